What follows belongs to an exercise in optimizing a design on an open flow for small area; a production flow would make more cautious choices. In this exercise RTL edits were held to simulation tests only and were not proved equivalent to the original. Runs are listed by start time; runs that overlapped did not see each other's results, and the first one shown may already differ from the original design. The series may have gaps, and a smaller design here may also do less where the tests do not look. The clock port is modelled as an ideal driver; clocking choices that lean on that would not hold on a real chip. Power and IR drop assume default switching activity.

**design/flow/config.mk**
```make
export PLATFORM = sky130hd
export DESIGN_NAME = LandauController
export DESIGN_NICKNAME = LandauController
export VERILOG_FILES = /design/flow/design.v
export SDC_FILE = /design/flow/constraint.sdc
export NUM_CORES = 4
export LEC_CHECK = 0
export CAP_MARGIN = 20
export CORE_MARGIN = 2
export CORE_UTILIZATION = 40
export SLEW_MARGIN = 20
```
**design/flow/constraint.sdc**
```tcl
create_clock -name core_clock -period 20.0 [get_ports {clk}]
set_input_delay 4.0000 -clock core_clock [delete_from_list [all_inputs] [get_ports {clk}]]
set_output_delay 4.0000 -clock core_clock [all_outputs]
set_load 0.01 [all_outputs]
```
**design/flow/design.v**
```verilog
module UartRx#(
    parameter CLK_FREQ = 50_000_000,
    parameter BAUD_RATE = 9600,
    parameter FRAME_BITS = 8
)(
    input wire clk,
    input wire rst,
    input wire rx,
    output reg [FRAME_BITS-1:0] rx_data,
    output reg rx_done,
    output reg rx_busy
);
localparam CLKS_PER_BIT = CLK_FREQ / BAUD_RATE;
localparam MID_BIT = CLKS_PER_BIT / 2;
localparam BIT_INDEX_WIDTH = 4;
reg [15:0] clk_count;
reg [BIT_INDEX_WIDTH-1:0] bit_index;
reg [FRAME_BITS-1:0] shift_reg;
reg [1:0] state;
localparam IDLE  = 2'd0,
           START = 2'd1,
           READ  = 2'd2,
           DONE  = 2'd3;
always @(posedge clk or posedge rst) begin
    if (rst) begin
        rx_data <= 0;
        rx_done <= 0;
        rx_busy <= 0;
        clk_count <= 0;
        bit_index <= 0;
        shift_reg <= 0;
        state <= IDLE;
    end else begin
        case (state)
            IDLE: begin
                rx_done <= 0;
                rx_busy <= 0;
                clk_count <= 0;
                bit_index <= 0;
                if (rx == 0) begin
                    state <= START;
                    rx_busy <= 1;
                end
            end
            START: begin
                if (clk_count == MID_BIT) begin
                    if (rx == 0) begin
                        clk_count <= 0;
                        bit_index <= 0;
                        state <= READ;
                    end else begin
                        state <= IDLE;
                    end
                end else begin
                    clk_count <= clk_count + 1;
                end
            end
            READ: begin
                if (clk_count < CLKS_PER_BIT - 1) begin
                    clk_count <= clk_count + 1;
                end else begin
                    clk_count <= 0;
                    if (bit_index == FRAME_BITS) begin
                        state <= DONE;
                    end else begin
                        shift_reg[bit_index] <= rx;
                        bit_index <= bit_index + 1;
                    end
                end
            end
            DONE: begin
                rx_data <= shift_reg;
                rx_done <= 1;
                rx_busy <= 0;
                state <= IDLE;
            end
        endcase
    end
end
endmodule
module UartRxPidBuffer(
    input  wire        clk,
    input  wire        rst,
    input  wire        rx_done,
    input  wire [7:0]  rx_byte,
    output reg  [31:0] a1,
    output reg  [31:0] a2,
    output reg         ready,
    output reg         test
);
    localparam TEST_PID    = 8'h69;
    localparam START_FRAME = 8'hAA;
    localparam END_FRAME   = 8'h55;
    localparam IDLE      = 2'd0;
    localparam GOT_START = 2'd1;    
    localparam GOT_PID   = 2'd2;    
    localparam GOT_VAL   = 2'd3;    
    reg [1:0] state;
    reg [7:0] pid_byte;
    reg [7:0] value_byte;
    reg [7:0] a1_bytes [3:0];
    reg [7:0] a2_bytes [3:0];
    reg [3:0] a1_written;
    reg [3:0] a2_written;
    reg set_ready;
    reg set_ready_ff;
    always @(posedge clk or posedge rst) begin
        if (rst) begin
            state        <= IDLE;
            pid_byte     <= 8'h00;
            value_byte   <= 8'h00;
            a1_bytes[0]  <= 8'h00; a1_bytes[1] <= 8'h00;
            a1_bytes[2]  <= 8'h00; a1_bytes[3] <= 8'h00;
            a2_bytes[0]  <= 8'h00; a2_bytes[1] <= 8'h00;
            a2_bytes[2]  <= 8'h00; a2_bytes[3] <= 8'h00;
            a1_written   <= 4'b0;
            a2_written   <= 4'b0;
            set_ready    <= 1'b0;
        end else begin
            set_ready <= 1'b0;                       
            if (rx_done) begin
                case (state)
                    IDLE:       if (rx_byte == START_FRAME)
                                     state <= GOT_START;
                    GOT_START:  begin
                                    pid_byte <= rx_byte;  
                                    state    <= GOT_PID;
                                 end
                    GOT_PID:    begin
                                    value_byte <= rx_byte;  
                                    state      <= GOT_VAL;
                                 end
                    GOT_VAL:    begin
                                    if (rx_byte == END_FRAME) begin
                                        reg [3:0] a1_written_n;
                                        reg [3:0] a2_written_n;
                                        a1_written_n = a1_written;
                                        a2_written_n = a2_written;
                                        case (pid_byte)
                                            8'h10: begin a1_bytes[3] <= value_byte; a1_written_n[3] = 1'b1; end
                                            8'h11: begin a1_bytes[2] <= value_byte; a1_written_n[2] = 1'b1; end
                                            8'h12: begin a1_bytes[1] <= value_byte; a1_written_n[1] = 1'b1; end
                                            8'h13: begin a1_bytes[0] <= value_byte; a1_written_n[0] = 1'b1; end
                                            8'h20: begin a2_bytes[3] <= value_byte; a2_written_n[3] = 1'b1; end
                                            8'h21: begin a2_bytes[2] <= value_byte; a2_written_n[2] = 1'b1; end
                                            8'h22: begin a2_bytes[1] <= value_byte; a2_written_n[1] = 1'b1; end
                                            8'h23: begin a2_bytes[0] <= value_byte; a2_written_n[0] = 1'b1; end
                                            TEST_PID: begin
                                                a1_bytes[0] <= value_byte;
                                                a2_bytes[0] <= value_byte;
                                                set_ready   <= 1'b1;
                                                a1_written_n = 4'b0;
                                                a2_written_n = 4'b0;
                                            end
                                            default: ;  
                                        endcase
                                        a1_written <= a1_written_n;
                                        a2_written <= a2_written_n;
                                        if (pid_byte != TEST_PID &&
                                            &a1_written_n && &a2_written_n) begin
                                            set_ready  <= 1'b1;
                                            a1_written <= 4'b0;
                                            a2_written <= 4'b0;
                                        end
                                    end
                                    state <= IDLE;
                                 end
                    default:     state <= IDLE;
                endcase
            end
        end
    end
    always @(posedge clk or posedge rst) begin
        if (rst) begin
            a1 <= 32'h0;  a2 <= 32'h0;
            ready <= 1'b0; test <= 1'b0;
            set_ready_ff <= 1'b0;
        end else begin
            set_ready_ff <= set_ready;               
            if (set_ready_ff) begin
                a1    <= {a1_bytes[3], a1_bytes[2], a1_bytes[1], a1_bytes[0]};
                a2    <= {a2_bytes[3], a2_bytes[2], a2_bytes[1], a2_bytes[0]};
                ready <= 1'b1;
            end else begin
                ready <= 1'b0;
            end
            test <= (pid_byte == TEST_PID);
        end
    end
endmodule
module LandauControlLaw#(
    parameter signed [31:0] K1 = -32'sd13107,  
    parameter signed [31:0] K2 = -32'sd26214   
)(
    input wire signed [31:0] a1,
    input wire signed [31:0] a2,
    input wire test,
    output reg signed [31:0] b
);
    wire signed [63:0] mult1_wide = a1 * K1;
    wire signed [63:0] mult2_wide = a2 * K2;
    wire signed [63:0] sum_wide   = mult1_wide + mult2_wide;
    wire signed [31:0] sum_result = sum_wide[47:16];
    always @(*) begin
        if (test) begin
            b = a1 + 32'sh00010000;  
        end else begin
            b = sum_result;
        end
    end
endmodule
module UartTxPidBuffer( 
    input  wire        clk,
    input  wire        rst,
    input  wire [31:0] tx_float,      
    input  wire        tx_valid,      
    input  wire        tx_busy,       
    input  wire        test,          
    output reg  [7:0]  tx_data,       
    output reg         tx_start       
);
    localparam START_DEL   = 8'hAA;
    localparam END_DEL     = 8'h55;
    localparam TEST_PID    = 8'h42;
    localparam DATA_PID    = 8'h69;
    localparam [1:0]
        S_IDLE     = 2'd0,
        S_LOAD     = 2'd1,
        S_WAITBUSY = 2'd2,
        S_WAITFREE = 2'd3;
    reg [1:0]  state;
    reg [2:0]  byte_index;
    reg [31:0] buffer;
    reg        pending_valid;
    reg        test_latched;
    always @(posedge clk or posedge rst) begin
        if (rst) begin
            state         <= S_IDLE;
            tx_data       <= 8'h00;
            tx_start      <= 1'b0;
            byte_index    <= 3'd0;
            buffer        <= 32'h0;
            pending_valid <= 1'b0;
            test_latched  <= 1'b0;
        end else begin
            tx_start <= 1'b0;
            if (tx_valid && state == S_IDLE && tx_busy)
                pending_valid <= 1'b1;
            case (state)
                S_IDLE: begin
                    if ((tx_valid && !tx_busy) || (pending_valid && !tx_busy)) begin
                        buffer        <= tx_float;
                        test_latched  <= test;
                        byte_index    <= 3'd0;
                        state         <= S_LOAD;
                        pending_valid <= 1'b0;  
                    end
                end
                S_LOAD: begin
                    case (byte_index)
                        3'd0: tx_data <= START_DEL;
                        3'd1: tx_data <= test_latched ? TEST_PID : DATA_PID;
                        3'd2: tx_data <= buffer[7:0];
                        3'd3: tx_data <= buffer[15:8];
                        3'd4: tx_data <= buffer[23:16];
                        3'd5: tx_data <= buffer[31:24];
                        3'd6: tx_data <= END_DEL;
                        default: tx_data <= 8'h00;
                    endcase
                    tx_start <= 1'b1;
                    state    <= S_WAITBUSY;
                end
                S_WAITBUSY: begin
                    if (tx_busy) begin
                        tx_start <= 1'b0;  
                        state    <= S_WAITFREE;
                    end
                end
                S_WAITFREE: begin
                    if (!tx_busy) begin
                        if (byte_index == 3'd6)
                            state <= S_IDLE;
                        else begin
                            byte_index <= byte_index + 1;
                            state      <= S_LOAD;
                        end
                    end
                end
                default: state <= S_IDLE;
            endcase
        end
    end
endmodule
module UartTx#(
    parameter CLK_FREQ = 50_000_000,         
    parameter BAUD_RATE = 9600,              
    parameter FRAME_BITS = 8 
)(
    input wire clk,                          
    input wire rst,                          
    input wire [FRAME_BITS-1:0] frame_data,  
    input wire tx_start,                     
    output reg tx,                           
    output reg tx_busy,                      
    output reg tx_done                       
);
    localparam CLKS_PER_BIT = CLK_FREQ / BAUD_RATE;
    localparam BIT_INDEX_WIDTH = 4;
    reg [15:0] clk_count;   
    reg [BIT_INDEX_WIDTH-1:0] bit_index;   
    reg [FRAME_BITS+1:0] tx_shift_reg;         
    reg [1:0] state;
    localparam IDLE  = 2'd0,
               TRANS = 2'd1,
               DONE  = 2'd2;
    always @(posedge clk or posedge rst) begin
        if (rst) begin
            tx <= 1'b1;           
            tx_busy <= 0;
            tx_done <= 0;
            clk_count <= 0;
            bit_index <= 0;
            tx_shift_reg <= 0;
            state <= IDLE;
        end else begin
            case (state)
                IDLE: begin
                    tx <= 1'b1;
                    tx_done <= 0;
                    if (tx_start) begin  
                        tx_shift_reg <= {1'b1, frame_data, 1'b0};   
                        tx_busy <= 1;
                        clk_count <= 0;
                        bit_index <= 0;
                        state <= TRANS;
                    end
                end
                TRANS: begin
                    tx <= tx_shift_reg[bit_index];   
                    if (clk_count < CLKS_PER_BIT - 1) begin
                        clk_count <= clk_count + 1;
                    end else begin
                        clk_count <= 0;
                        bit_index <= bit_index + 1;
                        if (bit_index == FRAME_BITS + 1) begin
                            state <= DONE;
                        end
                    end
                end
                DONE: begin
                    tx <= 1'b1;        
                    tx_busy <= 0;
                    tx_done <= 1;      
                    state <= IDLE;
                end
            endcase
        end
    end
endmodule
module LandauController (
    input  wire clk,
    input  wire rst,
    input  wire rx,
    output wire tx
);
    wire [7:0]  rx_data;
    wire        rx_done;
    wire        rx_busy;
    wire [31:0] a1;
    wire [31:0] a2;
    wire        ready;
    wire        test;
    wire [31:0] b;
    wire [7:0]  tx_data;
    wire        tx_start;
    wire        tx_busy;
    wire        tx_done;
    UartRx #(
        .CLK_FREQ(50_000_000),
        .BAUD_RATE(9600),
        .FRAME_BITS(8)
    ) uart_rx_inst (
        .clk(clk),
        .rst(rst),
        .rx(rx),
        .rx_data(rx_data),
        .rx_done(rx_done),
        .rx_busy(rx_busy)
    );
    UartRxPidBuffer rx_pid_buffer (
        .clk(clk),
        .rst(rst),
        .rx_done(rx_done),
        .rx_byte(rx_data),
        .a1(a1),
        .a2(a2),
        .ready(ready),
        .test(test)
    );
    LandauControlLaw control_law (
        .a1(a1),
        .a2(a2),
        .test(test),
        .b(b)
    );
    UartTxPidBuffer tx_pid_buffer (
        .clk(clk),
        .rst(rst),
        .tx_float(b),
        .tx_valid(ready),
        .tx_busy(tx_busy),
        .test(test),
        .tx_data(tx_data),
        .tx_start(tx_start)
    );
    UartTx #(
        .CLK_FREQ(50_000_000),
        .BAUD_RATE(9600),
        .FRAME_BITS(8)
    ) uart_tx_inst (
        .clk(clk),
        .rst(rst),
        .frame_data(tx_data),
        .tx_start(tx_start),
        .tx(tx),
        .tx_busy(tx_busy),
        .tx_done(tx_done)
    );
endmodule
```
**design/flow/run.sh**
```bash
#!/bin/bash
# synth_recipe.tcl (not shown) runs the flow's synth.tcl, then flattens the netlist and writes it again
# the make line also repeats each setting of config.mk as NAME=value (left out here)
make -C /OpenROAD-flow-scripts/flow DESIGN_CONFIG=/design/flow/config.mk WORK_HOME=/design/flow/orfs CLKGATE_MAP_FILE= SYNTH_SCRIPT=/design/flow/synth_recipe.tcl finish
```
==> reports/summary.json, run 1 <==
{
  "grt_antenna_before_repair": {"value": 4},
  "insertedDiodeCount": {"value": 0},
  "area.growth.synth_to_final": {"value": 7.36, "unit": "%"},
  "min-delay-path-class": {"value": "reg2reg"},
  "routedWlPerCell": {"value": 18.4, "unit": "um"},
  "ctsHoldBuffers": {"value": 0},
  "worst_setup_path_end_kind": {"value": "flip-flop"},
  "cts_post_setup_buffers_inserted": {"value": 0},
  "critPathKind": {"value": "reg2reg"},
  "drt_pass1_iterations": {"value": 5},
  "synth_enable_flop_cells": {"value": 0},
  "max_root_sink_buffers": {"value": 3},
  "cp.required": {"value": 20410, "unit": "ps"},
  "grt_pass1_vias": {"value": 24902},
  "drt-total-wl": {"value": 82.5, "unit": "mm"},
  "cts_tree": {"value": "yes"},
  "mapped_avg_cell_area": {"value": 9.82, "unit": "sq um"},
  "power.share.sequential": {"value": 0.440},
  "cts_inserted_buffers": {"value": 36},
  "chipHeight": {"value": 292, "unit": "um"},
  "hpwlAfterDp": {"value": 66.6, "unit": "mm"},
  "post-route-min-period": {"value": 8510, "unit": "ps"},
  "power.net_switching": {"value": 391, "unit": "uW"},
  "ioPinCount": {"value": 4},
  "global_route.overflow_total": {"value": 0},
  "finalSetupTns": {"value": 0, "unit": "ps"},
  "core": {"value": 0.0822, "unit": "sq mm"},
  "synth-warning-count": {"value": 7},
  "post_cts.resized_instances": {"value": 0},
  "setup_violations": {"value": 0},
  "run_status": {"value": "timing/DRC/antenna clean"},
  "post-synth-top-area-fraction": {"value": 0.217},
  "vias_per_cell": {"value": 5.26},
  "power.switching_fraction": {"value": 0.279},
  "nets": {"value": 4318},
  "max_fclk": {"value": 0.118, "unit": "GHz"},
  "synth_async_sr_flop_share": {"value": 1.00},
  "num_clock_sinks": {"value": 278},
  "clk_pin_slew_worst_paths": {"value": 60, "unit": "ps"},
  "port_buffers": {"value": 3},
  "global_route.usage.total": {"value": 0.201},
  "finalCritPeriodShare": {"value": 0.425},
  "max_cap_violations": {"value": 0},
  "detailedRoute.firstIterationViolations": {"value": 1359},
  "totalPowerFinal": {"value": 1.40, "unit": "mW"},
  "powerDensity": {"value": 39.3, "unit": "mW/mm^2"},
  "synth.area.top_cells": {"value": "fa_1, ha_1, dfrtp_1"},
  "synth_cells": {"value": 3386},
  "cts-htree-levels": {"value": 2},
  "postSynthRegisterBits": {"value": 278},
  "largest_net_degree_at_the_start_of_global_routing": {"value": 158},
  "floorplan.rows": {"value": 105},
  "synth_commonest_cells": {"value": "inv_1, ha_1, fa_1, dfrtp_1, nand2_1"},
  "crit_start_category": {"value": "flip-flop"},
  "ant_nets": {"value": 0},
  "synth_most_common_cell": {"value": "inv_1"},
  "start_util": {"value": 0.405},
  "cell_internal_power": {"value": 1.01, "unit": "mW"},
  "largest_vdd_supply_drop": {"value": 0.0838, "unit": "mV"},
  "cellLeakagePower": {"value": 19.3, "unit": "nW"},
  "timing.critical_path.max_delay_family": {"value": "adder cells"},
  "finalHoldViolations": {"value": 0},
  "slowest_delay": {"value": 740, "unit": "ps"},
  "grt_pass1_wl": {"value": 135, "unit": "mm"},
  "pwr-share-clk": {"value": 0.471},
  "die-area": {"value": 0.0855, "unit": "sq mm"},
  "slew_viol_final": {"value": 0},
  "mappedNetlistArea": {"value": 0.0333, "unit": "sq mm"},
  "post-route-drc-count": {"value": 0},
  "netlist-cell-type-count": {"value": 92},
  "netlist.top_cell.by_area": {"value": "fa_1"},
  "synth.net_count": {"value": 4322},
  "cts.root.buffer_cell": {"value": "clkbuf_16"},
  "cp.arrival": {"value": 8920, "unit": "ps"},
  "synth_ff_type": {"value": "dfrtp_1"},
  "power_frac_comb": {"value": 0.089},
  "rsz0062_at_grt": {"value": "false"},
  "slew-limit-headroom": {"value": 0.304},
  "detailroute.via_count": {"value": 23542},
  "clk_latency": {"value": 560, "unit": "ps"},
  "worstPathMaxFanout": {"value": 9},
  "cp_slowest_cell": {"value": "a211oi_1"},
  "fin_worst_skew": {"value": 17.0, "unit": "ps"},
  "cp.buffers_inverters": {"value": 2},
  "gp_congestion": {"value": 0.924},
  "tightest_slew": {"value": 1040, "unit": "ps"},
  "die_width": {"value": 292, "unit": "um"},
  "post_route_cells_drive_above_1_share": {"value": 0.0602},
  "seq_total_area_yosys": {"value": 0.209}
}
worst paths after layout:
path                                              start  depth (start not counted)                    endpoint  slack (ps)
worst min register to register  rx_pid_buffer.set_ready                          0  rx_pid_buffer.set_ready_ff         350
min in group asynchronous                           rst                          2   uart_rx_inst.clk_count[3]        4000
worst max register to register     rx_pid_buffer.a1[16]                         30    tx_pid_buffer.buffer[27]       11490
worst max-delay path               rx_pid_buffer.a1[16]                         30    tx_pid_buffer.buffer[27]       11490
max in group asynchronous                           rst                          3         rx_pid_buffer.a2[2]       14500
worst min-delay path            rx_pid_buffer.set_ready                          0  rx_pid_buffer.set_ready_ff         350
power groups by stage:
stage | Sequential [mW] | Combinational, mW | Clock (mW)
global route | 0.622 | 0.145 | 0.699
finish | 0.618 | 0.125 | 0.662
global placement | 0.629 | 0.124 | 0
detailed placement | 0.629 | 0.126 | 0
CTS | 0.619 | 0.127 | 0.679
floorplan | 0.606 | 0.103 | 0
per-stage QoR:
stage | std cells | instance area [sq um] | hold WS, ps | worst slack (ps) | utilization
after floorplan | 3386 | 33300 | 331 | 8340 | -
after global placement | 4414 | 34500 | 335 | 11660 | 0.420
after detailed placement | 4414 | 34500 | 336 | 11640 | 0.420
after CTS | 4476 | 35700 | 352 | 11600 | 0.434
after global routing | 4476 | 35700 | 357 | 10970 | 0.434
final | 4476 | 35700 | 350 | 11490 | 0.434
layout by cell type, fill, tap and decap left out, types with 53 or more instances in the layout:
master,Yosys,final
a21o_1,71,71
a21oi_1,147,147
dfrtp_1,277,276
fa_1,360,360
ha_1,573,573
inv_1,624,623
mux2_2,97,97
nand2_1,234,234
nand3_1,53,53
nor2_1,111,111
o21ai_0,228,228
xnor2_1,86,86
xor2_1,59,59
cells by family (layout without fill, tap and decap cells):
logic type      after synthesis  in the layout  synth area share
fa+ha+maj                   933            933             0.432
buf+inv                     682            702            0.0770
compound gates              640            640             0.120
simple gates                597            597            0.0855
flops                       278            278             0.209
xor+xnor                    146            146            0.0389
mux                         110            110            0.0371
metal layers:
layer | GRT usage | part of all wire | vias to the layer above
met1 | 0.272 | 0.46 | 11667
li1 | - | - | 11309
met5 | 0 | 0.00027 | -
met3 | 0.0255 | 0.043 | 122
met4 | 0.0537 | 0.028 | 2
met2 | 0.339 | 0.47 | 442
layout make-up:
cell class,instances,area [sq um]
clock buffers,42,963
clock inverters,20,208
inverters,625,2350
repair buffers,15,133
multi-input cells,2426,23800
fillers,7902,46500
flip-flops and latches,278,6960
well taps,1070,1340
==> run 2: changes to the inputs <==
==> design/flow/design.v (replaced) <==
module LandauController (
    input  wire clk,
    input  wire rst,
    input  wire rx,
    output wire tx
);
    reg  [10:0] presc;
    wire        tick = presc[10] & presc[9] & presc[7] & presc[6] & presc[2] & presc[1] & presc[0];
    wire [2:0]  ph   = presc[2:0];
    wire        win  = (presc[10:3] == 8'd0);
    always @(posedge clk or posedge rst)
        if (rst) presc <= 11'd0;
        else     presc <= tick ? 11'd0 : presc + 11'd1;
    reg [3:0] rxbit;
    reg [1:0] rxsub;
    wire rx_idle = (rxbit == 4'd9);
    wire rsamp   = tick & (rxsub == 2'd1) & ~rx_idle;    
    wire rdata   = rsamp & ~rxbit[3];                    
    wire rend    = rsamp & (rxbit == 4'd8);              
    always @(posedge clk or posedge rst)
        if (rst)
            rxbit <= 4'd9;
        else if (rx_idle) begin
            if (!rx) rxbit <= 4'd15;
        end else if (tick) begin
            if (rend)               rxbit <= 4'd9;
            else if (rxsub == 2'd2) rxbit <= rxbit + 4'd1;
        end
    always @(posedge clk)
        if (rx_idle)
            rxsub <= 2'd0;
        else if (tick)
            rxsub <= (rxsub == 2'd2) ? 2'd0 : rxsub + 2'd1;
    localparam P_AA = 2'd0, P_PID = 2'd1, P_VAL = 2'd2, P_END = 2'd3;
    reg [1:0] ps;
    reg       mt;                   
    reg       p0, p1;               
    reg       f1, f2, f69;          
    reg [7:0] marks;
    reg       pv;                   
    reg [2:0] pl;                   
    reg       rtest;                
    wire [2:0] k = rxbit[2:0];
    reg  pat1, pat2, pat69;
    always @(*) begin
        case (k)
            3'd4:    pat1 = 1'b1;
            default: pat1 = 1'b0;
        endcase
        case (k)
            3'd5:    pat2 = 1'b1;
            default: pat2 = 1'b0;
        endcase
        case (k)
            3'd0, 3'd3, 3'd5, 3'd6: pat69 = 1'b1;
            default:                pat69 = 1'b0;
        endcase
    end
    wire        is69   = f69 & p0 & ~p1;
    wire        islane = f1 | f2;
    wire [2:0]  lane   = {f2, ~p1, ~p0};
    wire [7:0]  mnew   = marks | ({7'd0, islane} << lane);
    wire        fend   = rend & (ps == P_END) & mt;            
    wire        go     = fend & (is69 | (islane & (&mnew)));   
    reg  [2:0] txbyte;    
    reg  [3:0] txbit;     
    reg  [1:0] txsub;
    wire       hold = txbyte[2] & ~(txbyte[1] & txbyte[0] & txbit[3]);
    wire       endw = win & (ph == 3'd7);
    always @(posedge clk or posedge rst)
        if (rst) begin
            ps    <= P_AA;
            marks <= 8'd0;
            pv    <= 1'b0;
        end else begin
            if (rend) begin
                case (ps)
                    P_AA:    if (mt) ps <= P_PID;
                    P_PID:   ps <= P_VAL;
                    P_VAL:   ps <= P_END;
                    default: ps <= P_AA;
                endcase
            end
            if (fend & (islane | is69)) begin
                pv    <= 1'b1;
                marks <= go ? 8'd0 : mnew;
            end else if (pv & ~hold & endw)
                pv <= 1'b0;
        end
    always @(posedge clk) begin
        if (rx_idle)
            mt <= 1'b1;
        else if (rdata)
            mt <= mt & (rx == (k[0] ^ (ps == P_END)));
        if (rdata & (ps == P_PID)) begin
            if (k == 3'd0) begin
                p0 <= rx; f1 <= 1'b1; f2 <= 1'b1; f69 <= rx;
            end else if (k == 3'd1) begin
                p1 <= rx; f69 <= f69 & ~rx;
            end else begin
                f1  <= f1  & (rx == pat1);
                f2  <= f2  & (rx == pat2);
                f69 <= f69 & (rx == pat69);
            end
        end
        if (fend) pl <= lane;
        if (go)   rtest <= is69;
    end
    reg clr;    
    always @(posedge clk or posedge rst)
        if (rst)       clr <= 1'b1;
        else if (endw) clr <= 1'b0;
    reg [7:0] vl;                         
    wire vwr = (ps == P_VAL) & ~rxbit[3] & (rxsub == 2'd2) & win & (ph == k) & ~rx_idle;
    always @(posedge clk)
        vl <= {vwr ? rx : vl[0], vl[7:1]};
    wire wtest = is69 & (ps == P_AA);
    reg [7:0] ln [0:7];                   
    wire cw = pv & ~hold;
    genvar g;
    generate
        for (g = 0; g < 8; g = g + 1) begin : lanes
            wire we = cw & (wtest ? (g[1:0] == 2'd0) : (pl == g[2:0]));
            always @(posedge clk)
                ln[g] <= {clr ? 1'b0 : (we ? vl[0] : ln[g][0]), ln[g][7:1]};
        end
    endgenerate
    reg txr;
    reg qd1, qd2;                      
    assign tx = txr;
    wire [2:0] d = txbit[2:0];         
    reg  nbit;
    always @(*) begin
        case (txbyte)
            3'd2:    nbit = d[0];                                   
            3'd3:    nbit = rtest ? (d == 3'd1 || d == 3'd6)        
                                  : (d == 3'd0 || d == 3'd3 || d == 3'd5 || d == 3'd6);  
            3'd0:    nbit = ~d[0];                                  
            default: nbit = qd1;                                    
        endcase
    end
    always @(posedge clk or posedge rst)
        if (rst) begin
            txbyte <= 3'd1; txr <= 1'b1;
        end else if (tick) begin
            if (txbyte == 3'd1) begin
                if (go) begin
                    txbyte <= 3'd2; txr <= 1'b0;
                end
            end else if (txsub == 2'd2) begin
                if (txbit == 4'd9) begin
                    txbyte <= txbyte + 3'd1;
                    txr    <= (txbyte == 3'd0);
                end else
                    txr    <= (txbit == 4'd8) ? 1'b1 : nbit;
            end
        end
    always @(posedge clk)
        if (tick) begin
            if (txbyte == 3'd1) begin
                txbit <= 4'd0; txsub <= 2'd0;
            end else if (txsub == 2'd2) begin
                txsub <= 2'd0;
                txbit <= (txbit == 4'd9) ? 4'd0 : txbit + 4'd1;
            end else
                txsub <= txsub + 2'd1;
        end
    wire pass1 = ~txbyte[2] & txbyte[1];       
    wire pass2 = txbyte[2];                    
    wire step  = (pass1 | pass2) & ~txbit[3] & (txsub == 2'd1) & win & (ph == d);
    wire [4:0] i  = {txbyte[2] & txbyte[1], txbyte[0], d};
    wire [4:0] j  = i - 5'd1;
    wire i0   = (i == 5'd0);
    wire i16  = (i == 5'd16);
    wire ge17 = i[4] & (i[3:0] != 4'd0);
    wire m_lo1 = i[3] ? ln[1][0] : ln[0][0];
    wire m_hi1 = i[3] ? ln[3][0] : ln[2][0];
    wire m_lo2 = j[3] ? ln[5][7] : ln[4][7];
    wire m_hi2 = j[3] ? ln[7][7] : ln[6][7];
    reg cA, cB, sg1, sg2;
    reg [2:0] acc;
    wire x1  = i[4] ? m_hi1 : m_lo1;                          
    wire x2  = rtest ? i16 : (~i0 & (j[4] ? m_hi2 : m_lo2));  
    wire ca  = ~i0 & cA;
    wire s   = x1 ^ x2 ^ ca;
    wire coA = (x1 & x2) | (x1 & ca) | (x2 & ca);
    wire y1  = i[4] ? sg1 : m_hi1;                            
    wire y2  = ge17 ? sg2 : (j[4] ? m_lo2 : m_hi2);           
    wire h   = y1 ^ y2 ^ cB;
    wire coB = (y1 & y2) | (y1 & cB) | (y2 & cB);
    wire [2:0] u  = acc + {2'd0, qd2} + {2'd0, s};
    wire       q  = h ^ u[0];
    wire [2:0] vn = {1'b0, u[2:1]} + {2'd0, u[0] & ~h};
    wire [2:0] an = i0 ? 3'd0 : acc;
    reg  [2:0] acc_n;
    always @(*) begin
        case ({s, an})
            4'b0_000: acc_n = 3'd0;
            4'b0_001: acc_n = 3'd3;
            4'b0_010: acc_n = 3'd1;
            4'b0_011: acc_n = 3'd4;
            4'b0_100: acc_n = 3'd2;
            4'b1_000: acc_n = 3'd2;
            4'b1_001: acc_n = 3'd0;
            4'b1_010: acc_n = 3'd3;
            4'b1_011: acc_n = 3'd1;
            4'b1_100: acc_n = 3'd4;
            default:  acc_n = 3'd0;
        endcase
    end
    always @(posedge clk)
        if (step) begin
            cA  <= coA;
            sg1 <= i[4] ? sg1 : m_hi1;
            sg2 <= ge17 ? sg2 : y2;
            if (pass1) begin
                acc <= acc_n;
                qd1 <= 1'b0;
                qd2 <= 1'b0;
                if (i[3:0] == 4'd15) cB <= coA;
            end else begin
                acc <= vn;
                cB  <= coB;
                qd2 <= qd1;
                qd1 <= rtest ? s : q;
            end
        end
endmodule
==> reports/summary.json, run 2 <==
{
  "cts-htree-levels": {"value": 4, "change": "was 2"},
  "fin_worst_skew": {"value": 8.39, "unit": "ps", "change": "was 17.0 ps"},
  "path_cells": {"value": "clkdlybuf4s50_1"},
  "max_cap_violations": {"value": 0, "change": "unchanged"},
  "largest_register_ffs": {"value": 64},
  "vias_per_cell": {"value": 5.05, "change": "was 5.26"},
  "global_route.usage.total": {"value": 0.150, "change": "was 0.201"},
  "cp.depth": {"value": 1, "change": "was 30"},
  "synth_enable_flop_cells": {"value": 24, "change": "was 0"},
  "cts_post_setup_buffers_inserted": {"value": 0, "change": "unchanged"},
  "cts.root.buffer_cell": {"value": "clkbuf_16", "change": "unchanged"},
  "slew_viol_final": {"value": 0, "change": "unchanged"},
  "grt_antenna_before_repair": {"value": 0, "change": "was 4"},
  "area.growth.synth_to_final": {"value": 14.1, "unit": "%", "change": "was 7.36%"},
  "cts_tree": {"value": "yes", "change": "unchanged"},
  "global_route.overflow_total": {"value": 0, "change": "unchanged"},
  "gp_congestion": {"value": 0.828, "change": "was 0.924"},
  "core": {"value": 0.0133, "unit": "sq mm", "change": "was 0.0822 sq mm"},
  "ctsHoldBuffers": {"value": 0, "change": "unchanged"},
  "post-route-min-period": {"value": 5480, "unit": "ps", "change": "was 8510 ps"},
  "min-delay-path-class": {"value": "reg2reg", "change": "unchanged"},
  "hold_path_startpoint": {"value": "ln[0][5]", "change": "was rx_pid_buffer.set_ready"},
  "synthAdderAreaFrac": {"value": 0.0821, "change": "was 0.432"},
  "drt-total-wl": {"value": 10.0, "unit": "mm", "change": "was 82.5 mm"},
  "crit-reg2reg-launch": {"value": "txbit[0]", "change": "was rx_pid_buffer.a1[16]"},
  "crit_start_category": {"value": "flip-flop", "change": "unchanged"},
  "setup_violations": {"value": 0, "change": "unchanged"},
  "nFillCells": {"value": 1221, "change": "was 7,902"},
  "worstPathMaxFanout": {"value": 3, "change": "was 9"},
  "mappedNetlistArea": {"value": 0.00546, "unit": "sq mm", "change": "was 0.0333 sq mm"},
  "synth_cells": {"value": 499, "change": "was 3,386"},
  "nets": {"value": 543, "change": "was 4,318"},
  "clk_latency": {"value": 410, "unit": "ps", "change": "was 560 ps"},
  "synth_xor_area_frac": {"value": 0.0321, "change": "was 0.0389"},
  "detailedRoute.firstIterationViolations": {"value": 261, "change": "was 1,359"},
  "max_root_sink_buffers": {"value": 2, "change": "was 3"},
  "detailroute.via_count": {"value": 3507, "change": "was 23,542"},
  "chipHeight": {"value": 121, "unit": "um", "change": "was 292 um"},
  "clk_pin_slew_worst_paths": {"value": 60, "unit": "ps", "change": "about the same"},
  "synth_ff_type": {"value": "dfxtp_1", "change": "was dfrtp_1"},
  "multiInputGateArea": {"value": 0.00223, "unit": "sq mm", "change": "was 0.0238 sq mm"},
  "start_util": {"value": 0.411, "change": "was 0.405"},
  "worst_setup_path_end_kind": {"value": "output pin", "change": "was flip-flop"},
  "layout_commonest_cell": {"value": "dfxtp_1", "change": "was inv_1"},
  "routedWlPerCell": {"value": 14.5, "unit": "um", "change": "was 18.4 um"},
  "synth_most_common_cell": {"value": "dfxtp_1", "change": "was inv_1"},
  "drt_pass1_iterations": {"value": 4, "change": "was 5"},
  "slowest_delay": {"value": 540, "unit": "ps", "change": "was 740 ps"},
  "cp.required": {"value": 16000, "unit": "ps", "change": "was 20,410 ps"},
  "finalCritPeriodShare": {"value": 0.274, "change": "was 0.425"},
  "timing.critical_path.max_delay_family": {"value": "flip-flops", "change": "was adder cells"},
  "run_status": {"value": "timing/DRC/antenna clean", "change": "unchanged"},
  "cp.arrival": {"value": 1480, "unit": "ps", "change": "was 8920 ps"},
  "ant_nets": {"value": 0, "change": "unchanged"},
  "reg_top3": {"value": "ln x64, presc x11"},
  "synth-simple-area-share": {"value": 0.161, "change": "was 0.0855"},
  "port_buffers": {"value": 3, "change": "unchanged"},
  "seq_total_area_yosys": {"value": 0.550, "change": "was 0.209"},
  "grt_pass1_vias": {"value": 3551, "change": "was 24,902"},
  "ioPinCount": {"value": 4, "change": "unchanged"},
  "cp_slowest_cell": {"value": "dfstp_2", "change": "was a211oi_1"},
  "complex_gate_fraction_of_the_synthesized_area": {"value": 0.0986, "change": "was 0.120"},
  "netlist-cell-type-count": {"value": 69, "change": "was 92"},
  "postSynthRegisterBits": {"value": 130, "change": "was 278"},
  "register_area": {"value": 0.00300, "unit": "sq mm", "change": "was 0.00696 sq mm"},
  "largest_register": {"value": "ln"},
  "mapped_avg_cell_area": {"value": 10.9, "unit": "sq um", "change": "was 9.82 sq um"},
  "synth.net_count": {"value": 536, "change": "was 4,322"},
  "yosys-mux-area-fraction": {"value": 0.0358, "change": "was 0.0371"},
  "r2r_cells": {"value": 14, "change": "was 30"},
  "min_delay_path_depth": {"value": 0, "change": "unchanged"},
  "finalSetupTns": {"value": 0, "unit": "ps", "change": "unchanged"},
  "cts_inserted_buffers": {"value": 17, "change": "was 36"},
  "post_cts.resized_instances": {"value": 0, "change": "unchanged"},
  "max_fclk": {"value": 0.183, "unit": "GHz", "change": "was 0.118 GHz"},
  "post-synth-top-area-fraction": {"value": 0.275, "change": "was 0.217"},
  "synth.area.top_cells": {"value": "dfxtp_1, edfxtp_1, dfrtp_1", "change": "was fa_1, ha_1, dfrtp_1"},
  "cp-startpoint": {"value": "txr", "change": "was rx_pid_buffer.a1[16]"},
  "finalHoldViolations": {"value": 0, "change": "unchanged"},
  "synth_async_sr_flop_share": {"value": 0.238, "change": "was 1.00"},
  "post_route_cells_drive_above_1_share": {"value": 0.106, "change": "was 0.0602"},
  "synth-warning-count": {"value": 2, "change": "was 7"},
  "floorplan.rows": {"value": 42, "change": "was 105"},
  "die_width": {"value": 121, "unit": "um", "change": "was 292 um"},
  "final_cell_mix": {"value": "dfxtp_1, nor2_1, inv_1", "change": "was inv_1, ha_1, fa_1"},
  "cp.buffers_inverters": {"value": 1, "change": "was 2"},
  "netlist.top_cell.by_area": {"value": "dfxtp_1", "change": "was fa_1"},
  "grt_pass1_wl": {"value": 17.1, "unit": "mm", "change": "was 135 mm"},
  "rsz0062_at_grt": {"value": "false", "change": "unchanged"},
  "synth_top_family_by_area": {"value": "simple AND/OR/NAND/NOR gates", "change": "was adder cells"},
  "hpwlAfterDp": {"value": 6.89, "unit": "mm", "change": "was 66.6 mm"},
  "largest_net_degree_at_the_start_of_global_routing": {"value": 32, "change": "was 158"},
  "post-route-drc-count": {"value": 0, "change": "unchanged"},
  "slew-limit-headroom": {"value": 0.591, "change": "was 0.304"},
  "insertedDiodeCount": {"value": 0, "change": "unchanged"},
  "synth_commonest_cells": {"value": "dfxtp_1, nor2_1, inv_1, ha_1, nand2_1", "change": "was inv_1, ha_1, fa_1, dfrtp_1, nand2_1"},
  "num_clock_sinks": {"value": 130, "change": "was 278"},
  "tightest_slew": {"value": 612, "unit": "ps", "change": "was 1040 ps"},
  "die-area": {"value": 0.0146, "unit": "sq mm", "change": "was 0.0855 sq mm"},
  "critPathKind": {"value": "reg2out", "change": "was reg2reg"}
}
## run 2: cell families after synthesis
| family | Yosys count |
|---|---|
| AND/OR/NAND/NOR | 163 |
| multiplexers | 18 |
| AO/OA/AOI/OAI | 78 |
| flip-flops | 130 |
| buffers and inverters | 56 |
| XOR/XNOR | 20 |
| adder cells (fa/ha/maj) | 34 |
## run 2: path summary, 6_finish.rpt
path                       endpoint  slack, ps
min reg2reg                ln[0][4]        320
max in group asynchronous       clr      15680
min in group asynchronous  rxbit[2]       3970
min                        ln[0][4]        320
max                              tx      14520
max reg2reg                  acc[1]      15720
## run 2: routing by layer
| layer | wire length (um) | share of wire | up-vias | GRT usage |
|---|---|---|---|---|
| met1 | 4820 | 0.48 | 1707 | 0.193 |
| met3 | 274 | 0.027 | 7 | 0.0396 |
| met5 | 0 | 0 | - | 0 |
| met2 | 4840 | 0.48 | 36 | 0.244 |
| li1 | - | - | 1757 | - |
| met4 | 108 | 0.011 | 0 | 0.0509 |
## run 2: layout make-up
cell class | count | area share
Sequential cell | 130 | 0.482
Multi-Input combinational cell | 313 | 0.359
Clock buffer | 17 | 0.0683
Tap cell | 176 | 0.0353
Clock inverter | 15 | 0.0253
Inverter | 40 | 0.0241
Timing Repair Buffer | 4 | 0.00603
## run 2: per-stage QoR
step	util	cell area, sq um	setup WS (ps)	hold WS (ps)	cells
global placement	0.425	5650	14390	310	663
detailed placement	0.425	5650	14340	312	663
global route	0.469	6230	14480	334	695
finish	0.469	6230	14520	322	695
floorplan	-	5460	14930	310	499
CTS	0.469	6230	14490	323	695
Power of run 2 is not shown: the default activity estimate is doubtful for this run.
==> run 3: changes to the inputs <==
==> design/flow/flow/run.sh (new file) <==
#!/bin/bash
# Standard layout, but clock tree synthesis without dummy loads.
set -euo pipefail
export CTS_ARGS="-sink_clustering_enable -repair_clock_nets -dont_use_dummy_load -buf_list sky130_fd_sc_hd__clkbuf_8"
bash standard.sh finish > standard.log 2>&1
==> design/flow/standard.sh (new file) <==
#!/bin/bash
# synth_recipe.tcl (not shown) runs the flow's synth.tcl, then flattens the netlist and writes it again
# the make line also repeats each setting of config.mk as NAME=value (left out here)
make -C /OpenROAD-flow-scripts/flow DESIGN_CONFIG=/design/flow/config.mk WORK_HOME=/design/flow/orfs CLKGATE_MAP_FILE= SYNTH_SCRIPT=/design/flow/synth_recipe.tcl "${@:-finish}"
removed: design/flow/run.sh
==> reports/summary.json, run 3 <==
{
  "finalSetupTns": {"value": 0, "unit": "ps", "change": "unchanged"},
  "cp_slowest_cell": {"value": "dfstp_2", "change": "unchanged"},
  "run_status": {"value": "timing/DRC/antenna clean", "change": "unchanged"},
  "die-area": {"value": 0.0146, "unit": "sq mm", "change": "unchanged"},
  "slowest_delay": {"value": 540, "unit": "ps", "change": "about the same"},
  "post_route_cells_drive_above_1_share": {"value": 0.0794, "change": "was 0.106"},
  "slew-limit-headroom": {"value": 0.570, "change": "was 0.591"},
  "placed_area": {"value": 0.00565, "unit": "sq mm", "change": "unchanged"},
  "grt_antenna_before_repair": {"value": 0, "change": "unchanged"},
  "clk_latency": {"value": 430, "unit": "ps", "change": "was 410 ps"},
  "ctsHoldBuffers": {"value": 0, "change": "unchanged"},
  "max_cap_violations": {"value": 0, "change": "unchanged"},
  "final_area": {"value": 0.00588, "unit": "sq mm", "change": "was 0.00623 sq mm"},
  "synth_cells": {"value": 499, "change": "unchanged"},
  "post-synth-top-area-fraction": {"value": 0.275, "change": "unchanged"},
  "cp.required": {"value": 16000, "unit": "ps", "change": "about the same"},
  "reg_top3": {"value": "ln x64, presc x11", "change": "unchanged"},
  "rsz0062_at_grt": {"value": "false", "change": "unchanged"},
  "mapped_avg_cell_area": {"value": 10.9, "unit": "sq um", "change": "unchanged"},
  "slew_viol_final": {"value": 0, "change": "unchanged"},
  "netlist.top_cell.by_area": {"value": "dfxtp_1", "change": "unchanged"},
  "global_route.usage.total": {"value": 0.148, "change": "was 0.150"},
  "cts_inserted_buffers": {"value": 17, "change": "unchanged"},
  "synth.net_count": {"value": 536, "change": "unchanged"},
  "gp_congestion": {"value": 0.828, "change": "unchanged"},
  "hpwlAfterDp": {"value": 6.89, "unit": "mm", "change": "unchanged"},
  "drt-total-wl": {"value": 9.71, "unit": "mm", "change": "was 10.0 mm"},
  "min_delay_path_depth": {"value": 0, "change": "unchanged"},
  "timing.critical_path.max_delay_family": {"value": "flip-flops", "change": "unchanged"},
  "path_cells": {"value": "clkdlybuf4s50_1", "change": "unchanged"},
  "seq_total_area_yosys": {"value": 0.550, "change": "unchanged"},
  "grt_pass1_wl": {"value": 16.8, "unit": "mm", "change": "was 17.1 mm"},
  "global_route.overflow_total": {"value": 0, "change": "unchanged"},
  "tightest_slew": {"value": 644, "unit": "ps", "change": "was 612 ps"},
  "detailroute.via_count": {"value": 3470, "change": "was 3,507"},
  "post_cts.resized_instances": {"value": 0, "change": "unchanged"},
  "cp.buffers_inverters": {"value": 1, "change": "unchanged"},
  "cts_tree": {"value": "yes", "change": "unchanged"},
  "synth_async_sr_flop_share": {"value": 0.238, "change": "unchanged"},
  "chipHeight": {"value": 121, "unit": "um", "change": "unchanged"},
  "r2r_cells": {"value": 14, "change": "unchanged"},
  "final_cell_mix": {"value": "dfxtp_1, nor2_1, inv_1", "change": "unchanged"},
  "synth_most_common_cell": {"value": "dfxtp_1", "change": "unchanged"},
  "drt_pass1_iterations": {"value": 4, "change": "unchanged"},
  "detailedRoute.firstIterationViolations": {"value": 224, "change": "was 261"},
  "port_buffers": {"value": 3, "change": "unchanged"},
  "netlist-cell-type-count": {"value": 69, "change": "unchanged"},
  "insertedDiodeCount": {"value": 0, "change": "unchanged"},
  "nFillCells": {"value": 1259, "change": "was 1,221"},
  "routedWlPerCell": {"value": 14.3, "unit": "um", "change": "was 14.5 um"},
  "post-route-min-period": {"value": 5490, "unit": "ps", "change": "was 5480 ps"},
  "critPathKind": {"value": "reg2out", "change": "unchanged"},
  "start_util": {"value": 0.411, "change": "unchanged"},
  "synth_commonest_cells": {"value": "dfxtp_1, nor2_1, inv_1, ha_1, nand2_1", "change": "unchanged"},
  "floorplan.rows": {"value": 42, "change": "unchanged"},
  "nets": {"value": 543, "change": "unchanged"},
  "mappedNetlistArea": {"value": 0.00546, "unit": "sq mm", "change": "unchanged"},
  "synth_enable_flop_cells": {"value": 24, "change": "unchanged"},
  "worst_setup_path_end_kind": {"value": "output pin", "change": "unchanged"},
  "finalHoldViolations": {"value": 0, "change": "unchanged"},
  "core": {"value": 0.0133, "unit": "sq mm", "change": "unchanged"},
  "cp.arrival": {"value": 1490, "unit": "ps", "change": "was 1480 ps"},
  "cp.depth": {"value": 1, "change": "unchanged"},
  "clk_pin_slew_worst_paths": {"value": 90, "unit": "ps", "change": "was 60 ps"},
  "ioPinCount": {"value": 4, "change": "unchanged"},
  "synth.area.top_cells": {"value": "dfxtp_1, edfxtp_1, dfrtp_1", "change": "unchanged"},
  "area.growth.synth_to_final": {"value": 7.72, "unit": "%", "change": "was 14.1%"},
  "fin_worst_skew": {"value": 34.2, "unit": "ps", "change": "was 8.39 ps"},
  "post-route-drc-count": {"value": 0, "change": "unchanged"},
  "num_clock_sinks": {"value": 130, "change": "unchanged"},
  "ant_nets": {"value": 0, "change": "unchanged"},
  "largest_register_ffs": {"value": 64, "change": "unchanged"},
  "max_fclk": {"value": 0.182, "unit": "GHz", "change": "was 0.183 GHz"},
  "min-delay-path-class": {"value": "reg2reg", "change": "unchanged"},
  "finalCritPeriodShare": {"value": 0.274, "change": "about the same"},
  "largest_register": {"value": "ln", "change": "unchanged"},
  "grt_pass1_vias": {"value": 3499, "change": "was 3,551"},
  "worstPathMaxFanout": {"value": 3, "change": "unchanged"},
  "crit_start_category": {"value": "flip-flop", "change": "unchanged"},
  "die_width": {"value": 121, "unit": "um", "change": "unchanged"},
  "max_root_sink_buffers": {"value": 2, "change": "unchanged"},
  "cts-htree-levels": {"value": 4, "change": "unchanged"},
  "postSynthRegisterBits": {"value": 130, "change": "unchanged"},
  "synth_ff_type": {"value": "dfxtp_1", "change": "unchanged"},
  "layout_commonest_cell": {"value": "dfxtp_1", "change": "unchanged"},
  "vias_per_cell": {"value": 5.10, "change": "was 5.05"},
  "cts_post_setup_buffers_inserted": {"value": 0, "change": "unchanged"},
  "synth-warning-count": {"value": 2, "change": "unchanged"},
  "setup_violations": {"value": 0, "change": "unchanged"},
  "largest_net_degree_at_the_start_of_global_routing": {"value": 32, "change": "unchanged"},
  "cts.root.buffer_cell": {"value": "clkbuf_8", "change": "was clkbuf_16"}
}
## run 3: final timing paths
kind / slack [ps] / endpoint / startpoint
setup / recovery: 14510 / tx / txr
hold / removal: 300 / ln[7][3] / ln[7][4]
setup reg to reg: 15680 / acc[1] / txbit[0]
hold reg to reg: 300 / ln[7][3] / ln[7][4]
max in group asynchronous: 15680 / rxbit[3] / rst
min in group asynchronous: 3970 / txbyte[2] / rst
## run 3: cells by family (layout without fill, tap and decap cells)
kind of cell    Yosys count  in the layout  share of synthesized area
simple gates            163            163                      0.161
xor+xnor                 20             20                     0.0321
mux                      18             18                     0.0358
buf+inv                  56             61                     0.0403
fa+ha+maj                34             34                     0.0821
flops                   130            130                      0.550
compound gates           78             78                     0.0986
## run 3: worst register-to-register path: stages, from the launching register on
cell      delay, ps
edfxtp_1        540
inv_1           180
ha_1            220
nor3b_1         560
nand2_1         220
and2_1          220
fa_1            660
inv_1           110
fa_1            490
inv_1            40
ha_1            200
ha_1            210
ha_1            270
nand2_1          60
o21ai_1          60
## run 3: cell type report
| cell class | count | area, sq um | share of cell area |
|---|---|---|---|
| flip-flops and latches | 130 | 3000 | 0.511 |
| repair buffers | 4 | 37.5 | 0.00638 |
| clock buffers | 17 | 234 | 0.0398 |
| well taps | 176 | 220 | 0.0374 |
| multi-input cells | 313 | 2230 | 0.380 |
| inverters | 40 | 150 | 0.0255 |
## run 3: through the flow
step / hold WS, ps / instances / setup WS, ps / utilization
final: 305 / 680 / 14510 / 0.442
after global routing: 321 / 680 / 14470 / 0.442
after CTS: 303 / 680 / 14480 / 0.442
after detailed placement: 312 / 663 / 14340 / 0.425
after global placement: 310 / 663 / 14390 / 0.425
after floorplan: 310 / 499 / 14930 / -
## run 3: routing by layer
layer / vias up / part of all wire / wire (um) / global-route usage
li1: 1740 / - / - / -
met1: 1693 / 0.50 / 4810 / 0.191
met2: 33 / 0.48 / 4610 / 0.238
met3: 4 / 0.023 / 220 / 0.0382
met4: 0 / 0.0069 / 67 / 0.0567
met5: - / 0 / 0 / 0
Power of run 3 is not shown: the default activity estimate is doubtful for this run.
==> run 4: changes to the inputs <==
==> design/flow/run.sh (new file) <==
#!/bin/bash
# synth_recipe.tcl (not shown) runs the flow's synth.tcl, then flattens the netlist and writes it again
# the make line also repeats each setting of config.mk as NAME=value (left out here)
make -C /OpenROAD-flow-scripts/flow DESIGN_CONFIG=/design/flow/config.mk WORK_HOME=/design/flow/orfs CLKGATE_MAP_FILE= SYNTH_SCRIPT=/design/flow/synth_recipe.tcl finish
--- a/design/flow/config.mk
+++ b/design/flow/config.mk
@@ -8,4 +8,5 @@
 export CAP_MARGIN = 20
 export CORE_MARGIN = 2
 export CORE_UTILIZATION = 40
+export CTS_BUF_LIST = sky130_fd_sc_hd__clkbuf_8
 export SLEW_MARGIN = 20
removed: design/flow/flow/run.sh
removed: design/flow/standard.sh
==> reports/summary.json, run 4 <==
{
  "path_cells": {"value": "clkdlybuf4s50_1", "change": "unchanged"},
  "cp.buffers_inverters": {"value": 1, "change": "unchanged"},
  "crit_start_category": {"value": "flip-flop", "change": "unchanged"},
  "synth_most_common_cell": {"value": "dfxtp_1", "change": "unchanged"},
  "core": {"value": 0.0133, "unit": "sq mm", "change": "unchanged"},
  "nets": {"value": 543, "change": "unchanged"},
  "layout_commonest_cell": {"value": "dfxtp_1", "change": "unchanged"},
  "rsz0062_at_grt": {"value": "false", "change": "unchanged"},
  "synth_enable_flop_cells": {"value": 24, "change": "unchanged"},
  "cp.arrival": {"value": 1520, "unit": "ps", "change": "was 1490 ps"},
  "cts_tree": {"value": "yes", "change": "unchanged"},
  "synth_commonest_cells": {"value": "dfxtp_1, nor2_1, inv_1, ha_1, nand2_1", "change": "unchanged"},
  "cts-htree-levels": {"value": 4, "change": "unchanged"},
  "num_clock_sinks": {"value": 130, "change": "unchanged"},
  "routedWlPerCell": {"value": 14.2, "unit": "um", "change": "was 14.3 um"},
  "clk_latency": {"value": 440, "unit": "ps", "change": "was 430 ps"},
  "gp_congestion": {"value": 0.828, "change": "unchanged"},
  "port_buffers": {"value": 3, "change": "unchanged"},
  "vias_per_cell": {"value": 5.07, "change": "was 5.10"},
  "min-delay-path-class": {"value": "reg2reg", "change": "unchanged"},
  "netlist.top_cell.by_area": {"value": "dfxtp_1", "change": "unchanged"},
  "critPathKind": {"value": "reg2out", "change": "unchanged"},
  "insertedDiodeCount": {"value": 0, "change": "unchanged"},
  "grt_antenna_before_repair": {"value": 0, "change": "unchanged"},
  "synth.area.top_cells": {"value": "dfxtp_1, edfxtp_1, dfrtp_1", "change": "unchanged"},
  "grt_pass1_wl": {"value": 17.0, "unit": "mm", "change": "was 16.8 mm"},
  "post_route_cells_drive_above_1_share": {"value": 0.106, "change": "was 0.0794"},
  "fin_worst_skew": {"value": 14.7, "unit": "ps", "change": "was 34.2 ps"},
  "synth.net_count": {"value": 536, "change": "unchanged"},
  "ant_nets": {"value": 0, "change": "unchanged"},
  "global_route.overflow_total": {"value": 0, "change": "unchanged"},
  "max_fclk": {"value": 0.181, "unit": "GHz", "change": "was 0.182 GHz"},
  "slowest_delay": {"value": 550, "unit": "ps", "change": "was 540 ps"},
  "cp.required": {"value": 16000, "unit": "ps", "change": "about the same"},
  "tightest_slew": {"value": 609, "unit": "ps", "change": "was 644 ps"},
  "max_root_sink_buffers": {"value": 2, "change": "unchanged"},
  "detailroute.via_count": {"value": 3522, "change": "was 3,470"},
  "ioPinCount": {"value": 4, "change": "unchanged"},
  "area.growth.synth_to_final": {"value": 10.6, "unit": "%", "change": "was 7.72%"},
  "seq_total_area_yosys": {"value": 0.550, "change": "unchanged"},
  "post_cts.resized_instances": {"value": 0, "change": "unchanged"},
  "worstPathMaxFanout": {"value": 3, "change": "unchanged"},
  "mappedNetlistArea": {"value": 0.00546, "unit": "sq mm", "change": "unchanged"},
  "post-synth-top-area-fraction": {"value": 0.275, "change": "unchanged"},
  "postSynthRegisterBits": {"value": 130, "change": "unchanged"},
  "drt_pass1_iterations": {"value": 4, "change": "unchanged"},
  "synth_cells": {"value": 499, "change": "unchanged"},
  "final_cell_mix": {"value": "dfxtp_1, nor2_1, inv_1", "change": "unchanged"},
  "grt_pass1_vias": {"value": 3524, "change": "was 3,499"},
  "largest_net_degree_at_the_start_of_global_routing": {"value": 32, "change": "unchanged"},
  "post-route-drc-count": {"value": 0, "change": "unchanged"},
  "clk_pin_slew_worst_paths": {"value": 90, "unit": "ps", "change": "about the same"},
  "netlist-cell-type-count": {"value": 69, "change": "unchanged"},
  "floorplan.rows": {"value": 42, "change": "unchanged"},
  "largest_register": {"value": "ln", "change": "unchanged"},
  "finalCritPeriodShare": {"value": 0.276, "change": "was 0.274"},
  "cp_slowest_cell": {"value": "dfstp_2", "change": "unchanged"},
  "slew-limit-headroom": {"value": 0.593, "change": "was 0.570"},
  "die-area": {"value": 0.0146, "unit": "sq mm", "change": "unchanged"},
  "post-route-min-period": {"value": 5520, "unit": "ps", "change": "was 5490 ps"},
  "slew_viol_final": {"value": 0, "change": "unchanged"},
  "max_cap_violations": {"value": 0, "change": "unchanged"},
  "worst_setup_path_end_kind": {"value": "output pin", "change": "unchanged"},
  "ctsHoldBuffers": {"value": 0, "change": "unchanged"},
  "die_width": {"value": 121, "unit": "um", "change": "unchanged"},
  "synth_ff_type": {"value": "dfxtp_1", "change": "unchanged"},
  "setup_violations": {"value": 0, "change": "unchanged"},
  "cts_inserted_buffers": {"value": 17, "change": "unchanged"},
  "largest_register_ffs": {"value": 64, "change": "unchanged"},
  "synth-warning-count": {"value": 2, "change": "unchanged"},
  "detailedRoute.firstIterationViolations": {"value": 250, "change": "was 224"},
  "start_util": {"value": 0.411, "change": "unchanged"},
  "drt-total-wl": {"value": 9.87, "unit": "mm", "change": "was 9.71 mm"},
  "hpwlAfterDp": {"value": 6.89, "unit": "mm", "change": "unchanged"},
  "synth_async_sr_flop_share": {"value": 0.238, "change": "unchanged"},
  "cts_post_setup_buffers_inserted": {"value": 0, "change": "unchanged"},
  "run_status": {"value": "timing/DRC/antenna clean", "change": "unchanged"},
  "finalHoldViolations": {"value": 0, "change": "unchanged"},
  "reg_top3": {"value": "ln x64, presc x11", "change": "unchanged"},
  "chipHeight": {"value": 121, "unit": "um", "change": "unchanged"},
  "timing.critical_path.max_delay_family": {"value": "flip-flops", "change": "unchanged"},
  "mapped_avg_cell_area": {"value": 10.9, "unit": "sq um", "change": "unchanged"},
  "global_route.usage.total": {"value": 0.149, "change": "was 0.148"},
  "finalSetupTns": {"value": 0, "unit": "ps", "change": "unchanged"},
  "cts.root.buffer_cell": {"value": "clkbuf_8", "change": "unchanged"}
}
-- run 4: cell types whose count changed in the layout (fill, tap and decap cells not counted), sizes merged --
| cell | before | now |
|---|---|---|
| inv | 40 | 50 |
| clkinv | 0 | 2 |
| clkinvlp | 0 | 3 |
-- run 4: cell type report --
type                            instances  area (sq um)
Clock buffer                           17           234
Clock inverter                         15           158
Fill cell                            1251          7260
Inverter                               40           150
Multi-Input combinational cell        313          2230
Sequential cell                       130          3000
Tap cell                              176           220
Timing Repair Buffer                    4          37.5
-- run 4: routing by layer --
layer | share of wire | vias to the layer above | GRT usage
li1 | - | 1757 | -
met1 | 0.48 | 1709 | 0.192
met2 | 0.47 | 43 | 0.240
met3 | 0.028 | 13 | 0.0425
met4 | 0.014 | 0 | 0.0531
met5 | 0 | - | 0
-- run 4: path summary, 6_finish.rpt --
check | startpoint | slack [ps] | to | cells past startpoint
worst max-delay path | txr | 14480 | tx | 1
worst min-delay path | ln[0][5] | 320 | ln[0][4] | 0
worst max register to register | txbit[0] | 15730 | acc[1] | 14
worst min register to register | ln[0][5] | 320 | ln[0][4] | 0
max in group asynchronous | rst | 15720 | rxbit[3] | 3
min in group asynchronous | rst | 3940 | presc[7] | 3
-- run 4: cells by family (layout without fill, tap and decap cells) --
group,Yosys count,after routing,share of synthesized area
AO/OA/AOI/OAI,78,78,0.0986
XOR/XNOR,20,20,0.0321
adder cells (fa/ha/maj),34,34,0.0821
buffers and inverters,56,76,0.0403
flip-flops,130,130,0.550
multiplexers,18,18,0.0358
AND/OR/NAND/NOR,163,163,0.161
-- run 4: through the flow --
stage | hold slack, ps | utilization | cell area [sq um] | std cells | worst slack, ps
after detailed placement | 312 | 0.425 | 5650 | 663 | 14340
after global routing | 337 | 0.454 | 6040 | 695 | 14440
after floorplan | 310 | - | 5460 | 499 | 14930
final | 325 | 0.454 | 6040 | 695 | 14480
after CTS | 325 | 0.454 | 6040 | 695 | 14450
after global placement | 310 | 0.425 | 5650 | 663 | 14390
Power of run 4 is not shown: the default activity estimate is doubtful for this run.
==> run 5: changes to the inputs <==
--- a/design/flow/design.v
+++ b/design/flow/design.v
@@ -36,7 +36,6 @@
     reg       mt;                   
     reg       p0, p1;               
     reg       f1, f2, f69;          
-    reg [7:0] marks;
     reg       pv;                   
     reg [2:0] pl;                   
     reg       rtest;                
@@ -59,9 +58,12 @@
     wire        is69   = f69 & p0 & ~p1;
     wire        islane = f1 | f2;
     wire [2:0]  lane   = {f2, ~p1, ~p0};
-    wire [7:0]  mnew   = marks | ({7'd0, islane} << lane);
+    reg  [7:0]  mk;
+    reg         scan;
+    wire        mbit   = mk[0] | (ph == lane);
+    wire        others = (ph == 3'd0 ? 1'b1 : scan) & mbit;
     wire        fend   = rend & (ps == P_END) & mt;            
-    wire        go     = fend & (is69 | (islane & (&mnew)));   
+    wire        go     = fend & (is69 | (islane & others));    
     reg  [2:0] txbyte;    
     reg  [3:0] txbit;     
     reg  [1:0] txsub;
@@ -70,7 +72,6 @@
     always @(posedge clk or posedge rst)
         if (rst) begin
             ps    <= P_AA;
-            marks <= 8'd0;
             pv    <= 1'b0;
         end else begin
             if (rend) begin
@@ -81,10 +82,9 @@
                     default: ps <= P_AA;
                 endcase
             end
-            if (fend & (islane | is69)) begin
+            if (fend & (islane | is69))
                 pv    <= 1'b1;
-                marks <= go ? 8'd0 : mnew;
-            end else if (pv & ~hold & endw)
+            else if (pv & ~hold & endw)
                 pv <= 1'b0;
         end
     always @(posedge clk) begin
@@ -115,8 +115,12 @@
     always @(posedge clk)
         vl <= {vwr ? rx : vl[0], vl[7:1]};
     wire wtest = is69 & (ps == P_AA);
+    wire cw    = pv & ~hold;
+    always @(posedge clk) begin
+        scan <= others;
+        mk   <= {~clr & (txbyte != 3'd2) & (mk[0] | (cw & (ph == pl))), mk[7:1]};
+    end
     reg [7:0] ln [0:7];                   
-    wire cw = pv & ~hold;
     genvar g;
     generate
         for (g = 0; g < 8; g = g + 1) begin : lanes
==> design/flow/flow/run.sh (new file) <==
#!/bin/bash
set -euo pipefail
export CTS_ARGS="-sink_clustering_enable -repair_clock_nets -dont_use_dummy_load -buf_list sky130_fd_sc_hd__clkbuf_8"
bash standard.sh cts > standard_cts.log 2>&1
R=orfs/results/$FLOW_PLATFORM/LandauController/base
openroad -no_init -exit flow/shrink_clk.tcl > shrink_clk.log 2>&1
bash standard.sh finish > standard.log 2>&1
==> design/flow/flow/shrink_clk.tcl (new file) <==
# Shrink clock buffers after CTS, checking clock-pin slew with placement parasitics.
set plat $::env(FLOW_PLATFORM)
set res orfs/results/$plat/LandauController/base
read_liberty $::env(FLOW_HOME)/platforms/$plat/lib/sky130_fd_sc_hd__tt_025C_1v80.lib
read_db $res/4_cts.odb
read_sdc $res/4_cts.sdc
source $::env(FLOW_HOME)/platforms/$plat/setRC.tcl
set limit 0.105
set sizes {sky130_fd_sc_hd__clkbuf_2 sky130_fd_sc_hd__clkbuf_4 sky130_fd_sc_hd__clkbuf_8}
proc max_slew {} {
  estimate_parasitics -placement
  set mx 0
  foreach p [get_pins -hierarchical */CLK] {
    set s [get_property $p slew_max]
    if {$s > $mx} { set mx $s }
  }
  return $mx
}
puts "before: max clock pin slew [max_slew]"
foreach inst [get_cells clkbuf_*] {
  set name [get_full_name $inst]
  set orig [get_full_name [get_lib_cells -of_objects $inst]]
  set orig [lindex [split $orig /] end]
  foreach sz $sizes {
    if {$sz == $orig} { break }
    replace_cell $name $sz
    set s [max_slew]
    if {$s <= $limit} {
      puts "$name: $orig -> $sz (max slew $s)"
      break
    }
    replace_cell $name $orig
  }
}
puts "after: max clock pin slew [max_slew]"
write_db $res/4_cts.odb
==> design/flow/standard.sh (new file) <==
#!/bin/bash
# synth_recipe.tcl (not shown) runs the flow's synth.tcl, then flattens the netlist and writes it again
# the make line also repeats each setting of config.mk as NAME=value (left out here)
make -C /OpenROAD-flow-scripts/flow DESIGN_CONFIG=/design/flow/config.mk WORK_HOME=/design/flow/orfs CLKGATE_MAP_FILE= SYNTH_SCRIPT=/design/flow/synth_recipe.tcl "${@:-finish}"
--- a/design/flow/config.mk
+++ b/design/flow/config.mk
@@ -8,5 +8,4 @@
 export CAP_MARGIN = 20
 export CORE_MARGIN = 2
 export CORE_UTILIZATION = 40
-export CTS_BUF_LIST = sky130_fd_sc_hd__clkbuf_8
 export SLEW_MARGIN = 20
removed: design/flow/run.sh
==> reports/summary.json, run 5 <==
{
  "run_status": {"value": "timing/DRC/antenna clean", "change": "unchanged"},
  "r2r_cells": {"value": 15, "change": "was 14"},
  "mapped_avg_cell_area": {"value": 11.2, "unit": "sq um", "change": "was 10.9 sq um"},
  "post_cts.resized_instances": {"value": 0, "change": "unchanged"},
  "reg_top3": {"value": "ln x64, presc x11", "change": "unchanged"},
  "gp_congestion": {"value": 0.794, "change": "was 0.828"},
  "synth_commonest_cells": {"value": "dfxtp_1, nor2_1, inv_1, ha_1, nand2_1", "change": "unchanged"},
  "num_clock_sinks": {"value": 131, "change": "was 130"},
  "grt_pass1_wl": {"value": 15.4, "unit": "mm", "change": "was 17.0 mm"},
  "grt_antenna_before_repair": {"value": 0, "change": "unchanged"},
  "synth_ff_type": {"value": "dfxtp_1", "change": "unchanged"},
  "clk_latency": {"value": 660, "unit": "ps", "change": "was 440 ps"},
  "worstPathMaxFanout": {"value": 3, "change": "unchanged"},
  "largest_register": {"value": "ln", "change": "unchanged"},
  "detailroute.via_count": {"value": 3186, "change": "was 3,522"},
  "vias_per_cell": {"value": 4.95, "change": "was 5.07"},
  "max_cap_violations": {"value": 0, "change": "unchanged"},
  "slowest_delay": {"value": 540, "unit": "ps", "change": "was 550 ps"},
  "nFillCells": {"value": 1239, "change": "was 1,251"},
  "netlist.top_cell.by_area": {"value": "dfxtp_1", "change": "unchanged"},
  "slew_viol_final": {"value": 0, "change": "unchanged"},
  "start_util": {"value": 0.413, "change": "was 0.411"},
  "post-route-drc-count": {"value": 0, "change": "unchanged"},
  "ctsHoldBuffers": {"value": 0, "change": "unchanged"},
  "max_root_sink_buffers": {"value": 2, "change": "unchanged"},
  "die_width": {"value": 118, "unit": "um", "change": "was 121 um"},
  "hold_path_startpoint": {"value": "ln[7][5]", "change": "was ln[0][5]"},
  "path_cells": {"value": "clkdlybuf4s50_1", "change": "unchanged"},
  "finalCritPeriodShare": {"value": 0.285, "change": "was 0.276"},
  "layout_commonest_cell": {"value": "dfxtp_1", "change": "unchanged"},
  "netlist-cell-type-count": {"value": 63, "change": "was 69"},
  "area.growth.synth_to_final": {"value": 6.03, "unit": "%", "change": "was 10.6%"},
  "synth_cells": {"value": 466, "change": "was 499"},
  "slew-limit-headroom": {"value": 0.402, "change": "was 0.593"},
  "routedWlPerCell": {"value": 14.2, "unit": "um", "change": "about the same"},
  "synth_enable_flop_cells": {"value": 24, "change": "unchanged"},
  "synth_async_sr_flop_share": {"value": 0.176, "change": "was 0.238"},
  "cts_tree": {"value": "yes", "change": "unchanged"},
  "floorplan.rows": {"value": 41, "change": "was 42"},
  "crit_start_category": {"value": "flip-flop", "change": "unchanged"},
  "fin_worst_skew": {"value": 51.8, "unit": "ps", "change": "was 14.7 ps"},
  "rsz0062_at_grt": {"value": "false", "change": "unchanged"},
  "grt_pass1_vias": {"value": 3161, "change": "was 3,524"},
  "worst_path_setup_slack_after_routing": {"value": 14290, "unit": "ps", "change": "was 14,480 ps"},
  "chipHeight": {"value": 118, "unit": "um", "change": "was 121 um"},
  "post-synth-top-area-fraction": {"value": 0.322, "change": "was 0.275"},
  "cp_slowest_cell": {"value": "dfstp_2", "change": "unchanged"},
  "post-route-min-period": {"value": 5710, "unit": "ps", "change": "was 5520 ps"},
  "ioPinCount": {"value": 4, "change": "unchanged"},
  "min-delay-path-class": {"value": "reg2reg", "change": "unchanged"},
  "tightest_slew": {"value": 896, "unit": "ps", "change": "was 609 ps"},
  "cts-htree-levels": {"value": 4, "change": "unchanged"},
  "global_route.usage.total": {"value": 0.141, "change": "was 0.149"},
  "postLayoutCoreUtil": {"value": 0.437, "change": "was 0.454"},
  "clk_pin_slew_worst_paths": {"value": 90, "unit": "ps", "change": "about the same"},
  "critPathKind": {"value": "reg2out", "change": "unchanged"},
  "seq_total_area_yosys": {"value": 0.571, "change": "was 0.550"},
  "synth.net_count": {"value": 503, "change": "was 536"},
  "worst_setup_path_end_kind": {"value": "output pin", "change": "unchanged"},
  "post_route_cells_drive_above_1_share": {"value": 0.0722, "change": "was 0.106"},
  "mappedNetlistArea": {"value": 0.00523, "unit": "sq mm", "change": "was 0.00546 sq mm"},
  "detailedRoute.firstIterationViolations": {"value": 137, "change": "was 250"},
  "drt_pass1_iterations": {"value": 4, "change": "unchanged"},
  "finalSetupTns": {"value": 0, "unit": "ps", "change": "unchanged"},
  "timing.critical_path.max_delay_family": {"value": "flip-flops", "change": "unchanged"},
  "hpwlAfterDp": {"value": 6.42, "unit": "mm", "change": "was 6.89 mm"},
  "synth.area.top_cells": {"value": "dfxtp_1, edfxtp_1, dfrtp_1", "change": "unchanged"},
  "nets": {"value": 510, "change": "was 543"},
  "max_fclk": {"value": 0.175, "unit": "GHz", "change": "was 0.181 GHz"},
  "ant_nets": {"value": 0, "change": "unchanged"},
  "setup_violations": {"value": 0, "change": "unchanged"},
  "cp.arrival": {"value": 1710, "unit": "ps", "change": "was 1520 ps"},
  "die-area": {"value": 0.0140, "unit": "sq mm", "change": "was 0.0146 sq mm"},
  "core": {"value": 0.0127, "unit": "sq mm", "change": "was 0.0133 sq mm"},
  "cp.required": {"value": 16000, "unit": "ps", "change": "about the same"},
  "postSynthRegisterBits": {"value": 131, "change": "was 130"},
  "drt-total-wl": {"value": 9.14, "unit": "mm", "change": "was 9.87 mm"},
  "final_cell_mix": {"value": "dfxtp_1, nor2_1, inv_1", "change": "unchanged"},
  "finalHoldViolations": {"value": 0, "change": "unchanged"},
  "crit-reg2reg-launch": {"value": "txbit[0]", "change": "unchanged"},
  "port_buffers": {"value": 3, "change": "unchanged"},
  "global_route.overflow_total": {"value": 0, "change": "unchanged"},
  "cp.buffers_inverters": {"value": 1, "change": "unchanged"},
  "synth_most_common_cell": {"value": "dfxtp_1", "change": "unchanged"},
  "cts.root.buffer_cell": {"value": "clkbuf_8", "change": "unchanged"},
  "holdPathEnd": {"value": "ln[7][4]", "change": "was ln[0][4]"},
  "min_delay_path_depth": {"value": 0, "change": "unchanged"},
  "cts_inserted_buffers": {"value": 17, "change": "unchanged"},
  "insertedDiodeCount": {"value": 0, "change": "unchanged"},
  "largest_net_degree_at_the_start_of_global_routing": {"value": 24, "change": "was 32"},
  "dp_worst_setup_slack": {"value": 14510, "unit": "ps", "change": "was 14,340 ps"},
  "finalHoldWorstSlack": {"value": 308, "unit": "ps", "change": "was 325 ps"},
  "reg2reg_slack": {"value": 15850, "unit": "ps", "change": "was 15,730 ps"},
  "cts_post_setup_buffers_inserted": {"value": 0, "change": "unchanged"},
  "largest_register_ffs": {"value": 64, "change": "unchanged"},
  "synth-warning-count": {"value": 2, "change": "unchanged"},
  "crit-reg2reg-capture": {"value": "acc[1]", "change": "unchanged"}
}
==> run 5: cell count changes after synthesis, sizes merged, moves of 3 or more <==
| cell | previous run | this run |
|---|---|---|
| dfxtp | 75 | 84 |
| dfrtp | 26 | 18 |
| nor2 | 49 | 41 |
| nand3 | 13 | 8 |
| o21a | 5 | 0 |
| xnor2 | 11 | 16 |
| a31oi | 9 | 5 |
| nand2 | 31 | 27 |
| mux2 | 2 | 5 |
| o211ai | 5 | 2 |
==> run 5: worst max path at each step <==
stage / to / from / depth (start not counted) / slack, ps
floorplan: rxbit[1] / rx / 3 / 15300
global placement: rxbit[1] / rx / 4 / 14550
detailed placement: rxbit[1] / rx / 4 / 14510
CTS: tx / txr / 1 / 14480
global route: tx / txr / 1 / 14200
finish: tx / txr / 1 / 14290
==> run 5: kinds of logic (layout without fill, tap and decap cells) <==
kind of cell / count (synthesis) / after routing / share of synthesized area
flip-flops: 131 / 131 / 0.571
AO/OA/AOI/OAI: 62 / 62 / 0.0771
multiplexers: 20 / 20 / 0.0419
adder cells (fa/ha/maj): 34 / 34 / 0.0857
AND/OR/NAND/NOR: 140 / 140 / 0.141
buffers and inverters: 55 / 60 / 0.0431
XOR/XNOR: 24 / 24 / 0.0402
==> run 5: layout make-up <==
class | instances | area (sq um) | area share
clock buffers | 17 | 145 | 0.0262
well taps | 172 | 215 | 0.0388
flip-flops and latches | 131 | 2980 | 0.538
repair buffers | 3 | 30.0 | 0.00542
inverters | 40 | 150 | 0.0271
multi-input cells | 280 | 2020 | 0.364
==> run 5: per-layer routing <==
layer | global-route usage | routed length, um
met1 | 0.179 | 4470
met2 | 0.222 | 4290
met3 | 0.0434 | 252
met4 | 0.0587 | 129
met5 | 0 | 0
==> run 5: metrics by stage <==
step | area [sq um] | instances
2_1_floorplan | 5230 | 466
3_3_place_gp | 5400 | 626
3_5_place_dp | 5400 | 626
4_1_cts | 5630 | 643
5_1_grt | 5540 | 643
6_report | 5540 | 643
==> run 5: worst register-to-register path, cell delays in order (launching register included) <==
cell and delay [ps]:
edfxtp_1 580, inv_1 160, ha_1 220, and3_1 190
xnor2_1 270, mux2i_1 140, o211a_1 240, fa_1 670
inv_1 120, fa_1 500, inv_1 40, ha_1 190
ha_1 190, ha_1 260, nand2_1 50, o21ai_0 80
Power of run 5 is not shown: the default activity estimate is doubtful for this run.
==> run 6: changes to the inputs <==
--- a/design/flow/design.v
+++ b/design/flow/design.v
@@ -8,6 +8,12 @@
     wire        tick = presc[10] & presc[9] & presc[7] & presc[6] & presc[2] & presc[1] & presc[0];
     wire [2:0]  ph   = presc[2:0];
     wire        win  = (presc[10:3] == 8'd0);
+    wire        w64  = (presc[10:6] == 5'd0);      
+    wire        e64  = w64 & (presc[5:0] == 6'd63);
+    reg  [2:0]  phh;
+    always @(posedge clk)
+        if (ph == 3'd7) phh <= phh + 3'd1;
+    wire [5:0]  ph64 = {phh, ph};
     always @(posedge clk or posedge rst)
         if (rst) presc <= 11'd0;
         else     presc <= tick ? 11'd0 : presc + 11'd1;
@@ -35,29 +41,27 @@
     reg [1:0] ps;
     reg       mt;                   
     reg       p0, p1;               
-    reg       f1, f2, f69;          
+    reg [1:0] cs;                   
     reg       pv;                   
     reg [2:0] pl;                   
     reg       rtest;                
     wire [2:0] k = rxbit[2:0];
-    reg  pat1, pat2, pat69;
+    reg [1:0] cs_n;
     always @(*) begin
+        cs_n = cs;
         case (k)
-            3'd4:    pat1 = 1'b1;
-            default: pat1 = 1'b0;
+            3'd2: if (rx) cs_n = 2'd0;
+            3'd3: if (rx) cs_n = (cs == 2'd1) ? 2'd3 : 2'd0;
+            3'd4: if (cs == 2'd1) cs_n = rx ? 2'd1 : 2'd2;
+                  else if (rx) cs_n = 2'd0;
+            3'd5: if (rx == (cs == 2'd1)) cs_n = 2'd0;
+            3'd6: if (rx != (cs == 2'd3)) cs_n = 2'd0;
+            default: if (rx) cs_n = 2'd0;
         endcase
-        case (k)
-            3'd5:    pat2 = 1'b1;
-            default: pat2 = 1'b0;
-        endcase
-        case (k)
-            3'd0, 3'd3, 3'd5, 3'd6: pat69 = 1'b1;
-            default:                pat69 = 1'b0;
-        endcase
-    end
-    wire        is69   = f69 & p0 & ~p1;
-    wire        islane = f1 | f2;
-    wire [2:0]  lane   = {f2, ~p1, ~p0};
+    end
+    wire        is69   = (cs == 2'd3) & p0 & ~p1;
+    wire        islane = cs[0] ^ cs[1];
+    wire [2:0]  lane   = {cs[1], ~p1, ~p0};
     reg  [7:0]  mk;
     reg         scan;
     wire        mbit   = mk[0] | (ph == lane);
@@ -84,7 +88,7 @@
             end
             if (fend & (islane | is69))
                 pv    <= 1'b1;
-            else if (pv & ~hold & endw)
+            else if (pv & ~hold & e64)
                 pv <= 1'b0;
         end
     always @(posedge clk) begin
@@ -94,14 +98,11 @@
             mt <= mt & (rx == (k[0] ^ (ps == P_END)));
         if (rdata & (ps == P_PID)) begin
             if (k == 3'd0) begin
-                p0 <= rx; f1 <= 1'b1; f2 <= 1'b1; f69 <= rx;
-            end else if (k == 3'd1) begin
-                p1 <= rx; f69 <= f69 & ~rx;
-            end else begin
-                f1  <= f1  & (rx == pat1);
-                f2  <= f2  & (rx == pat2);
-                f69 <= f69 & (rx == pat69);
-            end
+                p0 <= rx; cs <= 2'd1;
+            end else if (k == 3'd1)
+                p1 <= rx;
+            else
+                cs <= cs_n;
         end
         if (fend) pl <= lane;
         if (go)   rtest <= is69;
@@ -109,7 +110,7 @@
     reg clr;    
     always @(posedge clk or posedge rst)
         if (rst)       clr <= 1'b1;
-        else if (endw) clr <= 1'b0;
+        else if (e64)  clr <= 1'b0;
     reg [7:0] vl;                         
     wire vwr = (ps == P_VAL) & ~rxbit[3] & (rxsub == 2'd2) & win & (ph == k) & ~rx_idle;
     always @(posedge clk)
@@ -120,15 +121,10 @@
         scan <= others;
         mk   <= {~clr & (txbyte != 3'd2) & (mk[0] | (cw & (ph == pl))), mk[7:1]};
     end
-    reg [7:0] ln [0:7];                   
-    genvar g;
-    generate
-        for (g = 0; g < 8; g = g + 1) begin : lanes
-            wire we = cw & (wtest ? (g[1:0] == 2'd0) : (pl == g[2:0]));
-            always @(posedge clk)
-                ln[g] <= {clr ? 1'b0 : (we ? vl[0] : ln[g][0]), ln[g][7:1]};
-        end
-    endgenerate
+    reg [63:0] al;
+    wire we = cw & (wtest ? (phh[1:0] == 2'd0) : (phh == pl));
+    always @(posedge clk)
+        al <= {clr ? 1'b0 : (we ? vl[0] : al[0]), al[63:1]};
     reg txr;
     reg qd1, qd2;                      
     assign tx = txr;
@@ -171,25 +167,20 @@
         end
     wire pass1 = ~txbyte[2] & txbyte[1];       
     wire pass2 = txbyte[2];                    
-    wire step  = (pass1 | pass2) & ~txbit[3] & (txsub == 2'd1) & win & (ph == d);
+    wire step  = (pass1 | pass2) & ~txbit[3] & (txsub == 2'd1) & w64 & (ph64 == {1'b0, i});
     wire [4:0] i  = {txbyte[2] & txbyte[1], txbyte[0], d};
-    wire [4:0] j  = i - 5'd1;
     wire i0   = (i == 5'd0);
     wire i16  = (i == 5'd16);
     wire ge17 = i[4] & (i[3:0] != 4'd0);
-    wire m_lo1 = i[3] ? ln[1][0] : ln[0][0];
-    wire m_hi1 = i[3] ? ln[3][0] : ln[2][0];
-    wire m_lo2 = j[3] ? ln[5][7] : ln[4][7];
-    wire m_hi2 = j[3] ? ln[7][7] : ln[6][7];
     reg cA, cB, sg1, sg2;
     reg [2:0] acc;
-    wire x1  = i[4] ? m_hi1 : m_lo1;                          
-    wire x2  = rtest ? i16 : (~i0 & (j[4] ? m_hi2 : m_lo2));  
+    wire x1  = al[0];                                         
+    wire x2  = rtest ? i16 : (~i0 & al[31]);                  
     wire ca  = ~i0 & cA;
     wire s   = x1 ^ x2 ^ ca;
     wire coA = (x1 & x2) | (x1 & ca) | (x2 & ca);
-    wire y1  = i[4] ? sg1 : m_hi1;                            
-    wire y2  = ge17 ? sg2 : (j[4] ? m_lo2 : m_hi2);           
+    wire y1  = i[4] ? sg1 : al[16];                           
+    wire y2  = ge17 ? sg2 : al[47];                           
     wire h   = y1 ^ y2 ^ cB;
     wire coB = (y1 & y2) | (y1 & cB) | (y2 & cB);
     wire [2:0] u  = acc + {2'd0, qd2} + {2'd0, s};
@@ -215,7 +206,7 @@
     always @(posedge clk)
         if (step) begin
             cA  <= coA;
-            sg1 <= i[4] ? sg1 : m_hi1;
+            sg1 <= i[4] ? sg1 : al[16];
             sg2 <= ge17 ? sg2 : y2;
             if (pass1) begin
                 acc <= acc_n;
==> reports/summary.json, run 6 <==
{
  "worst_path_setup_slack_after_routing": {"value": 14400, "unit": "ps", "change": "was 14,290 ps"},
  "global_route.overflow_total": {"value": 0, "change": "unchanged"},
  "port_buffers": {"value": 3, "change": "unchanged"},
  "largest_register": {"value": "al", "change": "was ln"},
  "drt_pass1_iterations": {"value": 4, "change": "unchanged"},
  "nets": {"value": 510, "change": "unchanged"},
  "netlist-cell-type-count": {"value": 61, "change": "was 63"},
  "cp.arrival": {"value": 1600, "unit": "ps", "change": "was 1710 ps"},
  "finalSetupTns": {"value": 0, "unit": "ps", "change": "unchanged"},
  "critPathKind": {"value": "reg2out", "change": "unchanged"},
  "postSynthRegisterBits": {"value": 133, "change": "was 131"},
  "detailroute.via_count": {"value": 3214, "change": "was 3,186"},
  "clk_latency": {"value": 520, "unit": "ps", "change": "was 660 ps"},
  "max_cap_violations": {"value": 0, "change": "unchanged"},
  "grt_pass1_vias": {"value": 3179, "change": "was 3,161"},
  "grt_util_met1": {"value": 0.183, "change": "was 0.179"},
  "crit_start_category": {"value": "flip-flop", "change": "unchanged"},
  "synth-warning-count": {"value": 1, "change": "was 2"},
  "nFillCells": {"value": 1204, "change": "was 1,239"},
  "seq_total_area_yosys": {"value": 0.584, "change": "was 0.571"},
  "slowest_delay": {"value": 560, "unit": "ps", "change": "was 540 ps"},
  "max_fclk": {"value": 0.179, "unit": "GHz", "change": "was 0.175 GHz"},
  "fin_worst_skew": {"value": 41.8, "unit": "ps", "change": "was 51.8 ps"},
  "finalCritPeriodShare": {"value": 0.280, "change": "was 0.285"},
  "num_clock_sinks": {"value": 133, "change": "was 131"},
  "holdPathEnd": {"value": "al[9]", "change": "was ln[7][4]"},
  "synth.area.top_cells": {"value": "dfxtp_1, edfxtp_1, dfrtp_1", "change": "unchanged"},
  "dp_worst_setup_slack": {"value": 14220, "unit": "ps", "change": "was 14,510 ps"},
  "area.growth.synth_to_final": {"value": 6.41, "unit": "%", "change": "was 6.03%"},
  "post-route-drc-count": {"value": 0, "change": "unchanged"},
  "synth.net_count": {"value": 499, "change": "was 503"},
  "grtUsageMet3": {"value": 0.0455, "change": "was 0.0434"},
  "timing.critical_path.max_delay_family": {"value": "flip-flops", "change": "unchanged"},
  "cts_inserted_buffers": {"value": 17, "change": "unchanged"},
  "finalHoldViolations": {"value": 0, "change": "unchanged"},
  "crit-reg2reg-capture": {"value": "acc[1]", "change": "unchanged"},
  "reg2reg_slack": {"value": 15870, "unit": "ps", "change": "was 15,850 ps"},
  "vias_per_cell": {"value": 5.03, "change": "was 4.95"},
  "cts.root.buffer_cell": {"value": "clkbuf_8", "change": "unchanged"},
  "largest_vdd_supply_drop": {"value": 0.0383, "unit": "mV"},
  "synth_enable_flop_cells": {"value": 26, "change": "was 24"},
  "cellLeakagePower": {"value": 2.34, "unit": "nW"},
  "grt_antenna_before_repair": {"value": 0, "change": "unchanged"},
  "core": {"value": 0.0127, "unit": "sq mm", "change": "unchanged"},
  "post_route_cells_drive_above_1_share": {"value": 0.0728, "change": "was 0.0722"},
  "r2r_cells": {"value": 14, "change": "was 15"},
  "synth_most_common_cell": {"value": "dfxtp_1", "change": "unchanged"},
  "drt-total-wl": {"value": 9.35, "unit": "mm", "change": "was 9.14 mm"},
  "synth_commonest_cells": {"value": "dfxtp_1, inv_1, ha_1, nand2_1, nor2_1", "change": "was dfxtp_1, nor2_1, inv_1, ha_1, nand2_1"},
  "cts_tree": {"value": "yes", "change": "unchanged"},
  "die_width": {"value": 118, "unit": "um", "change": "about the same"},
  "grt_pass1_wl": {"value": 15.6, "unit": "mm", "change": "was 15.4 mm"},
  "setup_violations": {"value": 0, "change": "unchanged"},
  "layout_commonest_cell": {"value": "dfxtp_1", "change": "unchanged"},
  "cp.required": {"value": 16000, "unit": "ps", "change": "about the same"},
  "slew_viol_final": {"value": 0, "change": "unchanged"},
  "global_route.usage.total": {"value": 0.142, "change": "was 0.141"},
  "cp.buffers_inverters": {"value": 1, "change": "unchanged"},
  "run_status": {"value": "timing/DRC/antenna clean", "change": "unchanged"},
  "routedWlPerCell": {"value": 14.6, "unit": "um", "change": "was 14.2 um"},
  "powerDensity": {"value": 72.5, "unit": "mW/mm^2"},
  "grt_busiest_layer": {"value": "met2", "change": "unchanged"},
  "cts-htree-levels": {"value": 4, "change": "unchanged"},
  "mappedNetlistArea": {"value": 0.00521, "unit": "sq mm", "change": "was 0.00523 sq mm"},
  "max_root_sink_buffers": {"value": 2, "change": "unchanged"},
  "detailedRoute.firstIterationViolations": {"value": 200, "change": "was 137"},
  "worst_setup_path_end_kind": {"value": "output pin", "change": "unchanged"},
  "use_met2": {"value": 0.223, "change": "was 0.222"},
  "path_cells": {"value": "clkdlybuf4s50_1", "change": "unchanged"},
  "clk_pin_slew_worst_paths": {"value": 100, "unit": "ps", "change": "was 90 ps"},
  "post_cts.resized_instances": {"value": 0, "change": "unchanged"},
  "worstPathMaxFanout": {"value": 3, "change": "unchanged"},
  "post-synth-top-area-fraction": {"value": 0.323, "change": "was 0.322"},
  "synth_cells": {"value": 458, "change": "was 466"},
  "min-delay-path-class": {"value": "reg2reg", "change": "unchanged"},
  "hold_path_startpoint": {"value": "al[10]", "change": "was ln[7][5]"},
  "ctsHoldBuffers": {"value": 0, "change": "unchanged"},
  "reg_top3": {"value": "al x64, presc x11", "change": "was ln x64, presc x11"},
  "crit-reg2reg-launch": {"value": "txbit[0]", "change": "unchanged"},
  "min_delay_path_depth": {"value": 0, "change": "unchanged"},
  "chipHeight": {"value": 118, "unit": "um", "change": "about the same"},
  "cp.depth": {"value": 1, "change": "unchanged"},
  "synth_ff_type": {"value": "dfxtp_1", "change": "unchanged"},
  "die-area": {"value": 0.0140, "unit": "sq mm", "change": "about the same"},
  "ioPinCount": {"value": 4, "change": "unchanged"},
  "insertedDiodeCount": {"value": 0, "change": "unchanged"},
  "rsz0062_at_grt": {"value": "false", "change": "unchanged"},
  "largest_register_ffs": {"value": 64, "change": "unchanged"},
  "postLayoutCoreUtil": {"value": 0.438, "change": "was 0.437"},
  "mapped_avg_cell_area": {"value": 11.4, "unit": "sq um", "change": "was 11.2 sq um"},
  "slew-limit-headroom": {"value": 0.328, "change": "was 0.402"},
  "cp_slowest_cell": {"value": "dfstp_2", "change": "unchanged"},
  "hpwlAfterDp": {"value": 6.41, "unit": "mm", "change": "was 6.42 mm"},
  "start_util": {"value": 0.411, "change": "was 0.413"},
  "netlist.top_cell.by_area": {"value": "dfxtp_1", "change": "unchanged"},
  "synth_async_sr_flop_share": {"value": 0.173, "change": "was 0.176"},
  "post-route-min-period": {"value": 5600, "unit": "ps", "change": "was 5710 ps"},
  "largest_net_degree_at_the_start_of_global_routing": {"value": 24, "change": "unchanged"},
  "gp_congestion": {"value": 0.782, "change": "was 0.794"},
  "ant_nets": {"value": 0, "change": "unchanged"},
  "final_cell_mix": {"value": "dfxtp_1, inv_1, ha_1", "change": "was dfxtp_1, nor2_1, inv_1"},
  "tightest_slew": {"value": 1000, "unit": "ps", "change": "was 896 ps"},
  "cts_post_setup_buffers_inserted": {"value": 0, "change": "unchanged"},
  "floorplan.rows": {"value": 41, "change": "unchanged"}
}
## run 6: layout make-up
cell class	count	area (sq um)	share of cell area
flip-flops and latches	133	3040	0.549
multi-input cells	270	1940	0.351
well taps	172	215	0.0388
inverters	44	166	0.0300
clock buffers	17	144	0.0260
repair buffers	3	30.0	0.00542
## run 6: cells by family after synthesis
family,count (synthesis),share of synthesized area
flops,133,0.584
simple gates,124,0.128
compound gates,75,0.0920
buf+inv,55,0.0425
fa+ha+maj,38,0.0956
xor+xnor,26,0.0437
mux,7,0.0139
## run 6: metrics by stage
| step | total power, mW | hold slack, ps | area [sq um] | std cells |
|---|---|---|---|---|
| detailed placement | 0.284 | 312 | 5400 | 622 |
| CTS | 0.442 | 312 | 5630 | 639 |
| global route | 0.419 | 306 | 5540 | 639 |
| floorplan | 0.283 | 310 | 5210 | 458 |
| global placement | 0.284 | 311 | 5400 | 622 |
| finish | 0.402 | 299 | 5540 | 639 |
## run 6: power by group
group          total (mW)  internal [mW]  switching [mW]
combinational     0.00473        0.00168         0.00305
sequential          0.273          0.273        0.000462
clock               0.124         0.0441          0.0798
## run 6: worst max-delay path by stage
stage / startpoint / to / slack, ps
floorplan: rx / cs[0] / 14800
global placement: rx / cs[0] / 14270
detailed placement: rx / cs[0] / 14220
CTS: txr / tx / 14470
global route: txr / tx / 14310
finish: txr / tx / 14400
## run 6: routing by layer
metal  wire length, um  share of wire
met1              4590           0.49
met2              4330           0.46
met3               255          0.027
met4               178          0.019
met5                 0              0
==> run 7: changes to the inputs <==
--- a/design/flow/design.v
+++ b/design/flow/design.v
@@ -5,7 +5,8 @@
     output wire tx
 );
     reg  [10:0] presc;
-    wire        tick = presc[10] & presc[9] & presc[7] & presc[6] & presc[2] & presc[1] & presc[0];
+    wire        tick = presc[10] & presc[9] & ~presc[8] & presc[7] & presc[6] & presc[2] & presc[1] & presc[0];
+    wire        clr  = presc[10] & presc[9] & presc[8] & presc[7] & presc[6];
     wire [2:0]  ph   = presc[2:0];
     wire        win  = (presc[10:3] == 8'd0);
     wire        w64  = (presc[10:6] == 5'd0);      
@@ -15,7 +16,7 @@
         if (ph == 3'd7) phh <= phh + 3'd1;
     wire [5:0]  ph64 = {phh, ph};
     always @(posedge clk or posedge rst)
-        if (rst) presc <= 11'd0;
+        if (rst) presc <= 11'd1984;
         else     presc <= tick ? 11'd0 : presc + 11'd1;
     reg [3:0] rxbit;
     reg [1:0] rxsub;
@@ -107,10 +108,6 @@
         if (fend) pl <= lane;
         if (go)   rtest <= is69;
     end
-    reg clr;    
-    always @(posedge clk or posedge rst)
-        if (rst)       clr <= 1'b1;
-        else if (e64)  clr <= 1'b0;
     reg [7:0] vl;                         
     wire vwr = (ps == P_VAL) & ~rxbit[3] & (rxsub == 2'd2) & win & (ph == k) & ~rx_idle;
     always @(posedge clk)
@@ -172,16 +169,17 @@
     wire i0   = (i == 5'd0);
     wire i16  = (i == 5'd16);
     wire ge17 = i[4] & (i[3:0] != 4'd0);
-    reg cA, cB, sg1, sg2;
+    wire ge18 = i[4] & (i[3:1] != 3'd0);
+    reg cA, cB;
     reg [2:0] acc;
     wire x1  = al[0];                                         
     wire x2  = rtest ? i16 : (~i0 & al[31]);                  
     wire ca  = ~i0 & cA;
     wire s   = x1 ^ x2 ^ ca;
     wire coA = (x1 & x2) | (x1 & ca) | (x2 & ca);
-    wire y1  = i[4] ? sg1 : al[16];                           
-    wire y2  = ge17 ? sg2 : al[47];                           
-    wire h   = y1 ^ y2 ^ cB;
+    wire y1  = ~i[4] ? al[16] : (ge17 ? al[14] : al[15]);
+    wire y2  = ge17 ? al[46] : al[47];
+    wire h   = ge18 ? cB : (y1 ^ y2 ^ cB);
     wire coB = (y1 & y2) | (y1 & cB) | (y2 & cB);
     wire [2:0] u  = acc + {2'd0, qd2} + {2'd0, s};
     wire       q  = h ^ u[0];
@@ -206,8 +204,6 @@
     always @(posedge clk)
         if (step) begin
             cA  <= coA;
-            sg1 <= i[4] ? sg1 : al[16];
-            sg2 <= ge17 ? sg2 : y2;
             if (pass1) begin
                 acc <= acc_n;
                 qd1 <= 1'b0;
@@ -215,7 +211,7 @@
                 if (i[3:0] == 4'd15) cB <= coA;
             end else begin
                 acc <= vn;
-                cB  <= coB;
+                cB  <= ge17 ? h : coB;
                 qd2 <= qd1;
                 qd1 <= rtest ? s : q;
             end
==> reports/summary.json, run 7 <==
{
  "seq_total_area_yosys": {"value": 0.574, "change": "was 0.584"},
  "min-delay-path-class": {"value": "reg2reg", "change": "unchanged"},
  "setup_violations": {"value": 0, "change": "unchanged"},
  "routedWlPerCell": {"value": 14.6, "unit": "um", "change": "about the same"},
  "synth.net_count": {"value": 501, "change": "was 499"},
  "largest_vdd_supply_drop": {"value": 0.0429, "unit": "mV", "change": "was 0.0383 mV"},
  "finalHoldViolations": {"value": 0, "change": "unchanged"},
  "area.growth.synth_to_final": {"value": 6.08, "unit": "%", "change": "was 6.41%"},
  "slew-limit-headroom": {"value": 0.410, "change": "was 0.328"},
  "fin_worst_skew": {"value": 34.4, "unit": "ps", "change": "was 41.8 ps"},
  "cts.root.buffer_cell": {"value": "clkbuf_8", "change": "unchanged"},
  "layout_commonest_cell": {"value": "dfxtp_1", "change": "unchanged"},
  "global_route.usage.total": {"value": 0.145, "change": "was 0.142"},
  "critPathKind": {"value": "in2reg", "change": "was reg2out"},
  "ioPinCount": {"value": 4, "change": "unchanged"},
  "detailroute.via_count": {"value": 3126, "change": "was 3,214"},
  "crit_start_category": {"value": "primary input", "change": "was flip-flop"},
  "mappedNetlistArea": {"value": 0.00517, "unit": "sq mm", "change": "was 0.00521 sq mm"},
  "cp.required": {"value": 20060, "unit": "ps", "change": "was 16,000 ps"},
  "synth_cells": {"value": 460, "change": "was 458"},
  "worst_path_setup_slack_after_routing": {"value": 14320, "unit": "ps", "change": "was 14,400 ps"},
  "post-synth-top-area-fraction": {"value": 0.326, "change": "was 0.323"},
  "synth_ff_type": {"value": "dfxtp_1", "change": "unchanged"},
  "synth_most_common_cell": {"value": "dfxtp_1", "change": "unchanged"},
  "clk_latency": {"value": 400, "unit": "ps", "change": "was 520 ps"},
  "drt-total-wl": {"value": 9.28, "unit": "mm", "change": "was 9.35 mm"},
  "layoutNonFillerInstCount": {"value": 636, "change": "was 639"},
  "synth_xor_area_frac": {"value": 0.0492, "change": "was 0.0437"},
  "post_route_cells_drive_above_1_share": {"value": 0.0797, "change": "was 0.0728"},
  "nFillCells": {"value": 1225, "change": "was 1,204"},
  "synth_async_sr_flop_share": {"value": 0.169, "change": "was 0.173"},
  "cp-startpoint": {"value": "rx", "change": "was txr"},
  "cts_inserted_buffers": {"value": 17, "change": "unchanged"},
  "worst_setup_path_end_kind": {"value": "flip-flop", "change": "was output pin"},
  "largest_register_ffs": {"value": 64, "change": "unchanged"},
  "dp_worst_setup_slack": {"value": 13940, "unit": "ps", "change": "was 14,220 ps"},
  "slew_viol_final": {"value": 0, "change": "unchanged"},
  "grt_pass1_vias": {"value": 3200, "change": "was 3,179"},
  "largest_net_degree_at_the_start_of_global_routing": {"value": 23, "change": "was 24"},
  "reg_top3": {"value": "al x64, presc x11", "change": "unchanged"},
  "hpwlAfterDp": {"value": 6.64, "unit": "mm", "change": "was 6.41 mm"},
  "yosys-mux-area-fraction": {"value": 0.0167, "change": "was 0.0139"},
  "max_root_sink_buffers": {"value": 2, "change": "unchanged"},
  "grt_pass1_wl": {"value": 15.8, "unit": "mm", "change": "was 15.6 mm"},
  "synthAdderAreaFrac": {"value": 0.0964, "change": "was 0.0956"},
  "post-route-min-period": {"value": 5680, "unit": "ps", "change": "was 5600 ps"},
  "hold_path_startpoint": {"value": "al[58]", "change": "was al[10]"},
  "max_cap_violations": {"value": 0, "change": "unchanged"},
  "mapped_avg_cell_area": {"value": 11.2, "unit": "sq um", "change": "was 11.4 sq um"},
  "nets": {"value": 507, "change": "was 510"},
  "totalPowerFinal": {"value": 391, "unit": "uW", "change": "was 402 uW"},
  "vias_per_cell": {"value": 4.92, "change": "was 5.03"},
  "grt_antenna_before_repair": {"value": 0, "change": "unchanged"},
  "drt_pass1_iterations": {"value": 5, "change": "was 4"},
  "global_route.overflow_total": {"value": 0, "change": "unchanged"},
  "cp.arrival": {"value": 5740, "unit": "ps", "change": "was 1600 ps"},
  "numPlacedInstances": {"value": 619, "change": "was 622"},
  "netlist-cell-type-count": {"value": 65, "change": "was 61"},
  "final_cell_mix": {"value": "dfxtp_1, inv_1, ha_1", "change": "unchanged"},
  "chipHeight": {"value": 118, "unit": "um", "change": "about the same"},
  "die_width": {"value": 118, "unit": "um", "change": "about the same"},
  "largest_register": {"value": "al", "change": "unchanged"},
  "detailedRoute.firstIterationViolations": {"value": 155, "change": "was 200"},
  "post_cts.resized_instances": {"value": 0, "change": "unchanged"},
  "gp_congestion": {"value": 0.768, "change": "was 0.782"},
  "netlist.top_cell.by_area": {"value": "dfxtp_1", "change": "unchanged"},
  "cts_tree": {"value": "yes", "change": "unchanged"},
  "finalSetupTns": {"value": 0, "unit": "ps", "change": "unchanged"},
  "synth_enable_flop_cells": {"value": 24, "change": "was 26"},
  "synth_commonest_cells": {"value": "dfxtp_1, inv_1, ha_1, nor2_1", "change": "was dfxtp_1, inv_1, ha_1, nand2_1, nor2_1"},
  "synth-warning-count": {"value": 1, "change": "unchanged"},
  "num_clock_sinks": {"value": 130, "change": "was 133"},
  "synth-simple-area-share": {"value": 0.127, "change": "was 0.128"},
  "start_util": {"value": 0.409, "change": "was 0.411"},
  "run_status": {"value": "timing/DRC/antenna clean", "change": "unchanged"},
  "post-route-drc-count": {"value": 0, "change": "unchanged"},
  "postLayoutCoreUtil": {"value": 0.434, "change": "was 0.438"},
  "worstPathMaxFanout": {"value": 12, "change": "was 3"},
  "postSynthRegisterBits": {"value": 130, "change": "was 133"},
  "insertedDiodeCount": {"value": 0, "change": "unchanged"},
  "core": {"value": 0.0126, "unit": "sq mm", "change": "was 0.0127 sq mm"},
  "floorplan.rows": {"value": 41, "change": "unchanged"},
  "die-area": {"value": 0.0138, "unit": "sq mm", "change": "was 0.0140 sq mm"},
  "max_fclk": {"value": 0.176, "unit": "GHz", "change": "was 0.179 GHz"},
  "finalCritPeriodShare": {"value": 0.284, "change": "was 0.280"},
  "tightest_slew": {"value": 884, "unit": "ps", "change": "was 1000 ps"},
  "cts-htree-levels": {"value": 4, "change": "unchanged"},
  "ctsHoldBuffers": {"value": 0, "change": "unchanged"},
  "synth_top_family_by_area": {"value": "simple AND/OR/NAND/NOR gates", "change": "unchanged"},
  "port_buffers": {"value": 3, "change": "unchanged"},
  "cellLeakagePower": {"value": 2.23, "unit": "nW", "change": "was 2.34 nW"},
  "synth.area.top_cells": {"value": "dfxtp_1, edfxtp_1, ha_1", "change": "was dfxtp_1, edfxtp_1, dfrtp_1"},
  "ant_nets": {"value": 0, "change": "unchanged"},
  "powerDensity": {"value": 71.4, "unit": "mW/mm^2", "change": "was 72.5 mW/mm^2"},
  "crit-reg2reg-launch": {"value": "txbit[0]", "change": "unchanged"},
  "rsz0062_at_grt": {"value": "false", "change": "unchanged"},
  "cts_post_setup_buffers_inserted": {"value": 0, "change": "unchanged"},
  "clk_pin_slew_worst_paths": {"value": 110, "unit": "ps", "change": "was 100 ps"},
  "complex_gate_fraction_of_the_synthesized_area": {"value": 0.0915, "change": "was 0.0920"}
}
run 7: cell types whose count changed after synthesis, moves of 4 or more:
cell,before,now
nand2_1,28,24
o31ai_1,7,2
dfrtp_1,18,13
clkbuf_1,6,10
dfstp_2,5,9
nor2_1,27,32
o21ai_0,21,15
xnor2_1,9,13
run 7: final timing paths:
| check | end | slack (ps) | cells past startpoint |
|---|---|---|---|
| setup / recovery | cs[0] | 14320 | 5 |
| hold / removal | al[57] | 300 | 0 |
| setup reg to reg | acc[1] | 15780 | 14 |
| hold reg to reg | al[57] | 300 | 0 |
| max in group asynchronous | presc[5] | 15360 | 2 |
| min in group asynchronous | txbyte[1] | 4090 | 2 |
run 7: layout make-up:
cell class / instances / area (sq um) / share of cell area
timing repair buffer: 4 / 37.5 / 0.00685
inverter: 41 / 154 / 0.0281
tap: 172 / 215 / 0.0393
multi-input combinational: 272 / 1970 / 0.359
sequential: 130 / 2960 / 0.541
clock buffer: 17 / 141 / 0.0258
run 7: report_power, final:
part / switching, mW / leakage, nW / internal (mW)
registers: 0.000476 / 1.14 / 0.266
logic: 0.00293 / 0.999 / 0.00184
clock network: 0.0758 / 0.0851 / 0.0439
total: 0.0792 / 2.23 / 0.312
run 7: metal layers:
layer | global-route usage | share of wire | vias to the layer above | routed length [um]
met3 | 0.0465 | 0.038 | 10 | 356
li1 | - | - | 1577 | -
met2 | 0.230 | 0.47 | 49 | 4410
met4 | 0.0497 | 0.014 | 0 | 127
met1 | 0.187 | 0.47 | 1490 | 4390
met5 | 0 | 0 | - | 0
run 7: kinds of logic after synthesis:
group,count (synthesis)
compound gates,74
xor+xnor,29
fa+ha+maj,38
buf+inv,58
flops,130
mux,8
simple gates,123
run 7: stage by stage:
stage	instance area [sq um]	hold WS, ps
finish	5480	305
global route	5480	305
CTS	5570	310
detailed placement	5340	312
global placement	5340	312
floorplan	5170	310
run 7: worst max-delay path, stage by stage:
cell             delay [ps]
clkdlybuf4s50_1         630
or3_1                   470
a21oi_1                 150
a211oi_1                 70
a311oi_1                410
==> run 8: changes to the inputs <==
--- a/design/flow/flow/run.sh
+++ b/design/flow/flow/run.sh
@@ -1,5 +1,7 @@
 #!/bin/bash
 set -euo pipefail
+# ports are buffered as usual, with the smallest buffer
+export BUFFER_PORTS_ARGS="-buffer_cell sky130_fd_sc_hd__buf_1"
 export CTS_ARGS="-sink_clustering_enable -repair_clock_nets -dont_use_dummy_load -buf_list sky130_fd_sc_hd__clkbuf_8"
 bash standard.sh cts > standard_cts.log 2>&1
 R=orfs/results/$FLOW_PLATFORM/LandauController/base
==> reports/summary.json, run 8 <==
{
  "final_cell_mix": {"value": "dfxtp_1, inv_1, ha_1", "change": "unchanged"},
  "layout_commonest_cell": {"value": "dfxtp_1", "change": "unchanged"},
  "ioPinCount": {"value": 4, "change": "unchanged"},
  "complex_gate_fraction_of_the_synthesized_area": {"value": 0.0915, "change": "unchanged"},
  "gp_congestion": {"value": 0.751, "change": "was 0.768"},
  "cp.buffers_inverters": {"value": 1, "change": "unchanged"},
  "grt_pass1_wl": {"value": 15.6, "unit": "mm", "change": "was 15.8 mm"},
  "insertedDiodeCount": {"value": 0, "change": "unchanged"},
  "cp.arrival": {"value": 1340, "unit": "ps", "change": "was 5740 ps"},
  "hpwlAfterDp": {"value": 6.55, "unit": "mm", "change": "was 6.64 mm"},
  "r2r_cells": {"value": 14, "change": "unchanged"},
  "largest_register": {"value": "al", "change": "unchanged"},
  "synth.area.top_cells": {"value": "dfxtp_1, edfxtp_1, ha_1", "change": "unchanged"},
  "drt-total-wl": {"value": 9.16, "unit": "mm", "change": "was 9.28 mm"},
  "floorplan.rows": {"value": 41, "change": "unchanged"},
  "worst_setup_path_end_kind": {"value": "output pin", "change": "was flip-flop"},
  "cellLeakagePower": {"value": 2.22, "unit": "nW", "change": "was 2.23 nW"},
  "reg2reg_slack": {"value": 15800, "unit": "ps", "change": "was 15,780 ps"},
  "clk_latency": {"value": 650, "unit": "ps", "change": "was 400 ps"},
  "post_cts.resized_instances": {"value": 0, "change": "unchanged"},
  "cts.root.buffer_cell": {"value": "clkbuf_8", "change": "unchanged"},
  "global_route.usage.total": {"value": 0.143, "change": "was 0.145"},
  "chipHeight": {"value": 118, "unit": "um", "change": "unchanged"},
  "hold_path_startpoint": {"value": "vl[2]", "change": "was al[58]"},
  "grt_pass1_vias": {"value": 3191, "change": "was 3,200"},
  "crit-reg2reg-launch": {"value": "txbit[0]", "change": "unchanged"},
  "synth_xor_area_frac": {"value": 0.0492, "change": "unchanged"},
  "mappedNetlistArea": {"value": 0.00517, "unit": "sq mm", "change": "unchanged"},
  "num_clock_sinks": {"value": 130, "change": "unchanged"},
  "synth_enable_flop_cells": {"value": 24, "change": "unchanged"},
  "min-delay-path-class": {"value": "reg2reg", "change": "unchanged"},
  "ant_nets": {"value": 0, "change": "unchanged"},
  "reg_top3": {"value": "al x64, presc x11", "change": "unchanged"},
  "largest_register_ffs": {"value": 64, "change": "unchanged"},
  "synth_top_family_by_area": {"value": "simple AND/OR/NAND/NOR gates", "change": "unchanged"},
  "cts_tree": {"value": "yes", "change": "unchanged"},
  "cp.required": {"value": 16000, "unit": "ps", "change": "was 20,060 ps"},
  "cts_inserted_buffers": {"value": 17, "change": "unchanged"},
  "slew-limit-headroom": {"value": 0.398, "change": "was 0.410"},
  "crit-reg2reg-capture": {"value": "acc[1]", "change": "unchanged"},
  "cts-htree-levels": {"value": 4, "change": "unchanged"},
  "area.growth.synth_to_final": {"value": 5.84, "unit": "%", "change": "was 6.08%"},
  "postLayoutCoreUtil": {"value": 0.433, "change": "was 0.434"},
  "largest_vdd_supply_drop": {"value": 0.0382, "unit": "mV", "change": "was 0.0429 mV"},
  "max_cap_violations": {"value": 0, "change": "unchanged"},
  "setup_violations": {"value": 0, "change": "unchanged"},
  "port_buffers": {"value": 3, "change": "unchanged"},
  "post_route_cells_drive_above_1_share": {"value": 0.0797, "change": "unchanged"},
  "ctsHoldBuffers": {"value": 0, "change": "unchanged"},
  "crit_start_category": {"value": "flip-flop", "change": "was primary input"},
  "timing.critical_path.max_delay_family": {"value": "flip-flops", "change": "was buffers and inverters"},
  "slowest_delay": {"value": 540, "unit": "ps", "change": "was 630 ps"},
  "finalHoldViolations": {"value": 0, "change": "unchanged"},
  "postSynthRegisterBits": {"value": 130, "change": "unchanged"},
  "drt_pass1_iterations": {"value": 6, "change": "was 5"},
  "finalHoldWorstSlack": {"value": 297, "unit": "ps", "change": "was 305 ps"},
  "clk_pin_slew_worst_paths": {"value": 100, "unit": "ps", "change": "was 110 ps"},
  "post-synth-top-area-fraction": {"value": 0.326, "change": "unchanged"},
  "slew_viol_final": {"value": 0, "change": "unchanged"},
  "totalPowerFinal": {"value": 393, "unit": "uW", "change": "was 391 uW"},
  "min_delay_path_depth": {"value": 0, "change": "unchanged"},
  "synth-warning-count": {"value": 1, "change": "unchanged"},
  "max_fclk": {"value": 0.187, "unit": "GHz", "change": "was 0.176 GHz"},
  "start_util": {"value": 0.409, "change": "unchanged"},
  "finalSetupTns": {"value": 0, "unit": "ps", "change": "unchanged"},
  "synth_commonest_cells": {"value": "dfxtp_1, inv_1, ha_1, nor2_1", "change": "unchanged"},
  "synth.net_count": {"value": 501, "change": "unchanged"},
  "nets": {"value": 507, "change": "unchanged"},
  "synth_cells": {"value": 460, "change": "unchanged"},
  "synth_async_sr_flop_share": {"value": 0.169, "change": "unchanged"},
  "finalCritPeriodShare": {"value": 0.267, "change": "was 0.284"},
  "detailroute.via_count": {"value": 3179, "change": "was 3,126"},
  "post-route-drc-count": {"value": 0, "change": "unchanged"},
  "mapped_avg_cell_area": {"value": 11.2, "unit": "sq um", "change": "unchanged"},
  "dp_worst_setup_slack": {"value": 14330, "unit": "ps", "change": "was 13,940 ps"},
  "global_route.overflow_total": {"value": 0, "change": "unchanged"},
  "yosys-mux-area-fraction": {"value": 0.0167, "change": "unchanged"},
  "worst_path_setup_slack_after_routing": {"value": 14660, "unit": "ps", "change": "was 14,320 ps"},
  "max_root_sink_buffers": {"value": 2, "change": "unchanged"},
  "largest_net_degree_at_the_start_of_global_routing": {"value": 23, "change": "unchanged"},
  "detailedRoute.firstIterationViolations": {"value": 171, "change": "was 155"},
  "fin_worst_skew": {"value": 57.5, "unit": "ps", "change": "was 34.4 ps"},
  "routedWlPerCell": {"value": 14.4, "unit": "um", "change": "was 14.6 um"},
  "synth_ff_type": {"value": "dfxtp_1", "change": "unchanged"},
  "netlist-cell-type-count": {"value": 65, "change": "unchanged"},
  "vias_per_cell": {"value": 5.00, "change": "was 4.92"},
  "cts_post_setup_buffers_inserted": {"value": 0, "change": "unchanged"},
  "grt_antenna_before_repair": {"value": 0, "change": "unchanged"},
  "die-area": {"value": 0.0138, "unit": "sq mm", "change": "unchanged"},
  "synthAdderAreaFrac": {"value": 0.0964, "change": "unchanged"},
  "synth-simple-area-share": {"value": 0.127, "change": "unchanged"},
  "holdPathEnd": {"value": "vl[1]", "change": "was al[57]"},
  "netlist.top_cell.by_area": {"value": "dfxtp_1", "change": "unchanged"},
  "core": {"value": 0.0126, "unit": "sq mm", "change": "unchanged"},
  "tightest_slew": {"value": 896, "unit": "ps", "change": "was 884 ps"},
  "powerDensity": {"value": 71.9, "unit": "mW/mm^2", "change": "was 71.4 mW/mm^2"},
  "synth_most_common_cell": {"value": "dfxtp_1", "change": "unchanged"},
  "post-route-min-period": {"value": 5340, "unit": "ps", "change": "was 5680 ps"},
  "cp_slowest_cell": {"value": "dfstp_2", "change": "was clkdlybuf4s50_1"},
  "path_cells": {"value": "buf_1", "change": "was clkdlybuf4s50_1 -> or3_1 -> a21oi_1 -> a211oi_1 -> a311oi_1"},
  "run_status": {"value": "timing/DRC/antenna clean", "change": "unchanged"},
  "seq_total_area_yosys": {"value": 0.574, "change": "unchanged"},
  "worstPathMaxFanout": {"value": 2, "change": "was 12"},
  "critPathKind": {"value": "reg2out", "change": "was in2reg"},
  "rsz0062_at_grt": {"value": "false", "change": "unchanged"},
  "die_width": {"value": 118, "unit": "um", "change": "unchanged"}
}
==> run 8: report_power, final <==
part           switching [mW]  total, mW  leakage [nW]  internal (mW)
Clock                  0.0767      0.122        0.0877         0.0449
Combinational         0.00292    0.00449         0.991        0.00157
Sequential           0.000495      0.267          1.14          0.266
Total                  0.0801      0.393          2.22          0.313
==> run 8: worst reg2reg max path: cells and delay by family, from the launching register on <==
family,cells,cell delay (ps)
AO/OA/AOI/OAI,1,90
adder cells (fa/ha/maj),6,1970
buffers and inverters,3,330
flip-flops,1,510
AND/OR/NAND/NOR,4,1050
==> run 8: kinds of logic (layout without fill, tap and decap cells) <==
| family | count (synthesis) | in the layout |
|---|---|---|
| AND/OR/NAND/NOR | 123 | 123 |
| adder cells (fa/ha/maj) | 38 | 38 |
| flip-flops | 130 | 130 |
| multiplexers | 8 | 8 |
| buffers and inverters | 58 | 62 |
| AO/OA/AOI/OAI | 74 | 74 |
| XOR/XNOR | 29 | 29 |
==> run 8: per-stage QoR <==
step                area [sq um]  instances
floorplan                   5170        460
detailed placement          5320        619
global route                5470        636
global placement            5320        619
finish                      5470        636
CTS                         5550        636
==> run 8: area by class of cell <==
cell class	instances	area, sq um
inverter	41	154
multi-input combinational	272	1970
fill	1221	7150
clock buffer	17	148
sequential	130	2960
timing repair buffer	4	18.8
tap	172	215
==> run 8: worst max-delay path by stage <==
stage,to,startpoint,cells past startpoint
5_1_grt,tx,txr,1
3_3_place_gp,cs[0],rx,5
4_1_cts,cs[1],rx,5
2_1_floorplan,cs[0],rx,5
6_report,tx,txr,1
3_5_place_dp,cs[1],rx,5
==> run 8: routing by layer <==
metal | GRT usage | part of all wire | vias to the layer above
met1 | 0.184 | 0.48 | 1546
met3 | 0.0422 | 0.026 | 13
met5 | 0 | 0 | -
met4 | 0.0602 | 0.016 | 0
li1 | - | - | 1581
met2 | 0.225 | 0.48 | 39
==> run 9: changes to the inputs <==
--- a/design/flow/design.v
+++ b/design/flow/design.v
@@ -12,8 +12,9 @@
     wire        w64  = (presc[10:6] == 5'd0);      
     wire        e64  = w64 & (presc[5:0] == 6'd63);
     reg  [2:0]  phh;
-    always @(posedge clk)
-        if (ph == 3'd7) phh <= phh + 3'd1;
+    always @(posedge clk or posedge rst)
+        if (rst)             phh <= 3'd0;
+        else if (ph == 3'd7) phh <= phh + 3'd1;
     wire [5:0]  ph64 = {phh, ph};
     always @(posedge clk or posedge rst)
         if (rst) presc <= 11'd1984;
==> reports/summary.json, run 9 <==
{
  "run_status": {"value": "timing/DRC/antenna clean", "change": "unchanged"},
  "hpwlAfterDp": {"value": 6.42, "unit": "mm", "change": "was 6.55 mm"},
  "core": {"value": 0.0127, "unit": "sq mm", "change": "was 0.0126 sq mm"},
  "r2r_cells": {"value": 14, "change": "unchanged"},
  "synth-warning-count": {"value": 1, "change": "unchanged"},
  "slew_viol_final": {"value": 0, "change": "unchanged"},
  "insertedDiodeCount": {"value": 0, "change": "unchanged"},
  "grt_antenna_before_repair": {"value": 0, "change": "unchanged"},
  "grt_pass1_wl": {"value": 15.4, "unit": "mm", "change": "was 15.6 mm"},
  "post_cts.resized_instances": {"value": 0, "change": "unchanged"},
  "detailroute.via_count": {"value": 3105, "change": "was 3,179"},
  "global_route.overflow_total": {"value": 0, "change": "unchanged"},
  "crit_start_category": {"value": "flip-flop", "change": "unchanged"},
  "die_width": {"value": 118, "unit": "um", "change": "about the same"},
  "synth_cells": {"value": 447, "change": "was 460"},
  "gp_congestion": {"value": 0.791, "change": "was 0.751"},
  "largest_register": {"value": "al", "change": "unchanged"},
  "largest_net_degree_at_the_start_of_global_routing": {"value": 26, "change": "was 23"},
  "cts.root.buffer_cell": {"value": "clkbuf_8", "change": "unchanged"},
  "post-synth-top-area-fraction": {"value": 0.324, "change": "was 0.326"},
  "grt_pass1_vias": {"value": 3256, "change": "was 3,191"},
  "synth.net_count": {"value": 488, "change": "was 501"},
  "vias_per_cell": {"value": 4.93, "change": "was 5.00"},
  "cts-htree-levels": {"value": 4, "change": "unchanged"},
  "timing.critical_path.max_delay_family": {"value": "flip-flops", "change": "unchanged"},
  "cp.arrival": {"value": 1350, "unit": "ps", "change": "was 1340 ps"},
  "finalSetupTns": {"value": 0, "unit": "ps", "change": "unchanged"},
  "routedWlPerCell": {"value": 14.4, "unit": "um", "change": "about the same"},
  "detailedRoute.firstIterationViolations": {"value": 147, "change": "was 171"},
  "post-route-drc-count": {"value": 0, "change": "unchanged"},
  "synth_most_common_cell": {"value": "dfxtp_1", "change": "unchanged"},
  "num_clock_sinks": {"value": 130, "change": "unchanged"},
  "mappedNetlistArea": {"value": 0.00519, "unit": "sq mm", "change": "was 0.00517 sq mm"},
  "path_cells": {"value": "buf_1", "change": "unchanged"},
  "netlist-cell-type-count": {"value": 73, "change": "was 65"},
  "max_root_sink_buffers": {"value": 2, "change": "unchanged"},
  "synth_enable_flop_cells": {"value": 21, "change": "was 24"},
  "final_cell_mix": {"value": "dfxtp_1, inv_1, nand2_1, ha_1, nor2_1", "change": "was dfxtp_1, inv_1, ha_1"},
  "multiInputGateArea": {"value": 0.00201, "unit": "sq mm", "change": "was 0.00197 sq mm"},
  "min_delay_path_depth": {"value": 0, "change": "unchanged"},
  "rsz0062_at_grt": {"value": "false", "change": "unchanged"},
  "worst_setup_path_end_kind": {"value": "output pin", "change": "unchanged"},
  "ant_nets": {"value": 0, "change": "unchanged"},
  "floorplan.rows": {"value": 41, "change": "unchanged"},
  "port_buffers": {"value": 3, "change": "unchanged"},
  "critPathKind": {"value": "reg2out", "change": "unchanged"},
  "ioPinCount": {"value": 4, "change": "unchanged"},
  "worstPathMaxFanout": {"value": 2, "change": "unchanged"},
  "cts_inserted_buffers": {"value": 17, "change": "unchanged"},
  "clk_pin_slew_worst_paths": {"value": 90, "unit": "ps", "change": "was 100 ps"},
  "seq_total_area_yosys": {"value": 0.568, "change": "was 0.574"},
  "chipHeight": {"value": 118, "unit": "um", "change": "about the same"},
  "max_cap_violations": {"value": 0, "change": "unchanged"},
  "postSynthRegisterBits": {"value": 130, "change": "unchanged"},
  "fin_worst_skew": {"value": 28.8, "unit": "ps", "change": "was 57.5 ps"},
  "area.growth.synth_to_final": {"value": 5.92, "unit": "%", "change": "was 5.84%"},
  "mapped_avg_cell_area": {"value": 11.6, "unit": "sq um", "change": "was 11.2 sq um"},
  "setup_violations": {"value": 0, "change": "unchanged"},
  "post_route_cells_drive_above_1_share": {"value": 0.111, "change": "was 0.0797"},
  "die-area": {"value": 0.0139, "unit": "sq mm", "change": "was 0.0138 sq mm"},
  "nets": {"value": 501, "change": "was 507"},
  "finalCritPeriodShare": {"value": 0.267, "change": "about the same"},
  "cp.depth": {"value": 1, "change": "unchanged"},
  "layout_commonest_cell": {"value": "dfxtp_1", "change": "unchanged"},
  "cp.buffers_inverters": {"value": 1, "change": "unchanged"},
  "netlist.top_cell.by_area": {"value": "dfxtp_1", "change": "unchanged"},
  "start_util": {"value": 0.410, "change": "was 0.409"},
  "clk_latency": {"value": 690, "unit": "ps", "change": "was 650 ps"},
  "finalHoldViolations": {"value": 0, "change": "unchanged"},
  "reg_top3": {"value": "al x64, presc x11", "change": "unchanged"},
  "nFillCells": {"value": 1220, "change": "was 1,221"},
  "synth.area.top_cells": {"value": "dfxtp_1, edfxtp_1, ha_1", "change": "unchanged"},
  "largest_register_ffs": {"value": 64, "change": "unchanged"},
  "post-route-min-period": {"value": 5350, "unit": "ps", "change": "was 5340 ps"},
  "global_route.usage.total": {"value": 0.141, "change": "was 0.143"},
  "slowest_delay": {"value": 530, "unit": "ps", "change": "was 540 ps"},
  "synth_async_sr_flop_share": {"value": 0.192, "change": "was 0.169"},
  "synth_ff_type": {"value": "dfxtp_1", "change": "unchanged"},
  "cts_post_setup_buffers_inserted": {"value": 0, "change": "unchanged"},
  "drt_pass1_iterations": {"value": 4, "change": "was 6"},
  "tightest_slew": {"value": 937, "unit": "ps", "change": "was 896 ps"},
  "min-delay-path-class": {"value": "reg2reg", "change": "unchanged"},
  "cp.required": {"value": 16000, "unit": "ps", "change": "about the same"},
  "synth_commonest_cells": {"value": "dfxtp_1, inv_1, ha_1, nand2_1, nor2_1", "change": "was dfxtp_1, inv_1, ha_1, nor2_1"},
  "register_area": {"value": 0.00295, "unit": "sq mm", "change": "was 0.00296 sq mm"},
  "ctsHoldBuffers": {"value": 0, "change": "unchanged"},
  "slew-limit-headroom": {"value": 0.371, "change": "was 0.398"},
  "drt-total-wl": {"value": 9.07, "unit": "mm", "change": "was 9.16 mm"},
  "max_fclk": {"value": 0.187, "unit": "GHz", "change": "about the same"},
  "cts_tree": {"value": "yes", "change": "unchanged"},
  "cp_slowest_cell": {"value": "dfstp_2", "change": "unchanged"}
}
## run 9: changes by cell type in the layout (fill, tap and decap cells not counted), sizes merged, moves of 3 or more
| cell | before | now |
|---|---|---|
| dfrtp | 13 | 16 |
| edfxtp | 24 | 21 |
| inv | 40 | 37 |
| nand2 | 24 | 35 |
| nand2b | 6 | 1 |
| nand3 | 12 | 9 |
| o21ai | 18 | 14 |
## run 9: path summary, 6_finish.rpt
kind                       startpoint        to  slack, ps
setup reg to reg             txbit[0]    acc[1]      16090
hold reg to reg                al[17]    al[16]        320
min in group asynchronous         rst    phh[0]       3290
hold / removal                 al[17]    al[16]        320
setup / recovery                  txr        tx      14650
max in group asynchronous         rst  presc[7]      16130
## run 9: kinds of logic after synthesis
| logic type | share of synthesized area |
|---|---|
| AOI/OAI and AO/OA | 0.0903 |
| xor gates and xnor gates | 0.0523 |
| adders and majority gates | 0.0959 |
| buffers and inverters | 0.0448 |
| DFF | 0.568 |
| muxes | 0.0183 |
| and+or+nand+nor | 0.131 |
## run 9: area by class of cell
type                    count  share of cell area
flip-flops and latches    130               0.536
multi-input cells         269               0.366
well taps                 172              0.0391
clock buffers              17              0.0284
inverters                  38              0.0259
repair buffers              4             0.00477
## run 9: per-layer routing
layer | track usage | share of wire | wire (um) | vias to the layer above
met5 | 0 | 0 | 0 | -
met4 | 0.0663 | 0.015 | 140 | 0
met3 | 0.0441 | 0.029 | 261 | 13
met2 | 0.231 | 0.47 | 4290 | 42
met1 | 0.168 | 0.48 | 4370 | 1492
li1 | - | - | - | 1558
## run 9: worst register-to-register path, stage by stage (launching register included)
cell	delay (ps)
edfxtp_1	530
inv_1	140
ha_1	220
nor3b_2	260
nand2_1	220
and2_1	230
fa_1	620
inv_1	110
fa_1	500
inv_1	50
ha_1	190
ha_1	200
ha_1	270
nand2_1	50
o21ai_0	80
## run 9: metrics by stage
step | instances | area [sq um] | setup WS (ps) | util | hold WS [ps]
CTS | 629 | 5570 | 14860 | 0.439 | 303
global route | 630 | 5500 | 14560 | 0.434 | 324
global placement | 612 | 5330 | 14610 | 0.421 | 313
floorplan | 447 | 5190 | 14750 | - | 310
detailed placement | 612 | 5330 | 14490 | 0.421 | 312
finish | 630 | 5500 | 14650 | 0.434 | 321
Power of run 9 is not shown: the default activity estimate is doubtful for this run.
==> run 10: changes to the inputs <==
--- a/design/flow/design.v
+++ b/design/flow/design.v
@@ -12,9 +12,8 @@
     wire        w64  = (presc[10:6] == 5'd0);      
     wire        e64  = w64 & (presc[5:0] == 6'd63);
     reg  [2:0]  phh;
-    always @(posedge clk or posedge rst)
-        if (rst)             phh <= 3'd0;
-        else if (ph == 3'd7) phh <= phh + 3'd1;
+    always @(posedge clk)
+        if (ph == 3'd7) phh <= phh + 3'd1;
     wire [5:0]  ph64 = {phh, ph};
     always @(posedge clk or posedge rst)
         if (rst) presc <= 11'd1984;
@@ -172,7 +171,7 @@
     wire ge17 = i[4] & (i[3:0] != 4'd0);
     wire ge18 = i[4] & (i[3:1] != 3'd0);
     reg cA, cB;
-    reg [2:0] acc;
+    reg [1:0] acc;
     wire x1  = al[0];                                         
     wire x2  = rtest ? i16 : (~i0 & al[31]);                  
     wire ca  = ~i0 & cA;
@@ -182,39 +181,25 @@
     wire y2  = ge17 ? al[46] : al[47];
     wire h   = ge18 ? cB : (y1 ^ y2 ^ cB);
     wire coB = (y1 & y2) | (y1 & cB) | (y2 & cB);
-    wire [2:0] u  = acc + {2'd0, qd2} + {2'd0, s};
-    wire       q  = h ^ u[0];
-    wire [2:0] vn = {1'b0, u[2:1]} + {2'd0, u[0] & ~h};
-    wire [2:0] an = i0 ? 3'd0 : acc;
-    reg  [2:0] acc_n;
-    always @(*) begin
-        case ({s, an})
-            4'b0_000: acc_n = 3'd0;
-            4'b0_001: acc_n = 3'd3;
-            4'b0_010: acc_n = 3'd1;
-            4'b0_011: acc_n = 3'd4;
-            4'b0_100: acc_n = 3'd2;
-            4'b1_000: acc_n = 3'd2;
-            4'b1_001: acc_n = 3'd0;
-            4'b1_010: acc_n = 3'd3;
-            4'b1_011: acc_n = 3'd1;
-            4'b1_100: acc_n = 3'd4;
-            default:  acc_n = 3'd0;
-        endcase
-    end
+    wire       dd = pass2 ? h : s;
+    wire       st = pass1 & i0;                               
+    wire [2:0] u  = {1'b0, st ? 2'd0 : acc} + {2'd0, ~st & qd2} + {2'd0, pass2 & s};
+    wire       q  = dd ^ u[0];
+    wire [1:0] vn = u[2:1] + {1'b0, u[0] & ~dd};
+    wire       big = (i[3:0] == 4'd15) & q & vn[1] & (vn[0] | qd1);    
     always @(posedge clk)
         if (step) begin
             cA  <= coA;
-            if (pass1) begin
-                acc <= acc_n;
+            if (pass1 & (i[3:0] == 4'd15)) cB <= coA;
+            else if (pass2)                cB <= ge17 ? h : coB;
+            if (pass1 & big) begin
+                acc <= {1'b0, vn[0] & qd1};
+                qd2 <= 1'b0;
                 qd1 <= 1'b0;
-                qd2 <= 1'b0;
-                if (i[3:0] == 4'd15) cB <= coA;
             end else begin
                 acc <= vn;
-                cB  <= ge17 ? h : coB;
-                qd2 <= qd1;
-                qd1 <= rtest ? s : q;
+                qd2 <= ~st & qd1;
+                qd1 <= (pass2 & rtest) ? s : q;
             end
         end
 endmodule
==> reports/summary.json, run 10 <==
{
  "finalSetupTns": {"value": 0, "unit": "ps", "change": "unchanged"},
  "num_clock_sinks": {"value": 129, "change": "was 130"},
  "synth.net_count": {"value": 476, "change": "was 488"},
  "post_route_cells_drive_above_1_share": {"value": 0.0863, "change": "was 0.111"},
  "cts_tree": {"value": "yes", "change": "unchanged"},
  "grt_antenna_before_repair": {"value": 0, "change": "unchanged"},
  "run_status": {"value": "timing/DRC/antenna clean", "change": "unchanged"},
  "postSynthRegisterBits": {"value": 129, "change": "was 130"},
  "cp_slowest_cell": {"value": "dfstp_2", "change": "unchanged"},
  "cts-htree-levels": {"value": 4, "change": "unchanged"},
  "cts_post_setup_buffers_inserted": {"value": 0, "change": "unchanged"},
  "netlist-cell-type-count": {"value": 58, "change": "was 73"},
  "core": {"value": 0.0121, "unit": "sq mm", "change": "was 0.0127 sq mm"},
  "synth_most_common_cell": {"value": "dfxtp_1", "change": "unchanged"},
  "synth.area.top_cells": {"value": "dfxtp_1, edfxtp_1, ha_1", "change": "unchanged"},
  "grt_pass1_vias": {"value": 3073, "change": "was 3,256"},
  "detailedRoute.firstIterationViolations": {"value": 204, "change": "was 147"},
  "reg_top3": {"value": "al x64, presc x11", "change": "unchanged"},
  "post-route-min-period": {"value": 5400, "unit": "ps", "change": "was 5350 ps"},
  "nFillCells": {"value": 1194, "change": "was 1,220"},
  "floorplan.rows": {"value": 40, "change": "was 41"},
  "die_width": {"value": 116, "unit": "um", "change": "was 118 um"},
  "path_cells": {"value": "buf_1", "change": "unchanged"},
  "clk_pin_slew_worst_paths": {"value": 100, "unit": "ps", "change": "was 90 ps"},
  "insertedDiodeCount": {"value": 0, "change": "unchanged"},
  "crit_start_category": {"value": "flip-flop", "change": "unchanged"},
  "ant_nets": {"value": 0, "change": "unchanged"},
  "routedWlPerCell": {"value": 14.2, "unit": "um", "change": "was 14.4 um"},
  "port_buffers": {"value": 3, "change": "unchanged"},
  "synth_cells": {"value": 440, "change": "was 447"},
  "synth_async_sr_flop_share": {"value": 0.171, "change": "was 0.192"},
  "worstPathMaxFanout": {"value": 3, "change": "was 2"},
  "finalHoldViolations": {"value": 0, "change": "unchanged"},
  "tightest_slew": {"value": 985, "unit": "ps", "change": "was 937 ps"},
  "detailroute.via_count": {"value": 3046, "change": "was 3,105"},
  "post-synth-top-area-fraction": {"value": 0.336, "change": "was 0.324"},
  "nets": {"value": 490, "change": "was 501"},
  "clk_latency": {"value": 690, "unit": "ps", "change": "about the same"},
  "largest_register_ffs": {"value": 64, "change": "unchanged"},
  "max_fclk": {"value": 0.185, "unit": "GHz", "change": "was 0.187 GHz"},
  "max_cap_violations": {"value": 0, "change": "unchanged"},
  "fin_worst_skew": {"value": 67.5, "unit": "ps", "change": "was 28.8 ps"},
  "mappedNetlistArea": {"value": 0.00501, "unit": "sq mm", "change": "was 0.00519 sq mm"},
  "cts_inserted_buffers": {"value": 17, "change": "unchanged"},
  "slew-limit-headroom": {"value": 0.326, "change": "was 0.371"},
  "gp_congestion": {"value": 0.795, "change": "was 0.791"},
  "slew_viol_final": {"value": 0, "change": "unchanged"},
  "global_route.overflow_total": {"value": 0, "change": "unchanged"},
  "start_util": {"value": 0.414, "change": "was 0.410"},
  "timing.critical_path.max_delay_family": {"value": "flip-flops", "change": "unchanged"},
  "seq_total_area_yosys": {"value": 0.586, "change": "was 0.568"},
  "chipHeight": {"value": 116, "unit": "um", "change": "was 118 um"},
  "slowest_delay": {"value": 560, "unit": "ps", "change": "was 530 ps"},
  "ctsHoldBuffers": {"value": 0, "change": "unchanged"},
  "worst_setup_path_end_kind": {"value": "output pin", "change": "unchanged"},
  "drt_pass1_iterations": {"value": 4, "change": "unchanged"},
  "cts.root.buffer_cell": {"value": "clkbuf_8", "change": "unchanged"},
  "global_route.usage.total": {"value": 0.149, "change": "was 0.141"},
  "critPathKind": {"value": "reg2out", "change": "unchanged"},
  "synth_ff_type": {"value": "dfxtp_1", "change": "unchanged"},
  "netlist.top_cell.by_area": {"value": "dfxtp_1", "change": "unchanged"},
  "synth_enable_flop_cells": {"value": 23, "change": "was 21"},
  "min-delay-path-class": {"value": "reg2reg", "change": "unchanged"},
  "post_cts.resized_instances": {"value": 0, "change": "unchanged"},
  "vias_per_cell": {"value": 4.91, "change": "was 4.93"},
  "hpwlAfterDp": {"value": 6.19, "unit": "mm", "change": "was 6.42 mm"},
  "synth_commonest_cells": {"value": "dfxtp_1, nor2_1, inv_1, nand2_1, ha_1", "change": "was dfxtp_1, inv_1, ha_1, nand2_1, nor2_1"},
  "ioPinCount": {"value": 4, "change": "unchanged"},
  "synth-warning-count": {"value": 1, "change": "unchanged"},
  "max_root_sink_buffers": {"value": 2, "change": "unchanged"},
  "largest_net_degree_at_the_start_of_global_routing": {"value": 23, "change": "was 26"},
  "mapped_avg_cell_area": {"value": 11.4, "unit": "sq um", "change": "was 11.6 sq um"},
  "grt_pass1_wl": {"value": 15.1, "unit": "mm", "change": "was 15.4 mm"},
  "area.growth.synth_to_final": {"value": 6.49, "unit": "%", "change": "was 5.92%"},
  "largest_register": {"value": "al", "change": "unchanged"},
  "drt-total-wl": {"value": 8.80, "unit": "mm", "change": "was 9.07 mm"},
  "cp.required": {"value": 16000, "unit": "ps", "change": "about the same"},
  "finalCritPeriodShare": {"value": 0.270, "change": "was 0.267"},
  "die-area": {"value": 0.0134, "unit": "sq mm", "change": "was 0.0139 sq mm"},
  "final_cell_mix": {"value": "dfxtp_1, nor2_1, inv_1, nand2_1, ha_1", "change": "was dfxtp_1, inv_1, nand2_1, ha_1, nor2_1"},
  "cp.buffers_inverters": {"value": 1, "change": "unchanged"},
  "post-route-drc-count": {"value": 0, "change": "unchanged"},
  "rsz0062_at_grt": {"value": "false", "change": "unchanged"},
  "cp.arrival": {"value": 1400, "unit": "ps", "change": "was 1350 ps"},
  "setup_violations": {"value": 0, "change": "unchanged"},
  "layout_commonest_cell": {"value": "dfxtp_1", "change": "unchanged"}
}
run 10: kinds of logic after synthesis:
logic type / count (synthesis) / share of synthesized area
buffers and inverters: 41 / 0.0342
flip-flops: 129 / 0.586
AND/OR/NAND/NOR: 133 / 0.137
AO/OA/AOI/OAI: 69 / 0.0894
adder cells (fa/ha/maj): 33 / 0.0884
XOR/XNOR: 25 / 0.0437
multiplexers: 10 / 0.0212
run 10: per-stage QoR:
step / setup slack [ps] / std cells / cell area (sq um) / hold slack, ps / util
after detailed placement: 14420 / 603 / 5190 / 312 / 0.428
final: 14600 / 620 / 5340 / 285 / 0.440
after CTS: 14850 / 620 / 5420 / 303 / 0.448
after global routing: 14510 / 620 / 5340 / 290 / 0.440
after floorplan: 14680 / 440 / 5010 / 310 / -
after global placement: 14430 / 603 / 5190 / 310 / 0.428
run 10: layout make-up:
cell class / instances / area, sq um / area share
sequential: 129 / 2930 / 0.550
multi-input combinational: 270 / 1900 / 0.357
tap: 168 / 210 / 0.0394
clock buffer: 17 / 148 / 0.0277
inverter: 32 / 120 / 0.0225
timing repair buffer: 4 / 18.8 / 0.00352
run 10: worst paths after layout:
| path | depth (start not counted) | slack [ps] | from | endpoint |
|---|---|---|---|---|
| worst min register to register | 0 | 280 | al[58] | al[57] |
| worst max register to register | 13 | 14980 | txbit[0] | acc[0] |
| worst max-delay path | 1 | 14600 | txr | tx |
| worst min-delay path | 0 | 280 | al[58] | al[57] |
| min in group asynchronous | 2 | 3470 | rst | txbyte[2] |
| max in group asynchronous | 2 | 15960 | rst | presc[3] |
run 10: layer usage:
metal,vias up,GRT usage,share of wire
li1,1529,-,-
met1,1468,0.188,0.48
met2,40,0.235,0.47
met3,9,0.0502,0.032
met4,0,0.0603,0.012
met5,-,0,0
Power of run 10 is not shown: the default activity estimate is doubtful for this run.
==> run 11: changes to the inputs <==
--- a/design/flow/design.v
+++ b/design/flow/design.v
@@ -65,13 +65,15 @@
     wire [2:0]  lane   = {cs[1], ~p1, ~p0};
     reg  [7:0]  mk;
     reg         scan;
-    wire        mbit   = mk[0] | (ph == lane);
+    wire        atl    = (ph == lane);
+    wire        mbit   = mk[0] | atl;
     wire        others = (ph == 3'd0 ? 1'b1 : scan) & mbit;
     wire        fend   = rend & (ps == P_END) & mt;            
     wire        go     = fend & (is69 | (islane & others));    
     reg  [2:0] txbyte;    
     reg  [3:0] txbit;     
     reg  [1:0] txsub;
+    wire       pass1 = ~txbyte[2] & txbyte[1];    
     wire       hold = txbyte[2] & ~(txbyte[1] & txbyte[0] & txbit[3]);
     wire       endw = win & (ph == 3'd7);
     always @(posedge clk or posedge rst)
@@ -109,14 +111,14 @@
         if (go)   rtest <= is69;
     end
     reg [7:0] vl;                         
-    wire vwr = (ps == P_VAL) & ~rxbit[3] & (rxsub == 2'd2) & win & (ph == k) & ~rx_idle;
+    wire vwr = (ps == P_VAL) & ~rxbit[3] & (rxsub == 2'd2) & win & (ph == k);
     always @(posedge clk)
         vl <= {vwr ? rx : vl[0], vl[7:1]};
     wire wtest = is69 & (ps == P_AA);
     wire cw    = pv & ~hold;
     always @(posedge clk) begin
         scan <= others;
-        mk   <= {~clr & (txbyte != 3'd2) & (mk[0] | (cw & (ph == pl))), mk[7:1]};
+        mk   <= {~clr & ~pass1 & (mk[0] | (pv & (ps == P_AA) & atl)), mk[7:1]};
     end
     reg [63:0] al;
     wire we = cw & (wtest ? (phh[1:0] == 2'd0) : (phh == pl));
@@ -162,7 +164,6 @@
             end else
                 txsub <= txsub + 2'd1;
         end
-    wire pass1 = ~txbyte[2] & txbyte[1];       
     wire pass2 = txbyte[2];                    
     wire step  = (pass1 | pass2) & ~txbit[3] & (txsub == 2'd1) & w64 & (ph64 == {1'b0, i});
     wire [4:0] i  = {txbyte[2] & txbyte[1], txbyte[0], d};
==> reports/summary.json, run 11 <==
{
  "run_status": {"value": "timing/DRC/antenna clean", "change": "unchanged"},
  "reg2reg_slack": {"value": 15300, "unit": "ps", "change": "was 14,980 ps"},
  "ant_nets": {"value": 0, "change": "unchanged"},
  "detailroute.via_count": {"value": 2992, "change": "was 3,046"},
  "largest_register": {"value": "al", "change": "unchanged"},
  "finalHoldViolations": {"value": 0, "change": "unchanged"},
  "detailedRoute.firstIterationViolations": {"value": 115, "change": "was 204"},
  "max_root_sink_buffers": {"value": 2, "change": "unchanged"},
  "rsz0062_at_grt": {"value": "false", "change": "unchanged"},
  "max_fclk": {"value": 0.193, "unit": "GHz", "change": "was 0.185 GHz"},
  "top_signal_layer_used": {"value": "met4", "change": "unchanged"},
  "gp_congestion": {"value": 0.824, "change": "was 0.795"},
  "synth.net_count": {"value": 461, "change": "was 476"},
  "cts_inserted_buffers": {"value": 17, "change": "unchanged"},
  "largest_register_ffs": {"value": 64, "change": "unchanged"},
  "slew-limit-headroom": {"value": 0.414, "change": "was 0.326"},
  "synth_async_sr_flop_share": {"value": 0.171, "change": "unchanged"},
  "nets": {"value": 471, "change": "was 490"},
  "hpwlAfterDp": {"value": 6.12, "unit": "mm", "change": "was 6.19 mm"},
  "tightest_slew": {"value": 872, "unit": "ps", "change": "was 985 ps"},
  "die_width": {"value": 115, "unit": "um", "change": "was 116 um"},
  "layoutNonFillerInstCount": {"value": 581, "change": "was 620"},
  "fin_worst_skew": {"value": 32.5, "unit": "ps", "change": "was 67.5 ps"},
  "synth_enable_flop_cells": {"value": 23, "change": "unchanged"},
  "mappedNetlistArea": {"value": 0.00491, "unit": "sq mm", "change": "was 0.00501 sq mm"},
  "post-route-drc-count": {"value": 0, "change": "unchanged"},
  "setup_violations": {"value": 0, "change": "unchanged"},
  "ioPinCount": {"value": 4, "change": "unchanged"},
  "grt_pass1_wl": {"value": 14.8, "unit": "mm", "change": "was 15.1 mm"},
  "cp.buffers_inverters": {"value": 1, "change": "unchanged"},
  "dp_worst_setup_slack": {"value": 14670, "unit": "ps", "change": "was 14,420 ps"},
  "synth_cells": {"value": 425, "change": "was 440"},
  "synth.area.top_cells": {"value": "dfxtp_1, edfxtp_1, ha_1", "change": "unchanged"},
  "die-area": {"value": 0.0132, "unit": "sq mm", "change": "was 0.0134 sq mm"},
  "final_cell_mix": {"value": "dfxtp_1, nor2_1, inv_1", "change": "was dfxtp_1, nor2_1, inv_1, nand2_1, ha_1"},
  "post_cts.resized_instances": {"value": 0, "change": "unchanged"},
  "grt_pass1_vias": {"value": 3094, "change": "was 3,073"},
  "cp.required": {"value": 16000, "unit": "ps", "change": "about the same"},
  "seq_total_area_yosys": {"value": 0.597, "change": "was 0.586"},
  "finalCritPeriodShare": {"value": 0.259, "change": "was 0.270"},
  "vias_per_cell": {"value": 5.15, "change": "was 4.91"},
  "routedWlPerCell": {"value": 14.9, "unit": "um", "change": "was 14.2 um"},
  "netlist.top_cell.by_area": {"value": "dfxtp_1", "change": "unchanged"},
  "synth_ff_type": {"value": "dfxtp_1", "change": "unchanged"},
  "path_cells": {"value": "buf_1", "change": "unchanged"},
  "drt-total-wl": {"value": 8.64, "unit": "mm", "change": "was 8.80 mm"},
  "largest_net_degree_at_the_start_of_global_routing": {"value": 23, "change": "unchanged"},
  "worst_setup_path_end_kind": {"value": "output pin", "change": "unchanged"},
  "global_route.usage.total": {"value": 0.146, "change": "was 0.149"},
  "synth_most_common_cell": {"value": "dfxtp_1", "change": "unchanged"},
  "port_buffers": {"value": 3, "change": "unchanged"},
  "slew_viol_final": {"value": 0, "change": "unchanged"},
  "layout_commonest_cell": {"value": "dfxtp_1", "change": "unchanged"},
  "synth_commonest_cells": {"value": "dfxtp_1, nor2_1, inv_1, ha_1, edfxtp_1", "change": "was dfxtp_1, nor2_1, inv_1, nand2_1, ha_1"},
  "critPathKind": {"value": "reg2out", "change": "unchanged"},
  "timing.critical_path.max_delay_family": {"value": "flip-flops", "change": "unchanged"},
  "slowest_delay": {"value": 540, "unit": "ps", "change": "was 560 ps"},
  "floorplan.rows": {"value": 40, "change": "unchanged"},
  "crit_start_category": {"value": "flip-flop", "change": "unchanged"},
  "dr_wl_met3": {"value": 250, "unit": "um", "change": "was 280 um"},
  "drt_pass1_iterations": {"value": 5, "change": "was 4"},
  "netlist-cell-type-count": {"value": 56, "change": "was 58"},
  "global_route.overflow_total": {"value": 0, "change": "unchanged"},
  "post-route-min-period": {"value": 5180, "unit": "ps", "change": "was 5400 ps"},
  "min-delay-path-class": {"value": "reg2reg", "change": "unchanged"},
  "max_cap_violations": {"value": 0, "change": "unchanged"},
  "post_route_cells_drive_above_1_share": {"value": 0.0855, "change": "was 0.0863"},
  "core": {"value": 0.0120, "unit": "sq mm", "change": "was 0.0121 sq mm"},
  "cts_post_setup_buffers_inserted": {"value": 0, "change": "unchanged"},
  "synth-warning-count": {"value": 1, "change": "unchanged"},
  "grt_antenna_before_repair": {"value": 1, "change": "was 0"},
  "post-synth-top-area-fraction": {"value": 0.342, "change": "was 0.336"},
  "start_util": {"value": 0.409, "change": "was 0.414"},
  "num_clock_sinks": {"value": 129, "change": "unchanged"},
  "cp.arrival": {"value": 1180, "unit": "ps", "change": "was 1400 ps"},
  "cts-htree-levels": {"value": 4, "change": "unchanged"},
  "finalSetupTns": {"value": 0, "unit": "ps", "change": "unchanged"},
  "worstPathMaxFanout": {"value": 2, "change": "was 3"},
  "postSynthRegisterBits": {"value": 129, "change": "unchanged"},
  "cp_slowest_cell": {"value": "dfstp_2", "change": "unchanged"},
  "dr_wl_met2": {"value": 4.17, "unit": "mm", "change": "was 4.15 mm"},
  "reg_top3": {"value": "al x64, presc x11", "change": "unchanged"},
  "worst_path_setup_slack_after_routing": {"value": 14820, "unit": "ps", "change": "was 14,600 ps"},
  "chipHeight": {"value": 115, "unit": "um", "change": "was 116 um"},
  "detail_route.wirelength.met1": {"value": 4.08, "unit": "mm", "change": "was 4.26 mm"},
  "clk_latency": {"value": 500, "unit": "ps", "change": "was 690 ps"},
  "mapped_avg_cell_area": {"value": 11.6, "unit": "sq um", "change": "was 11.4 sq um"},
  "cts_tree": {"value": "yes", "change": "unchanged"},
  "postLayoutCoreUtil": {"value": 0.433, "change": "was 0.440"},
  "cts.root.buffer_cell": {"value": "clkbuf_8", "change": "unchanged"},
  "ctsHoldBuffers": {"value": 0, "change": "unchanged"},
  "numPlacedInstances": {"value": 563, "change": "was 603"},
  "area.growth.synth_to_final": {"value": 5.83, "unit": "%", "change": "was 6.49%"},
  "clk_pin_slew_worst_paths": {"value": 100, "unit": "ps", "change": "about the same"}
}
-- run 11: changes by cell type in the layout (fill, tap and decap cells not counted), moves of 4 or more --
| cell | previous run | this run |
|---|---|---|
| a21oi_1 | 16 | 20 |
| nand2_1 | 31 | 17 |
| nand3_1 | 8 | 13 |
| o21ai_0 | 21 | 11 |
| xnor2_1 | 15 | 10 |
| xor2_1 | 10 | 15 |
-- run 11: path summary, 6_finish.rpt --
kind,depth (start not counted),to,start
worst max register to register,13,acc[0],txbit[0]
min in group asynchronous,2,rxbit[2],rst
max in group asynchronous,2,presc[5],rst
worst min-delay path,0,vl[1],vl[2]
worst max-delay path,1,tx,txr
worst min register to register,0,vl[1],vl[2]
-- run 11: through the flow --
| step | instance area [sq um] | hold slack (ps) |
|---|---|---|
| after floorplan | 4910 | 310 |
| after CTS | 5290 | 313 |
| after global placement | 5060 | 313 |
| after detailed placement | 5060 | 312 |
| after global routing | 5200 | 313 |
| final | 5200 | 308 |
-- run 11: cells by family (layout without fill, tap and decap cells) --
family / count (synthesis) / count (layout) / share of synthesized area
compound gates: 65 / 65 / 0.0879
xor+xnor: 25 / 25 / 0.0446
fa+ha+maj: 33 / 33 / 0.0901
buf+inv: 45 / 53 / 0.0359
flops: 129 / 129 / 0.597
mux: 11 / 11 / 0.0239
other cells: 0 / 1 / 0
simple gates: 117 / 117 / 0.120
-- run 11: final cells by class --
type                            instances  area (sq um)
Timing Repair Buffer                    3          11.3
Multi-Input combinational cell        251          1800
Antenna cell                            1          2.50
Inverter                               33           124
Tap cell                              147           184
Fill cell                            1119          6810
Sequential cell                       129          2930
Clock buffer                           17           141
-- run 11: routing by layer --
layer | track usage | vias up
met5 | 0 | -
met4 | 0.0683 | 0
met3 | 0.0485 | 10
met2 | 0.241 | 50
met1 | 0.174 | 1461
li1 | - | 1471
Power of run 11 is not shown: the default activity estimate is doubtful for this run.

[afterwards: timing with drivers on the ports]
The results above use ideal ports. As a check the final layouts listed here were re-extracted and re-timed, cells and wires unchanged. Step 1, drivers: a clkbuf_16 drives clk and a buf_2 each remaining input, both assumed. Step 2 adds t to the input delays and takes it off the output delays; t is the mean of the earliest and latest rising clock arrival at the registers after step 1. Input paths then give back, and output paths get back, about the clock's delay inside the block. Slacks: ideal / step 1 / step 2; pairs: ideal / step 1.
run | shift t [ns] | slack for setup (ns) | clock arrival spread, ns
run 1 | 0.617 | 11.495 / 11.495 / 11.495 | 0.018 / 0.019
run 2 | 0.443 | 14.522 / 14.482 / 14.290 | 0.008 / 0.008
run 3 | 0.444 | 14.511 / 14.478 / 14.306 | 0.037 / 0.037
run 4 | 0.470 | 14.483 / 14.449 / 14.314 | 0.015 / 0.015
run 5 | 0.671 | 14.291 / 14.261 / 14.497 | 0.057 / 0.057
run 6 | 0.526 | 14.405 / 14.376 / 14.171 | 0.042 / 0.043
run 7 | 0.423 | 14.320 / 14.333 / 13.910 | 0.042 / 0.042
run 8 | 0.655 | 14.659 / 14.628 / 14.274 | 0.058 / 0.057
run 9 | 0.709 | 14.652 / 14.623 / 14.496 | 0.029 / 0.030
run 10 | 0.686 | 14.603 / 14.573 / 14.409 | 0.067 / 0.068
run 11 | 0.518 | 14.824 / 14.789 / 14.598 | 0.039 / 0.040
After both steps setup and hold are still met in every run listed. The setup slack of run 7, which loses most, moves by +0.013 ns with the drivers and by -0.410 ns with both steps.
